Context: an optimization exercise on an open-source flow, tuned for small area, a short achievable clock period and few clock cycles. The choices shown serve that exercise and are no tape-out recipe.
RTL that was checked went through simulation tests only; none was proved equivalent to the original.
Order is by start time. A run may have started before the one above it ended, and the first run may already hold edits.
Some runs may be left out. An edit can pass the tests and still lose a function that they never use.
For runs 7 to 15 and 23, only the layout was checked, not whether the RTL still works.

### design/flow/config.mk
export PLATFORM = sky130hd
export DESIGN_NAME = MM
export DESIGN_NICKNAME = MM
export VERILOG_FILES = /design/flow/design.v
export SDC_FILE = /design/flow/constraint.sdc
export NUM_CORES = 4
export LEC_CHECK = 0
export CAP_MARGIN = 20
export CORE_MARGIN = 2
export CORE_UTILIZATION = 40
export SLEW_MARGIN = 20
### design/flow/constraint.sdc
create_clock -name core_clock -period 9.0 [get_ports {clk}]
set_input_delay 1.8000 -clock core_clock [delete_from_list [all_inputs] [get_ports {clk}]]
set_output_delay 1.8000 -clock core_clock [all_outputs]
set_load 0.01 [all_outputs]
### design/flow/run.sh
#!/bin/bash
# synth_recipe.tcl (not shown) runs the flow's synth.tcl, then flattens the netlist and writes it again
# the make line also repeats each setting of config.mk as NAME=value (left out here)
make -C /OpenROAD-flow-scripts/flow DESIGN_CONFIG=/design/flow/config.mk WORK_HOME=/design/flow/orfs CLKGATE_MAP_FILE= SYNTH_SCRIPT=/design/flow/synth_recipe.tcl finish
### design/flow/design.v
module MM(clk,i,j,reset,read,write,index,read_data,write_data,finish);
	parameter n=20;
	input reset,clk;
	input signed [n-1:0]read_data;
	output [n-1:0]i,j;
	output read,write,index,finish;
	output signed[2*n-1:0]write_data;
	reg [1:0]state, next_state;
	reg signed [2*n-1:0]sum, next_sum;
	reg [n-1:0]row, next_row, col, next_col; 
	reg signed [n-1:0]rA, rB, next_rA, next_rB; 
	reg [n-1:0]ma, mb, mc, next_ma, next_mb, next_mc;
	reg [3:0]counter, next_counter; 
	reg idx_con, next_idx_con; 
	reg [n-1:0]B_col, next_B_col;
	wire signed [n-1:0]ra, rb;
	wire signed [n*2-1:0]p;
	assign ra = next_rA;
	assign rb = next_rB;
	assign p = ra*rb;
	always@(posedge clk)begin 
		if(reset == 1'd1)begin
			state <= 2'b00;
			sum <= 40'd0;
			row <= 20'd0;
			col <= 20'd0;
			idx_con <= 1'd0;
			counter <= 4'd0;
			B_col <= 20'd0;
			ma <= 20'd0;
			mb <= 20'd0;
			mc <= 20'd0;
			rA <= 20'd0;
			rB <= 20'd0;
		end
		else begin
			state <= next_state;
			sum <= next_sum;
			row <= next_row;
			col <= next_col;
			idx_con <= next_idx_con;
			counter <= next_counter;
			B_col <= next_B_col;
			ma <= next_ma;
			mb <= next_mb;
			mc <= next_mc;
			rA <= next_rA;
			rB <= next_rB;
		end
	end
	always@(*)begin 
		case(state)
			2'b00:begin 
				next_state = 2'b11;
			end
			2'b11:begin
				next_state = (row == 20'd2)? 2'b10 : 2'b11;
			end
			2'b10:begin
				next_state = (counter == 2*mb-1)? 2'b01 : 2'b10;
			end
			2'b01:begin
				next_state = 2'b10;
			end
			default:begin
				next_state = 2'b00;
			end
		endcase
	end
	always@(*)begin 
		case(state)
			2'b00:begin 
				next_sum = 40'd0;
				next_row = 20'd0;
				next_col = 20'd0;
				next_idx_con = 1'd0;
				next_counter = 4'd0;
				next_B_col = 20'd0;
			end
			2'b11:begin
				next_sum = sum; 
				next_row = (row == 20'd2)? 20'd0 : row + 20'd1;
				next_col = col; 
				next_idx_con = idx_con; 
				next_counter = 4'd0;
				next_B_col = 20'd0;
			end
			2'b10:begin
				next_sum = (idx_con == 1'd1)? sum + p : sum;
				next_row = row;
				next_col = (idx_con == 1'd1)? col + 20'd1 : col;
				next_idx_con = (idx_con == 1'd1)? 1'd0 : 1'd1;
				next_counter = (counter == 2*mb-1)? 4'd0 : counter + 4'd1;
				next_B_col = B_col;
			end
			2'b01:begin
				next_sum = 40'd0;
				next_row = (B_col == mc-1)? row + 20'b1 : row;
				next_col = 20'd0;
				next_idx_con = 1'd0;
				next_counter = 4'd0;
				next_B_col = (B_col == mc-1)? 20'd0 : B_col + 20'd1;
			end
			default:begin
				next_sum = 40'd0;
				next_row = 20'd0;
				next_col = 20'd0;
				next_idx_con = 1'd0;
				next_counter = 4'd0;
				next_B_col = 20'd0;
			end
		endcase
	end
	always@(*)begin
		case(state)
			2'b00:begin 
				next_ma = 20'd0;
				next_mb = 20'd0;
				next_mc = 20'd0;
				next_rA = 20'd0;
				next_rB = 20'd0;
			end
			2'b11:begin
				next_ma = (row == 20'd0)? read_data : ma; 
				next_mb = (row == 20'd1)? read_data : mb;
				next_mc = (row == 20'd2)? read_data : mc;
				next_rA = 20'd0;
				next_rB = 20'd0;
			end
			2'b10:begin
				next_ma = ma;
				next_mb = mb;
				next_mc = mc;
				next_rA = (idx_con == 1'd0)? read_data : rA;
				next_rB = (idx_con == 1'd1)? read_data : rB;
			end
			2'b01:begin
				next_ma = ma;
				next_mb = mb;
				next_mc = mc;
				next_rA = 20'd0;
				next_rB = 20'd0;
			end
			default:begin
				next_ma = 20'd0;
				next_mb = 20'd0;
				next_mc = 20'd0;
				next_rA = 20'd0;
				next_rB = 20'd0;
			end
		endcase
	end
	assign i = (idx_con == 1'b0)? row : col;
	assign j = (idx_con == 1'b0 && state != 2'b01)? col : B_col; 
	assign read = state[1];
	assign write = state[0];
	assign index = idx_con;
	assign finish = (state == 2'b10  && row == ma)? 1'd1 : 1'd0;
	assign write_data = sum;
endmodule
==> impl_results.md, run 1 <==
* Status: no timing/DRC/antenna violations
* Antenna diodes at 0
* Final ANT Viol Nets at 0
* Clock transition at path regs at 60 ps
* Setup repair after global routing missed its margin: no
* Row count at 94
* Area inside the core boundary at 65600 um2
* Dominant register cell in the synthesized netlist: dfxtp_1
* Number of clock sinks seen by CTS at 207
* Setup TNS at 0 ps
* Horizontal extent of the die at 261 um
* Cell count after placement at 4231
* Average footprint of a synthesized cell at 8.59 um2
* Final routed DRC violation total at 0
* Clock root cell: clkbuf_16
* Worst hold path class: flop to flop
* Count of synthesis-stage warnings from yosys at 1
* Overall via count from detail_route at 21000
* Post-Syn Instances at 3076
* Count of final hold-check violations at 0
* Highest achievable clock rate at 0.115 GHz
* Post-synthesis cell type with the largest combined area: fa_1
* Port Buffers at 105
* GRT Resource Usage Total at 22.9%
* Number of standard cells in the final layout excluding fillers at 4284
* Aggregate routed wire length at 75400 um
* Post-Route Skew at 23.8 ps
* Placement Cell Area at 30700 um2
* Maximum number of pins on one net before global-route repair at 70
* Slew at the pin closest to its max-slew limit at 1040 ps
* Number of vias per cell at 4.90
* Global routing met2 resource utilization at 38.7%
* Type of the setup path with the least slack: primary input to flop
* Minimum period implied by the final worst setup slack at 8710 ps
* Busiest layer in global routing: met2
* Syn-to-layout area delta at 20.5%
* Clk buf depth at 3
* Number of detailed-route iterations in the first pass at 6
* Final count of pins violating max slew at 0
* TritonCTS clock tree: done
* Yosys top cell area share at 35.4%
* Met3 routing resource usage after global routing at 2.19%
* Number of fill cells in the layout at 6426
* Required time of the worst setup path at 9450 ps
* Routed wire per std cell at 17.6 um
* Flip-flop and latch count after synthesis at 207
* Boundary Pins at 106
* Startpoint types: primary input
* Summed instance area of the synthesized netlist at 26400 um2
* Leading cell types by total area after synthesis: fa_1, dfxtp_1, inv_1
* Gp weighted congestion at 0.914
* Final setup violation count at 0
* GR met1 Demand/Resource at 31.0%
* Wire length of the first global-routing pass at 122000 um
* Fraction of registers with async set/reset at 0%
* Finished layout cell area at 31800 um2
* Clock buffers created by TritonCTS at 27
* Share of cells above drive strength 1 at 14.6%
* Distinct cell type count after synthesis at 66
* Crit path arrival time at 9170 ps
* Portion of the clock cycle consumed by the worst path in the final layout at 96.8%
* Count of routing violations after the opening detailed-route iteration at 1419
* Number of flops mapped to enable cells by yosys at 0
* Worst skew pair latency at 600 ps
* Starting Density at 40.3%
* Die Span Y at 261 um
* HPWL reported at the end of detailed placement at 63100 um
* Net count, final at 4031
* Global route total overflow at 0
* Number of antenna violations at the first check in global routing at 0
* Via count of the first global-routing pass at 21600
* Slew headroom at 30.4%
* CP Capture Type: flop
* Depth of the CTS H-tree at 1
* Number of nets produced by synthesis at 3708
* Number of maximum-capacitance violations at 0
* Die area at 68100 um2
* Register area share after synthesis at 15.7%
* Top fanout value on the critical path at 5
repair_timing:
| item | 4_1_cts | 5_1_grt |
|---|---|---|
| endpoints found under the hold margin | 0 | 0 |
| hold buffers | 0 | 0 |
| resized for setup | 3 | 49 |
| pin swaps | 1 | 4 |
| buffers inserted | 0 | 3 |
| setup endpoints to repair | 4 | 9 |
cell families (layout without fill, tap and decap cells):
group                    count (synthesis)  count (layout)  share of synthesized area (%)
AND/OR/NAND/NOR                        983             983                           16.3
XOR/XNOR                               152             152                           5.04
multiplexers                            80              80                           3.37
flip-flops                             207             207                           15.7
adder cells (fa/ha/maj)                610             610                           42.2
AO/OA/AOI/OAI                          251             251                           6.13
buffers and inverters                  793            1137                           11.3
cells in the final DEF (no fill, tap or decap), drive strengths merged, types with 88 or more instances in the layout:
cell type      count
buf              333
inv              650
fa               468
nand3            111
nor2             369
nand2            332
a21oi            106
clkdlybuf4s50     88
dfxtp            207
ha               142
per-layer routing:
metal	wire, um	vias to the layer above
li1	-	10000
met1	33200	10400
met2	36500	460
met3	3070	121
met4	2620	0
met5	0	-
critical path: stages:
cell and delay, ps:
clkdlybuf4s50_1 580, mux2_2 200, and2_2 300, buf_4 160, nand2_1 60, fa_1 490
inv_1 50, fa_1 580, fa_1 480, fa_1 410, fa_1 500, fa_1 490
inv_1 50, fa_1 470, inv_1 40, ha_1 310, buf_4 130, nand4_1 110
or2_2 340, or3_4 440, nor4_4 380, nor2_2 120, a21oi_2 200, a21o_1 210
and3_1 170, o22ai_1 90
synthesized netlist by cell type, drive strengths merged, types with 7 or more instances:
cell    number
clkbuf     126
o21bai       8
nor3        27
and2        28
nor4        22
and3        19
a21oi      106
ha         142
or2          7
nand2b       8
nor2       369
xnor2       76
dfxtp      207
mux2i        8
fa         468
a31oi        9
a22o        19
xor2        76
nand4       21
mux2        72
inv        649
a21o        25
o21ai       25
or3         12
nor2b        7
nand2      332
nand3      111
a22oi       14
buf         17
final timing paths:
path / start / end / slack, ps / cells after the start
worst max-delay path: read_data[8] / sum[37]$_SDFFE_PP0P_ / 290 / 26
worst min-delay path: mb[13]$_SDFFE_PP0P_ / mb[13]$_SDFFE_PP0P_ / 460 / 2
worst max register to register: state[0]$_SDFF_PP0_ / sum[37]$_SDFFE_PP0P_ / 640 / 28
worst min register to register: mb[13]$_SDFFE_PP0P_ / mb[13]$_SDFFE_PP0P_ / 460 / 2
state kept, by name (all words and copies together) (netlist names):
signal,count
B_col,20
col,20
counter,4
idx_con,1
ma,20
mb,20
mc,20
rA,20
rB,20
row,20
state,2
sum,40
final cells by class:
cell class                 count  area [um2]  share of cell area (%)
sequential                   207        4150                    13.0
multi-input combinational   2076       19400                    61.0
timing repair buffer         437        3830                    12.0
clock inverter                13         150                   0.472
clock buffer                  37         773                    2.43
tap                          864        1080                    3.40
inverter                     650        2440                    7.67
stage by stage:
stage	setup slack (ps)	utilization, %	hold slack [ps]
2_1_floorplan	42.0	-	426
3_3_place_gp	-1220	46.8	445
3_5_place_dp	-1100	46.8	447
4_1_cts	1.89	48.2	456
5_1_grt	3.22	48.5	475
6_report	286	48.5	459
Testbench counts, summed over its fixed seeds: cycles 19,422.
Power of run 1 is not shown: the default activity estimate is doubtful for this run.
==> inputs of run 2 (changes only) <==
==> design/flow/design.v (replaced) <==
module MM(clk,i,j,reset,read,write,index,read_data,write_data,finish);
	input clk, reset;
	input [19:0] read_data;
	output [19:0] i, j;
	output read, write, index, finish;
	output [39:0] write_data;
	localparam S_SZ = 3'd0, S_RA = 3'd1, S_RB = 3'd2, S_W = 3'd3,
	           S_X = 3'd4, S_DR = 3'd5, S_FIN = 3'd6;
	reg [2:0] st, st_n;
	reg [2:0] k, k_n;           
	reg pend, pend_n;           
	reg [1:0] dcnt, dcnt_n;
	reg lastw, lastw_n;
	reg [19:0] row, row_n, col, col_n;    
	reg [19:0] mcm1, mcm1_n;
	reg [2:0] mbm1, mbm1_n;
	reg [19:0] ir, ir_n, jr, jr_n;
	reg rd, rd_n, wr, wr_n, idx, idx_n, fin, fin_n;
	wire col0 = (col == 20'd0);
	wire row0 = (row == 20'd0);
	wire [19:0] rowm1 = row - 20'd1;
	wire [19:0] colm1 = col - 20'd1;
	wire [19:0] nrow = col0 ? rowm1 : row;
	wire [19:0] ncol = col0 ? mcm1 : colm1;
	wire elast = row0 & col0;
	wire nlast = col0 ? ((row == 20'd1) & (mcm1 == 20'd0)) : (row0 & (col == 20'd1));
	wire [19:0] rd_dec = read_data - 20'd1;
	always @(*) begin
		st_n = st; k_n = k; pend_n = pend; dcnt_n = dcnt; lastw_n = lastw;
		row_n = row; col_n = col; mcm1_n = mcm1; mbm1_n = mbm1;
		ir_n = ir; jr_n = jr;
		rd_n = 1'b0; wr_n = 1'b0; idx_n = 1'b0; fin_n = 1'b0;
		case (st)
		S_SZ: begin
			rd_n = 1'b1; wr_n = 1'b1;
			case (ir[1:0])
			2'd0: begin row_n = rd_dec; ir_n = 20'd1; end
			2'd1: begin mbm1_n = rd_dec[2:0]; ir_n = 20'd2; end
			default: begin
				mcm1_n = rd_dec; col_n = rd_dec;
				st_n = S_RA; k_n = 3'd0; pend_n = 1'b0; lastw_n = 1'b0;
				ir_n = row; jr_n = 20'd0; wr_n = 1'b0;
			end
			endcase
		end
		S_RA: begin
			if (k == 3'd1 && pend) begin
				st_n = S_W; ir_n = row; jr_n = col; wr_n = 1'b1;
			end else begin
				st_n = S_RB; ir_n = {17'd0, k}; jr_n = pend ? ncol : col;
				rd_n = 1'b1; idx_n = 1'b1;
			end
		end
		S_RB: begin
			if (k != mbm1) begin
				st_n = S_RA; k_n = k + 3'd1;
				ir_n = pend ? nrow : row; jr_n = {17'd0, k + 3'd1}; rd_n = 1'b1;
			end else if (pend) begin
				st_n = S_W; ir_n = row; jr_n = col; wr_n = 1'b1;
			end else if (elast) begin
				st_n = S_DR; dcnt_n = 2'd2;
			end else if (mbm1 == 3'd0) begin
				st_n = S_X; pend_n = 1'b1;
			end else begin
				st_n = S_RA; k_n = 3'd0; pend_n = 1'b1;
				ir_n = nrow; jr_n = 20'd0; rd_n = 1'b1;
			end
		end
		S_X: begin
			st_n = S_RA; k_n = 3'd0; ir_n = nrow; jr_n = 20'd0; rd_n = 1'b1;
		end
		S_W: begin
			if (lastw) begin
				st_n = S_FIN;
			end else begin
				row_n = nrow; col_n = ncol; pend_n = 1'b0;
				if (mbm1 != 3'd0) begin
					st_n = S_RB; ir_n = 20'd1; jr_n = ncol; rd_n = 1'b1; idx_n = 1'b1;
				end else if (nlast) begin
					st_n = S_DR; dcnt_n = 2'd1;
				end else begin
					st_n = S_X; pend_n = 1'b1;
				end
			end
		end
		S_DR: begin
			if (dcnt == 2'd0) begin
				st_n = S_W; lastw_n = 1'b1; ir_n = row; jr_n = col; wr_n = 1'b1; fin_n = 1'b1;
			end else dcnt_n = dcnt - 2'd1;
		end
		default: begin
			st_n = S_FIN;
		end
		endcase
	end
	always @(posedge clk) begin
		if (reset) begin
			st <= S_SZ; ir <= 20'd0; rd <= 1'b1; wr <= 1'b1; idx <= 1'b0; fin <= 1'b0;
		end else begin
			st <= st_n; ir <= ir_n; rd <= rd_n; wr <= wr_n; idx <= idx_n; fin <= fin_n;
		end
		k <= k_n; pend <= pend_n; dcnt <= dcnt_n; lastw <= lastw_n;
		row <= row_n; col <= col_n; mcm1 <= mcm1_n; mbm1 <= mbm1_n;
		jr <= jr_n;
	end
	assign i = ir;
	assign j = jr;
	assign read = rd;
	assign write = wr;
	assign index = idx;
	assign finish = fin;
	reg [19:0] areg, breg;
	always @(posedge clk) begin
		if (st == S_RA) areg <= read_data;
		if (st == S_RB) breg <= read_data;
	end
	wire [10:0] y = (st == S_RB) ? {areg[9:0], 1'b0} : areg[19:9];
	reg [4:0] e_one, e_two, e_neg;
	integer m;
	always @(posedge clk) begin
		for (m = 0; m < 5; m = m + 1) begin
			e_neg[m] <= y[2*m+2];
			e_one[m] <= y[2*m+1] ^ y[2*m];
			e_two[m] <= (y[2*m+2] & ~y[2*m+1] & ~y[2*m]) | (~y[2*m+2] & y[2*m+1] & y[2*m]);
		end
	end
	wire [20:0] bx = {breg[19], breg};
	wire [20:0] b2 = {breg, 1'b0};
	reg [29:0] r0, r1, r2, r3, r4, r5;
	reg [20:0] pp;
	integer q;
	always @(*) begin
		r0 = 30'd0; r1 = 30'd0; r2 = 30'd0; r3 = 30'd0; r4 = 30'd0; r5 = 30'd0;
		for (q = 0; q < 5; q = q + 1) begin
			pp = ((bx & {21{e_one[q]}}) | (b2 & {21{e_two[q]}})) ^ {21{e_neg[q]}};
			case (q)
			0: r0 = {9'd0, ~pp[20], pp[19:0]};
			1: r1 = {7'd0, ~pp[20], pp[19:0], 1'b0, e_neg[0]};
			2: r2 = {5'd0, ~pp[20], pp[19:0], 1'b0, e_neg[1], 2'd0};
			3: r3 = {3'd0, ~pp[20], pp[19:0], 1'b0, e_neg[2], 4'd0};
			default: r4 = {1'd0, ~pp[20], pp[19:0], 1'b0, e_neg[3], 6'd0};
			endcase
		end
		r5 = {21'd0, e_neg[4], 8'd0};
	end
	wire [29:0] a1s = r0 ^ r1 ^ r2;
	wire [29:0] a1c = {((r0 & r1) | (r0 & r2) | (r1 & r2)), 1'b0};
	wire [29:0] b1s = r3 ^ r4 ^ r5;
	wire [29:0] b1c = {((r3 & r4) | (r3 & r5) | (r4 & r5)), 1'b0};
	wire [29:0] a2s = a1s ^ a1c ^ b1s;
	wire [29:0] a2c = {((a1s & a1c) | (a1s & b1s) | (a1c & b1s)), 1'b0};
	wire [29:0] a3s = a2s ^ a2c ^ b1c;
	wire [29:0] a3c = {((a2s & a2c) | (a2s & b1c) | (a2c & b1c)), 1'b0};
	reg [29:0] ps, pc;
	reg v_lo1, f_lo1, v_hi1, v_lo2, f_lo2, v_hi2;
	always @(posedge clk) begin
		ps <= a3s; pc <= a3c;
		v_lo1 <= (st == S_RB); f_lo1 <= (st == S_RB) && (k == 3'd0);
		v_hi1 <= v_lo1; v_lo2 <= v_lo1; f_lo2 <= f_lo1; v_hi2 <= v_hi1;
	end
	reg [39:0] init;
	always @(*) begin
		case (mbm1)
		3'd0: init = 40'd0 - 40'd1 * 40'd341 * 40'd1025 * 40'd1048576;
		3'd1: init = 40'd0 - 40'd2 * 40'd341 * 40'd1025 * 40'd1048576;
		3'd2: init = 40'd0 - 40'd3 * 40'd341 * 40'd1025 * 40'd1048576;
		3'd3: init = 40'd0 - 40'd4 * 40'd341 * 40'd1025 * 40'd1048576;
		3'd4: init = 40'd0 - 40'd5 * 40'd341 * 40'd1025 * 40'd1048576;
		3'd5: init = 40'd0 - 40'd6 * 40'd341 * 40'd1025 * 40'd1048576;
		3'd6: init = 40'd0 - 40'd7 * 40'd341 * 40'd1025 * 40'd1048576;
		default: init = 40'd0 - 40'd8 * 40'd341 * 40'd1025 * 40'd1048576;
		endcase
	end
	reg [39:0] acc;
	wire [39:0] accm = f_lo2 ? init : acc;
	wire [39:0] sm = ({40{v_lo2}} & {10'd0, ps}) | ({40{v_hi2}} & {ps, 10'd0});
	wire [39:0] cm = ({40{v_lo2}} & {10'd0, pc}) | ({40{v_hi2}} & {pc, 10'd0});
	wire [39:0] t3 = accm ^ sm ^ cm;
	wire [39:0] w3 = {((accm & sm) | (accm & cm) | (sm & cm)), 1'b0};
	always @(posedge clk) acc <= t3 + w3;
	assign write_data = acc;
endmodule
==> run 2 against run 1 <==
  * Still clean on timing, DRC and antenna
  * First-iteration DRC count is 13% lower
  * Final area down 36%
  * Global-route usage fell by 1.4 points
  * Utilization is 2.4 points lower
  * Clock skew up 7.7 ps
  * Register-to-register slack improved by 3900 ps
  * Hold slack worse by 130 ps
  * Critical endpoint is now acc[39]$_DFF_P_
==> impl_results.md, run 2 <==
* Status: no timing/DRC/antenna violations
* Depth of the CTS H-tree at 1 (unchanged)
* Clock transition at path regs at 60 ps (about the same)
* Slew headroom at 30.7% (+0.24 points)
* Yosys top cell area share at 22.1% (-13 points)
* Number of vias per cell at 5.56 (+13%)
* Post-layout utilization of the core at 46.1% (-2.4 points)
* Startpoint types: flop
* Final setup violation count at 0 (unchanged)
* TritonCTS clock tree: done
* Clock root cell: clkbuf_16
* Reg2Reg Launch Point: f_lo2$_DFF_P_
* Fraction of registers with async set/reset at 0% (unchanged)
* Reg2Reg Setup Slack at 4590 ps (+3950 ps)
* Slew at the pin closest to its max-slew limit at 1040 ps (-6.54 ps)
* Leading cell types by total area after synthesis: edfxtp_1, dfxtp_1, fa_1
* Number of detailed-route iterations in the first pass at 5 (-1)
* Crit path to: acc[39]$_DFF_P_
* Summed instance area of the synthesized netlist at 17700 um2 (-33%)
* Final ANT Viol Nets at 0 (unchanged)
* Number of flip-flops under the largest register name at 40 (unchanged)
* CP Capture Type: flop
* Most common library cell in the layout ignoring fill and taps: xnor2_1
* Register area share after synthesis at 38.0% (+22 points)
* Average footprint of a synthesized cell at 9.78 um2 (+14%)
* # resized after CTS at 0 (-3)
* Largest registers in the final layout: acc (40), ps (29), pc (25)
* Worst skew pair latency at 590 ps (about the same)
* Wire length of the first global-routing pass at 78600 um (-35%)
* Final routed DRC violation total at 0 (unchanged)
* Required time of the worst setup path at 9480 ps (+30 ps)
* Count of synthesis-stage warnings from yosys at 1 (unchanged)
* Highest achievable clock rate at 0.227 GHz (+97%)
* Setup TNS at 0 ps (unchanged)
* Worst hold path class: flop to flop
* Post-CTS Setup Repair Bufs at 0 (unchanged)
* Distinct cell type count after synthesis at 73 (+11%)
* Number of fill cells in the layout at 4219 (-34%)
* Area inside the core boundary at 43900 um2 (-33%)
* Aggregate routed wire length at 49800 um (-34%)
* Critical Path Source: f_lo2$_DFF_P_
* Setup repair after global routing missed its margin: no
* Post-synthesis cell type with the largest combined area: edfxtp_1
* Clock buffers created by TritonCTS at 30 (+11%)
* Net count, final at 2043 (-49%)
* Post-Route Skew at 31.6 ps (+7.72 ps)
* Count of routing violations after the opening detailed-route iteration at 1232 (-13%)
* Dominant cell by count in the synthesized netlist: xnor2_1
* Die area at 45900 um2 (-33%)
* Global route total overflow at 0 (unchanged)
* Type of the setup path with the least slack: flop to flop
* Gp weighted congestion at 0.874 (-4.4%)
* Minimum period implied by the final worst setup slack at 4410 ps (-4300 ps)
* Number of maximum-capacitance violations at 0 (unchanged)
* HPWL reported at the end of detailed placement at 37800 um (-40%)
* Via count of the first global-routing pass at 13600 (-37%)
* Ranking of synthesized cells by instance count: xnor2_1, nor2_1, dfxtp_1
* Post-Syn Instances at 1808 (-41%)
* Starting Density at 40.2% (about the same)
* Overall via count from detail_route at 13700 (-35%)
* Number of flops mapped to enable cells by yosys at 130 (+130)
* Antenna diodes at 0 (unchanged)
* Horizontal extent of the die at 214 um (-18%)
* Syn-to-layout area delta at 14.6%
* Routed wire per std cell at 20.3 um (+15%)
* Share of cells above drive strength 1 at 5.03% (-9.6 points)
* Register bank with the most flops: acc
* Number of nets produced by synthesis at 2008 (-46%)
* GRT Resource Usage Total at 21.4% (-1.4 points)
* Die Span Y at 214 um (-18%)
* Logic depth of the worst register-to-register path at 14 (-50%)
* Boundary Pins at 106 (unchanged)
* Portion of the clock cycle consumed by the worst path in the final layout at 49.0% (-48 points)
* Row count at 77 (-18%)
* Crit path arrival time at 4890 ps (-4280 ps)
* Count of final hold-check violations at 0 (unchanged)
* Number of clock sinks seen by CTS at 271 (+31%)
* Top fanout value on the critical path at 41 (+36)
* Post-CTS Hold Fix Bufs at 0 (unchanged)
* Port Buffers at 105 (unchanged)
* Maximum number of pins on one net before global-route repair at 56 (-20%)
* Number of antenna violations at the first check in global routing at 0 (unchanged)
* Dominant register cell in the synthesized netlist: dfxtp_1
* Flip-flop and latch count after synthesis at 271 (+31%)
* Top library cells by usage in the layout, fill and taps aside: xnor2_1, nor2_1, dfxtp_1, edfxtp_1, nand2_1
* Capture point of the worst reg-to-reg path: acc[39]$_DFF_P_
* Clk buf depth at 3 (unchanged)
* Final count of pins violating max slew at 0 (unchanged)
==> run 2: logic make-up (layout without fill, tap and decap cells) <==
kind of cell | Yosys count | after routing | synth area share, %
AND/OR/NAND/NOR | 483 | 483 | 13.2
AO/OA/AOI/OAI | 466 | 466 | 17.3
flip-flops | 271 | 271 | 38.0
XOR/XNOR | 202 | 202 | 10.0
buffers and inverters | 194 | 253 | 4.25
adder cells (fa/ha/maj) | 178 | 178 | 16.4
multiplexers | 14 | 14 | 0.814
==> run 2: worst min path at each step <==
stage | start | end | slack (ps) | cells past startpoint
final | f_lo1$_DFF_P_ | f_lo2$_DFF_P_ | 320 | 0
after global routing | f_lo1$_DFF_P_ | f_lo2$_DFF_P_ | 330 | 0
after CTS | f_lo1$_DFF_P_ | f_lo2$_DFF_P_ | 330 | 0
after detailed placement | f_lo1$_DFF_P_ | f_lo2$_DFF_P_ | 320 | 0
after global placement | f_lo1$_DFF_P_ | f_lo2$_DFF_P_ | 310 | 0
after floorplan | f_lo1$_DFF_P_ | f_lo2$_DFF_P_ | 310 | 0
==> run 2: layout make-up <==
class / count / area, um2 / share of cell area (%)
clock buffer: 34 / 766 / 3.78
sequential: 271 / 6730 / 33.2
tap: 592 / 741 / 3.66
inverter: 72 / 270 / 1.33
timing repair buffer: 125 / 1230 / 6.06
clock inverter: 22 / 277 / 1.37
multi-input combinational: 1343 / 10200 / 50.6
==> run 2: per-layer routing <==
layer  GRT usage (%)  wire length [um]  vias up
met5               0                 0        -
met2            34.0             22400      459
met4            7.69              1720        0
met1            30.2             22600     6594
met3            2.62              3090       99
li1                -                 -     6510
==> run 2: critical path: stages (launching register included) <==
cell and delay, ps:
dfxtp_1 300, buf_4 360, inv_1 220, a211oi_1 760
nor2_1 140, fa_1 460, ha_1 440, and3_1 260
and3_1 200, nand4_1 100, a211o_1 280, a211o_1 310
o211ai_1 200, a21oi_1 110, xnor2_1 130
==> run 2: per-stage QoR <==
stage	setup slack, ps	instance area (um2)	hold slack (ps)	std cells
after floorplan	5180	17700	310	1808
after global placement	4680	19200	311	2400
after detailed placement	4600	19200	315	2402
after CTS	4570	20200	326	2458
after global routing	4260	20300	330	2459
final	4590	20300	324	2459
Testbench counts for the RTL of run 2, summed over its fixed seeds: cycles 19,549.
Power of run 2 is not shown: the default activity estimate is doubtful for this run.
==> inputs of run 3 (changes only) <==
--- a/design/flow/config.mk
+++ b/design/flow/config.mk
@@ -7,2 +7,3 @@
 export LEC_CHECK = 0
+export ABC_CLOCK_PERIOD_IN_PS = 3000
 export CAP_MARGIN = 20
@@ -10,2 +11,3 @@
 export CORE_UTILIZATION = 40
+export SETUP_SLACK_MARGIN = 5
 export SLEW_MARGIN = 20
==> run 3 against run 2 <==
  * Still clean on timing, DRC and antenna
  * Hold slack is essentially flat
  * Non-clock buffer count increased by 7
  * Die area unchanged
  * Cell count is 0.28% higher
  * Area after synthesis did not move
  * Utilization grew 0.32 points
  * Critical endpoint unchanged
==> impl_results.md, run 3 <==
* Routed wire per std cell at 20.3 um (+0.30%)
* Number of clock sinks seen by CTS at 271 (unchanged)
* Crit path arrival time at 4360 ps (-530 ps)
* Maximum number of pins on one net before global-route repair at 56 (unchanged)
* Count of synthesis-stage warnings from yosys at 1 (unchanged)
* Number of detailed-route iterations in the first pass at 5 (unchanged)
* Average footprint of a synthesized cell at 9.78 um2 (unchanged)
* Horizontal extent of the die at 214 um (unchanged)
* Net count, final at 2050 (+0.34%)
* Register area share after synthesis at 38.0% (unchanged)
* Top fanout value on the critical path at 7 (-83%)
* Antenna diodes at 0 (unchanged)
* Yosys top cell area share at 22.1% (unchanged)
* GRT Resource Usage Total at 21.4% (about the same)
* Area inside the core boundary at 43900 um2 (unchanged)
* Via count of the first global-routing pass at 13600 (+0.19%)
* Syn-to-layout area delta at 15.4%
* Count of final hold-check violations at 0 (unchanged)
* Overall via count from detail_route at 13700 (+0.60%)
* Flip-flop and latch count after synthesis at 271 (unchanged)
* Reg2Reg Launch Point: mbm1[0]$_DFFE_PP_
* Dominant register cell in the synthesized netlist: dfxtp_1
* Final ANT Viol Nets at 0 (unchanged)
* Largest registers in the final layout: acc (40), ps (29), pc (25)
* Starting Density at 40.2% (unchanged)
* Register area at 6730 um2 (about the same)
* Post-Route Skew at 31.1 ps (-0.484 ps)
* Critical Path Source: mbm1[0]$_DFFE_PP_
* Number of antenna violations at the first check in global routing at 0 (unchanged)
* Register bank with the most flops: acc
* Depth of the CTS H-tree at 1 (unchanged)
* Status: no timing/DRC/antenna violations
* Wire length of the first global-routing pass at 78600 um (about the same)
* Hold path startpoint: f_lo1$_DFF_P_
* Clock root cell: clkbuf_16
* Dominant cell by count in the synthesized netlist: xnor2_1
* Startpoint types: flop
* Final setup violation count at 0 (unchanged)
* Boundary Pins at 106 (unchanged)
* Top library cells by usage in the layout, fill and taps aside: xnor2_1, nor2_1, dfxtp_1, edfxtp_1, nand2_1
* Global route total overflow at 0 (unchanged)
* Final routed DRC violation total at 0 (unchanged)
* Clock transition at path regs at 60 ps (about the same)
* Port Buffers at 105 (unchanged)
* Ranking of synthesized cells by instance count: xnor2_1, nor2_1, dfxtp_1
* Die area at 45900 um2 (unchanged)
* Most common library cell in the layout ignoring fill and taps: xnor2_1
* Die Span Y at 214 um (unchanged)
* Worst hold path class: flop to flop
* Number of flip-flops under the largest register name at 40 (unchanged)
* Number of flops mapped to enable cells by yosys at 130 (unchanged)
* Number of nets produced by synthesis at 2008 (unchanged)
* Highest achievable clock rate at 0.258 GHz (+14%)
* Share of cells above drive strength 1 at 5.98% (+0.94 points)
* Row count at 77 (unchanged)
* Final count of pins violating max slew at 0 (unchanged)
* Multi-input logic area at 10300 um2 (+0.67%)
* Setup TNS at 0 ps (unchanged)
* Number of vias per cell at 5.57 (+0.31%)
* Post-synthesis cell type with the largest combined area: edfxtp_1
* Gp weighted congestion at 0.874 (unchanged)
* CP Capture Type: flop
* Portion of the clock cycle consumed by the worst path in the final layout at 43.1% (-5.9 points)
* Clk buf depth at 3 (unchanged)
* Leading cell types by total area after synthesis: edfxtp_1, dfxtp_1, fa_1
* Summed instance area of the synthesized netlist at 17700 um2 (unchanged)
* Count of routing violations after the opening detailed-route iteration at 1221 (-0.89%)
* Aggregate routed wire length at 50100 um (+0.58%)
* Type of the setup path with the least slack: flop to flop
* Number of maximum-capacitance violations at 0 (unchanged)
* Number of fill cells in the layout at 4216 (-0.071%)
* Required time of the worst setup path at 9480 ps (about the same)
* Setup repair after global routing missed its margin: yes
* Minimum period implied by the final worst setup slack at 3880 ps (-532 ps)
* Post-Syn Instances at 1808 (unchanged)
* HPWL reported at the end of detailed placement at 37800 um (unchanged)
* Fraction of registers with async set/reset at 0% (unchanged)
* TritonCTS clock tree: done
* Worst skew pair latency at 590 ps (about the same)
* Slew at the pin closest to its max-slew limit at 924 ps (-113 ps)
* Distinct cell type count after synthesis at 73 (unchanged)
* Slew headroom at 38.2% (+7.6 points)
* Clock buffers created by TritonCTS at 30 (unchanged)
[run 3: what timing repair did]
action,4_1_cts,5_1_grt
resized for setup,7,17
cloned,0,0
hold buffers,0,0
setup endpoints to repair,25,14
buffers inserted,3,4
pin swaps,1,2
[run 3: cell type report]
cell class | count | area share [%]
Multi-Input combinational cell | 1343 | 50.6
Sequential cell | 271 | 33.0
Timing Repair Buffer | 132 | 6.37
Clock buffer | 34 | 3.75
Tap cell | 592 | 3.63
Clock inverter | 22 | 1.36
Inverter | 72 | 1.33
[run 3: through the flow]
stage	hold WS [ps]	cells	area, um2	util, %	setup WS (ps)
2_1_floorplan	310	1808	17700	-	5180
3_3_place_gp	311	2400	19200	43.6	4680
3_5_place_dp	315	2402	19200	43.7	4600
4_1_cts	326	2461	20300	46.2	5030
5_1_grt	330	2466	20400	46.4	4940
6_report	324	2466	20400	46.4	5120
[run 3: worst max-delay path, stage by stage (launching register included)]
cell and delay [ps]:
edfxtp_1 520, buf_4 200, or3_1 410, a31oi_1 240, fa_1 500, ha_4 340
and3_1 230, and3_1 200, nand4_1 100, a211o_1 270, a211o_1 320, o211ai_1 210
a21oi_1 110, xnor2_1 130
[run 3: worst paths after layout]
| path | end | slack [ps] | depth (start not counted) |
|---|---|---|---|
| worst max register to register | acc[39]$_DFF_P_ | 5120 | 13 |
| worst min-delay path | f_lo2$_DFF_P_ | 320 | 0 |
| worst min register to register | f_lo2$_DFF_P_ | 320 | 0 |
| worst max-delay path | acc[39]$_DFF_P_ | 5120 | 13 |
[run 3: kinds of logic (layout without fill, tap and decap cells)]
logic type	after synthesis	after routing	synth area share, %
AND/OR/NAND/NOR	483	483	13.2
AO/OA/AOI/OAI	466	466	17.3
flip-flops	271	271	38.0
XOR/XNOR	202	202	10.0
buffers and inverters	194	260	4.25
adder cells (fa/ha/maj)	178	178	16.4
multiplexers	14	14	0.814
[run 3: metal layers]
metal	track usage, %	vias up	share of wire, %
li1	-	6522	-
met1	30.1	6658	46
met2	34.1	460	45
met3	2.68	104	5.7
met4	7.71	0	3.6
met5	0	-	0
Power of run 3 is not shown: the default activity estimate is doubtful for this run.
==> inputs of run 4 (changes only) <==
--- a/design/flow/config.mk
+++ b/design/flow/config.mk
@@ -7,3 +7,3 @@
 export LEC_CHECK = 0
-export ABC_CLOCK_PERIOD_IN_PS = 3000
+export ABC_CLOCK_PERIOD_IN_PS = 2000
 export CAP_MARGIN = 20
==> run 4 against run 3 <==
  * First-iteration DRC count is the same
  * Global-route usage is the same
  * Via count is the same
  * Routed wire length is the same
  * Die area is the same
  * Critical path type unchanged
  * Critical endpoint unchanged
  * Register-to-register slack is essentially flat
==> impl_results.md, run 4 <==
* Worst hold path class: flop to flop
* Gp weighted congestion at 0.874 (unchanged)
* Number of flip-flops under the largest register name at 40 (unchanged)
* Slew at the pin closest to its max-slew limit at 924 ps (unchanged)
* Flip-flop and latch count after synthesis at 271 (unchanged)
* Aggregate routed wire length at 50100 um (unchanged)
* Cell chain of the critical path: buf_4 -> or3_1 -> a31oi_1 -> fa_1 -> ha_4 -> and3_1 -> and3_1 -> nand4_1 -> a211o_1 -> a211o_1 -> o211ai_1 -> a21oi_1 -> xnor2_1
* Number of antenna violations at the first check in global routing at 0 (unchanged)
* Minimum period implied by the final worst setup slack at 3880 ps (unchanged)
* Syn-to-layout area delta at 15.4% (unchanged)
* Die area at 45900 um2 (unchanged)
* GRT Resource Usage Total at 21.4% (unchanged)
* Post-Route Skew at 31.1 ps (unchanged)
* Routed wire per std cell at 20.3 um (unchanged)
* Register bank with the most flops: acc
* Slew headroom at 38.2% (unchanged)
* Count of final hold-check violations at 0 (unchanged)
* Fraction of registers with async set/reset at 0% (unchanged)
* Post-synthesis cell type with the largest combined area: edfxtp_1
* Clock root cell: clkbuf_16
* Number of vias per cell at 5.57 (unchanged)
* Area inside the core boundary at 43900 um2 (unchanged)
* Number of clock sinks seen by CTS at 271 (unchanged)
* Top fanout value on the critical path at 7 (unchanged)
* Leading cell types by total area after synthesis: edfxtp_1, dfxtp_1, fa_1
* Portion of the clock cycle consumed by the worst path in the final layout at 43.1% (unchanged)
* Horizontal extent of the die at 214 um (unchanged)
* Clock buffers created by TritonCTS at 30 (unchanged)
* Number of standard cells in the final layout excluding fillers at 2466 (unchanged)
* Largest registers in the final layout: acc (40), ps (29), pc (25)
* Number of flops mapped to enable cells by yosys at 130 (unchanged)
* Worst skew pair latency at 590 ps (about the same)
* Startpoint types: flop
* Average footprint of a synthesized cell at 9.78 um2 (unchanged)
* Crit path arrival time at 4360 ps (about the same)
* Depth of the CTS H-tree at 1 (unchanged)
* Share of cells above drive strength 1 at 5.98% (unchanged)
* Highest achievable clock rate at 0.258 GHz (unchanged)
* Summed instance area of the synthesized netlist at 17700 um2 (unchanged)
* Final setup violation count at 0 (unchanged)
* Boundary Pins at 106 (unchanged)
* Required time of the worst setup path at 9480 ps (about the same)
* Number of maximum-capacitance violations at 0 (unchanged)
* Type of the setup path with the least slack: flop to flop
* Number of nets produced by synthesis at 2008 (unchanged)
* Net count, final at 2050 (unchanged)
* Top library cells by usage in the layout, fill and taps aside: xnor2_1, nor2_1, dfxtp_1, edfxtp_1, nand2_1
* Yosys top cell area share at 22.1% (unchanged)
* Slowest stage cell, crit path: edfxtp_1
* HPWL reported at the end of detailed placement at 37800 um (unchanged)
* Worst-case setup margin in the final layout at 5120 ps (unchanged)
* Count of synthesis-stage warnings from yosys at 1 (unchanged)
* Wire length of the first global-routing pass at 78600 um (unchanged)
* Antenna diodes at 0 (unchanged)
* Finished layout cell area at 20400 um2 (unchanged)
* TritonCTS clock tree: done
* Clock transition at path regs at 60 ps (about the same)
* Number of detailed-route iterations in the first pass at 5 (unchanged)
* Most common library cell in the layout ignoring fill and taps: xnor2_1
* Starting Density at 40.2% (unchanged)
* Overall via count from detail_route at 13700 (unchanged)
* Count of routing violations after the opening detailed-route iteration at 1221 (unchanged)
* Clk buf depth at 3 (unchanged)
* Setup repair after global routing missed its margin: yes
* Via count of the first global-routing pass at 13600 (unchanged)
* Final routed DRC violation total at 0 (unchanged)
* Stage delay of the slowest cell on the critical path at 520 ps (about the same)
* Ranking of synthesized cells by instance count: xnor2_1, nor2_1, dfxtp_1
* Dominant register cell in the synthesized netlist: dfxtp_1
* Maximum number of pins on one net before global-route repair at 56 (unchanged)
* Setup TNS at 0 ps (unchanged)
* Final ANT Viol Nets at 0 (unchanged)
* Port Buffers at 105 (unchanged)
* Register area share after synthesis at 38.0% (unchanged)
* Placement Cell Area at 19200 um2 (unchanged)
* Post-Syn Instances at 1808 (unchanged)
* Row count at 77 (unchanged)
* Die Span Y at 214 um (unchanged)
* Status: no timing/DRC/antenna violations
* Post-placement setup slack at 4600 ps (unchanged)
* Global route total overflow at 0 (unchanged)
* Distinct cell type count after synthesis at 73 (unchanged)
* Dominant cell by count in the synthesized netlist: xnor2_1
* CP Capture Type: flop
* Cell count after placement at 2402 (unchanged)
* Final count of pins violating max slew at 0 (unchanged)
## run 4: final cells by class
class                           instances  area [um2]
Clock buffer                           34         766
Timing Repair Buffer                  132        1300
Inverter                               72         270
Clock inverter                         22         277
Fill cell                            4216       23500
Multi-Input combinational cell       1343       10300
Tap cell                              592         741
Sequential cell                       271        6730
## run 4: worst paths after layout
check                          from               to  cells after the start  slack [ps]
setup / recovery  mbm1[0]$_DFFE_PP_  acc[39]$_DFF_P_                     13        5120
hold / removal        f_lo1$_DFF_P_    f_lo2$_DFF_P_                      0         320
setup reg to reg  mbm1[0]$_DFFE_PP_  acc[39]$_DFF_P_                     13        5120
hold reg to reg       f_lo1$_DFF_P_    f_lo2$_DFF_P_                      0         320
## run 4: metal layers
layer,GRT usage [%],part of all wire (%),vias to the layer above
li1,-,-,6522
met1,30.1,46,6658
met2,34.1,45,460
met3,2.68,5.7,104
met4,7.71,3.6,0
met5,0,0,-
## run 4: stage by stage
step                hold slack [ps]  util, %
floorplan                       310        -
global placement                311     43.6
detailed placement              315     43.7
CTS                             326     46.2
global route                    330     46.4
finish                          324     46.4
## run 4: logic make-up (layout without fill, tap and decap cells)
group | Yosys count | in the layout | synth area share [%]
AO/OA/AOI/OAI | 466 | 466 | 17.3
XOR/XNOR | 202 | 202 | 10.0
adder cells (fa/ha/maj) | 178 | 178 | 16.4
buffers and inverters | 194 | 260 | 4.25
flip-flops | 271 | 271 | 38.0
multiplexers | 14 | 14 | 0.814
AND/OR/NAND/NOR | 483 | 483 | 13.2
## run 4: worst max-delay path, delay by kind of cell (launching register included)
kind / cells / cell delay, ps
buffers and inverters: 1 / 200
xor gates and xnor gates: 1 / 130
and+or+nand+nor: 4 / 940
DFF: 1 / 520
adders and majority gates: 2 / 840
AOI/OAI and AO/OA: 5 / 1150
## run 4: repair_timing
| action | in CTS | in global routing |
|---|---|---|
| gates resized for setup | 7 | 17 |
| buffers inserted | 3 | 4 |
| hold buffers | 0 | 0 |
| pin swaps | 1 | 2 |
| endpoints found under the hold margin | 0 | 0 |
| setup endpoints to repair | 25 | 14 |
Power of run 4 is not shown: the default activity estimate is doubtful for this run.
==> inputs of run 5 (changes only) <==
==> design/flow/flow/run.sh (new file) <==
#!/bin/bash
# Standard ORFS layout, with repair_timing aiming further below the clock period.
set -euo pipefail
bash standard.sh SETUP_SLACK_MARGIN=6.0 finish > standard_flow.log 2>&1
==> design/flow/standard.sh (new file) <==
#!/bin/bash
# synth_recipe.tcl (not shown) runs the flow's synth.tcl, then flattens the netlist and writes it again
# the make line also repeats each setting of config.mk as NAME=value (left out here)
make -C /OpenROAD-flow-scripts/flow DESIGN_CONFIG=/design/flow/config.mk WORK_HOME=/design/flow/orfs CLKGATE_MAP_FILE= SYNTH_SCRIPT=/design/flow/synth_recipe.tcl "${@:-finish}"
--- a/design/flow/config.mk
+++ b/design/flow/config.mk
@@ -7,3 +7,2 @@
 export LEC_CHECK = 0
-export ABC_CLOCK_PERIOD_IN_PS = 2000
 export CAP_MARGIN = 20
removed: design/flow/run.sh
==> run 5 against run 4 <==
  * Still clean
  * Sequential share of layout area down 3.7 points
  * Global-route usage increased by 2.0 points
  * Flip-flop and latch count stayed put
  * Hold slack better by 3.5 ps
  * Area after synthesis unchanged
  * Synthesized cell count did not move
  * Critical endpoint unchanged
==> impl_results.md, run 5 <==
* Status: no timing/DRC/antenna violations
* Row count at 77 (unchanged)
* Gp weighted congestion at 0.887 (+1.4%)
* Die area at 45900 um2 (unchanged)
* Via count of the first global-routing pass at 14600 (+7.7%)
* Post-CTS Hold Fix Bufs at 0 (unchanged)
* Overall via count from detail_route at 14700 (+6.7%)
* Summed instance area of the synthesized netlist at 17700 um2 (unchanged)
* Final ANT Viol Nets at 0 (unchanged)
* Highest achievable clock rate at 0.277 GHz (+7.5%)
* Register area share after synthesis at 38.0% (unchanged)
* Worst-case setup margin in the final layout at 5390 ps (+269 ps)
* Type of the setup path with the least slack: flop to flop
* Leading cell types by total area after synthesis: edfxtp_1, dfxtp_1, fa_1
* Setup TNS at 0 ps (unchanged)
* Die Span Y at 214 um (unchanged)
* Logic depth of the worst register-to-register path at 14 (+1)
* Number of maximum-capacitance violations at 0 (unchanged)
* Clock transition at path regs at 60 ps (about the same)
* Number of detailed-route iterations in the first pass at 6 (+1)
* Startpoint types: flop
* Post-placement setup slack at 4930 ps (+327 ps)
* Register bank with the most flops: acc
* Number of standard cells in the final layout excluding fillers at 2593 (+5.2%)
* Yosys top cell area share at 22.1% (unchanged)
* Number of vias per cell at 5.65 (+1.5%)
* Horizontal extent of the die at 214 um (unchanged)
* Area inside the core boundary at 43900 um2 (unchanged)
* Instance count along the most critical hold path at 0 (unchanged)
* Clock root cell: clkbuf_16
* Number of flops mapped to enable cells by yosys at 130 (unchanged)
* Number of nets produced by synthesis at 2008 (unchanged)
* Fraction of registers with async set/reset at 0% (unchanged)
* Dominant register cell in the synthesized netlist: dfxtp_1
* Share of cells above drive strength 1 at 25.8% (+20 points)
* Reg2Reg Launch Point: mbm1[0]$_DFFE_PP_
* Number of flip-flops under the largest register name at 40 (unchanged)
* Portion of the clock cycle consumed by the worst path in the final layout at 40.1% (-3.0 points)
* Final count of pins violating max slew at 0 (unchanged)
* Top fanout value on the critical path at 5 (-2)
* Syn-to-layout area delta at 30.6%
* Average footprint of a synthesized cell at 9.78 um2 (unchanged)
* Cell count after placement at 2400 (-0.083%)
* Count of routing violations after the opening detailed-route iteration at 1301 (+6.6%)
* Crit path arrival time at 4050 ps (-310 ps)
* Slew at the pin closest to its max-slew limit at 1050 ps (+127 ps)
* Ranking of synthesized cells by instance count: xnor2_1, nor2_1, dfxtp_1
* Post-Syn Instances at 1808 (unchanged)
* Required time of the worst setup path at 9440 ps (-40 ps)
* Clock buffers created by TritonCTS at 34 (+13%)
* Worst hold path class: flop to flop
* Final setup violation count at 0 (unchanged)
* Post-Route Skew at 48.7 ps (+17.6 ps)
* Depth of the CTS H-tree at 2 (+1)
* Setup repair after global routing missed its margin: yes
* Critical Path Source: mbm1[0]$_DFFE_PP_
* Routed wire per std cell at 21.5 um (+6.0%)
* GRT Resource Usage Total at 23.4% (+2.0 points)
* Hold path startpoint: f_lo1$_DFF_P_
* Distinct cell type count after synthesis at 73 (unchanged)
* Number of clock sinks seen by CTS at 271 (unchanged)
* Worst skew pair latency at 570 ps (-20 ps)
* Count of final hold-check violations at 0 (unchanged)
* Minimum period implied by the final worst setup slack at 3610 ps (-269 ps)
* Post-synthesis cell type with the largest combined area: edfxtp_1
* Slew headroom at 29.8% (-8.4 points)
* Largest registers in the final layout: acc (40), ps (29), pc (25)
* Clk buf depth at 3 (unchanged)
* Post-layout utilization of the core at 52.6% (+6.2 points)
* Number of antenna violations at the first check in global routing at 0 (unchanged)
* Most common library cell in the layout ignoring fill and taps: xnor2_1
* Top library cells by usage in the layout, fill and taps aside: xnor2_1, edfxtp_1, nor2_1, nand2_1, dfxtp_1
* Aggregate routed wire length at 55800 um (+11%)
* Starting Density at 40.2% (unchanged)
* Port Buffers at 105 (unchanged)
* Antenna diodes at 0 (unchanged)
* HPWL reported at the end of detailed placement at 37800 um (+0.12%)
* Wire length of the first global-routing pass at 84800 um (+7.8%)
* CP Capture Type: flop
* Net count, final at 2177 (+6.2%)
* Boundary Pins at 106 (unchanged)
* Flip-flop and latch count after synthesis at 271 (unchanged)
* Dominant cell by count in the synthesized netlist: xnor2_1
* TritonCTS clock tree: done
* Maximum number of pins on one net before global-route repair at 55 (-1.8%)
* Final routed DRC violation total at 0 (unchanged)
* Global route total overflow at 0 (unchanged)
* Count of synthesis-stage warnings from yosys at 1 (unchanged)
[run 5: logic make-up (layout without fill, tap and decap cells)]
family | Yosys count | after routing | share of synthesized area [%]
simple gates | 483 | 487 | 13.2
compound gates | 466 | 469 | 17.3
flops | 271 | 271 | 38.0
xor+xnor | 202 | 202 | 10.0
buf+inv | 194 | 380 | 4.25
fa+ha+maj | 178 | 178 | 16.4
mux | 14 | 14 | 0.814
[run 5: what timing repair did]
action                                  4_1_cts  5_1_grt
gates cloned                                 13        3
hold endpoints to repair                      0        0
setup buffers                                79       38
endpoints found under the setup margin      231      154
pin swaps                                    97       89
resized for setup                           403      212
[run 5: worst max-delay path, stage by stage, from the launching register on]
cell and delay (ps):
edfxtp_1 520, inv_2 150, ha_4 210, mux2_4 260
fa_2 460, ha_4 300, buf_6 90, and3_4 180
and3_4 180, nand4_1 70, a211o_1 280, a211o_1 310
o211ai_1 210, a21oi_1 110, xnor2_1 130
[run 5: per-layer routing]
metal	share of wire [%]	routed length [um]	up-vias	track usage, %
met5	0	0	-	0
met4	4.4	2440	0	10.9
met3	5.5	3100	130	3.84
met2	47	26100	537	37.7
met1	43	24200	7194	30.9
li1	-	-	6801	-
[run 5: cell type report]
class,count,area (um2)
sequential,271,6770
clock inverter,15,245
clock buffer,45,956
inverter,72,277
multi-input combinational,1350,11800
timing repair buffer,248,2310
tap,592,741
fill,3938,20800
[run 5: final timing paths]
check | endpoint | slack (ps)
worst max-delay path | acc[39]$_DFF_P_ | 5390
worst min-delay path | f_lo2$_DFF_P_ | 330
worst max register to register | acc[39]$_DFF_P_ | 5390
worst min register to register | f_lo2$_DFF_P_ | 330
[run 5: metrics by stage]
stage	instance area, um2	hold slack, ps
6_report	23100	328
2_1_floorplan	18000	310
3_5_place_dp	19400	316
4_1_cts	22300	333
5_1_grt	23100	339
3_3_place_gp	19400	311
Power of run 5 is not shown: the default activity estimate is doubtful for this run.
==> inputs of run 6 (changes only) <==
==> design/flow/flow/run.sh (replaced) <==
#!/bin/bash
# Standard ORFS layout, with repair_timing aiming further below the clock period.
set -euo pipefail
bash standard.sh SETUP_SLACK_MARGIN=5.6 finish > standard_flow.log 2>&1
==> run 6 against run 5 <==
  * Highest routed layer unchanged
  * Via count is 5.1% lower
  * Non-clock buffer count fell by 92
  * Still clean on timing, DRC and antenna
  * Cell count down 3.9%
  * Fmax decreased by 1.3%
  * Worst setup slack lost 46 ps
  * Clock skew fell by 21 ps
  * First-iteration DRC count fell by 19%
  * Die area unchanged
  * Hold slack worse by 1.6 ps
  * Largest cell class unchanged
  * Sequential share of layout area increased by 2.7 points
  * Utilization shrank 4.7 points
==> impl_results.md, run 6 <==
* Minimum period implied by the final worst setup slack at 3660 ps (+46.2 ps)
* Antenna diodes at 0 (unchanged)
* Leading cell types by total area after synthesis: edfxtp_1, dfxtp_1, fa_1
* Post-synthesis cell type with the largest combined area: edfxtp_1
* CP Capture Type: flop
* Boundary Pins at 106 (unchanged)
* Area inside the core boundary at 43900 um2 (unchanged)
* Starting Density at 40.2% (unchanged)
* HPWL reported at the end of detailed placement at 37500 um (-0.89%)
* Count of buffering cells on the critical path with inverters included at 2 (unchanged)
* Final routed DRC violation total at 0 (unchanged)
* Summed instance area of the synthesized netlist at 17700 um2 (unchanged)
* Final count of pins violating max slew at 0 (unchanged)
* Cell chain of the critical path: buf_6 -> buf_6 -> or3_4 -> a31oi_4 -> fa_1 -> ha_4 -> and3_4 -> and3_4 -> nand4_1 -> a211o_1 -> a211o_1 -> o211ai_1 -> a21oi_1 -> xnor2_1
* Worst skew pair latency at 600 ps (+30 ps)
* Met3 Wirelength at 2790 um (-10%)
* Detailed-routed wire length on met2 at 22900 um (-12%)
* Status: no timing/DRC/antenna violations
* Net count, final at 2075 (-4.7%)
* Fraction of registers with async set/reset at 0% (unchanged)
* Overall via count from detail_route at 13900 (-5.1%)
* Flip-flop and latch count after synthesis at 271 (unchanged)
* Type of the setup path with the least slack: flop to flop
* Average footprint of a synthesized cell at 9.78 um2 (unchanged)
* Slowest stage cell, crit path: edfxtp_1
* Via count of the first global-routing pass at 13900 (-5.2%)
* Dominant register cell in the synthesized netlist: dfxtp_1
* Top library cells by usage in the layout, fill and taps aside: xnor2_1, nor2_1, dfxtp_1, edfxtp_1, nand2_1
* Routed met1 length at 23300 um (-3.5%)
* Clk buf depth at 3 (unchanged)
* TritonCTS clock tree: done
* Count of synthesis-stage warnings from yosys at 1 (unchanged)
* Largest registers in the final layout: acc (40), ps (29), pc (25)
* Setup repair after global routing missed its margin: yes
* Number of nets produced by synthesis at 2008 (unchanged)
* Aggregate routed wire length at 50900 um (-8.7%)
* Highest achievable clock rate at 0.273 GHz (-1.3%)
* Number of clock sinks seen by CTS at 271 (unchanged)
* Horizontal extent of the die at 214 um (unchanged)
* Depth of the CTS H-tree at 1 (-1)
* Syn-to-layout area delta at 19.0%
* Gate family responsible for the most delay along the worst path: compound AO/OA/AOI/OAI gates
* Setup TNS at 0 ps (unchanged)
* Highest signal layer in the routed design: met4
* Share of cells above drive strength 1 at 10.6% (-15 points)
* Number of flops mapped to enable cells by yosys at 130 (unchanged)
* Routed wire per std cell at 20.5 um (-5.0%)
* Clock root cell: clkbuf_16
* Number of maximum-capacitance violations at 0 (unchanged)
* Ranking of synthesized cells by instance count: xnor2_1, nor2_1, dfxtp_1
* Top fanout value on the critical path at 3 (-2)
* Count of routing violations after the opening detailed-route iteration at 1056 (-19%)
* Gp weighted congestion at 0.889 (+0.25%)
* Dominant cell by count in the synthesized netlist: xnor2_1
* GRT Resource Usage Total at 21.8% (-1.7 points)
* Startpoint types: flop
* Row count at 77 (unchanged)
* Stage delay of the slowest cell on the critical path at 500 ps (-20 ps)
* Global route total overflow at 0 (unchanged)
* Slew headroom at 30.9% (+1.0 points)
* Post-Syn Instances at 1808 (unchanged)
* Number of vias per cell at 5.59 (-1.2%)
* Wire length of the first global-routing pass at 79700 um (-6.0%)
* Yosys top cell area share at 22.1% (unchanged)
* Required time of the worst setup path at 9490 ps (+50 ps)
* Number of flip-flops under the largest register name at 40 (unchanged)
* Distinct cell type count after synthesis at 73 (unchanged)
* Die area at 45900 um2 (unchanged)
* Die Span Y at 214 um (unchanged)
* Number of antenna violations at the first check in global routing at 0 (unchanged)
* Slew at the pin closest to its max-slew limit at 1030 ps (-16.8 ps)
* Port Buffers at 105 (unchanged)
* Crit path arrival time at 4150 ps (+100 ps)
* Number of detailed-route iterations in the first pass at 7 (+1)
* Clock transition at path regs at 60 ps (about the same)
* Count of final hold-check violations at 0 (unchanged)
* Register area share after synthesis at 38.0% (unchanged)
* Clock buffers created by TritonCTS at 31 (-8.8%)
* Worst hold path class: flop to flop
* Portion of the clock cycle consumed by the worst path in the final layout at 40.6% (+0.51 points)
* Post-Route Skew at 27.9 ps (-20.7 ps)
* Register bank with the most flops: acc
* Final setup violation count at 0 (unchanged)
* Maximum number of pins on one net before global-route repair at 55 (unchanged)
* Final ANT Viol Nets at 0 (unchanged)
* Most common library cell in the layout ignoring fill and taps: xnor2_1
run 6: cell counts after synthesis:
Identical to the previous run, type by type.
run 6: path summary, 6_finish.rpt:
kind                startpoint         endpoint  slack (ps)  cells after the start
max          mbm1[0]$_DFFE_PP_  acc[39]$_DFF_P_        5340                     14
min reg2reg      v_lo1$_DFF_P_    v_lo2$_DFF_P_         330                      0
min              v_lo1$_DFF_P_    v_lo2$_DFF_P_         330                      0
max reg2reg  mbm1[0]$_DFFE_PP_  acc[39]$_DFF_P_        5340                     14
run 6: worst register-to-register path, delay by kind of cell, from the launching register on:
family | cells | cell delay, ps
DFF | 1 | 500
AOI/OAI and AO/OA | 5 | 1070
and+or+nand+nor | 4 | 800
adders and majority gates | 2 | 790
xor gates and xnor gates | 1 | 120
buffers and inverters | 2 | 280
run 6: repair_timing:
item,CTS,global route
endpoints found under the setup margin,85,57
gates cloned,2,0
resized for setup,68,58
pin swaps,17,24
hold buffers,0,0
setup buffers,16,15
run 6: cells by family after synthesis:
kind of cell    share of synthesized area, %
simple gates                            13.2
compound gates                          17.3
flops                                   38.0
xor+xnor                                10.0
buf+inv                                 4.25
fa+ha+maj                               16.4
mux                                    0.814
run 6: routing by layer:
| metal | vias to the layer above | GRT usage (%) |
|---|---|---|
| met5 | - | 0 |
| li1 | 6592 | - |
| met1 | 6771 | 30.2 |
| met3 | 99 | 2.92 |
| met2 | 452 | 34.6 |
| met4 | 0 | 8.61 |
run 6: final cells by class:
cell class / instances / area, um2
Inverter: 72 / 274
Fill cell: 4156 / 22900
Multi-Input combinational cell: 1343 / 10700
Sequential cell: 271 / 6740
Clock buffer: 37 / 840
Timing Repair Buffer: 156 / 1570
Tap cell: 592 / 741
Clock inverter: 20 / 178
run 6: metrics by stage:
| stage | util (%) | std cells | area (um2) | hold WS, ps | worst slack (ps) |
|---|---|---|---|---|---|
| detailed placement | 43.7 | 2400 | 19200 | 313 | 4840 |
| global route | 47.9 | 2491 | 21000 | 342 | 5260 |
| floorplan | - | 1808 | 17800 | 310 | 5550 |
| finish | 47.9 | 2491 | 21000 | 326 | 5340 |
| CTS | 47.1 | 2475 | 20700 | 326 | 5340 |
| global placement | 43.7 | 2400 | 19200 | 311 | 4890 |
Power of run 6 is not shown: the default activity estimate is doubtful for this run.
==> inputs of run 7 (changes only) <==
--- a/design/flow/design.v
+++ b/design/flow/design.v
@@ -179,3 +179,22 @@
 	wire [39:0] w3 = {((accm & sm) | (accm & cm) | (sm & cm)), 1'b0};
-	always @(posedge clk) acc <= t3 + w3;
+	wire [39:0] g0 = t3 & w3;
+	wire [39:0] p0 = t3 ^ w3;
+	reg [39:0] gg, pp2, gn, pn;
+	integer s, b;
+	always @(*) begin
+		gg = g0; pp2 = p0;
+		for (s = 1; s < 40; s = s * 2) begin
+			for (b = 0; b < 40; b = b + 1) begin
+				if (b >= s) begin
+					gn[b] = gg[b] | (pp2[b] & gg[b-s]);
+					pn[b] = pp2[b] & pp2[b-s];
+				end else begin
+					gn[b] = gg[b];
+					pn[b] = pp2[b];
+				end
+			end
+			gg = gn; pp2 = pn;
+		end
+	end
+	always @(posedge clk) acc <= p0 ^ {gg[38:0], 1'b0};
 	assign write_data = acc;
==> design/flow/flow/run.sh (replaced) <==
#!/bin/bash
# Standard ORFS layout, with repair_timing aiming further below the clock period.
set -euo pipefail
bash standard.sh SETUP_SLACK_MARGIN=6.0 finish > standard_flow.log 2>&1
==> run 7 against run 6 <==
  * Still clean on timing, DRC and antenna
  * Utilization grew 3.4 points
  * Area after synthesis shrank 1.5%
  * Die area shrank 1.5%
  * Flip-flop and latch count is the same
  * Critical path depth grew 1
  * Synthesized cell count shrank 3.7%
==> impl_results.md, run 7 <==
* Antenna diodes at 0 (unchanged)
* Syn-to-layout area delta at 26.7%
* Row count at 76 (-1.3%)
* Register area share after synthesis at 38.6% (+0.58 points)
* Adder-cell area share of the yosys netlist at 16.6% (+0.18 points)
* Average footprint of a synthesized cell at 10.0 um2 (+2.3%)
* Largest family of logic cells by synthesized area: compound AO/OA/AOI/OAI gates
* Slew at the pin closest to its max-slew limit at 976 ps (-57.8 ps)
* Number of detailed-route iterations in the first pass at 5 (-2)
* Setup TNS at 0 ps (unchanged)
* Post-synthesis cell type with the largest combined area: edfxtp_1
* Clock root cell: clkbuf_16
* Portion of the clock cycle consumed by the worst path in the final layout at 41.9% (+1.2 points)
* Boundary Pins at 106 (unchanged)
* Setup repair after global routing missed its margin: yes
* Overall via count from detail_route at 14000 (+0.52%)
* Final setup violation count at 0 (unchanged)
* Most repeated library cell on the critical path: and3_1
* Share of cells above drive strength 1 at 25.1% (+14 points)
* Gp weighted congestion at 0.887 (-0.22%)
* Die Span Y at 213 um (-0.74%)
* Reg2Reg Launch Point: mbm1[2]$_DFFE_PP_
* TritonCTS clock tree: done
* Logic depth of the worst register-to-register path at 15 (+1)
* Global route total overflow at 0 (unchanged)
* Highest achievable clock rate at 0.265 GHz (-3.0%)
* Most common library cell in the layout ignoring fill and taps: xnor2_1
* Reg2Reg Setup Slack at 5230 ps (-110 ps)
* Gate family responsible for the most delay along the worst path: compound AO/OA/AOI/OAI gates
* Number of antenna violations at the first check in global routing at 0 (unchanged)
* Slew headroom at 34.7% (+3.9 points)
* Wire length of the first global-routing pass at 79100 um (-0.73%)
* Hold path startpoint: f_lo1$_DFF_P_
* Crit path arrival time at 4270 ps (+120 ps)
* Number of clock sinks seen by CTS at 271 (unchanged)
* Largest registers in the final layout: acc (40), ps (29), pc (25)
* Dominant register cell in the synthesized netlist: dfxtp_1
* Hold path endpoint: f_lo2$_DFF_P_
* Routed wire per std cell at 21.0 um (+2.4%)
* Die area at 45200 um2 (-1.5%)
* Post-Route Skew at 22.5 ps (-5.47 ps)
* Flip-flop and latch count after synthesis at 271 (unchanged)
* Number of flops mapped to enable cells by yosys at 130 (unchanged)
* Clock buffers created by TritonCTS at 29 (-6.5%)
* Post-Syn Instances at 1741 (-3.7%)
* Multiplexer area fraction after synthesis at 0.769% (-0.045 points)
* Finished layout cell area at 22100 um2 (+4.8%)
* Final routed DRC violation total at 0 (unchanged)
* Xor and xnor area share after synthesis at 9.86% (-0.15 points)
* Depth of the CTS H-tree at 1 (unchanged)
* Cell chain of the critical path: buf_6 -> xnor2_4 -> o21ai_2 -> or2_4 -> o21a_1 -> fa_1 -> ha_1 -> and3_1 -> and3_1 -> a21oi_1 -> o31ai_4 -> a21o_1 -> a31o_2 -> a21oi_2 -> xnor2_1
* Required time of the worst setup path at 9500 ps (about the same)
* Net count, final at 2094 (+0.92%)
* Dominant cell by count in the synthesized netlist: dfxtp_1
* Count of buffering cells on the critical path with inverters included at 1 (-1)
* Number of flip-flops under the largest register name at 40 (unchanged)
* Cell count after placement at 2332 (-2.8%)
* Count of final hold-check violations at 0 (unchanged)
* CP Capture Type: flop
* Number of maximum-capacitance violations at 0 (unchanged)
* Capture point of the worst reg-to-reg path: acc[39]$_DFF_P_
* Placement Cell Area at 19200 um2 (+0.22%)
* Number of vias per cell at 5.59 (about the same)
* Port Buffers at 105 (unchanged)
* GRT Resource Usage Total at 22.5% (+0.68 points)
* Status: no timing/DRC/antenna violations
* Post-CTS Hold Fix Bufs at 0 (unchanged)
* Final count of pins violating max slew at 0 (unchanged)
* Register bank with the most flops: acc
* Worst-case setup margin in the final layout at 5230 ps (-112 ps)
* Count of synthesis-stage warnings from yosys at 1 (unchanged)
* Final ANT Viol Nets at 0 (unchanged)
* Top library cells by usage in the layout, fill and taps aside: xnor2_1, edfxtp_1, dfxtp_1, nor2_1, nand2_1
* Leading cell types by total area after synthesis: edfxtp_1, dfxtp_1, fa_1
* Area inside the core boundary at 43000 um2 (-2.2%)
* Aggregate routed wire length at 52400 um (+2.9%)
* Worst hold path class: flop to flop
* Top fanout value on the critical path at 6 (+3)
* Stage delay of the slowest cell on the critical path at 440 ps (-60 ps)
* Startpoint types: flop
* Compound-cell area share of the yosys netlist at 16.9% (-0.35 points)
* Worst skew pair latency at 590 ps (about the same)
* Maximum number of pins on one net before global-route repair at 60 (+9.1%)
* Ranking of synthesized cells by instance count: dfxtp_1, xnor2_1, edfxtp_1
* HPWL reported at the end of detailed placement at 35100 um (-6.3%)
* Clk buf depth at 3 (unchanged)
* Via count of the first global-routing pass at 13800 (-0.60%)
* Fraction of registers with async set/reset at 0% (unchanged)
* Number of nets produced by synthesis at 1940 (-3.4%)
* Summed instance area of the synthesized netlist at 17400 um2 (-1.5%)
* Slowest stage cell, crit path: fa_1
* Instance count along the most critical hold path at 0 (unchanged)
* Type of the setup path with the least slack: flop to flop
* Distinct cell type count after synthesis at 74 (+1.4%)
* Count of routing violations after the opening detailed-route iteration at 1067 (+1.0%)
* Simple-Gate Fraction of Synth Area at 13.2% (about the same)
* Starting Density at 40.5% (+0.27 points)
* Number of standard cells in the final layout excluding fillers at 2503 (+0.48%)
* Minimum period implied by the final worst setup slack at 3770 ps (+112 ps)
* Horizontal extent of the die at 213 um (-0.74%)
* Post-placement setup slack at 4450 ps (-389 ps)
* Yosys top cell area share at 22.4% (+0.34 points)
* Clock transition at path regs at 60 ps (about the same)
==> run 7: how the worst max path moves through the flow <==
stage                            startpoint                 to  slack [ps]  cells past startpoint
after global placement         read_data[5]  row[16]$_DFFE_PP_        4530                      9
after detailed placement       read_data[5]  row[16]$_DFFE_PP_        4450                      9
after floorplan                read_data[5]  col[19]$_DFFE_PP_        5210                      8
after CTS                 mbm1[0]$_DFFE_PP_    acc[39]$_DFF_P_        5200                     16
after global routing      mbm1[2]$_DFFE_PP_    acc[39]$_DFF_P_        5100                     16
final                     mbm1[2]$_DFFE_PP_    acc[39]$_DFF_P_        5230                     15
==> run 7: kinds of logic after synthesis <==
| family | Yosys count |
|---|---|
| AOI/OAI and AO/OA | 445 |
| xor gates and xnor gates | 196 |
| adders and majority gates | 177 |
| buffers and inverters | 183 |
| DFF | 271 |
| muxes | 13 |
| and+or+nand+nor | 456 |
==> run 7: worst register-to-register path, cell delays in order (launching register included) <==
cell and delay [ps]:
edfxtp_1 400, buf_6 160, xnor2_4 180, o21ai_2 80
or2_4 240, o21a_1 110, fa_1 440, ha_1 390
and3_1 250, and3_1 210, a21oi_1 420, o31ai_4 130
a21o_1 190, a31o_2 230, a21oi_2 140, xnor2_1 120
==> run 7: metal layers <==
layer  vias up  routed length [um]  part of all wire (%)  track usage [%]
li1       6545                   -                     -                -
met1      6883               23500                    45             31.2
met3        94                2950                   5.6             3.38
met2       464               24400                    46             36.2
met4         0                1610                   3.1             6.75
met5         -                   0                     0                0
==> run 7: layout make-up <==
cell class	count	area, um2
Timing Repair Buffer	232	2080
Multi-Input combinational cell	1290	11300
Fill cell	3899	20900
Clock inverter	13	124
Sequential cell	271	6780
Tap cell	585	732
Timing Repair inverter	1	5.00
Inverter	70	279
Clock buffer	41	812
==> run 7: timing repair <==
| item | in CTS | in global routing |
|---|---|---|
| setup endpoints to repair | 229 | 186 |
| setup buffers | 63 | 42 |
| hold endpoints to repair | 0 | 0 |
| gates resized for setup | 388 | 175 |
| cloned | 8 | 4 |
| pin swaps | 44 | 73 |
==> run 7: stage by stage <==
stage	utilization [%]	hold WS, ps
global placement	44.7	310
detailed placement	44.7	315
global route	51.3	332
finish	51.3	327
floorplan	-	310
CTS	49.6	329
Power of run 7 is not shown: the default activity estimate is doubtful for this run.
==> inputs of run 8 (changes only) <==
--- a/design/flow/design.v
+++ b/design/flow/design.v
@@ -12,2 +12,3 @@
 	reg [1:0] dcnt, dcnt_n;
+	reg xcnt, xcnt_n;
 	reg lastw, lastw_n;
@@ -27,4 +28,6 @@
 	wire [19:0] rd_dec = read_data - 20'd1;
+	wire b1 = (mbm1 == 3'd0);
+	wire b2 = (mbm1 == 3'd1);
 	always @(*) begin
-		st_n = st; k_n = k; pend_n = pend; dcnt_n = dcnt; lastw_n = lastw;
+		st_n = st; k_n = k; pend_n = pend; dcnt_n = dcnt; xcnt_n = xcnt; lastw_n = lastw;
 		row_n = row; col_n = col; mcm1_n = mcm1; mbm1_n = mbm1;
@@ -46,19 +49,15 @@
 		S_RA: begin
-			if (k == 3'd1 && pend) begin
-				st_n = S_W; ir_n = row; jr_n = col; wr_n = 1'b1;
-			end else begin
-				st_n = S_RB; ir_n = {17'd0, k}; jr_n = pend ? ncol : col;
-				rd_n = 1'b1; idx_n = 1'b1;
-			end
+			st_n = S_RB; ir_n = {17'd0, k}; jr_n = pend ? ncol : col;
+			rd_n = 1'b1; idx_n = 1'b1;
 		end
 		S_RB: begin
-			if (k != mbm1) begin
+			if (pend && (k == 3'd1 || b1)) begin
+				st_n = S_W; ir_n = row; jr_n = col; wr_n = 1'b1;
+			end else if (k != mbm1) begin
 				st_n = S_RA; k_n = k + 3'd1;
 				ir_n = pend ? nrow : row; jr_n = {17'd0, k + 3'd1}; rd_n = 1'b1;
-			end else if (pend) begin
-				st_n = S_W; ir_n = row; jr_n = col; wr_n = 1'b1;
 			end else if (elast) begin
-				st_n = S_DR; dcnt_n = 2'd2;
-			end else if (mbm1 == 3'd0) begin
-				st_n = S_X; pend_n = 1'b1;
+				st_n = S_DR; dcnt_n = 2'd3;
+			end else if (b1 | b2) begin
+				st_n = S_X; xcnt_n = b1; pend_n = 1'b1;
 			end else begin
@@ -69,3 +68,6 @@
 		S_X: begin
-			st_n = S_RA; k_n = 3'd0; ir_n = nrow; jr_n = 20'd0; rd_n = 1'b1;
+			if (xcnt) xcnt_n = 1'b0;
+			else begin
+				st_n = S_RA; k_n = 3'd0; ir_n = nrow; jr_n = 20'd0; rd_n = 1'b1;
+			end
 		end
@@ -76,8 +78,9 @@
 				row_n = nrow; col_n = ncol; pend_n = 1'b0;
-				if (mbm1 != 3'd0) begin
-					st_n = S_RB; ir_n = 20'd1; jr_n = ncol; rd_n = 1'b1; idx_n = 1'b1;
+				if (k != mbm1) begin
+					st_n = S_RA; k_n = k + 3'd1;
+					ir_n = nrow; jr_n = {17'd0, k + 3'd1}; rd_n = 1'b1;
 				end else if (nlast) begin
-					st_n = S_DR; dcnt_n = 2'd1;
+					st_n = S_DR; dcnt_n = 2'd2;
 				end else begin
-					st_n = S_X; pend_n = 1'b1;
+					st_n = S_X; xcnt_n = 1'b0; pend_n = 1'b1;
 				end
@@ -101,3 +104,3 @@
 		end
-		k <= k_n; pend <= pend_n; dcnt <= dcnt_n; lastw <= lastw_n;
+		k <= k_n; pend <= pend_n; dcnt <= dcnt_n; xcnt <= xcnt_n; lastw <= lastw_n;
 		row <= row_n; col <= col_n; mcm1 <= mcm1_n; mbm1 <= mbm1_n;
@@ -127,3 +130,3 @@
 	wire [20:0] bx = {breg[19], breg};
-	wire [20:0] b2 = {breg, 1'b0};
+	wire [20:0] b2x = {breg, 1'b0};
 	reg [29:0] r0, r1, r2, r3, r4, r5;
@@ -134,3 +137,3 @@
 		for (q = 0; q < 5; q = q + 1) begin
-			pp = ((bx & {21{e_one[q]}}) | (b2 & {21{e_two[q]}})) ^ {21{e_neg[q]}};
+			pp = ((bx & {21{e_one[q]}}) | (b2x & {21{e_two[q]}})) ^ {21{e_neg[q]}};
 			case (q)
@@ -153,8 +156,10 @@
 	wire [29:0] a3c = {((a2s & a2c) | (a2s & b1c) | (a2c & b1c)), 1'b0};
-	reg [29:0] ps, pc;
-	reg v_lo1, f_lo1, v_hi1, v_lo2, f_lo2, v_hi2;
+	reg [29:0] ps, pc, pr;
+	reg v_lo1, f_lo1, v_hi1, v_lo2, f_lo2, v_hi2, v_lo3, f_lo3, v_hi3;
 	always @(posedge clk) begin
 		ps <= a3s; pc <= a3c;
+		pr <= ps + pc;
 		v_lo1 <= (st == S_RB); f_lo1 <= (st == S_RB) && (k == 3'd0);
 		v_hi1 <= v_lo1; v_lo2 <= v_lo1; f_lo2 <= f_lo1; v_hi2 <= v_hi1;
+		v_lo3 <= v_lo2; f_lo3 <= f_lo2; v_hi3 <= v_hi2;
 	end
@@ -174,27 +179,5 @@
 	reg [39:0] acc;
-	wire [39:0] accm = f_lo2 ? init : acc;
-	wire [39:0] sm = ({40{v_lo2}} & {10'd0, ps}) | ({40{v_hi2}} & {ps, 10'd0});
-	wire [39:0] cm = ({40{v_lo2}} & {10'd0, pc}) | ({40{v_hi2}} & {pc, 10'd0});
-	wire [39:0] t3 = accm ^ sm ^ cm;
-	wire [39:0] w3 = {((accm & sm) | (accm & cm) | (sm & cm)), 1'b0};
-	wire [39:0] g0 = t3 & w3;
-	wire [39:0] p0 = t3 ^ w3;
-	reg [39:0] gg, pp2, gn, pn;
-	integer s, b;
-	always @(*) begin
-		gg = g0; pp2 = p0;
-		for (s = 1; s < 40; s = s * 2) begin
-			for (b = 0; b < 40; b = b + 1) begin
-				if (b >= s) begin
-					gn[b] = gg[b] | (pp2[b] & gg[b-s]);
-					pn[b] = pp2[b] & pp2[b-s];
-				end else begin
-					gn[b] = gg[b];
-					pn[b] = pp2[b];
-				end
-			end
-			gg = gn; pp2 = pn;
-		end
-	end
-	always @(posedge clk) acc <= p0 ^ {gg[38:0], 1'b0};
+	wire [39:0] accm = f_lo3 ? init : acc;
+	wire [39:0] pm = ({40{v_lo3}} & {10'd0, pr}) | ({40{v_hi3}} & {pr, 10'd0});
+	always @(posedge clk) acc <= accm + pm;
 	assign write_data = acc;
==> run 8 against run 7 <==
  * Still clean
  * Fmax rose by 12%
  * Via count rose by 8.5%
  * First-iteration DRC count rose by 18%
  * Cell count rose by 8.0%
  * Register-to-register slack improved by 410 ps
  * Critical path depth fell by 2
  * Area after synthesis rose by 7.0%
  * Worst setup slack improved by 410 ps
  * Clock-buffer cell count rose by 8
  * Clock skew rose by 6.3 ps
  * Critical endpoint unchanged
  * Highest routed layer unchanged
==> impl_results.md, run 8 <==
* Status: no timing/DRC/antenna violations
* Setup repair after global routing missed its margin: yes
* Area inside the core boundary at 46300 um2 (+7.6%)
* Clk buf depth at 3 (unchanged)
* Die Span Y at 220 um (+3.4%)
* Slowest stage cell, crit path: edfxtp_1
* Slew at the pin closest to its max-slew limit at 942 ps (-34.0 ps)
* Post-CTS Hold Fix Bufs at 0 (unchanged)
* Aggregate routed wire length at 52800 um (+0.77%)
* Largest registers in the final layout: acc (40), pr (30), ps (29)
* Clock root cell: clkbuf_16
* Ranking of synthesized cells by instance count: dfxtp_1, xnor2_1, nor2_1
* Instance count along the most critical hold path at 0 (unchanged)
* Cell chain of the critical path: inv_2 -> or3_4 -> o211a_4 -> nor2_4 -> ha_4 -> a21o_1 -> a22o_1 -> o41ai_4 -> o2111ai_2 -> a21oi_2 -> o31ai_4 -> or4_1 -> and3_1
* Post-Syn Instances at 1923 (+10%)
* TritonCTS clock tree: done
* Number of fill cells in the layout at 4220 (+8.2%)
* Post-Route Skew at 28.8 ps (+6.30 ps)
* Crit path arrival time at 3820 ps (-450 ps)
* Syn-to-layout area delta at 24.3%
* Hold path startpoint: f_lo2$_DFF_P_
* Final ANT Viol Nets at 0 (unchanged)
* Routed wire per std cell at 19.6 um (-6.7%)
* Leading cell types by total area after synthesis: edfxtp_1, dfxtp_1, xnor2_1
* Final routed DRC violation total at 0 (unchanged)
* Minimum period implied by the final worst setup slack at 3360 ps (-412 ps)
* Met3 routing resource usage after global routing at 3.85% (+0.47 points)
* Worst hold path class: flop to flop
* Fraction of registers with async set/reset at 0% (unchanged)
* Distinct cell type count after synthesis at 81 (+9.5%)
* Global route total overflow at 0 (unchanged)
* Setup TNS at 0 ps (unchanged)
* Count of final hold-check violations at 0 (unchanged)
* Overall via count from detail_route at 15200 (+8.5%)
* Horizontal extent of the die at 220 um (+3.4%)
* Boundary Pins at 106 (unchanged)
* GR met1 Demand/Resource at 28.3% (-2.9 points)
* Global routing met2 resource utilization at 33.7% (-2.5 points)
* Startpoint types: flop
* Dominant register cell in the synthesized netlist: dfxtp_1
* Busiest layer in global routing: met2
* Stage delay of the slowest cell on the critical path at 500 ps (+60 ps)
* Via count of the first global-routing pass at 14500 (+5.0%)
* Count of routing violations after the opening detailed-route iteration at 1263 (+18%)
* Logic depth of the worst register-to-register path at 13 (-2)
* Portion of the clock cycle consumed by the worst path in the final layout at 37.3% (-4.6 points)
* Die area at 48300 um2 (+6.9%)
* Required time of the worst setup path at 9460 ps (-40 ps)
* Capture point of the worst reg-to-reg path: acc[39]$_DFF_P_
* Final count of pins violating max slew at 0 (unchanged)
* Number of flip-flops under the largest register name at 40 (unchanged)
* Register area at 7440 um2 (+9.7%)
* Post-placement setup slack at 4610 ps (+161 ps)
* Most common library cell in the layout ignoring fill and taps: xnor2_1
* Register bank with the most flops: acc
* Average footprint of a synthesized cell at 9.69 um2 (-3.1%)
* Net count, final at 2256 (+7.7%)
* CP Capture Type: flop
* Row count at 79 (+3.9%)
* Reg2Reg Setup Slack at 5640 ps (+410 ps)
* HPWL reported at the end of detailed placement at 35600 um (+1.4%)
* Gate family responsible for the most delay along the worst path: compound AO/OA/AOI/OAI gates
* Number of flops mapped to enable cells by yosys at 131 (+0.77%)
* Number of clock sinks seen by CTS at 304 (+12%)
* Highest achievable clock rate at 0.298 GHz (+12%)
* Top fanout value on the critical path at 4 (-2)
* Worst-case setup margin in the final layout at 5640 ps (+412 ps)
* Worst skew pair latency at 570 ps (-20 ps)
* Dominant cell by count in the synthesized netlist: dfxtp_1
* Yosys top cell area share at 21.1% (-1.3 points)
* Summed instance area of the synthesized netlist at 18600 um2 (+7.0%)
* Number of detailed-route iterations in the first pass at 7 (+2)
* Register area share after synthesis at 39.7% (+1.1 points)
* Count of buffering cells on the critical path with inverters included at 1 (unchanged)
* Number of antenna violations at the first check in global routing at 0 (unchanged)
* Count of synthesis-stage warnings from yosys at 1 (unchanged)
* Depth of the CTS H-tree at 2 (+1)
* Wire length of the first global-routing pass at 79600 um (+0.65%)
* Port Buffers at 105 (unchanged)
* Starting Density at 40.3% (-0.22 points)
* Number of nets produced by synthesis at 2111 (+8.8%)
* Number of vias per cell at 5.61 (+0.43%)
* Gp weighted congestion at 0.871 (-1.8%)
* Multi-input logic area at 11500 um2 (+2.0%)
* Clock transition at path regs at 70 ps (about the same)
* Reg2Reg Launch Point: mbm1[2]$_DFFE_PP_
* Number of maximum-capacitance violations at 0 (unchanged)
* Slew headroom at 37.1% (+2.4 points)
* Hold path endpoint: f_lo3$_DFF_P_
* Post-synthesis cell type with the largest combined area: edfxtp_1
* Maximum number of pins on one net before global-route repair at 60 (unchanged)
* Flip-flop and latch count after synthesis at 304 (+12%)
* Share of cells above drive strength 1 at 19.7% (-5.4 points)
* Type of the setup path with the least slack: flop to flop
* Antenna diodes at 0 (unchanged)
* Top library cells by usage in the layout, fill and taps aside: xnor2_1, dfxtp_1, edfxtp_1, nor2_1, a21oi_1
* Final setup violation count at 0 (unchanged)
* Clock buffers created by TritonCTS at 36 (+24%)
* GRT Resource Usage Total at 20.9% (-1.5 points)
-- run 8: changes by cell type after synthesis, moves of 12 or more --
cell	before	now
o21a_1	7	19
o21ai_0	95	117
xnor2_1	139	168
ha_1	87	111
nor2_1	121	151
fa_1	90	55
and2_1	39	24
a211oi_1	10	27
a21oi_1	97	132
dfxtp_1	141	173
-- run 8: area by class of cell --
class,count,share of cell area (%)
clock buffer,49,4.59
multi-input combinational,1440,49.5
sequential,304,32.1
tap,607,3.28
clock inverter,17,0.918
inverter,68,1.12
timing repair buffer,218,8.48
-- run 8: per-layer routing --
| layer | share of wire, % | vias to the layer above |
|---|---|---|
| li1 | - | 7250 |
| met1 | 44 | 7326 |
| met3 | 6.1 | 101 |
| met2 | 46 | 492 |
| met4 | 3.0 | 0 |
| met5 | 0 | - |
-- run 8: stage by stage --
step                hold slack, ps  cell area, um2  utilization (%)  cells
detailed placement             314           20300             43.8   2536
floorplan                      310           18700                -   1923
global route                   334           23200             50.1   2703
finish                         320           23200             50.1   2703
global placement               313           20200             43.8   2536
CTS                            317           22300             48.2   2651
-- run 8: cells by family after synthesis --
| kind of cell | count (synthesis) | share of synthesized area (%) |
|---|---|---|
| compound gates | 523 | 18.1 |
| simple gates | 513 | 13.9 |
| flops | 304 | 39.7 |
| xor+xnor | 218 | 10.2 |
| buf+inv | 183 | 3.79 |
| mux | 16 | 0.879 |
| fa+ha+maj | 166 | 13.4 |
-- run 8: worst max path at each step --
stage / depth (start not counted) / slack (ps) / start / end
global route: 13 / 5540 / mbm1[2]$_DFFE_PP_ / acc[39]$_DFF_P_
global placement: 9 / 4660 / read_data[6] / col[19]$_DFFE_PP_
CTS: 12 / 5570 / mbm1[2]$_DFFE_PP_ / acc[39]$_DFF_P_
floorplan: 8 / 5440 / read_data[6] / col[19]$_DFFE_PP_
finish: 13 / 5640 / mbm1[2]$_DFFE_PP_ / acc[39]$_DFF_P_
detailed placement: 9 / 4610 / read_data[6] / col[19]$_DFFE_PP_
-- run 8: repair_timing --
action                                  in CTS  in global routing
endpoints found under the setup margin     242                160
gates resized for setup                    316                178
cloned                                       4                  7
buffers inserted                            45                 45
pin swaps                                   35                 58
Power of run 8 is not shown: the default activity estimate is doubtful for this run.
==> inputs of run 9 (changes only) <==
--- a/design/flow/design.v
+++ b/design/flow/design.v
@@ -160,3 +160,3 @@
 		ps <= a3s; pc <= a3c;
-		pr <= ps + pc;
+		pr <= ps + pc + {10'd683, 20'd0};    
 		v_lo1 <= (st == S_RB); f_lo1 <= (st == S_RB) && (k == 3'd0);
@@ -165,18 +165,5 @@
 	end
-	reg [39:0] init;
-	always @(*) begin
-		case (mbm1)
-		3'd0: init = 40'd0 - 40'd1 * 40'd341 * 40'd1025 * 40'd1048576;
-		3'd1: init = 40'd0 - 40'd2 * 40'd341 * 40'd1025 * 40'd1048576;
-		3'd2: init = 40'd0 - 40'd3 * 40'd341 * 40'd1025 * 40'd1048576;
-		3'd3: init = 40'd0 - 40'd4 * 40'd341 * 40'd1025 * 40'd1048576;
-		3'd4: init = 40'd0 - 40'd5 * 40'd341 * 40'd1025 * 40'd1048576;
-		3'd5: init = 40'd0 - 40'd6 * 40'd341 * 40'd1025 * 40'd1048576;
-		3'd6: init = 40'd0 - 40'd7 * 40'd341 * 40'd1025 * 40'd1048576;
-		default: init = 40'd0 - 40'd8 * 40'd341 * 40'd1025 * 40'd1048576;
-		endcase
-	end
 	reg [39:0] acc;
-	wire [39:0] accm = f_lo3 ? init : acc;
-	wire [39:0] pm = ({40{v_lo3}} & {10'd0, pr}) | ({40{v_hi3}} & {pr, 10'd0});
+	wire [39:0] accm = f_lo3 ? 40'd0 : acc;
+	wire [39:0] pm = ({40{v_lo3}} & {{10{pr[29]}}, pr}) | ({40{v_hi3}} & {pr, 10'd0});
 	always @(posedge clk) acc <= accm + pm;
==> run 9 against run 8 <==
  * Sequential share of layout area increased by 0.25 points
  * First-iteration DRC count decreased by 0.40%
  * Area after synthesis increased by 0.68%
  * Non-clock buffer count decreased by 29
  * Die area increased by 0.67%
  * Via count decreased by 1.9%
  * Cell count decreased by 0.70%
  * Clock-buffer cell count unchanged
  * Worst setup slack improved by 220 ps
==> impl_results.md, run 9 <==
* Worst hold path class: flop to flop
* Via count of the first global-routing pass at 14500 (+0.055%)
* Post-synthesis cell type with the largest combined area: edfxtp_1
* Cell count after placement at 2546 (+0.39%)
* Highest achievable clock rate at 0.319 GHz (+7.0%)
* Cell chain of the critical path: buf_12 -> nor2b_4 -> ha_4 -> fa_2 -> a21oi_4 -> o211ai_1 -> a2111o_1 -> o221ai_2 -> o21ai_2 -> a211oi_4 -> buf_6 -> a31oi_4 -> a31oi_1 -> o41ai_2
* Post-CTS Hold Fix Bufs at 0 (unchanged)
* Summed instance area of the synthesized netlist at 18800 um2 (+0.68%)
* Number of vias per cell at 5.55 (-1.2%)
* Status: no timing/DRC/antenna violations
* Placement Cell Area at 20300 um2 (+0.31%)
* Finished layout cell area at 23000 um2 (-0.93%)
* Maximum number of pins on one net before global-route repair at 55 (-8.3%)
* Top fanout value on the critical path at 3 (-1)
* Top library cells by usage in the layout, fill and taps aside: dfxtp_1, edfxtp_1, xnor2_1, a21oi_1, nand2_1
* Clock transition at path regs at 50 ps (-20 ps)
* Share of cells above drive strength 1 at 17.1% (-2.6 points)
* Number of clock sinks seen by CTS at 304 (unchanged)
* Number of flip-flops under the largest register name at 40 (unchanged)
* Count of routing violations after the opening detailed-route iteration at 1258 (-0.40%)
* Routed wire per std cell at 19.1 um (-2.4%)
* Final setup violation count at 0 (unchanged)
* Number of flops mapped to enable cells by yosys at 131 (unchanged)
* Minimum period implied by the final worst setup slack at 3140 ps (-219 ps)
* Final routed DRC violation total at 0 (unchanged)
* Depth of the CTS H-tree at 2 (unchanged)
* Syn-to-layout area delta at 22.3%
* Startpoint types: flop
* Setup repair after global routing missed its margin: yes
* Distinct cell type count after synthesis at 77 (-4.9%)
* Number of maximum-capacitance violations at 0 (unchanged)
* Dominant cell by count in the synthesized netlist: dfxtp_1
* Die area at 48700 um2 (+0.67%)
* Count of buffering cells on the critical path with inverters included at 2 (+1)
* Overall via count from detail_route at 14900 (-1.9%)
* Leading cell types by total area after synthesis: edfxtp_1, dfxtp_1, ha_1
* Boundary Pins at 106 (unchanged)
* Clk buf depth at 3 (unchanged)
* Post-Route Skew at 29.1 ps (+0.287 ps)
* Area inside the core boundary at 46500 um2 (+0.43%)
* Required time of the worst setup path at 9430 ps (-30 ps)
* Die Span Y at 221 um (+0.34%)
* CP Capture Type: flop
* Post-layout utilization of the core at 49.4% (-0.68 points)
* Final count of pins violating max slew at 0 (unchanged)
* Flip-flop and latch count after synthesis at 304 (unchanged)
* Most common library cell in the layout ignoring fill and taps: dfxtp_1
* Average footprint of a synthesized cell at 9.69 um2 (about the same)
* Portion of the clock cycle consumed by the worst path in the final layout at 34.9% (-2.4 points)
* Count of synthesis-stage warnings from yosys at 1 (unchanged)
* Row count at 79 (unchanged)
* Post-Syn Instances at 1936 (+0.68%)
* Slew headroom at 32.5% (-4.6 points)
* Slowest stage cell, crit path: fa_2
* Type of the setup path with the least slack: flop to flop
* Worst skew pair latency at 570 ps (about the same)
* Aggregate routed wire length at 51200 um (-3.1%)
* Dominant register cell in the synthesized netlist: dfxtp_1
* Number of fill cells in the layout at 4265 (+1.1%)
* Crit path arrival time at 3570 ps (-250 ps)
* Count of final hold-check violations at 0 (unchanged)
* Starting Density at 40.4% (+0.10 points)
* Setup TNS at 0 ps (unchanged)
* GRT Resource Usage Total at 20.7% (-0.25 points)
* Yosys top cell area share at 21.0% (-0.14 points)
* Wire length of the first global-routing pass at 79400 um (-0.30%)
* Slew at the pin closest to its max-slew limit at 1010 ps (+69.3 ps)
* Fraction of registers with async set/reset at 0% (unchanged)
* Stage delay of the slowest cell on the critical path at 420 ps (-80 ps)
* Number of antenna violations at the first check in global routing at 0 (unchanged)
* Clock root cell: clkbuf_16
* Final ANT Viol Nets at 0 (unchanged)
* Gate family responsible for the most delay along the worst path: compound AO/OA/AOI/OAI gates
* Global route total overflow at 0 (unchanged)
* HPWL reported at the end of detailed placement at 35200 um (-1.2%)
* Net count, final at 2263 (+0.31%)
* Register bank with the most flops: acc
* Antenna diodes at 0 (unchanged)
* Number of standard cells in the final layout excluding fillers at 2684 (-0.70%)
* Number of nets produced by synthesis at 2147 (+1.7%)
* Port Buffers at 105 (unchanged)
* Clock buffers created by TritonCTS at 37 (+2.8%)
* Ranking of synthesized cells by instance count: dfxtp_1, a21oi_1, ha_1
* Horizontal extent of the die at 221 um (+0.34%)
* Largest registers in the final layout: acc (40), pr (30), ps (29)
* Register area share after synthesis at 39.4% (-0.27 points)
* TritonCTS clock tree: done
* Gp weighted congestion at 0.915 (+5.1%)
* Number of detailed-route iterations in the first pass at 5 (-2)
## run 9: cell types whose count changed in the layout (fill, tap and decap cells not counted), moves of 10 or more
cell           change
xnor2_1           -36
ha_1              +16
o21a_1            -11
dlygate4sd2_1     +16
ha_4              +10
xor2_1            +38
buf_4             -20
nor2b_2           +11
and2_1            -10
nand2_1           +16
inv_1             +31
## run 9: metrics by stage
| step | hold WS [ps] | worst slack [ps] |
|---|---|---|
| finish | 323 | 5860 |
| detailed placement | 312 | 4860 |
| global route | 328 | 5770 |
| global placement | 315 | 4910 |
| CTS | 324 | 5770 |
| floorplan | 310 | 5700 |
## run 9: layout make-up
| cell class | instances | area, um2 | area share [%] |
|---|---|---|---|
| timing repair inverter | 1 | 5.00 | 0.0218 |
| clock inverter | 15 | 183 | 0.796 |
| clock buffer | 49 | 1040 | 4.54 |
| tap | 607 | 759 | 3.31 |
| sequential | 304 | 7430 | 32.3 |
| inverter | 95 | 360 | 1.57 |
| multi-input combinational | 1424 | 11500 | 49.9 |
| timing repair buffer | 189 | 1720 | 7.49 |
## run 9: cell families after synthesis
logic type,share of synthesized area (%)
and+or+nand+nor,13.4
AOI/OAI and AO/OA,17.1
DFF,39.4
xor gates and xnor gates,10.2
buffers and inverters,4.40
adders and majority gates,14.8
muxes,0.653
## run 9: worst paths after layout
kind	slack, ps	to	startpoint	cells after the start
worst max register to register	5860	acc[36]$_DFF_P_	f_lo3$_DFF_P_	14
worst min-delay path	320	f_lo3$_DFF_P_	f_lo2$_DFF_P_	0
worst max-delay path	5860	acc[36]$_DFF_P_	f_lo3$_DFF_P_	14
worst min register to register	320	f_lo3$_DFF_P_	f_lo2$_DFF_P_	0
## run 9: repair_timing
action	4_1_cts	5_1_grt
endpoints found under the setup margin	234	170
gates resized for setup	306	144
setup buffers	39	28
pin swaps	57	58
gates cloned	5	2
## run 9: layer usage
metal | vias to the layer above | track usage, % | wire length, um
met5 | - | 0 | 0
met4 | 0 | 7.27 | 1530
met3 | 95 | 3.38 | 3140
met2 | 491 | 34.1 | 24100
met1 | 7140 | 27.5 | 22400
li1 | 7157 | - | -
Power of run 9 is not shown: the default activity estimate is doubtful for this run.
==> inputs of run 10 (changes only) <==
--- a/design/flow/design.v
+++ b/design/flow/design.v
@@ -12,3 +12,2 @@
 	reg [1:0] dcnt, dcnt_n;
-	reg xcnt, xcnt_n;
 	reg lastw, lastw_n;
@@ -28,6 +27,4 @@
 	wire [19:0] rd_dec = read_data - 20'd1;
-	wire b1 = (mbm1 == 3'd0);
-	wire b2 = (mbm1 == 3'd1);
 	always @(*) begin
-		st_n = st; k_n = k; pend_n = pend; dcnt_n = dcnt; xcnt_n = xcnt; lastw_n = lastw;
+		st_n = st; k_n = k; pend_n = pend; dcnt_n = dcnt; lastw_n = lastw;
 		row_n = row; col_n = col; mcm1_n = mcm1; mbm1_n = mbm1;
@@ -49,15 +46,19 @@
 		S_RA: begin
-			st_n = S_RB; ir_n = {17'd0, k}; jr_n = pend ? ncol : col;
-			rd_n = 1'b1; idx_n = 1'b1;
+			if (k == 3'd1 && pend) begin
+				st_n = S_W; ir_n = row; jr_n = col; wr_n = 1'b1;
+			end else begin
+				st_n = S_RB; ir_n = {17'd0, k}; jr_n = pend ? ncol : col;
+				rd_n = 1'b1; idx_n = 1'b1;
+			end
 		end
 		S_RB: begin
-			if (pend && (k == 3'd1 || b1)) begin
-				st_n = S_W; ir_n = row; jr_n = col; wr_n = 1'b1;
-			end else if (k != mbm1) begin
+			if (k != mbm1) begin
 				st_n = S_RA; k_n = k + 3'd1;
 				ir_n = pend ? nrow : row; jr_n = {17'd0, k + 3'd1}; rd_n = 1'b1;
+			end else if (pend) begin
+				st_n = S_W; ir_n = row; jr_n = col; wr_n = 1'b1;
 			end else if (elast) begin
-				st_n = S_DR; dcnt_n = 2'd3;
-			end else if (b1 | b2) begin
-				st_n = S_X; xcnt_n = b1; pend_n = 1'b1;
+				st_n = S_DR; dcnt_n = 2'd2;
+			end else if (mbm1 == 3'd0) begin
+				st_n = S_X; pend_n = 1'b1;
 			end else begin
@@ -68,6 +69,3 @@
 		S_X: begin
-			if (xcnt) xcnt_n = 1'b0;
-			else begin
-				st_n = S_RA; k_n = 3'd0; ir_n = nrow; jr_n = 20'd0; rd_n = 1'b1;
-			end
+			st_n = S_RA; k_n = 3'd0; ir_n = nrow; jr_n = 20'd0; rd_n = 1'b1;
 		end
@@ -78,9 +76,8 @@
 				row_n = nrow; col_n = ncol; pend_n = 1'b0;
-				if (k != mbm1) begin
-					st_n = S_RA; k_n = k + 3'd1;
-					ir_n = nrow; jr_n = {17'd0, k + 3'd1}; rd_n = 1'b1;
+				if (mbm1 != 3'd0) begin
+					st_n = S_RB; ir_n = 20'd1; jr_n = ncol; rd_n = 1'b1; idx_n = 1'b1;
 				end else if (nlast) begin
-					st_n = S_DR; dcnt_n = 2'd2;
+					st_n = S_DR; dcnt_n = 2'd1;
 				end else begin
-					st_n = S_X; xcnt_n = 1'b0; pend_n = 1'b1;
+					st_n = S_X; pend_n = 1'b1;
 				end
@@ -104,3 +101,3 @@
 		end
-		k <= k_n; pend <= pend_n; dcnt <= dcnt_n; xcnt <= xcnt_n; lastw <= lastw_n;
+		k <= k_n; pend <= pend_n; dcnt <= dcnt_n; lastw <= lastw_n;
 		row <= row_n; col <= col_n; mcm1 <= mcm1_n; mbm1 <= mbm1_n;
@@ -130,3 +127,3 @@
 	wire [20:0] bx = {breg[19], breg};
-	wire [20:0] b2x = {breg, 1'b0};
+	wire [20:0] b2 = {breg, 1'b0};
 	reg [29:0] r0, r1, r2, r3, r4, r5;
@@ -137,3 +134,3 @@
 		for (q = 0; q < 5; q = q + 1) begin
-			pp = ((bx & {21{e_one[q]}}) | (b2x & {21{e_two[q]}})) ^ {21{e_neg[q]}};
+			pp = ((bx & {21{e_one[q]}}) | (b2 & {21{e_two[q]}})) ^ {21{e_neg[q]}};
 			case (q)
@@ -156,15 +153,31 @@
 	wire [29:0] a3c = {((a2s & a2c) | (a2s & b1c) | (a2c & b1c)), 1'b0};
-	reg [29:0] ps, pc, pr;
-	reg v_lo1, f_lo1, v_hi1, v_lo2, f_lo2, v_hi2, v_lo3, f_lo3, v_hi3;
+	reg [29:0] ps, pc;
+	reg v_lo1, f_lo1, v_hi1, v_lo2, f_lo2, v_hi2;
 	always @(posedge clk) begin
 		ps <= a3s; pc <= a3c;
-		pr <= ps + pc + {10'd683, 20'd0};    
 		v_lo1 <= (st == S_RB); f_lo1 <= (st == S_RB) && (k == 3'd0);
 		v_hi1 <= v_lo1; v_lo2 <= v_lo1; f_lo2 <= f_lo1; v_hi2 <= v_hi1;
-		v_lo3 <= v_lo2; f_lo3 <= f_lo2; v_hi3 <= v_hi2;
 	end
+	reg [39:0] init;
+	always @(*) begin
+		case (mbm1)
+		3'd0: init = 40'd0 - 40'd1 * 40'd341 * 40'd1025 * 40'd1048576;
+		3'd1: init = 40'd0 - 40'd2 * 40'd341 * 40'd1025 * 40'd1048576;
+		3'd2: init = 40'd0 - 40'd3 * 40'd341 * 40'd1025 * 40'd1048576;
+		3'd3: init = 40'd0 - 40'd4 * 40'd341 * 40'd1025 * 40'd1048576;
+		3'd4: init = 40'd0 - 40'd5 * 40'd341 * 40'd1025 * 40'd1048576;
+		3'd5: init = 40'd0 - 40'd6 * 40'd341 * 40'd1025 * 40'd1048576;
+		3'd6: init = 40'd0 - 40'd7 * 40'd341 * 40'd1025 * 40'd1048576;
+		default: init = 40'd0 - 40'd8 * 40'd341 * 40'd1025 * 40'd1048576;
+		endcase
+	end
+	reg [19:0] initr;    
+	always @(posedge clk) initr <= init[39:20];
 	reg [39:0] acc;
-	wire [39:0] accm = f_lo3 ? 40'd0 : acc;
-	wire [39:0] pm = ({40{v_lo3}} & {{10{pr[29]}}, pr}) | ({40{v_hi3}} & {pr, 10'd0});
-	always @(posedge clk) acc <= accm + pm;
+	wire [39:0] accm = f_lo2 ? {initr, 20'd0} : acc;
+	wire [39:0] sm = ({40{v_lo2}} & {10'd0, ps}) | ({40{v_hi2}} & {ps, 10'd0});
+	wire [39:0] cm = ({40{v_lo2}} & {10'd0, pc}) | ({40{v_hi2}} & {pc, 10'd0});
+	wire [39:0] t3 = accm ^ sm ^ cm;
+	wire [39:0] w3 = {((accm & sm) | (accm & cm) | (sm & cm)), 1'b0};
+	always @(posedge clk) acc <= t3 + w3;
 	assign write_data = acc;
==> run 10 against run 9 <==
  * Highest routed layer unchanged
  * Global-route usage increased by 1.4 points
  * Sequential share of layout area decreased by 1.8 points
  * Critical endpoint is now acc[26]$_DFF_P_
  * Final area decreased by 1.3%
  * Critical path type unchanged
  * Largest cell class unchanged
  * Still clean
  * Register-to-register slack got worse by 210 ps
  * Synthesized cell count decreased by 5.2%
==> impl_results.md, run 10 <==
* Status: no timing/DRC/antenna violations
* Largest registers in the final layout: acc (40), ps (29), pc (25)
* Top library cells by usage in the layout, fill and taps aside: xnor2_1, nand2_1, edfxtp_1, a21oi_1, a22oi_1
* Fraction of registers with async set/reset at 0% (unchanged)
* Final ANT Viol Nets at 0 (unchanged)
* Via count of the first global-routing pass at 14100 (-3.0%)
* Row count at 77 (-2.5%)
* Dominant register cell in the synthesized netlist: dfxtp_1
* Share of cells above drive strength 1 at 26.2% (+9.1 points)
* Distinct cell type count after synthesis at 76 (-1.3%)
* Count of synthesis-stage warnings from yosys at 1 (unchanged)
* Capture point of the worst reg-to-reg path: acc[26]$_DFF_P_
* Count of routing violations after the opening detailed-route iteration at 1213 (-3.6%)
* Worst skew pair latency at 610 ps (+40 ps)
* Reg2Reg Launch Point: v_lo2$_DFF_P_
* Die area at 46200 um2 (-5.1%)
* Number of antenna violations at the first check in global routing at 0 (unchanged)
* Antenna diodes at 0 (unchanged)
* Clock root cell: clkbuf_16
* Most repeated library cell on the critical path: a21oi_4
* Post-layout utilization of the core at 51.5% (+2.1 points)
* Register area at 6920 um2 (-6.8%)
* Count of buffering cells on the critical path with inverters included at 3 (+1)
* Slowest stage cell, crit path: fa_1
* Type of the setup path with the least slack: flop to flop
* Number of maximum-capacitance violations at 0 (unchanged)
* Number of flip-flops under the largest register name at 40 (unchanged)
* Logic depth of the worst register-to-register path at 14 (unchanged)
* Setup TNS at 0 ps (unchanged)
* Overall via count from detail_route at 14600 (-1.7%)
* Count of final hold-check violations at 0 (unchanged)
* CP Capture Type: flop
* TritonCTS clock tree: done
* Die Span Y at 215 um (-2.6%)
* Crit path arrival time at 3800 ps (+230 ps)
* Number of fill cells in the layout at 3906 (-8.4%)
* Register area share after synthesis at 38.5% (-0.93 points)
* Critical Path Stages at 14 (unchanged)
* Stage delay of the slowest cell on the critical path at 560 ps (+140 ps)
* Worst-case setup margin in the final layout at 5650 ps (-209 ps)
* Global route total overflow at 0 (unchanged)
* Port Buffers at 105 (unchanged)
* GRT Resource Usage Total at 22.1% (+1.4 points)
* Clock buffers created by TritonCTS at 30 (-19%)
* Top fanout value on the critical path at 7 (+4)
* Dominant cell by count in the synthesized netlist: xnor2_1
* Maximum number of pins on one net before global-route repair at 58 (+5.5%)
* Clock transition at path regs at 70 ps (+20 ps)
* Final setup violation count at 0 (unchanged)
* Wire length of the first global-routing pass at 81200 um (+2.2%)
* Horizontal extent of the die at 215 um (-2.6%)
* Yosys top cell area share at 21.9% (+0.98 points)
* Number of flops mapped to enable cells by yosys at 130 (-0.76%)
* Routed wire per std cell at 20.6 um (+7.8%)
* Average footprint of a synthesized cell at 9.70 um2 (about the same)
* Number of clock sinks seen by CTS at 277 (-8.9%)
* Final count of pins violating max slew at 0 (unchanged)
* Portion of the clock cycle consumed by the worst path in the final layout at 37.2% (+2.3 points)
* Cell chain of the critical path: buf_6 -> clkbuf_16 -> and2_4 -> fa_1 -> ha_4 -> a21oi_4 -> o221ai_2 -> o21bai_4 -> a21oi_4 -> o21a_4 -> o21ai_4 -> a311o_1 -> buf_4 -> xor2_1
* Syn-to-layout area delta at 27.4%
* Gate family responsible for the most delay along the worst path: compound AO/OA/AOI/OAI gates
* Number of nets produced by synthesis at 2036 (-5.2%)
* Flip-flop and latch count after synthesis at 277 (-8.9%)
* Multi-input logic area at 11400 um2 (-0.61%)
* Boundary Pins at 106 (unchanged)
* Register bank with the most flops: acc
* Required time of the worst setup path at 9460 ps (+30 ps)
* Worst hold path class: flop to flop
* Post-placement setup slack at 4530 ps (-328 ps)
* Post-synthesis cell type with the largest combined area: edfxtp_1
* Critical Path Source: v_lo2$_DFF_P_
* Highest achievable clock rate at 0.299 GHz (-6.2%)
* Setup repair after global routing missed its margin: yes
* Number of vias per cell at 5.61 (+1.2%)
* Final routed DRC violation total at 0 (unchanged)
* Minimum period implied by the final worst setup slack at 3350 ps (+209 ps)
* Area inside the core boundary at 44000 um2 (-5.2%)
* Post-Syn Instances at 1835 (-5.2%)
* Reg2Reg Setup Slack at 5650 ps (-210 ps)
* Slew headroom at 12.6% (-20 points)
* Number of detailed-route iterations in the first pass at 5 (unchanged)
* Starting Density at 40.4% (about the same)
* Aggregate routed wire length at 53600 um (+4.7%)
* Instance count along the most critical hold path at 0 (unchanged)
* Depth of the CTS H-tree at 1 (-1)
* Net count, final at 2194 (-3.0%)
* Slew at the pin closest to its max-slew limit at 1310 ps (+294 ps)
* Ranking of synthesized cells by instance count: xnor2_1, nand2_1, dfxtp_1
* HPWL reported at the end of detailed placement at 36200 um (+2.8%)
* Most common library cell in the layout ignoring fill and taps: xnor2_1
* Crit path to: acc[26]$_DFF_P_
* Summed instance area of the synthesized netlist at 17800 um2 (-5.2%)
* Clk buf depth at 3 (unchanged)
* Gp weighted congestion at 0.860 (-6.0%)
* Post-Route Skew at 42.9 ps (+13.8 ps)
* Startpoint types: flop
* Leading cell types by total area after synthesis: edfxtp_1, dfxtp_1, fa_1
## run 10: changes by cell type in the layout (fill, tap and decap cells not counted), moves of 32 or more
cell | previous run | this run
dfxtp_2 | 12 | 45
xor2_1 | 85 | 34
buf_4 | 65 | 97
fa_1 | 54 | 89
ha_1 | 114 | 65
clkdlybuf4s15_2 | 6 | 38
dfxtp_1 | 157 | 97
## run 10: final cells by class
cell class | instances | share of cell area [%]
tap | 592 | 3.27
timing repair buffer | 232 | 9.44
timing repair inverter | 3 | 0.0994
sequential | 277 | 30.5
inverter | 119 | 2.05
clock buffer | 32 | 3.39
clock inverter | 22 | 0.960
multi-input combinational | 1330 | 50.3
## run 10: stage by stage
step / instance area (um2) / hold slack (ps) / cells
after floorplan: 18200 / 310 / 1835
after global placement: 19500 / 310 / 2429
after detailed placement: 19500 / 313 / 2429
after CTS: 21500 / 326 / 2543
after global routing: 22700 / 341 / 2607
final: 22700 / 324 / 2607
## run 10: cell families after synthesis
family / count (synthesis) / share of synthesized area [%]
AO/OA/AOI/OAI: 471 / 16.9
XOR/XNOR: 197 / 9.70
adder cells (fa/ha/maj): 179 / 16.4
buffers and inverters: 235 / 5.23
flip-flops: 277 / 38.5
multiplexers: 16 / 0.914
AND/OR/NAND/NOR: 460 / 12.4
## run 10: per-layer routing
metal  global-route usage [%]  up-vias  routed length (um)
met5                        0        -                   0
met3                     2.42       98                3330
met2                     34.6      529               24100
met4                     6.37        0                1520
met1                     32.2     7217               24600
li1                         -     6788                   -
## run 10: worst min-delay path by stage
stage | startpoint | to | slack [ps]
after global placement | v_lo1$_DFF_P_ | v_lo2$_DFF_P_ | 310
after CTS | f_lo1$_DFF_P_ | f_lo2$_DFF_P_ | 330
after global routing | f_lo1$_DFF_P_ | f_lo2$_DFF_P_ | 340
after detailed placement | f_lo1$_DFF_P_ | f_lo2$_DFF_P_ | 310
final | f_lo1$_DFF_P_ | f_lo2$_DFF_P_ | 320
after floorplan | f_lo1$_DFF_P_ | f_lo2$_DFF_P_ | 310
## run 10: timing repair
action / in CTS / in global routing
hold buffers: 0 / 0
pin swaps: 35 / 88
resized for setup: 431 / 183
buffers inserted: 51 / 58
setup endpoints to repair: 236 / 135
gates cloned: 9 / 6
Power of run 10 is not shown: the default activity estimate is doubtful for this run.
==> inputs of run 11 (changes only) <==
==> design/flow/design.v: back to that of run 9 <==
==> design/flow/flow/run.sh (replaced) <==
#!/bin/bash
# Standard ORFS layout, with repair_timing aiming further below the clock period.
set -euo pipefail
bash standard.sh SETUP_SLACK_MARGIN=5.3 finish > standard_flow.log 2>&1
==> run 11 against run 10 <==
  * Still clean
  * Routed wire length down 12%
  * Sequential share of layout area grew 3.8 points
  * Die area grew 5.4%
  * Global-route usage decreased by 2.6 points
  * Final area fell by 4.8%
  * Worst setup slack worse by 200 ps
  * Clock skew about the same
  * Critical path depth down 5
  * Fmax decreased by 5.6%
  * Critical path type is now primary input to flop
  * Critical endpoint is now col[19]$_DFFE_PP_
==> impl_results.md, run 11 <==
* TritonCTS clock tree: done
* Clock transition at path regs at 70 ps (about the same)
* Portion of the clock cycle consumed by the worst path in the final layout at 39.4% (+2.2 points)
* Cell chain of the critical path: clkdlybuf4s50_1 -> nor4_4 -> nand2_1 -> nor3_4 -> nand3_2 -> nor3_1 -> xor2_1 -> nor2_1 -> a21oi_1
* Largest family of logic cells by synthesized area: compound AO/OA/AOI/OAI gates
* Highest achievable clock rate at 0.282 GHz (-5.6%)
* HPWL reported at the end of detailed placement at 34400 um (-4.9%)
* Count of synthesis-stage warnings from yosys at 1 (unchanged)
* Flip-flop and latch count after synthesis at 304 (+9.7%)
* Leading cell types by total area after synthesis: edfxtp_1, dfxtp_1, ha_1
* Worst hold path class: flop to flop
* Adder-cell area share of the yosys netlist at 14.8% (-1.6 points)
* Dominant register cell in the synthesized netlist: dfxtp_1
* Post-CTS Hold Fix Bufs at 0 (unchanged)
* Register bank with the most flops: acc
* Boundary Pins at 106 (unchanged)
* Horizontal extent of the die at 221 um (+2.7%)
* Post-layout utilization of the core at 46.4% (-5.1 points)
* Global route total overflow at 0 (unchanged)
* Type of the setup path with the least slack: primary input to flop
* Simple-Gate Fraction of Synth Area at 13.4% (+1.0 points)
* Net count, final at 2186 (-0.36%)
* Slew headroom at 37.6% (+25 points)
* CP Capture Type: flop
* Number of detailed-route iterations in the first pass at 6 (+1)
* Clk buf depth at 3 (unchanged)
* Number of vias per cell at 5.48 (-2.4%)
* Number of antenna violations at the first check in global routing at 1 (+1)
* Dominant cell by count in the synthesized netlist: dfxtp_1
* Die area at 48700 um2 (+5.4%)
* Post-synthesis cell type with the largest combined area: edfxtp_1
* GRT Resource Usage Total at 19.5% (-2.6 points)
* Number of flops mapped to enable cells by yosys at 131 (+0.77%)
* Slew at the pin closest to its max-slew limit at 935 ps (-371 ps)
* Required time of the worst setup path at 9310 ps (-150 ps)
* Worst skew pair latency at 580 ps (-30 ps)
* Area inside the core boundary at 46500 um2 (+5.5%)
* Register area share after synthesis at 39.4% (+0.93 points)
* Average footprint of a synthesized cell at 9.69 um2 (about the same)
* Number of clock sinks seen by CTS at 304 (+9.7%)
* Top fanout value on the critical path at 4 (-3)
* Xor and xnor area share after synthesis at 10.2% (+0.52 points)
* Depth of the CTS H-tree at 2 (+1)
* Most common library cell in the layout ignoring fill and taps: dfxtp_1
* Yosys top cell area share at 21.0% (-0.98 points)
* Crit path arrival time at 3860 ps (+60 ps)
* Clock root cell: clkbuf_16
* Count of routing violations after the opening detailed-route iteration at 1238 (+2.1%)
* Number of maximum-capacitance violations at 0 (unchanged)
* Stage delay of the slowest cell on the critical path at 520 ps (-40 ps)
* Overall via count from detail_route at 14300 (-2.3%)
* Distinct cell type count after synthesis at 77 (+1.3%)
* Fraction of registers with async set/reset at 0% (unchanged)
* Count of final hold-check violations at 0 (unchanged)
* Final ANT Viol Nets at 0 (unchanged)
* Setup TNS at 0 ps (unchanged)
* Port Buffers at 105 (unchanged)
* Number of fill cells in the layout at 4334 (+11%)
* Setup repair after global routing missed its margin: no
* Largest registers in the final layout: acc (40), pr (30), ps (29)
* Via count of the first global-routing pass at 14100 (+0.0071%)
* Post-Route Skew at 43.1 ps (+0.200 ps)
* Number of flip-flops under the largest register name at 40 (unchanged)
* Summed instance area of the synthesized netlist at 18800 um2 (+5.5%)
* Row count at 79 (+2.6%)
* Multiplexer area fraction after synthesis at 0.653% (-0.26 points)
* Starting Density at 40.4% (about the same)
* Routed wire per std cell at 18.0 um (-13%)
* Slowest stage cell, crit path: clkdlybuf4s50_1
* Status: no timing/DRC/antenna violations
* Top library cells by usage in the layout, fill and taps aside: dfxtp_1, a21oi_1, ha_1, xnor2_1, edfxtp_1
* Final routed DRC violation total at 0 (unchanged)
* Aggregate routed wire length at 46900 um (-12%)
* Minimum period implied by the final worst setup slack at 3550 ps (+200 ps)
* Wire length of the first global-routing pass at 75700 um (-6.7%)
* Compound-cell area share of the yosys netlist at 17.1% (+0.19 points)
* Die Span Y at 221 um (+2.7%)
* Gp weighted congestion at 0.926 (+7.6%)
* Ranking of synthesized cells by instance count: dfxtp_1, a21oi_1, ha_1
* Syn-to-layout area delta at 14.9%
* Startpoint types: primary input
* Final setup violation count at 0 (unchanged)
* Final count of pins violating max slew at 0 (unchanged)
* Post-Syn Instances at 1936 (+5.5%)
* Number of nets produced by synthesis at 2147 (+5.5%)
* Share of cells above drive strength 1 at 5.79% (-20 points)
* Maximum number of pins on one net before global-route repair at 58 (unchanged)
* Clock buffers created by TritonCTS at 35 (+17%)
-- run 11: critical path, delay by kind of cell --
| kind | cells | cell delay [ps] |
|---|---|---|
| AND/OR/NAND/NOR | 6 | 1360 |
| AO/OA/AOI/OAI | 1 | 50 |
| XOR/XNOR | 1 | 130 |
| buffers and inverters | 1 | 520 |
-- run 11: layout make-up --
| class | instances | area (um2) | share of cell area [%] |
|---|---|---|---|
| Timing Repair Buffer | 117 | 1150 | 5.34 |
| Antenna cell | 1 | 2.50 | 0.0116 |
| Clock inverter | 20 | 309 | 1.43 |
| Inverter | 95 | 360 | 1.67 |
| Clock buffer | 44 | 950 | 4.40 |
| Sequential cell | 304 | 7410 | 34.3 |
| Tap cell | 607 | 759 | 3.52 |
| Multi-Input combinational cell | 1422 | 10600 | 49.3 |
-- run 11: stage by stage --
stage	setup slack (ps)	instances	instance area, um2	hold slack [ps]
global placement	4500	2544	20200	317
finish	5450	2610	21600	325
CTS	5310	2609	21500	327
floorplan	5420	1936	18800	310
global route	5310	2609	21600	330
detailed placement	4420	2544	20200	312
-- run 11: layer usage --
| metal | up-vias | global-route usage, % | share of wire, % |
|---|---|---|---|
| li1 | 6973 | - | - |
| met1 | 6829 | 26.7 | 46 |
| met2 | 412 | 31.1 | 45 |
| met3 | 88 | 3.20 | 5.0 |
| met4 | 0 | 7.40 | 3.4 |
| met5 | - | 0 | 0 |
-- run 11: cell families after synthesis --
family	after synthesis
simple gates	505
compound gates	497
flops	304
xor+xnor	219
buf+inv	210
fa+ha+maj	189
mux	12
-- run 11: final timing paths --
check / from / to / slack, ps / depth (start not counted)
worst max-delay path: read_data[5] / col[19]$_DFFE_PP_ / 5450 / 9
worst min register to register: v_lo1$_DFF_P_ / v_lo2$_DFF_P_ / 320 / 0
worst min-delay path: v_lo1$_DFF_P_ / v_lo2$_DFF_P_ / 320 / 0
worst max register to register: row[9]$_DFFE_PP_ / jr[7]$_DFFE_PP_ / 5470 / 8
-- run 11: what timing repair did --
action,4_1_cts,5_1_grt
endpoints found under the setup margin,25,32
pin swaps,1,0
resized for setup,6,14
buffers inserted,1,0
Power of run 11 is not shown: the default activity estimate is doubtful for this run.
==> inputs of run 12 (changes only) <==
==> design/flow/flow/run.sh (replaced) <==
#!/bin/bash
# Standard ORFS layout, with repair_timing aiming further below the clock period.
set -euo pipefail
bash standard.sh SETUP_SLACK_MARGIN=5.7 finish > standard_flow.log 2>&1
==> run 12 against run 11 <==
  * Highest routed layer unchanged
  * Worst setup slack improved by 180 ps
  * Critical path depth increased by 5
  * Still clean on timing, DRC and antenna
  * Synthesized cell count unchanged
  * Die area unchanged
  * Largest cell class unchanged
  * Routed wire length increased by 3.6%
  * Cell count increased by 0.92%
  * Hold slack about the same
  * Via count increased by 2.6%
  * Clock skew decreased by 24 ps
  * Area after synthesis unchanged
==> impl_results.md, run 12 <==
* Status: no timing/DRC/antenna violations
* Hold path startpoint: v_lo2$_DFF_P_
* Yosys top cell area share at 21.0% (unchanged)
* Summed instance area of the synthesized netlist at 18800 um2 (unchanged)
* Reg2Reg Launch Point: v_hi2$_DFF_P_
* Gp weighted congestion at 0.913 (-1.4%)
* Syn-to-layout area delta at 17.4%
* Count of synthesis-stage warnings from yosys at 1 (unchanged)
* Critical Path Source: v_hi2$_DFF_P_
* Cell chain of the critical path: buf_6 -> and2_1 -> ha_2 -> fa_2 -> a21oi_4 -> o211ai_1 -> a2111o_1 -> o221ai_2 -> o21ai_2 -> a211oi_2 -> buf_4 -> a31oi_2 -> a31oi_1 -> o41ai_1
* Number of clock sinks seen by CTS at 304 (unchanged)
* Number of vias per cell at 5.57 (+1.7%)
* Instance count along the most critical hold path at 0 (unchanged)
* Area inside the core boundary at 46500 um2 (unchanged)
* Starting Density at 40.4% (unchanged)
* Wire length of the first global-routing pass at 76600 um (+1.1%)
* Number of standard cells in the final layout excluding fillers at 2634 (+0.92%)
* Final routed DRC violation total at 0 (unchanged)
* Type of the setup path with the least slack: flop to flop
* Number of detailed-route iterations in the first pass at 6 (unchanged)
* Slowest stage cell, crit path: a2111o_1
* Average footprint of a synthesized cell at 9.69 um2 (unchanged)
* Dominant register cell in the synthesized netlist: dfxtp_1
* Required time of the worst setup path at 9420 ps (+110 ps)
* Minimum period implied by the final worst setup slack at 3360 ps (-183 ps)
* Die Span Y at 221 um (unchanged)
* Routed wire per std cell at 18.5 um (+2.6%)
* Clock root cell: clkbuf_16
* Overall via count from detail_route at 14700 (+2.6%)
* Post-CTS Hold Fix Bufs at 0 (unchanged)
* Final ANT Viol Nets at 0 (unchanged)
* Fraction of registers with async set/reset at 0% (unchanged)
* Port Buffers at 105 (unchanged)
* Clock transition at path regs at 60 ps (about the same)
* Register area at 7420 um2 (+0.12%)
* Share of cells above drive strength 1 at 9.23% (+3.4 points)
* GRT Resource Usage Total at 19.7% (+0.16 points)
* Startpoint types: flop
* Flip-flop and latch count after synthesis at 304 (unchanged)
* Gate family responsible for the most delay along the worst path: compound AO/OA/AOI/OAI gates
* Antenna diodes at 0 (-1)
* Number of flops mapped to enable cells by yosys at 131 (unchanged)
* Global route total overflow at 0 (unchanged)
* Depth of the CTS H-tree at 2 (unchanged)
* Stage delay of the slowest cell on the critical path at 450 ps (-70 ps)
* Post-Route Skew at 19.4 ps (-23.6 ps)
* Post-synthesis cell type with the largest combined area: edfxtp_1
* Logic depth of the worst register-to-register path at 14 (+6)
* Ranking of synthesized cells by instance count: dfxtp_1, a21oi_1, ha_1
* Register area share after synthesis at 39.4% (unchanged)
* Worst hold path class: flop to flop
* Slew headroom at 38.2% (+0.54 points)
* Highest achievable clock rate at 0.297 GHz (+5.4%)
* Aggregate routed wire length at 48600 um (+3.6%)
* Maximum number of pins on one net before global-route repair at 58 (unchanged)
* Critical Path Stages at 14 (+5)
* Clk buf depth at 3 (unchanged)
* Count of buffering cells on the critical path with inverters included at 2 (+1)
* TritonCTS clock tree: done
* CP Capture Type: flop
* Post-Syn Instances at 1936 (unchanged)
* Boundary Pins at 106 (unchanged)
* Row count at 79 (unchanged)
* Clock buffers created by TritonCTS at 36 (+2.9%)
* Crit path arrival time at 3790 ps (-70 ps)
* Final count of pins violating max slew at 0 (unchanged)
* Number of flip-flops under the largest register name at 40 (unchanged)
* Count of routing violations after the opening detailed-route iteration at 1423 (+15%)
* Leading cell types by total area after synthesis: edfxtp_1, dfxtp_1, ha_1
* Portion of the clock cycle consumed by the worst path in the final layout at 37.4% (-2.0 points)
* HPWL reported at the end of detailed placement at 34700 um (+0.79%)
* Net count, final at 2211 (+1.1%)
* Cell count after placement at 2545 (+0.039%)
* Largest registers in the final layout: acc (40), pr (30), ps (29)
* Die area at 48700 um2 (unchanged)
* Worst skew pair latency at 550 ps (-30 ps)
* Count of final hold-check violations at 0 (unchanged)
* Post-Route Hold Slack at 325 ps (-0.0620 ps)
* Final setup violation count at 0 (unchanged)
* Setup repair after global routing missed its margin: yes
* Top fanout value on the critical path at 9 (+5)
* Register bank with the most flops: acc
* Finished layout cell area at 22000 um2 (+2.1%)
* Number of nets produced by synthesis at 2147 (unchanged)
* Dominant cell by count in the synthesized netlist: dfxtp_1
* Slew at the pin closest to its max-slew limit at 919 ps (-15.5 ps)
* Distinct cell type count after synthesis at 77 (unchanged)
* Via count of the first global-routing pass at 14200 (+0.66%)
* Number of maximum-capacitance violations at 0 (unchanged)
* Number of antenna violations at the first check in global routing at 0 (-1)
* Multi-input logic area at 10800 um2 (+2.0%)
* Horizontal extent of the die at 221 um (unchanged)
* Top library cells by usage in the layout, fill and taps aside: dfxtp_1, a21oi_1, xnor2_1, edfxtp_1, ha_1
* Number of fill cells in the layout at 4298 (-0.83%)
* Setup TNS at 0 ps (unchanged)
* Most common library cell in the layout ignoring fill and taps: dfxtp_1
* Placement Cell Area at 20300 um2 (+0.24%)
[run 12: path summary, 6_finish.rpt]
| check | endpoint | slack [ps] |
|---|---|---|
| worst min-delay path | v_hi2$_DFF_P_ | 320 |
| worst max register to register | acc[36]$_DFF_P_ | 5640 |
| worst max-delay path | acc[36]$_DFF_P_ | 5640 |
| worst min register to register | v_hi2$_DFF_P_ | 320 |
[run 12: final cells by class]
class | count | share of cell area [%]
well taps | 607 | 3.45
clock buffers | 45 | 4.48
multi-input cells | 1423 | 49.2
flip-flops and latches | 304 | 33.7
clock inverters | 20 | 1.26
repair buffers | 140 | 6.31
inverters | 95 | 1.64
[run 12: through the flow]
stage          util (%)  worst slack [ps]
2_1_floorplan         -              5700
3_3_place_gp       43.6              4890
3_5_place_dp       43.6              4820
4_1_cts            46.9              5690
5_1_grt            47.4              5540
6_report           47.4              5640
[run 12: timing repair]
item,in CTS,in global routing
setup buffers,6,13
cloned,3,1
endpoints found under the setup margin,112,89
gates resized for setup,53,50
pin swaps,12,24
[run 12: layer usage]
layer	global-route usage (%)	share of wire [%]	vias to the layer above
li1	-	-	7043
met1	26.6	44	7014
met2	32.2	47	525
met3	3.41	6.1	91
met4	6.00	2.7	0
met5	0	0	-
[run 12: cell families after synthesis]
group,after synthesis,synth area share [%]
simple gates,505,13.4
compound gates,497,17.1
flops,304,39.4
xor+xnor,219,10.2
buf+inv,210,4.40
fa+ha+maj,189,14.8
mux,12,0.653
Power of run 12 is not shown: the default activity estimate is doubtful for this run.
==> inputs of run 13 (changes only) <==
--- a/design/flow/design.v
+++ b/design/flow/design.v
@@ -33,3 +33,3 @@
 		row_n = row; col_n = col; mcm1_n = mcm1; mbm1_n = mbm1;
-		ir_n = ir; jr_n = jr;
+		ir_n = row; jr_n = col;    
 		rd_n = 1'b0; wr_n = 1'b0; idx_n = 1'b0; fin_n = 1'b0;
@@ -156,15 +156,27 @@
 	wire [29:0] a3c = {((a2s & a2c) | (a2s & b1c) | (a2c & b1c)), 1'b0};
-	reg [29:0] ps, pc, pr;
-	reg v_lo1, f_lo1, v_hi1, v_lo2, f_lo2, v_hi2, v_lo3, f_lo3, v_hi3;
+	reg [29:0] ps, pc;
+	reg v_lo1, f_lo1, v_hi1, v_lo2, f_lo2, v_hi2, f_lo3;
 	always @(posedge clk) begin
 		ps <= a3s; pc <= a3c;
-		pr <= ps + pc + {10'd683, 20'd0};    
 		v_lo1 <= (st == S_RB); f_lo1 <= (st == S_RB) && (k == 3'd0);
 		v_hi1 <= v_lo1; v_lo2 <= v_lo1; f_lo2 <= f_lo1; v_hi2 <= v_hi1;
-		v_lo3 <= v_lo2; f_lo3 <= f_lo2; v_hi3 <= v_hi2;
+		f_lo3 <= f_lo2;
 	end
-	reg [39:0] acc;
-	wire [39:0] accm = f_lo3 ? 40'd0 : acc;
-	wire [39:0] pm = ({40{v_lo3}} & {{10{pr[29]}}, pr}) | ({40{v_hi3}} & {pr, 10'd0});
-	always @(posedge clk) acc <= accm + pm;
+	wire [29:0] pr = ps + pc + {10'd683, 20'd0};
+	reg [29:0] qh;     
+	reg [9:0] ql;      
+	always @(posedge clk) begin
+		qh <= ({30{v_lo2}} & {{10{pr[29]}}, pr[29:10]}) | ({30{v_hi2}} & pr);
+		ql <= {10{v_lo2}} & pr[9:0];
+	end
+	reg [29:0] acch;
+	reg [9:0] accl;
+	reg cy;
+	wire [29:0] acchm = f_lo3 ? 30'd0 : acch;
+	wire [9:0] acclm = f_lo3 ? 10'd0 : accl;
+	always @(posedge clk) begin
+		acch <= acchm + qh + {29'd0, cy};
+		{cy, accl} <= {1'b0, acclm} + {1'b0, ql};
+	end
+	wire [39:0] acc = {acch, accl};
 	assign write_data = acc;
==> design/flow/flow/run.sh (replaced) <==
#!/bin/bash
# Standard ORFS layout, with repair_timing aiming further below the clock period.
set -euo pipefail
bash standard.sh SETUP_SLACK_MARGIN=6.4 finish > standard_flow.log 2>&1
==> run 13 against run 12 <==
  * Die area down 0.70%
  * Final area up 19%
  * Synthesized cell count down 2.3%
  * Worst setup slack better by 290 ps
  * Clock-buffer cell count up 6
  * Via count up 7.8%
  * Area after synthesis down 0.71%
  * Hold slack better by 1.9 ps
  * First-iteration DRC count down 0.70%
  * Critical path type is now primary input to flop
  * Largest cell class unchanged
==> impl_results.md, run 13 <==
* Adder-cell area share of the yosys netlist at 15.1% (+0.25 points)
* Xor and xnor area share after synthesis at 10.3% (+0.073 points)
* Boundary Pins at 106 (unchanged)
* Simple-Gate Fraction of Synth Area at 13.0% (-0.42 points)
* Slowest stage cell, crit path: nor4_4
* Crit path arrival time at 3340 ps (-450 ps)
* Antenna diodes at 0 (unchanged)
* Aggregate routed wire length at 56500 um (+16%)
* Gate family responsible for the most delay along the worst path: simple AND/OR/NAND/NOR gates
* Status: no timing/DRC/antenna violations
* Most repeated library cell on the critical path: nor4_4
* Final routed DRC violation total at 0 (unchanged)
* Worst hold path class: flop to flop
* Number of flops mapped to enable cells by yosys at 111 (-15%)
* Slew headroom at 35.5% (-2.6 points)
* Largest registers in the final layout: acch (30), qh (30), ps (29)
* Syn-to-layout area delta at 40.7%
* Number of vias per cell at 5.64 (+1.3%)
* Starting Density at 40.3% (-0.11 points)
* Clock transition at path regs at 60 ps (about the same)
* Post-Route Skew at 46.6 ps (+27.1 ps)
* Net count, final at 2381 (+7.7%)
* Required time of the worst setup path at 9260 ps (-160 ps)
* Via count of the first global-routing pass at 15500 (+9.4%)
* Clock root cell: clkbuf_16
* Die area at 48300 um2 (-0.70%)
* HPWL reported at the end of detailed placement at 35900 um (+3.5%)
* Row count at 79 (unchanged)
* Wire length of the first global-routing pass at 85600 um (+12%)
* Depth of the CTS H-tree at 2 (unchanged)
* Gp weighted congestion at 0.899 (-1.6%)
* Fraction of registers with async set/reset at 0% (unchanged)
* Post-synthesis cell type with the largest combined area: dfxtp_1
* Clk buf depth at 3 (unchanged)
* TritonCTS clock tree: done
* Most common library cell in the layout ignoring fill and taps: buf_4
* Dominant cell by count in the synthesized netlist: dfxtp_1
* Share of cells above drive strength 1 at 40.3% (+31 points)
* Horizontal extent of the die at 220 um (-0.35%)
* Type of the setup path with the least slack: primary input to flop
* CP Capture Type: flop
* Compound-cell area share of the yosys netlist at 17.4% (+0.28 points)
* Number of nets produced by synthesis at 2103 (-2.0%)
* Stage delay of the slowest cell on the critical path at 360 ps (-90 ps)
* Slew at the pin closest to its max-slew limit at 957 ps (+38.1 ps)
* Yosys top cell area share at 21.8% (+0.85 points)
* Number of antenna violations at the first check in global routing at 0 (unchanged)
* Count of buffering cells on the critical path with inverters included at 2 (unchanged)
* Number of detailed-route iterations in the first pass at 6 (unchanged)
* Leading cell types by total area after synthesis: dfxtp_1, edfxtp_1, ha_1
* Ranking of synthesized cells by instance count: dfxtp_1, xnor2_1, a21oi_1
* Worst-case setup margin in the final layout at 5920 ps (+286 ps)
* Placement Cell Area at 20300 um2 (+0.36%)
* Finished layout cell area at 26200 um2 (+19%)
* Worst skew pair latency at 570 ps (+20 ps)
* Overall via count from detail_route at 15800 (+7.8%)
* Number of maximum-capacitance violations at 0 (unchanged)
* Routed wire per std cell at 20.2 um (+9.3%)
* Global route total overflow at 0 (unchanged)
* Post-Syn Instances at 1891 (-2.3%)
* Post-layout utilization of the core at 56.7% (+9.3 points)
* Setup TNS at 0 ps (unchanged)
* Clock buffers created by TritonCTS at 38 (+5.6%)
* Count of final hold-check violations at 0 (unchanged)
* Final setup violation count at 0 (unchanged)
* Multiplexer area fraction after synthesis at 0.658% (+0.0047 points)
* Final count of pins violating max slew at 0 (unchanged)
* Dominant register cell in the synthesized netlist: dfxtp_1
* Register area share after synthesis at 39.7% (+0.28 points)
* Top library cells by usage in the layout, fill and taps aside: buf_4, xnor2_1, buf_6, edfxtp_1, a21oi_1
* Port Buffers at 105 (unchanged)
* Flip-flop and latch count after synthesis at 314 (+3.3%)
* Cell chain of the critical path: buf_12 -> nor4_4 -> nand2_2 -> nor4_4 -> buf_4 -> nand2_4 -> xnor2_2 -> nor2_2 -> a21oi_1
* Die Span Y at 220 um (-0.35%)
* Number of clock sinks seen by CTS at 314 (+3.3%)
* Startpoint types: primary input
* Top fanout value on the critical path at 4 (-5)
* Count of routing violations after the opening detailed-route iteration at 1413 (-0.70%)
* Portion of the clock cycle consumed by the worst path in the final layout at 34.2% (-3.2 points)
* Setup repair after global routing missed its margin: yes
* Distinct cell type count after synthesis at 77 (unchanged)
* GRT Resource Usage Total at 22.4% (+2.7 points)
* Area inside the core boundary at 46300 um2 (-0.43%)
* Average footprint of a synthesized cell at 9.85 um2 (+1.7%)
* Post-placement setup slack at 4840 ps (+23.2 ps)
* Maximum number of pins on one net before global-route repair at 62 (+6.9%)
* Largest family of logic cells by synthesized area: compound AO/OA/AOI/OAI gates
* Final ANT Viol Nets at 0 (unchanged)
* Summed instance area of the synthesized netlist at 18600 um2 (-0.71%)
* Highest achievable clock rate at 0.325 GHz (+9.3%)
* Count of synthesis-stage warnings from yosys at 1 (unchanged)
* Minimum period implied by the final worst setup slack at 3080 ps (-286 ps)
[run 13: changes by cell type after synthesis, sizes merged, moves of 12 or more]
cell and delta:
nor2 -41, a311oi +12, buf -13, nand2b +18, xnor2 +37, inv -13
edfxtp -20, a211oi -15, xor2 -37, dfxtp +30, nand3 -13
[run 13: cell families after synthesis]
kind of cell,count (synthesis)
flip-flops,314
buffers and inverters,191
AND/OR/NAND/NOR,466
multiplexers,12
AO/OA/AOI/OAI,499
adder cells (fa/ha/maj),190
XOR/XNOR,219
[run 13: stage by stage]
stage / std cells / hold WS [ps]
3_3_place_gp: 2510 / 315
2_1_floorplan: 1891 / 310
6_report: 2804 / 327
5_1_grt: 2804 / 342
3_5_place_dp: 2510 / 315
4_1_cts: 2732 / 329
[run 13: worst paths after layout]
check | start | end | slack, ps | cells after the start
worst max-delay path | read_data[3] | col[13]$_DFFE_PP_ | 5920 | 9
worst min-delay path | f_lo1$_DFF_P_ | f_lo2$_DFF_P_ | 330 | 0
worst max register to register | col[6]$_DFFE_PP_ | row[8]$_DFFE_PP_ | 6100 | 8
worst min register to register | f_lo1$_DFF_P_ | f_lo2$_DFF_P_ | 330 | 0
[run 13: final cells by class]
class | count | area (um2)
clock buffer | 51 | 1090
clock inverter | 17 | 196
fill | 3747 | 20000
inverter | 82 | 318
multi-input combinational | 1390 | 13000
sequential | 314 | 7560
tap | 607 | 759
timing repair buffer | 343 | 3290
[run 13: timing repair]
item / CTS / global route
hold buffers: 0 / 0
gates cloned: 7 / 0
setup endpoints to repair: 279 / 247
setup buffers: 147 / 72
gates resized for setup: 814 / 290
pin swaps: 162 / 167
[run 13: layer usage]
metal	global-route usage, %	vias up	routed length [um]
met5	0	-	0
met4	9.02	0	2350
met3	3.40	145	3270
met2	38.1	606	27300
met1	28.6	7731	23600
li1	-	7342	-
Power of run 13 is not shown: the default activity estimate is doubtful for this run.
==> inputs of run 14 (changes only) <==
==> design/flow/flow/run.sh (replaced) <==
#!/bin/bash
# Standard ORFS layout, with repair_timing aiming further below the clock period.
set -euo pipefail
bash standard.sh SETUP_SLACK_MARGIN=6.0 finish > standard_flow.log 2>&1
==> run 14 against run 13 <==
  * Cell count is 5.1% lower
  * Routed wire length shrank 9.3%
  * Hold slack worse by 3.1 ps
  * Fmax fell by 1.7%
  * Global-route usage down 1.7 points
  * Final area decreased by 13%
  * First-iteration DRC count decreased by 4.7%
  * Clock-buffer cell count decreased by 4
  * Critical path depth rose by 2
  * Utilization decreased by 7.4 points
  * Flip-flop and latch count unchanged
  * Clock skew shrank 11 ps
  * Largest cell class unchanged
==> impl_results.md, run 14 <==
* Status: no timing/DRC/antenna violations
* Worst hold path class: flop to flop
* Number of maximum-capacitance violations at 0 (unchanged)
* Number of standard cells in the final layout excluding fillers at 2661 (-5.1%)
* Post-placement setup slack at 4680 ps (-162 ps)
* Horizontal extent of the die at 220 um (unchanged)
* Post-layout utilization of the core at 49.3% (-7.4 points)
* Syn-to-layout area delta at 22.4%
* Post-Syn Instances at 1891 (unchanged)
* Flip-flop and latch count after synthesis at 314 (unchanged)
* Count of routing violations after the opening detailed-route iteration at 1346 (-4.7%)
* Routed wire per std cell at 19.3 um (-4.4%)
* Busiest layer in global routing: met2
* Cell count after placement at 2508 (-0.080%)
* Number of flops mapped to enable cells by yosys at 111 (unchanged)
* Number of fill cells in the layout at 4196 (+12%)
* Summed instance area of the synthesized netlist at 18600 um2 (unchanged)
* Dominant register cell in the synthesized netlist: dfxtp_1
* Distinct cell type count after synthesis at 77 (unchanged)
* Worst skew pair latency at 570 ps (about the same)
* Post-Route Skew at 36.0 ps (-10.6 ps)
* Type of the setup path with the least slack: primary input to flop
* Global routing met2 resource utilization at 34.1% (-4.0 points)
* Count of synthesis-stage warnings from yosys at 1 (unchanged)
* Count of final hold-check violations at 0 (unchanged)
* Stage delay of the slowest cell on the critical path at 310 ps (-50 ps)
* Worst-case setup margin in the final layout at 5870 ps (-51.8 ps)
* Post-synthesis cell type with the largest combined area: dfxtp_1
* Ranking of synthesized cells by instance count: dfxtp_1, xnor2_1, a21oi_1
* Crit path arrival time at 3540 ps (+200 ps)
* Die Span Y at 220 um (unchanged)
* Dominant cell by count in the synthesized netlist: dfxtp_1
* Final ANT Viol Nets at 0 (unchanged)
* Depth of the CTS H-tree at 2 (unchanged)
* Global route total overflow at 0 (unchanged)
* Overall via count from detail_route at 14800 (-6.2%)
* Slew headroom at 29.3% (-6.2 points)
* Port Buffers at 105 (unchanged)
* Via count of the first global-routing pass at 14200 (-8.4%)
* Setup TNS at 0 ps (unchanged)
* Number of antenna violations at the first check in global routing at 4 (+4)
* Boundary Pins at 106 (unchanged)
* Starting Density at 40.3% (unchanged)
* Die area at 48300 um2 (unchanged)
* Slowest stage cell, crit path: nor4_4
* Number of clock sinks seen by CTS at 314 (unchanged)
* Count of buffering cells on the critical path with inverters included at 3 (+1)
* CP Capture Type: flop
* Area inside the core boundary at 46300 um2 (unchanged)
* Leading cell types by total area after synthesis: dfxtp_1, edfxtp_1, ha_1
* Yosys top cell area share at 21.8% (unchanged)
* Gate family responsible for the most delay along the worst path: simple AND/OR/NAND/NOR gates
* Maximum number of pins on one net before global-route repair at 63 (+1.6%)
* Largest registers in the final layout: acch (30), qh (30), ps (29)
* GRT Resource Usage Total at 20.7% (-1.7 points)
* Net count, final at 2235 (-6.1%)
* Met3 routing resource usage after global routing at 3.57% (+0.18 points)
* Final count of pins violating max slew at 0 (unchanged)
* Aggregate routed wire length at 51300 um (-9.3%)
* Number of vias per cell at 5.58 (-1.2%)
* Clock transition at path regs at 60 ps (about the same)
* Gp weighted congestion at 0.914 (+1.7%)
* Top library cells by usage in the layout, fill and taps aside: dfxtp_1, xnor2_1, ha_1, a21oi_1, nand2_1
* Top fanout value on the critical path at 5 (+1)
* Startpoint types: primary input
* Highest achievable clock rate at 0.320 GHz (-1.7%)
* Share of cells above drive strength 1 at 15.1% (-25 points)
* Wire length of the first global-routing pass at 78800 um (-8.0%)
* Number of nets produced by synthesis at 2103 (unchanged)
* Row count at 79 (unchanged)
* HPWL reported at the end of detailed placement at 35500 um (-1.2%)
* Fraction of registers with async set/reset at 0% (unchanged)
* Slew at the pin closest to its max-slew limit at 1060 ps (+101 ps)
* GR met1 Demand/Resource at 27.4% (-1.2 points)
* Register area share after synthesis at 39.7% (unchanged)
* Most common library cell in the layout ignoring fill and taps: dfxtp_1
* Setup repair after global routing missed its margin: yes
* Clk buf depth at 3 (unchanged)
* Minimum period implied by the final worst setup slack at 3130 ps (+51.8 ps)
* Final setup violation count at 0 (unchanged)
* Average footprint of a synthesized cell at 9.85 um2 (unchanged)
* Number of detailed-route iterations in the first pass at 6 (unchanged)
* Final routed DRC violation total at 0 (unchanged)
* Portion of the clock cycle consumed by the worst path in the final layout at 34.8% (+0.58 points)
* Clock root cell: clkbuf_16
* Cell chain of the critical path: buf_12 -> nor4_4 -> buf_4 -> nand2_4 -> nor4_4 -> nand2_2 -> buf_4 -> nor2_2 -> xor2_1 -> nor2_1 -> a21oi_1
* Required time of the worst setup path at 9410 ps (+150 ps)
* TritonCTS clock tree: done
* Reg2Reg Setup Slack at 6050 ps (-50 ps)
* Clock buffers created by TritonCTS at 38 (unchanged)
## run 14: metal layers
metal	part of all wire (%)	vias to the layer above
met5	0.078	-
met4	3.2	6
met3	7.0	111
met2	47	563
met1	43	7102
li1	-	7054
## run 14: cell families (layout without fill, tap and decap cells)
group	count (synthesis)	after routing	share of synthesized area [%]
buffers and inverters	191	352	3.93
adders and majority gates	190	190	15.1
and+or+nand+nor	466	466	13.0
DFF	314	314	39.7
other	0	1	0
xor gates and xnor gates	219	219	10.3
muxes	12	12	0.658
AOI/OAI and AO/OA	499	500	17.4
## run 14: area by class of cell
type / instances / area, um2 / share of cell area (%)
inverter: 82 / 320 / 1.40
timing repair buffer: 200 / 1830 / 8.02
antenna: 1 / 2.50 / 0.0110
clock buffer: 47 / 1080 / 4.72
sequential: 314 / 7430 / 32.6
clock inverter: 23 / 233 / 1.02
multi-input combinational: 1387 / 11200 / 48.9
tap: 607 / 759 / 3.33
## run 14: worst paths after layout
path | startpoint | to | cells after the start
max | read_data[3] | col[16]$_DFFE_PP_ | 11
min | f_lo2$_DFF_P_ | f_lo3$_DFF_P_ | 0
max reg2reg | f_lo3$_DFF_P_ | acch[18]$_DFF_P_ | 14
min reg2reg | f_lo2$_DFF_P_ | f_lo3$_DFF_P_ | 0
## run 14: worst reg2reg max path: stages, from the launching register on
cell and delay, ps:
dfxtp_4 410, buf_12 140, nand2b_4 130, fa_2 210, inv_2 40, fa_2 410
a211oi_2 260, o21a_1 210, nor2_2 60, a211oi_2 180, buf_4 190, o21ai_4 70
a211o_1 320, a21oi_2 150, xnor2_1 80
## run 14: per-stage QoR
step	hold slack [ps]	instance area, um2
floorplan	310	18700
global placement	317	20200
detailed placement	314	20200
CTS	325	22200
global route	327	22800
finish	324	22800
## run 14: what timing repair did
action | CTS | global route
resized for setup | 258 | 69
pin swaps | 28 | 37
hold buffers | 0 | 0
cloned | 2 | 3
setup buffers | 39 | 38
setup endpoints to repair | 202 | 104
Power of run 14 is not shown: the default activity estimate is doubtful for this run.
==> inputs of run 15 (changes only) <==
--- a/design/flow/design.v
+++ b/design/flow/design.v
@@ -15,3 +15,3 @@
 	reg [19:0] row, row_n, col, col_n;    
-	reg [19:0] mcm1, mcm1_n;
+	reg [19:0] mcr, mcr_n;      
 	reg [2:0] mbm1, mbm1_n;
@@ -22,8 +22,6 @@
 	wire [19:0] rowm1 = row - 20'd1;
-	wire [19:0] colm1 = col - 20'd1;
 	wire [19:0] nrow = col0 ? rowm1 : row;
-	wire [19:0] ncol = col0 ? mcm1 : colm1;
+	wire [19:0] ncol = (col0 ? mcr : col) - 20'd1;
 	wire elast = row0 & col0;
-	wire nlast = col0 ? ((row == 20'd1) & (mcm1 == 20'd0)) : (row0 & (col == 20'd1));
-	wire [19:0] rd_dec = read_data - 20'd1;
+	wire nlast = col0 ? ((row == 20'd1) & (mcr == 20'd1)) : (row0 & (col == 20'd1));
 	wire b1 = (mbm1 == 3'd0);
@@ -32,3 +30,3 @@
 		st_n = st; k_n = k; pend_n = pend; dcnt_n = dcnt; xcnt_n = xcnt; lastw_n = lastw;
-		row_n = row; col_n = col; mcm1_n = mcm1; mbm1_n = mbm1;
+		row_n = row; col_n = col; mcr_n = mcr; mbm1_n = mbm1;
 		ir_n = row; jr_n = col;    
@@ -39,8 +37,8 @@
 			case (ir[1:0])
-			2'd0: begin row_n = rd_dec; ir_n = 20'd1; end
-			2'd1: begin mbm1_n = rd_dec[2:0]; ir_n = 20'd2; end
+			2'd2: begin mcr_n = read_data; col_n = read_data; ir_n = 20'd0; end
+			2'd0: begin col_n = ncol; row_n = read_data; ir_n = 20'd1; end
 			default: begin
-				mcm1_n = rd_dec; col_n = rd_dec;
+				row_n = rowm1; mbm1_n = read_data[2:0] - 3'd1;
 				st_n = S_RA; k_n = 3'd0; pend_n = 1'b0; lastw_n = 1'b0;
-				ir_n = row; jr_n = 20'd0; wr_n = 1'b0;
+				ir_n = rowm1; jr_n = 20'd0; wr_n = 1'b0;
 			end
@@ -100,3 +98,3 @@
 		if (reset) begin
-			st <= S_SZ; ir <= 20'd0; rd <= 1'b1; wr <= 1'b1; idx <= 1'b0; fin <= 1'b0;
+			st <= S_SZ; ir <= 20'd2; rd <= 1'b1; wr <= 1'b1; idx <= 1'b0; fin <= 1'b0;
 		end else begin
@@ -105,3 +103,3 @@
 		k <= k_n; pend <= pend_n; dcnt <= dcnt_n; xcnt <= xcnt_n; lastw <= lastw_n;
-		row <= row_n; col <= col_n; mcm1 <= mcm1_n; mbm1 <= mbm1_n;
+		row <= row_n; col <= col_n; mcr <= mcr_n; mbm1 <= mbm1_n;
 		jr <= jr_n;
==> run 15 against run 14 <==
  * First-iteration DRC count shrank 6.5%
  * Area after synthesis up 0.99%
  * Largest cell class unchanged
  * Clock-buffer cell count rose by 6
  * Flip-flop and latch count is the same
  * Clock skew increased by 3.6 ps
  * Non-clock buffer count grew 5
  * Cell count is 2.1% higher
  * Critical path depth increased by 2
  * Die area rose by 0.97%
==> impl_results.md, run 15 <==
* Status: no timing/DRC/antenna violations
* Startpoint types: flop
* Setup repair after global routing missed its margin: yes
* Number of standard cells in the final layout excluding fillers at 2717 (+2.1%)
* Number of maximum-capacitance violations at 0 (unchanged)
* Wire length of the first global-routing pass at 82700 um (+5.0%)
* TritonCTS clock tree: done
* Portion of the clock cycle consumed by the worst path in the final layout at 37.9% (+3.1 points)
* CP Capture Type: flop
* Fraction of registers with async set/reset at 0% (unchanged)
* Stage delay of the slowest cell on the critical path at 470 ps (+160 ps)
* Share of cells above drive strength 1 at 14.9% (-0.17 points)
* Aggregate routed wire length at 53300 um (+3.8%)
* Post-Route Hold Slack at 331 ps (+7.44 ps)
* Final count of pins violating max slew at 0 (unchanged)
* Number of clock sinks seen by CTS at 314 (unchanged)
* Ranking of synthesized cells by instance count: dfxtp_1, xnor2_1, nor2_1
* Count of synthesis-stage warnings from yosys at 1 (unchanged)
* Clk buf depth at 3 (unchanged)
* Cell count after placement at 2568 (+2.4%)
* Port Buffers at 105 (unchanged)
* Number of detailed-route iterations in the first pass at 6 (unchanged)
* Summed instance area of the synthesized netlist at 18800 um2 (+0.99%)
* Number of antenna violations at the first check in global routing at 0 (-4)
* Minimum period implied by the final worst setup slack at 3410 ps (+278 ps)
* Global route total overflow at 0 (unchanged)
* Worst-case setup margin in the final layout at 5590 ps (-278 ps)
* Routed wire per std cell at 19.6 um (+1.7%)
* Xor and xnor area share after synthesis at 8.84% (-1.5 points)
* Dominant register cell in the synthesized netlist: dfxtp_1
* Most repeated library cell on the critical path: fa_2
* Starting Density at 40.5% (+0.22 points)
* Cell chain of the critical path: nand2b_4 -> fa_2 -> inv_2 -> fa_2 -> a21o_1 -> a41o_1 -> o31a_1 -> a221oi_4 -> o22a_2 -> o32ai_4 -> o41ai_2 -> or4b_1 -> o211ai_1
* Busiest layer in global routing: met2
* Worst hold path class: flop to flop
* Count of routing violations after the opening detailed-route iteration at 1258 (-6.5%)
* Largest registers in the final layout: acch (30), qh (30), ps (29)
* Slew at the pin closest to its max-slew limit at 979 ps (-79.4 ps)
* Syn-to-layout area delta at 21.6%
* Post-Route Skew at 39.6 ps (+3.63 ps)
* Post-Syn Instances at 1947 (+3.0%)
* Crit path arrival time at 3880 ps (+340 ps)
* Dominant cell by count in the synthesized netlist: dfxtp_1
* Average footprint of a synthesized cell at 9.67 um2 (-1.9%)
* Post-synthesis cell type with the largest combined area: dfxtp_1
* Depth of the CTS H-tree at 2 (unchanged)
* Compound-cell area share of the yosys netlist at 19.3% (+1.9 points)
* Gp weighted congestion at 0.943 (+3.2%)
* Count of final hold-check violations at 0 (unchanged)
* Antenna diodes at 0 (-1)
* Post-placement setup slack at 4660 ps (-20.6 ps)
* Most common library cell in the layout ignoring fill and taps: dfxtp_1
* Yosys top cell area share at 21.6% (-0.21 points)
* Register area share after synthesis at 39.3% (-0.39 points)
* Final routed DRC violation total at 0 (unchanged)
* Adder-cell area share of the yosys netlist at 14.6% (-0.41 points)
* Type of the setup path with the least slack: flop to flop
* Flip-flop and latch count after synthesis at 314 (unchanged)
* Clock root cell: clkbuf_16
* Final setup violation count at 0 (unchanged)
* Slowest stage cell, crit path: or4b_1
* Gate family responsible for the most delay along the worst path: compound AO/OA/AOI/OAI gates
* Largest family of logic cells by synthesized area: compound AO/OA/AOI/OAI gates
* Net count, final at 2289 (+2.4%)
* Worst skew pair latency at 570 ps (about the same)
* Number of fill cells in the layout at 4256 (+1.4%)
* Row count at 79 (unchanged)
* Via count of the first global-routing pass at 14500 (+2.6%)
* GRT Resource Usage Total at 21.0% (+0.30 points)
* Final ANT Viol Nets at 0 (unchanged)
* Die Span Y at 221 um (+0.48%)
* Setup TNS at 0 ps (unchanged)
* Multiplexer area fraction after synthesis at 0.665% (+0.0069 points)
* Boundary Pins at 106 (unchanged)
* Slew headroom at 34.6% (+5.3 points)
* Clock buffers created by TritonCTS at 37 (-2.6%)
* Horizontal extent of the die at 221 um (+0.48%)
* Simple-Gate Fraction of Synth Area at 13.3% (+0.31 points)
* Overall via count from detail_route at 15300 (+2.9%)
* Count of buffering cells on the critical path with inverters included at 1 (-2)
* Maximum number of pins on one net before global-route repair at 40 (-37%)
* HPWL reported at the end of detailed placement at 36500 um (+2.8%)
* Met3 routing resource usage after global routing at 2.96% (-0.61 points)
* Top fanout value on the critical path at 2 (-3)
* Leading cell types by total area after synthesis: dfxtp_1, edfxtp_1, ha_1
* GR met1 Demand/Resource at 28.1% (+0.76 points)
* Highest achievable clock rate at 0.293 GHz (-8.1%)
* Die area at 48800 um2 (+0.97%)
* Distinct cell type count after synthesis at 82 (+6.5%)
* Global routing met2 resource utilization at 35.3% (+1.2 points)
* Number of flops mapped to enable cells by yosys at 111 (unchanged)
* Area inside the core boundary at 46500 um2 (+0.43%)
* Clock transition at path regs at 60 ps (about the same)
* Number of nets produced by synthesis at 2155 (+2.5%)
* Number of vias per cell at 5.62 (+0.74%)
* Required time of the worst setup path at 9480 ps (+70 ps)
* Top library cells by usage in the layout, fill and taps aside: dfxtp_1, xnor2_1, nor2_1, nand2_1, ha_1
## run 15: logic make-up after synthesis
group | Yosys count
compound gates | 544
simple gates | 503
flops | 314
buf+inv | 198
xor+xnor | 190
fa+ha+maj | 186
mux | 12
## run 15: stage by stage
stage	utilization (%)	area [um2]
final	49.3	22900
after floorplan	-	18900
after global routing	49.3	22900
after global placement	43.9	20400
after detailed placement	43.9	20400
after CTS	47.8	22200
## run 15: final timing paths
path,start,end,slack (ps),depth (start not counted)
worst min register to register,f_lo2$_DFF_P_,f_lo3$_DFF_P_,330,0
worst min-delay path,f_lo2$_DFF_P_,f_lo3$_DFF_P_,330,0
worst max-delay path,f_lo3$_DFF_P_,acch[28]$_DFF_P_,5590,13
worst max register to register,f_lo3$_DFF_P_,acch[28]$_DFF_P_,5590,13
## run 15: per-layer routing
layer | share of wire, % | routed length, um | up-vias
met5 | 0 | 0 | -
met4 | 2.8 | 1510 | 0
met3 | 5.7 | 3040 | 106
met2 | 47 | 25300 | 526
met1 | 44 | 23400 | 7362
li1 | - | - | 7267
## run 15: timing repair
action,4_1_cts,5_1_grt
setup buffers,41,39
pin swaps,19,49
gates resized for setup,175,99
hold buffers,0,0
gates cloned,1,0
endpoints found under the setup margin,197,97
## run 15: layout make-up
| type | count | area (um2) | share of cell area [%] |
|---|---|---|---|
| multi-input combinational | 1436 | 11300 | 49.6 |
| inverter | 87 | 333 | 1.45 |
| clock inverter | 15 | 131 | 0.574 |
| sequential | 314 | 7420 | 32.4 |
| clock buffer | 53 | 1140 | 4.99 |
| tap | 607 | 759 | 3.32 |
| timing repair buffer | 205 | 1750 | 7.64 |
Power of run 15 is not shown: the default activity estimate is doubtful for this run.
==> inputs of run 16 (changes only) <==
--- a/design/flow/design.v
+++ b/design/flow/design.v
@@ -174,4 +174,5 @@
 	wire [9:0] acclm = f_lo3 ? 10'd0 : accl;
+	wire [30:0] hsum = {acchm, 1'b1} + {qh, cy};    
 	always @(posedge clk) begin
-		acch <= acchm + qh + {29'd0, cy};
+		acch <= hsum[30:1];
 		{cy, accl} <= {1'b0, acclm} + {1'b0, ql};
==> design/flow/flow/run.sh (replaced) <==
#!/bin/bash
# Standard ORFS layout, with repair_timing aiming further below the clock period
# and small buffers on the ports.
set -euo pipefail
bash standard.sh SETUP_SLACK_MARGIN=6.0 "BUFFER_PORTS_ARGS=-buffer_cell sky130_fd_sc_hd__buf_2" finish > standard_flow.log 2>&1
--- a/design/flow/config.mk
+++ b/design/flow/config.mk
@@ -10,2 +10,5 @@
 export CORE_UTILIZATION = 40
+export CTS_BUF_LIST = sky130_fd_sc_hd__clkbuf_8
+export CTS_CLUSTER_DIAMETER = 50
+export CTS_CLUSTER_SIZE = 20
 export SETUP_SLACK_MARGIN = 5
==> run 16 against run 15 <==
  * Still clean on timing, DRC and antenna
  * Synthesized cell count rose by 1.8%
  * Via count is 2.6% higher
  * First-iteration DRC count fell by 0.64%
  * Sequential share of layout area up 0.59 points
  * Critical path type unchanged
==> impl_results.md, run 16 <==
* Count of routing violations after the opening detailed-route iteration at 1250 (-0.64%)
* Ranking of synthesized cells by instance count: dfxtp_1, xnor2_1, a21oi_1
* Number of vias per cell at 5.69 (+1.4%)
* Final count of pins violating max slew at 0 (unchanged)
* Number of maximum-capacitance violations at 0 (unchanged)
* Summed instance area of the synthesized netlist at 18900 um2 (+0.66%)
* Highest achievable clock rate at 0.320 GHz (+9.1%)
* Stage delay of the slowest cell on the critical path at 570 ps (+100 ps)
* Fraction of registers with async set/reset at 0% (unchanged)
* HPWL reported at the end of detailed placement at 36900 um (+1.2%)
* Die area at 49100 um2 (+0.65%)
* Top fanout value on the critical path at 8 (+6)
* Global route total overflow at 0 (unchanged)
* Minimum period implied by the final worst setup slack at 3120 ps (-285 ps)
* Cell count after placement at 2595 (+1.1%)
* Portion of the clock cycle consumed by the worst path in the final layout at 34.7% (-3.2 points)
* Average footprint of a synthesized cell at 9.55 um2 (-1.2%)
* Dominant cell by count in the synthesized netlist: dfxtp_1
* Status: no timing/DRC/antenna violations
* Worst skew pair latency at 660 ps (+90 ps)
* Setup TNS at 0 ps (unchanged)
* Final setup violation count at 0 (unchanged)
* Critical Path Source: col[13]$_DFFE_PP_
* Clock root cell: clkbuf_8
* Port Buffers at 105 (unchanged)
* Row count at 79 (unchanged)
* Leading cell types by total area after synthesis: dfxtp_1, edfxtp_1, ha_1
* Post-Route Skew at 85.8 ps (+46.2 ps)
* Number of nets produced by synthesis at 2191 (+1.7%)
* Post-CTS Hold Fix Bufs at 0 (unchanged)
* Largest registers in the final layout: acch (30), qh (30), ps (29)
* Routed wire per std cell at 19.8 um (+0.98%)
* Count of synthesis-stage warnings from yosys at 1 (unchanged)
* Post-synthesis cell type with the largest combined area: dfxtp_1
* Overall via count from detail_route at 15700 (+2.6%)
* Worst hold path class: flop to flop
* Post-Route Hold Slack at 335 ps (+3.91 ps)
* Slew headroom at 34.9% (+0.21 points)
* Hold path startpoint: f_lo1$_DFF_P_
* Number of antenna violations at the first check in global routing at 1 (+1)
* Slowest stage cell, crit path: or4_4
* Syn-to-layout area delta at 18.9%
* Post-Syn Instances at 1983 (+1.8%)
* Via count of the first global-routing pass at 15200 (+4.4%)
* Flip-flop and latch count after synthesis at 314 (unchanged)
* Share of cells above drive strength 1 at 20.6% (+5.7 points)
* Distinct cell type count after synthesis at 82 (unchanged)
* Post-layout utilization of the core at 48.3% (-0.99 points)
* Yosys top cell area share at 21.5% (-0.14 points)
* Count of final hold-check violations at 0 (unchanged)
* Most common library cell in the layout ignoring fill and taps: dfxtp_1
* Clock buffers created by TritonCTS at 38 (+2.7%)
* Number of flops mapped to enable cells by yosys at 111 (unchanged)
* Reg2Reg Launch Point: col[13]$_DFFE_PP_
* TritonCTS clock tree: done
* Register area share after synthesis at 39.0% (-0.26 points)
* Boundary Pins at 106 (unchanged)
* Gate family responsible for the most delay along the worst path: simple AND/OR/NAND/NOR gates
* GRT Resource Usage Total at 21.3% (+0.26 points)
* Starting Density at 40.6% (+0.097 points)
* Aggregate routed wire length at 54400 um (+2.2%)
* Horizontal extent of the die at 222 um (+0.33%)
* Crit path arrival time at 3660 ps (-220 ps)
* Number of fill cells in the layout at 4329 (+1.7%)
* Top library cells by usage in the layout, fill and taps aside: dfxtp_1, xnor2_1, nor2_1, nand2_1, a21oi_1
* Die Span Y at 222 um (+0.33%)
* CP Capture Type: flop
* Cell chain of the critical path: or4_4 -> or4_4 -> nor3_4 -> buf_12 -> buf_12 -> buf_6 -> a2111oi_4 -> o21ai_4 -> and2_4 -> o21ai_0 -> a22o_1
* Dominant register cell in the synthesized netlist: dfxtp_1
* Setup repair after global routing missed its margin: yes
* Final ANT Viol Nets at 0 (unchanged)
* Required time of the worst setup path at 9540 ps (+60 ps)
* Startpoint types: flop
* Slew at the pin closest to its max-slew limit at 977 ps (-1.89 ps)
* Gp weighted congestion at 0.930 (-1.3%)
* Depth of the CTS H-tree at 2 (unchanged)
* Clk buf depth at 3 (unchanged)
* Number of standard cells in the final layout excluding fillers at 2749 (+1.2%)
* Number of clock sinks seen by CTS at 314 (unchanged)
* Number of detailed-route iterations in the first pass at 16 (+10)
* Count of buffering cells on the critical path with inverters included at 3 (+2)
* Maximum number of pins on one net before global-route repair at 41 (+2.5%)
* Final routed DRC violation total at 0 (unchanged)
* Net count, final at 2321 (+1.4%)
* Reg2Reg Setup Slack at 5880 ps (+280 ps)
* Type of the setup path with the least slack: flop to flop
* Area inside the core boundary at 46700 um2 (+0.43%)
* Wire length of the first global-routing pass at 83900 um (+1.5%)
* Clock transition at path regs at 110 ps (+50 ps)
## run 16: logic make-up after synthesis
| kind of cell | Yosys count | share of synthesized area (%) |
|---|---|---|
| buffers and inverters | 204 | 4.17 |
| AOI/OAI and AO/OA | 558 | 19.2 |
| xor gates and xnor gates | 185 | 8.55 |
| adders and majority gates | 186 | 14.5 |
| and+or+nand+nor | 521 | 13.7 |
| muxes | 15 | 0.832 |
| DFF | 314 | 39.0 |
## run 16: final timing paths
kind              depth (start not counted)                to
setup / recovery                         11  ir[1]$_SDFF_PP1_
hold / removal                            0     f_lo2$_DFF_P_
setup reg to reg                         11  ir[1]$_SDFF_PP1_
hold reg to reg                           0     f_lo2$_DFF_P_
## run 16: final cells by class
cell class	instances	area [um2]	share of cell area (%)
clock inverter	29	362	1.61
clock buffer	39	537	2.38
inverter	91	362	1.61
antenna	1	2.50	0.0111
tap	607	759	3.37
multi-input combinational	1469	11700	51.8
sequential	314	7440	33.0
timing repair inverter	1	5.00	0.0222
timing repair buffer	198	1380	6.13
## run 16: repair_timing
action                                  CTS  global route
buffers inserted                         28            50
endpoints found under the setup margin  126           105
cloned                                    6             1
resized for setup                        92           129
pin swaps                                 8            73
## run 16: per-layer routing
layer  GRT usage, %  vias to the layer above  part of all wire (%)
li1               -                     7397                     -
met1           26.4                     7474                    40
met3           3.18                      141                   6.9
met5              0                        -                     0
met4           8.52                        0                   3.9
met2           37.1                      640                    49
## run 16: through the flow
step / worst slack (ps) / instance area (um2)
final: 5880 / 22500
after global routing: 5790 / 22500
after CTS: 5890 / 21500
after detailed placement: 4900 / 19900
after global placement: 5080 / 19900
after floorplan: 6040 / 18900
Testbench counts for the RTL of run 16, summed over its fixed seeds: cycles 19,884.
Power of run 16 is not shown: the default activity estimate is doubtful for this run.
==> inputs of run 17 (changes only) <==
--- a/design/flow/config.mk
+++ b/design/flow/config.mk
@@ -10,5 +10,5 @@
 export CORE_UTILIZATION = 40
-export CTS_BUF_LIST = sky130_fd_sc_hd__clkbuf_8
-export CTS_CLUSTER_DIAMETER = 50
-export CTS_CLUSTER_SIZE = 20
+export CTS_BUF_LIST = sky130_fd_sc_hd__clkbuf_16
+export CTS_CLUSTER_DIAMETER = 60
+export CTS_CLUSTER_SIZE = 40
 export SETUP_SLACK_MARGIN = 5
==> run 17 against run 16 <==
  * Critical path depth stayed put
  * Non-clock buffer count is 16 lower
  * First-iteration DRC count is 4.6% higher
  * Area after synthesis stayed put
  * Hold slack worse by 2.2 ps
  * Sequential share of layout area hardly changed
  * Register-to-register slack better by 20 ps
  * Critical path type unchanged
  * Critical endpoint is now jr[18]$_DFF_P_
==> impl_results.md, run 17 <==
* Status: no timing/DRC/antenna violations
* HPWL reported at the end of detailed placement at 36900 um (unchanged)
* Aggregate routed wire length at 54000 um (-0.79%)
* Routed wire per std cell at 19.9 um (+0.38%)
* Number of detailed-route iterations in the first pass at 16 (unchanged)
* Wire length of the first global-routing pass at 83200 um (-0.89%)
* Highest achievable clock rate at 0.322 GHz (+0.55%)
* Flip-flop and latch count after synthesis at 314 (unchanged)
* Count of final hold-check violations at 0 (unchanged)
* Number of clock sinks seen by CTS at 314 (unchanged)
* Finished layout cell area at 22500 um2 (-0.14%)
* Leading cell types by total area after synthesis: dfxtp_1, edfxtp_1, ha_1
* Worst hold path class: flop to flop
* Reg2Reg Launch Point: col[13]$_DFFE_PP_
* Setup TNS at 0 ps (unchanged)
* Logic depth of the worst register-to-register path at 11 (unchanged)
* Critical Path Source: col[13]$_DFFE_PP_
* Boundary Pins at 106 (unchanged)
* Placement Cell Area at 19900 um2 (unchanged)
* Share of cells above drive strength 1 at 18.2% (-2.4 points)
* Crit path to: jr[18]$_DFF_P_
* Worst skew pair latency at 620 ps (-40 ps)
* Register area share after synthesis at 39.0% (unchanged)
* Stage delay of the slowest cell on the critical path at 560 ps (about the same)
* Overall via count from detail_route at 15500 (-1.3%)
* Count of routing violations after the opening detailed-route iteration at 1307 (+4.6%)
* Number of nets produced by synthesis at 2191 (unchanged)
* Post-placement setup slack at 4900 ps (unchanged)
* Count of synthesis-stage warnings from yosys at 1 (unchanged)
* Ranking of synthesized cells by instance count: dfxtp_1, xnor2_1, a21oi_1
* Maximum number of pins on one net before global-route repair at 41 (unchanged)
* Clock root cell: clkbuf_16
* Die Span Y at 222 um (unchanged)
* Clock transition at path regs at 90 ps (-20 ps)
* Row count at 79 (unchanged)
* Top fanout value on the critical path at 7 (-1)
* Most common library cell in the layout ignoring fill and taps: dfxtp_1
* Area inside the core boundary at 46700 um2 (unchanged)
* Portion of the clock cycle consumed by the worst path in the final layout at 34.5% (-0.19 points)
* Post-Route Skew at 60.8 ps (-25.0 ps)
* Post-synthesis cell type with the largest combined area: dfxtp_1
* Die area at 49100 um2 (unchanged)
* Setup repair after global routing missed its margin: yes
* Clock buffers created by TritonCTS at 29 (-24%)
* Crit path arrival time at 3670 ps (about the same)
* Number of vias per cell at 5.69 (-0.12%)
* TritonCTS clock tree: done
* Largest registers in the final layout: acch (30), qh (30), ps (29)
* Slew headroom at 34.2% (-0.70 points)
* Slew at the pin closest to its max-slew limit at 986 ps (+9.16 ps)
* Syn-to-layout area delta at 18.7%
* Post-Syn Instances at 1983 (unchanged)
* Final count of pins violating max slew at 0 (unchanged)
* Type of the setup path with the least slack: flop to flop
* Antenna diodes at 0 (-1)
* Horizontal extent of the die at 222 um (unchanged)
* Final routed DRC violation total at 0 (unchanged)
* Minimum period implied by the final worst setup slack at 3110 ps (-17.2 ps)
* Starting Density at 40.6% (unchanged)
* Distinct cell type count after synthesis at 82 (unchanged)
* Startpoint types: flop
* Instance count along the most critical hold path at 0 (unchanged)
* Cell chain of the critical path: or4_4 -> or4_4 -> nor3_4 -> buf_12 -> buf_12 -> buf_8 -> a21oi_4 -> o31a_4 -> o211ai_4 -> a21o_1 -> a22o_1
* Worst-case setup margin in the final layout at 5890 ps (+17.2 ps)
* Summed instance area of the synthesized netlist at 18900 um2 (unchanged)
* Net count, final at 2296 (-1.1%)
* GRT Resource Usage Total at 20.9% (-0.39 points)
* Reg2Reg Setup Slack at 5890 ps (+20 ps)
* Global route total overflow at 0 (unchanged)
* Fraction of registers with async set/reset at 0% (unchanged)
* Slowest stage cell, crit path: or4_4
* Depth of the CTS H-tree at 1 (-1)
* Gp weighted congestion at 0.930 (unchanged)
* Top library cells by usage in the layout, fill and taps aside: dfxtp_1, xnor2_1, nor2_1, nand2_1, a21oi_1
* Dominant register cell in the synthesized netlist: dfxtp_1
* Port Buffers at 105 (unchanged)
* Cell count after placement at 2595 (unchanged)
* Dominant cell by count in the synthesized netlist: dfxtp_1
* Number of standard cells in the final layout excluding fillers at 2717 (-1.2%)
* Number of maximum-capacitance violations at 0 (unchanged)
* Required time of the worst setup path at 9560 ps (+20 ps)
* Number of antenna violations at the first check in global routing at 0 (-1)
* Final ANT Viol Nets at 0 (unchanged)
* Final setup violation count at 0 (unchanged)
* Average footprint of a synthesized cell at 9.55 um2 (unchanged)
* Via count of the first global-routing pass at 15100 (-0.84%)
* CP Capture Type: flop
* Yosys top cell area share at 21.5% (unchanged)
* Clk buf depth at 3 (unchanged)
* Capture point of the worst reg-to-reg path: jr[18]$_DFF_P_
* Number of flops mapped to enable cells by yosys at 111 (unchanged)
## run 17: cell counts after synthesis
No cell type changed its count.
## run 17: worst min-delay path by stage
| stage | start | end | slack [ps] |
|---|---|---|---|
| CTS | f_lo1$_DFF_P_ | f_lo2$_DFF_P_ | 340 |
| floorplan | f_lo1$_DFF_P_ | f_lo2$_DFF_P_ | 310 |
| global route | f_lo1$_DFF_P_ | f_lo2$_DFF_P_ | 340 |
| finish | f_lo1$_DFF_P_ | f_lo2$_DFF_P_ | 330 |
| detailed placement | f_lo1$_DFF_P_ | f_lo2$_DFF_P_ | 310 |
| global placement | f_lo1$_DFF_P_ | f_lo2$_DFF_P_ | 310 |
## run 17: routing by layer
metal	part of all wire, %	track usage [%]	vias up
li1	-	-	7348
met1	42	26.5	7436
met2	50	36.8	554
met3	5.6	2.57	113
met4	3.3	7.02	0
met5	0	0	-
## run 17: logic make-up after synthesis
family	Yosys count	synth area share, %
AO/OA/AOI/OAI	558	19.2
AND/OR/NAND/NOR	521	13.7
flip-flops	314	39.0
buffers and inverters	204	4.17
adder cells (fa/ha/maj)	186	14.5
XOR/XNOR	185	8.55
multiplexers	15	0.832
## run 17: layout make-up
| class | instances | area [um2] |
|---|---|---|
| Sequential cell | 314 | 7420 |
| Fill cell | 4296 | 24200 |
| Clock inverter | 24 | 404 |
| Timing Repair Buffer | 182 | 1210 |
| Tap cell | 607 | 759 |
| Clock buffer | 29 | 726 |
| Multi-Input combinational cell | 1469 | 11600 |
| Timing Repair inverter | 1 | 5.00 |
| Inverter | 91 | 362 |
## run 17: worst max-delay path: cells and delay by family, from the launching register on
family	cells	cell delay (ps)
flops	1	400
compound gates	5	980
simple gates	3	1270
buf+inv	3	370
## run 17: stage by stage
| step | hold slack [ps] | util [%] |
|---|---|---|
| 6_report | 333 | 48.2 |
| 4_1_cts | 335 | 46.4 |
| 3_3_place_gp | 314 | 42.6 |
| 2_1_floorplan | 310 | - |
| 3_5_place_dp | 315 | 42.6 |
| 5_1_grt | 344 | 48.2 |
## run 17: repair_timing
item,in CTS,in global routing
buffers inserted,26,36
resized for setup,81,102
pin swaps,7,52
hold buffers,0,0
setup endpoints to repair,120,106
gates cloned,5,2
Power of run 17 is not shown: the default activity estimate is doubtful for this run.
==> inputs of run 18 (changes only) <==
--- a/design/flow/config.mk
+++ b/design/flow/config.mk
@@ -9,3 +9,3 @@
 export CORE_MARGIN = 2
-export CORE_UTILIZATION = 40
+export CORE_UTILIZATION = 65
 export CTS_BUF_LIST = sky130_fd_sc_hd__clkbuf_16
@@ -13,2 +13,3 @@
 export CTS_CLUSTER_SIZE = 40
+export PLACE_DENSITY = 0.7
 export SETUP_SLACK_MARGIN = 5
==> run 18 against run 17 <==
  * Largest cell class unchanged
  * Hold slack gained 7.4 ps
  * Die area shrank 38%
  * Synthesized cell count is the same
  * Non-clock buffer count grew 2
  * Sequential share of layout area grew 0.68 points
  * Routed wire length shrank 0.77%
  * Utilization grew 29 points
  * Still clean
  * Worst setup slack gained 2.5 ps
  * Clock skew shrank 12 ps
==> impl_results.md, run 18 <==
* Number of maximum-capacitance violations at 0 (unchanged)
* Slew headroom at 33.1% (-1.1 points)
* Slew at the pin closest to its max-slew limit at 1000 ps (+16.4 ps)
* Number of clock sinks seen by CTS at 314 (unchanged)
* Count of final hold-check violations at 0 (unchanged)
* Count of routing violations after the opening detailed-route iteration at 1798 (+38%)
* Dominant register cell in the synthesized netlist: dfxtp_1
* Top fanout value on the critical path at 6 (-1)
* Number of nets produced by synthesis at 2191 (unchanged)
* Boundary Pins at 106 (unchanged)
* Final count of pins violating max slew at 0 (unchanged)
* Startpoint types: flop
* Share of cells above drive strength 1 at 17.5% (-0.73 points)
* Fraction of registers with async set/reset at 0% (unchanged)
* Overall via count from detail_route at 16200 (+5.0%)
* HPWL reported at the end of detailed placement at 35500 um (-3.9%)
* Leading cell types by total area after synthesis: dfxtp_1, edfxtp_1, ha_1
* Post-synthesis cell type with the largest combined area: dfxtp_1
* Number of flops mapped to enable cells by yosys at 111 (unchanged)
* Clk buf depth at 3 (unchanged)
* Minimum period implied by the final worst setup slack at 3100 ps (-2.49 ps)
* Clock buffers created by TritonCTS at 26 (-10%)
* Busiest layer in global routing: met2
* Starting Density at 66.0% (+25 points)
* Flip-flop and latch count after synthesis at 314 (unchanged)
* Placement Cell Area at 19600 um2 (-1.5%)
* Reg2Reg Launch Point: col[1]$_DFFE_PP_
* Type of the setup path with the least slack: flop to flop
* Clock transition at path regs at 100 ps (about the same)
* Critical Path Source: col[1]$_DFFE_PP_
* Maximum number of pins on one net before global-route repair at 41 (unchanged)
* Worst hold path class: flop to flop
* Aggregate routed wire length at 53600 um (-0.77%)
* Portion of the clock cycle consumed by the worst path in the final layout at 34.5% (about the same)
* Final setup violation count at 0 (unchanged)
* Most common library cell in the layout ignoring fill and taps: dfxtp_1
* Depth of the CTS H-tree at 1 (unchanged)
* Antenna diodes at 0 (unchanged)
* Crit path arrival time at 3570 ps (-100 ps)
* Worst skew pair latency at 590 ps (-30 ps)
* Status: no timing/DRC/antenna violations
* Finished layout cell area at 22000 um2 (-2.1%)
* Port Buffers at 105 (unchanged)
* Average footprint of a synthesized cell at 9.55 um2 (unchanged)
* Number of antenna violations at the first check in global routing at 0 (unchanged)
* Die area at 30500 um2 (-38%)
* Required time of the worst setup path at 9470 ps (-90 ps)
* Distinct cell type count after synthesis at 82 (unchanged)
* Area inside the core boundary at 28700 um2 (-38%)
* Row count at 62 (-22%)
* Post-Route Skew at 48.5 ps (-12.3 ps)
* TritonCTS clock tree: done
* Clock root cell: clkbuf_16
* Ranking of synthesized cells by instance count: dfxtp_1, xnor2_1, a21oi_1
* Net count, final at 2295 (-0.044%)
* Largest registers in the final layout: acch (30), qh (30), ps (29)
* Gp weighted congestion at 0.969 (+4.2%)
* GR met1 Demand/Resource at 40.1% (+14 points)
* Die Span Y at 175 um (-21%)
* Count of synthesis-stage warnings from yosys at 1 (unchanged)
* Syn-to-layout area delta at 16.2%
* Final routed DRC violation total at 0 (unchanged)
* Yosys top cell area share at 21.5% (unchanged)
* Top library cells by usage in the layout, fill and taps aside: dfxtp_1, xnor2_1, a21oi_1, nand2_1, nor2_1
* Number of detailed-route iterations in the first pass at 5 (-11)
* Number of vias per cell at 6.52 (+15%)
* Met3 routing resource usage after global routing at 4.59% (+2.0 points)
* Setup TNS at 0 ps (unchanged)
* Horizontal extent of the die at 175 um (-21%)
* Wire length of the first global-routing pass at 80500 um (-3.3%)
* Summed instance area of the synthesized netlist at 18900 um2 (unchanged)
* Final ANT Viol Nets at 0 (unchanged)
* Global routing met2 resource utilization at 57.3% (+21 points)
* Post-Syn Instances at 1983 (unchanged)
* Setup repair after global routing missed its margin: yes
* Hold path startpoint: v_lo1$_DFF_P_
* Register area share after synthesis at 39.0% (unchanged)
* CP Capture Type: flop
* Highest achievable clock rate at 0.322 GHz (about the same)
* Via count of the first global-routing pass at 15100 (+0.51%)
* Post-CTS Hold Fix Bufs at 0 (unchanged)
* Global route total overflow at 0 (unchanged)
* Dominant cell by count in the synthesized netlist: dfxtp_1
* GRT Resource Usage Total at 33.0% (+12 points)
* Routed wire per std cell at 21.5 um (+8.2%)
## run 18: cell types whose count changed in the layout (fill, tap and decap cells not counted), moves of 3 or more
cell / change
a21oi_1: +7
o21ai_1: -3
nor2_2: +5
a21oi_2: -5
buf_6: +3
o31ai_1: +3
nor2_1: -3
o21ai_0: +4
## run 18: final cells by class
class                   instances  area (um2)
clock inverters                21         385
repair inverters                1        5.00
fillers                      1972        6680
inverters                      91         362
repair buffers                184        1240
flip-flops and latches        314        7420
well taps                     384         480
clock buffers                  27         676
multi-input cells            1469       11400
## run 18: metrics by stage
step	hold slack [ps]	util, %	cells	setup WS (ps)
floorplan	310	-	1983	6040
global placement	312	68.3	2370	5170
detailed placement	318	68.3	2370	4980
CTS	342	74.7	2455	5920
global route	346	76.7	2491	5830
finish	340	76.7	2491	5900
## run 18: logic make-up after synthesis
family,count (synthesis),share of synthesized area [%]
compound gates,558,19.2
simple gates,521,13.7
flops,314,39.0
buf+inv,204,4.17
fa+ha+maj,186,14.5
xor+xnor,185,8.55
mux,15,0.832
## run 18: per-layer routing
| layer | wire length [um] | part of all wire (%) | vias to the layer above |
|---|---|---|---|
| li1 | - | - | 7352 |
| met1 | 19600 | 37 | 7683 |
| met2 | 25900 | 48 | 968 |
| met3 | 4730 | 8.8 | 226 |
| met4 | 3290 | 6.1 | 0 |
| met5 | 0 | 0 | - |
## run 18: worst max-delay path, cell delays in order, from the launching register on
cell and delay (ps):
edfxtp_1 470, buf_4 210, nor3_1 370, nand2_1 120, a311oi_1 630, o211a_4 290, buf_6 100, nand4_1 250
a31o_1 320, a22o_1 230
## run 18: worst paths after layout
kind                                        to  slack [ps]  cells after the start
worst max register to register  jr[18]$_DFF_P_        5900                      9
worst min register to register   v_lo2$_DFF_P_         340                      0
worst max-delay path            jr[18]$_DFF_P_        5900                      9
worst min-delay path             v_lo2$_DFF_P_         340                      0
## run 18: repair_timing
item | CTS | global route
gates resized for setup | 91 | 61
endpoints found under the setup margin | 121 | 107
setup buffers | 32 | 33
pin swaps | 16 | 19
cloned | 5 | 3
Power of run 18 is not shown: the default activity estimate is doubtful for this run.
==> inputs of run 19 (changes only) <==
--- a/design/flow/design.v
+++ b/design/flow/design.v
@@ -19,4 +19,6 @@
 	reg rd, rd_n, wr, wr_n, idx, idx_n, fin, fin_n;
-	wire col0 = (col == 20'd0);
+	reg col0, col0_n, mc1, mc1_n, elast, nlast;
+	wire col1 = (col == 20'd1);
 	wire row0 = (row == 20'd0);
+	wire row1 = (row == 20'd1);
 	wire [19:0] rowm1 = row - 20'd1;
@@ -24,4 +26,6 @@
 	wire [19:0] ncol = (col0 ? mcr : col) - 20'd1;
-	wire elast = row0 & col0;
-	wire nlast = col0 ? ((row == 20'd1) & (mcr == 20'd1)) : (row0 & (col == 20'd1));
+	always @(posedge clk) begin
+		elast <= row0 & col0;
+		nlast <= col0 ? (row1 & mc1) : (row0 & col1);
+	end
 	wire b1 = (mbm1 == 3'd0);
@@ -30,3 +34,3 @@
 		st_n = st; k_n = k; pend_n = pend; dcnt_n = dcnt; xcnt_n = xcnt; lastw_n = lastw;
-		row_n = row; col_n = col; mcr_n = mcr; mbm1_n = mbm1;
+		row_n = row; col_n = col; mcr_n = mcr; mbm1_n = mbm1; col0_n = col0; mc1_n = mc1;
 		ir_n = row; jr_n = col;    
@@ -37,4 +41,4 @@
 			case (ir[1:0])
-			2'd2: begin mcr_n = read_data; col_n = read_data; ir_n = 20'd0; end
-			2'd0: begin col_n = ncol; row_n = read_data; ir_n = 20'd1; end
+			2'd2: begin mcr_n = read_data; col_n = read_data; mc1_n = (read_data == 20'd1); ir_n = 20'd0; end
+			2'd0: begin col_n = ncol; col0_n = mc1; row_n = read_data; ir_n = 20'd1; end
 			default: begin
@@ -75,3 +79,3 @@
 			end else begin
-				row_n = nrow; col_n = ncol; pend_n = 1'b0;
+				row_n = nrow; col_n = ncol; col0_n = col0 ? mc1 : col1; pend_n = 1'b0;
 				if (k != mbm1) begin
@@ -104,2 +108,3 @@
 		row <= row_n; col <= col_n; mcr <= mcr_n; mbm1 <= mbm1_n;
+		col0 <= col0_n; mc1 <= mc1_n;
 		jr <= jr_n;
--- a/design/flow/config.mk
+++ b/design/flow/config.mk
@@ -9,3 +9,3 @@
 export CORE_MARGIN = 2
-export CORE_UTILIZATION = 65
+export CORE_UTILIZATION = 40
 export CTS_BUF_LIST = sky130_fd_sc_hd__clkbuf_16
@@ -13,3 +13,2 @@
 export CTS_CLUSTER_SIZE = 40
-export PLACE_DENSITY = 0.7
 export SETUP_SLACK_MARGIN = 5
==> run 19 against run 18 <==
  * Still clean on timing, DRC and antenna
  * Non-clock buffer count decreased by 33
  * Via count fell by 11%
  * Global-route usage down 14 points
  * Cell count up 5.0%
  * Sequential share of layout area is 0.93 points higher
  * Clock-buffer cell count rose by 2
==> impl_results.md, run 19 <==
* Status: no timing/DRC/antenna violations
* TritonCTS clock tree: done
* Largest family of logic cells by synthesized area: compound AO/OA/AOI/OAI gates
* Portion of the clock cycle consumed by the worst path in the final layout at 32.8% (-1.6 points)
* Port Buffers at 105 (unchanged)
* Gate family responsible for the most delay along the worst path: flip-flops
* Yosys top cell area share at 21.7% (+0.29 points)
* Ranking of synthesized cells by instance count: dfxtp_1, xnor2_1, ha_1
* Gp weighted congestion at 0.908 (-6.3%)
* Dominant cell by count in the synthesized netlist: dfxtp_1
* Via count of the first global-routing pass at 14100 (-6.8%)
* Number of antenna violations at the first check in global routing at 1 (+1)
* Distinct cell type count after synthesis at 84 (+2.4%)
* Horizontal extent of the die at 221 um (+27%)
* Post-Syn Instances at 1930 (-2.7%)
* Clock root cell: clkbuf_16
* Highest achievable clock rate at 0.338 GHz (+5.0%)
* Routed wire per std cell at 18.5 um (-14%)
* Count of buffering cells on the critical path with inverters included at 1 (-1)
* Depth of the CTS H-tree at 1 (unchanged)
* Top library cells by usage in the layout, fill and taps aside: dfxtp_1, xnor2_1, nand2_1, ha_1, edfxtp_1
* Syn-to-layout area delta at 15.0%
* Number of flops mapped to enable cells by yosys at 113 (+1.8%)
* Compound-cell area share of the yosys netlist at 17.5% (-1.7 points)
* Flip-flop and latch count after synthesis at 318 (+1.3%)
* Startpoint types: flop
* Most common library cell in the layout ignoring fill and taps: dfxtp_1
* Setup TNS at 0 ps (unchanged)
* Fraction of registers with async set/reset at 0% (unchanged)
* Reg2Reg Setup Slack at 6120 ps (+220 ps)
* Antenna diodes at 0 (unchanged)
* Summed instance area of the synthesized netlist at 18900 um2 (-0.35%)
* Stage delay of the slowest cell on the critical path at 410 ps (-220 ps)
* HPWL reported at the end of detailed placement at 33700 um (-5.1%)
* Leading cell types by total area after synthesis: dfxtp_1, edfxtp_1, ha_1
* Maximum number of pins on one net before global-route repair at 43 (+4.9%)
* Number of detailed-route iterations in the first pass at 6 (+1)
* Row count at 79 (+27%)
* Worst hold path class: flop to flop
* Required time of the worst setup path at 7200 ps (-2270 ps)
* Number of clock sinks seen by CTS at 318 (+1.3%)
* Global route total overflow at 0 (unchanged)
* Xor and xnor area share after synthesis at 9.09% (+0.54 points)
* Simple-Gate Fraction of Synth Area at 13.1% (-0.61 points)
* Final setup violation count at 0 (unchanged)
* Register area share after synthesis at 39.7% (+0.67 points)
* Count of final hold-check violations at 0 (unchanged)
* Final count of pins violating max slew at 0 (unchanged)
* Worst skew pair latency at 610 ps (+20 ps)
* Clock transition at path regs at 80 ps (-20 ps)
* Overall via count from detail_route at 14500 (-11%)
* Minimum period implied by the final worst setup slack at 2960 ps (-148 ps)
* Die area at 48900 um2 (+60%)
* Placement Cell Area at 19800 um2 (+1.0%)
* Aggregate routed wire length at 48400 um (-9.7%)
* Type of the setup path with the least slack: flop to output port
* Boundary Pins at 106 (unchanged)
* Number of nets produced by synthesis at 2141 (-2.3%)
* Number of vias per cell at 5.54 (-15%)
* Setup repair after global routing missed its margin: no
* Adder-cell area share of the yosys netlist at 14.8% (+0.30 points)
* Clock buffers created by TritonCTS at 28 (+7.7%)
* Net count, final at 2198 (-4.2%)
* Multiplexer area fraction after synthesis at 1.74% (+0.91 points)
* Slowest stage cell, crit path: dfxtp_4
* Area inside the core boundary at 46600 um2 (+62%)
* Count of synthesis-stage warnings from yosys at 1 (unchanged)
* Post-Route Skew at 49.4 ps (+0.919 ps)
* Number of fill cells in the layout at 4291 (+120%)
* Final ANT Viol Nets at 0 (unchanged)
* Post-synthesis cell type with the largest combined area: dfxtp_1
* Crit path arrival time at 1160 ps (-2410 ps)
* Average footprint of a synthesized cell at 9.78 um2 (+2.4%)
* Count of routing violations after the opening detailed-route iteration at 1351 (-25%)
* GRT Resource Usage Total at 18.9% (-14 points)
* Final routed DRC violation total at 0 (unchanged)
* Share of cells above drive strength 1 at 15.4% (-2.1 points)
* Number of maximum-capacitance violations at 0 (unchanged)
* Starting Density at 40.5% (-25 points)
* Slew headroom at 32.3% (-0.81 points)
* Dominant register cell in the synthesized netlist: dfxtp_1
* Clk buf depth at 3 (unchanged)
* Post-CTS Hold Fix Bufs at 0 (unchanged)
* Top fanout value on the critical path at 9 (+3)
* Largest registers in the final layout: acch (30), qh (30), ps (29)
* Wire length of the first global-routing pass at 75900 um (-5.6%)
* Cell chain of the critical path: buf_2
* CP Capture Type: output port
* Slew at the pin closest to its max-slew limit at 1010 ps (+12.1 ps)
* Die Span Y at 221 um (+27%)
* Finished layout cell area at 21700 um2 (-1.4%)
## run 19: changes by cell type after synthesis, sizes merged, moves of 6 or more
cell,previous run,this run
or4,12,3
mux2i,9,28
clkbuf,91,100
or3,25,13
nor3,40,54
a21oi,140,104
nor2,135,112
xnor2,147,153
inv,91,74
a31oi,21,15
a21o,37,45
o22ai,16,8
## run 19: cells by family (layout without fill, tap and decap cells)
| family | after synthesis | after routing |
|---|---|---|
| compound gates | 500 | 500 |
| simple gates | 495 | 495 |
| flops | 318 | 318 |
| buf+inv | 199 | 277 |
| xor+xnor | 196 | 196 |
| fa+ha+maj | 190 | 190 |
| mux | 32 | 33 |
## run 19: routing by layer
| layer | GRT usage, % | routed length [um] | vias up |
|---|---|---|---|
| met2 | 30.1 | 22100 | 449 |
| met3 | 2.91 | 2650 | 88 |
| li1 | - | - | 6992 |
| met5 | 0 | 0 | - |
| met4 | 6.39 | 1340 | 0 |
| met1 | 26.2 | 22300 | 6959 |
## run 19: layout make-up
type,count,area (um2),area share (%)
tap,607,759,3.50
sequential,318,7520,34.6
timing repair buffer,151,960,4.42
multi-input combinational,1414,11100,51.3
clock buffer,29,726,3.34
clock inverter,23,319,1.47
inverter,74,284,1.31
## run 19: worst paths after layout
check / start / endpoint / cells past startpoint
worst max-delay path: ir[0]$_SDFF_PP0_ / i[0] / 1
worst min-delay path: f_lo2$_DFF_P_ / f_lo3$_DFF_P_ / 0
worst max register to register: ps[7]$_DFF_P_ / qh[25]$_DFF_P_ / 11
worst min register to register: f_lo2$_DFF_P_ / f_lo3$_DFF_P_ / 0
## run 19: stage by stage
step / setup WS (ps) / instances / hold WS (ps) / util (%)
after detailed placement: 5580 / 2531 / 322 / 42.5
final: 6040 / 2616 / 332 / 46.6
after CTS: 5990 / 2600 / 340 / 45.7
after global placement: 5680 / 2531 / 322 / 42.5
after global routing: 5920 / 2616 / 345 / 46.6
after floorplan: 5830 / 1930 / 310 / -
## run 19: repair_timing
| item | in CTS | in global routing |
|---|---|---|
| gates cloned | 2 | 2 |
| setup endpoints to repair | 133 | 94 |
| gates resized for setup | 54 | 57 |
| pin swaps | 7 | 17 |
| setup buffers | 15 | 14 |
Testbench counts for the RTL of run 19, summed over its fixed seeds: cycles 19,884.
Power of run 19 is not shown: the default activity estimate is doubtful for this run.
==> inputs of run 20 (changes only) <==
==> design/flow/flow/run.sh (replaced) <==
#!/bin/bash
# Standard ORFS layout, with repair_timing aiming further below the clock period
# and small buffers on the ports.
set -euo pipefail
bash standard.sh SETUP_SLACK_MARGIN=6.2 "BUFFER_PORTS_ARGS=-buffer_cell sky130_fd_sc_hd__buf_2" finish > standard_flow.log 2>&1
==> run 20 against run 19 <==
  * Still clean
  * Critical path depth is the same
  * First-iteration DRC count shrank 3.5%
  * Hold slack lost 9.3 ps
  * Global-route usage grew 0.93 points
  * Critical path type unchanged
  * Largest cell class unchanged
  * Highest routed layer unchanged
==> impl_results.md, run 20 <==
* Top fanout value on the critical path at 4 (-5)
* Highest achievable clock rate at 0.343 GHz (+1.3%)
* Crit path arrival time at 1120 ps (-40 ps)
* Post-Syn Instances at 1930 (unchanged)
* Clock root cell: clkbuf_16
* Share of cells above drive strength 1 at 25.9% (+10 points)
* Minimum period implied by the final worst setup slack at 2920 ps (-37.4 ps)
* Dominant register cell in the synthesized netlist: dfxtp_1
* Global routing met2 resource utilization at 32.5% (+2.4 points)
* Reg2Reg Setup Slack at 6140 ps (+20 ps)
* Slowest stage cell, crit path: dfxtp_4
* Leading cell types by total area after synthesis: dfxtp_1, edfxtp_1, ha_1
* Clk buf depth at 3 (unchanged)
* TritonCTS clock tree: done
* Number of maximum-capacitance violations at 0 (unchanged)
* Count of final hold-check violations at 0 (unchanged)
* Yosys top cell area share at 21.7% (unchanged)
* Number of clock sinks seen by CTS at 318 (unchanged)
* Post-Route Hold Slack at 323 ps (-9.27 ps)
* Die area at 48900 um2 (unchanged)
* GR met1 Demand/Resource at 26.9% (+0.71 points)
* Hold path startpoint: f_lo2$_DFF_P_
* Busiest layer in global routing: met2
* Via count of the first global-routing pass at 14700 (+4.0%)
* Stage delay of the slowest cell on the critical path at 380 ps (-30 ps)
* Gp weighted congestion at 0.880 (-3.0%)
* Maximum number of pins on one net before global-route repair at 44 (+2.3%)
* Syn-to-layout area delta at 24.5%
* Horizontal extent of the die at 221 um (unchanged)
* Cell chain of the critical path: buf_6
* Number of vias per cell at 5.58 (+0.72%)
* Setup repair after global routing missed its margin: yes
* HPWL reported at the end of detailed placement at 34100 um (+1.3%)
* Largest registers in the final layout: acch (30), qh (30), ps (29)
* GRT Resource Usage Total at 19.8% (+0.93 points)
* Final count of pins violating max slew at 0 (unchanged)
* Dominant cell by count in the synthesized netlist: dfxtp_1
* Port Buffers at 105 (unchanged)
* Reg2Reg Launch Point: pc[6]$_DFF_P_
* Area inside the core boundary at 46600 um2 (unchanged)
* Slew headroom at 36.5% (+4.3 points)
* Most common library cell in the layout ignoring fill and taps: xnor2_1
* Count of synthesis-stage warnings from yosys at 1 (unchanged)
* Boundary Pins at 106 (unchanged)
* Final setup violation count at 0 (unchanged)
* Fraction of registers with async set/reset at 0% (unchanged)
* Worst skew pair latency at 620 ps (about the same)
* Die Span Y at 221 um (unchanged)
* Slew at the pin closest to its max-slew limit at 950 ps (-64.4 ps)
* Portion of the clock cycle consumed by the worst path in the final layout at 32.4% (-0.42 points)
* Met3 routing resource usage after global routing at 2.26% (-0.65 points)
* Summed instance area of the synthesized netlist at 18900 um2 (unchanged)
* Final ANT Viol Nets at 0 (unchanged)
* Depth of the CTS H-tree at 1 (unchanged)
* Logic depth of the worst register-to-register path at 12 (+1)
* Post-synthesis cell type with the largest combined area: dfxtp_1
* Number of detailed-route iterations in the first pass at 5 (-1)
* Antenna diodes at 0 (unchanged)
* Aggregate routed wire length at 51400 um (+6.2%)
* Top library cells by usage in the layout, fill and taps aside: xnor2_1, nand2_1, dfxtp_1, edfxtp_1, buf_4
* Overall via count from detail_route at 15100 (+4.2%)
* Number of antenna violations at the first check in global routing at 0 (-1)
* Number of nets produced by synthesis at 2141 (unchanged)
* Setup TNS at 0 ps (unchanged)
* Status: no timing/DRC/antenna violations
* Clock buffers created by TritonCTS at 30 (+7.1%)
* Count of routing violations after the opening detailed-route iteration at 1304 (-3.5%)
* Hold path endpoint: f_lo3$_DFF_P_
* Instance count along the most critical hold path at 0 (unchanged)
* Routed wire per std cell at 19.0 um (+2.6%)
* Worst hold path class: flop to flop
* Capture point of the worst reg-to-reg path: qh[25]$_DFF_P_
* Global route total overflow at 0 (unchanged)
* Required time of the worst setup path at 7200 ps (about the same)
* Starting Density at 40.5% (unchanged)
* Clock transition at path regs at 90 ps (about the same)
* Gate family responsible for the most delay along the worst path: flip-flops
* Flip-flop and latch count after synthesis at 318 (unchanged)
* Wire length of the first global-routing pass at 79400 um (+4.5%)
* Final routed DRC violation total at 0 (unchanged)
* Distinct cell type count after synthesis at 84 (unchanged)
* Type of the setup path with the least slack: flop to output port
* Count of buffering cells on the critical path with inverters included at 1 (unchanged)
* Post-Route Skew at 55.6 ps (+6.21 ps)
* Net count, final at 2287 (+4.0%)
* Register area share after synthesis at 39.7% (unchanged)
* CP Capture Type: output port
* Average footprint of a synthesized cell at 9.78 um2 (unchanged)
* Ranking of synthesized cells by instance count: dfxtp_1, xnor2_1, ha_1
* Number of flops mapped to enable cells by yosys at 113 (unchanged)
* Row count at 79 (unchanged)
* Startpoint types: flop
-- run 20: cell counts after synthesis --
No cell type changed its count.
-- run 20: metrics by stage --
stage               std cells  instance area [um2]  setup slack [ps]  utilization (%)
floorplan                1930                19000              6000                -
global placement         2531                19900              5350             42.7
detailed placement       2531                19900              5280             42.7
CTS                      2641                22400              6040             48.0
global route             2707                23500              6040             50.5
finish                   2707                23500              6080             50.5
-- run 20: per-layer routing --
metal	part of all wire, %	up-vias
met2	47	509
met5	0	-
met1	45	7311
li1	-	7176
met3	4.9	104
met4	3.3	0
-- run 20: kinds of logic (layout without fill, tap and decap cells) --
logic type | count (synthesis) | in the layout | share of synthesized area, %
buf+inv | 199 | 367 | 4.11
xor+xnor | 196 | 196 | 9.09
flops | 318 | 318 | 39.7
compound gates | 500 | 500 | 17.5
fa+ha+maj | 190 | 190 | 14.8
simple gates | 495 | 496 | 13.1
mux | 32 | 33 | 1.74
-- run 20: cell type report --
| cell class | instances | area, um2 |
|---|---|---|
| clock buffers | 31 | 776 |
| multi-input cells | 1415 | 11600 |
| inverters | 74 | 287 |
| repair buffers | 237 | 2140 |
| well taps | 607 | 759 |
| fillers | 4145 | 23000 |
| clock inverters | 25 | 302 |
| flip-flops and latches | 318 | 7630 |
-- run 20: worst max path at each step --
stage                                start  slack (ps)                end  depth (start not counted)
final                     ir[1]$_SDFF_PP1_        6080               i[1]                          1
after global routing         pc[6]$_DFF_P_        6040     qh[25]$_DFF_P_                         12
after CTS                    pc[6]$_DFF_P_        6040     qh[25]$_DFF_P_                         12
after detailed placement    col0$_DFFE_PP_        5280  col[19]$_DFFE_PP_                         10
after global placement      col0$_DFFE_PP_        5350  col[19]$_DFFE_PP_                         10
after floorplan             col0$_DFFE_PP_        6000  col[16]$_DFFE_PP_                         15
-- run 20: timing repair --
action | in CTS | in global routing
cloned | 5 | 2
resized for setup | 210 | 150
pin swaps | 49 | 75
buffers inserted | 49 | 64
setup endpoints to repair | 261 | 198
hold buffers | 0 | 0
Power of run 20 is not shown: the default activity estimate is doubtful for this run.
==> inputs of run 21 (changes only) <==
==> design/flow/flow/run.sh (replaced) <==
#!/bin/bash
# Standard ORFS layout, with repair_timing aiming further below the clock period
# and small buffers on the ports.
set -euo pipefail
bash standard.sh SETUP_SLACK_MARGIN=5.9 "BUFFER_PORTS_ARGS=-buffer_cell sky130_fd_sc_hd__buf_2" finish > standard_flow.log 2>&1
==> run 21 against run 20 <==
  * Routed wire length decreased by 6.3%
  * Area after synthesis unchanged
  * Critical path depth increased by 8
  * Clock-buffer cell count decreased by 3
  * Die area unchanged
  * Synthesized cell count unchanged
  * Worst setup slack got worse by 110 ps
  * Global-route usage decreased by 1.0 points
  * Register-to-register slack got worse by 170 ps
  * Hold slack improved by 7.4 ps
  * Largest cell class unchanged
==> impl_results.md, run 21 <==
* Row count at 79 (unchanged)
* Type of the setup path with the least slack: flop to flop
* Average footprint of a synthesized cell at 9.78 um2 (unchanged)
* Distinct cell type count after synthesis at 84 (unchanged)
* Final routed DRC violation total at 0 (unchanged)
* Multi-input logic area at 10900 um2 (-6.0%)
* Post-CTS Hold Fix Bufs at 0 (unchanged)
* Wire length of the first global-routing pass at 75700 um (-4.6%)
* Flip-flop and latch count after synthesis at 318 (unchanged)
* Depth of the CTS H-tree at 1 (unchanged)
* Highest achievable clock rate at 0.330 GHz (-3.8%)
* Count of synthesis-stage warnings from yosys at 1 (unchanged)
* Gate family responsible for the most delay along the worst path: simple AND/OR/NAND/NOR gates
* Crit path arrival time at 3480 ps (+2360 ps)
* Slew at the pin closest to its max-slew limit at 981 ps (+30.6 ps)
* Number of nets produced by synthesis at 2141 (unchanged)
* Slowest stage cell, crit path: or4_4
* GRT Resource Usage Total at 18.8% (-1.0 points)
* Final setup violation count at 0 (unchanged)
* Ranking of synthesized cells by instance count: dfxtp_1, xnor2_1, ha_1
* Clk buf depth at 3 (unchanged)
* Required time of the worst setup path at 9450 ps (+2250 ps)
* Worst hold path class: flop to flop
* Die area at 48900 um2 (unchanged)
* Clock transition at path regs at 90 ps (about the same)
* Post-Route Skew at 20.8 ps (-34.8 ps)
* Number of flops mapped to enable cells by yosys at 113 (unchanged)
* Summed instance area of the synthesized netlist at 18900 um2 (unchanged)
* Setup repair after global routing missed its margin: yes
* Number of maximum-capacitance violations at 0 (unchanged)
* Reg2Reg Setup Slack at 5970 ps (-170 ps)
* Antenna diodes at 0 (unchanged)
* Dominant cell by count in the synthesized netlist: dfxtp_1
* Aggregate routed wire length at 48100 um (-6.3%)
* Fraction of registers with async set/reset at 0% (unchanged)
* Leading cell types by total area after synthesis: dfxtp_1, edfxtp_1, ha_1
* Yosys top cell area share at 21.7% (unchanged)
* Cell chain of the critical path: buf_6 -> or4_4 -> or2_4 -> nor4_4 -> nand2_2 -> or2_4 -> or3_4 -> a21oi_2 -> o21a_1
* Startpoint types: flop
* Share of cells above drive strength 1 at 13.6% (-12 points)
* Boundary Pins at 106 (unchanged)
* Slew headroom at 34.5% (-2.0 points)
* Register area at 7510 um2 (-1.5%)
* Most repeated library cell on the critical path: or2_4
* CP Capture Type: flop
* Via count of the first global-routing pass at 13900 (-5.0%)
* HPWL reported at the end of detailed placement at 33800 um (-0.75%)
* Number of fill cells in the layout at 4322 (+4.3%)
* Count of final hold-check violations at 0 (unchanged)
* Post-Syn Instances at 1930 (unchanged)
* Stage delay of the slowest cell on the critical path at 570 ps (+190 ps)
* Top library cells by usage in the layout, fill and taps aside: dfxtp_1, xnor2_1, nand2_1, ha_1, edfxtp_1
* Horizontal extent of the die at 221 um (unchanged)
* Final ANT Viol Nets at 0 (unchanged)
* Number of clock sinks seen by CTS at 318 (unchanged)
* Count of routing violations after the opening detailed-route iteration at 1391 (+6.7%)
* Maximum number of pins on one net before global-route repair at 74 (+68%)
* Gp weighted congestion at 0.906 (+2.9%)
* Dominant register cell in the synthesized netlist: dfxtp_1
* Global route total overflow at 0 (unchanged)
* Top fanout value on the critical path at 5 (+1)
* Portion of the clock cycle consumed by the worst path in the final layout at 33.7% (+1.3 points)
* Starting Density at 40.5% (unchanged)
* TritonCTS clock tree: done
* Routed wire per std cell at 18.5 um (-2.6%)
* Register area share after synthesis at 39.7% (unchanged)
* Overall via count from detail_route at 14400 (-4.4%)
* Most common library cell in the layout ignoring fill and taps: dfxtp_1
* Number of detailed-route iterations in the first pass at 5 (unchanged)
* Largest registers in the final layout: acch (30), qh (30), ps (29)
* Clock root cell: clkbuf_16
* Area inside the core boundary at 46600 um2 (unchanged)
* Post-synthesis cell type with the largest combined area: dfxtp_1
* Worst skew pair latency at 580 ps (-40 ps)
* Syn-to-layout area delta at 13.1%
* Count of buffering cells on the critical path with inverters included at 1 (unchanged)
* Net count, final at 2187 (-4.4%)
* Status: no timing/DRC/antenna violations
* Number of antenna violations at the first check in global routing at 1 (+1)
* Port Buffers at 105 (unchanged)
* Die Span Y at 221 um (unchanged)
* Minimum period implied by the final worst setup slack at 3030 ps (+115 ps)
* Final count of pins violating max slew at 0 (unchanged)
* Number of vias per cell at 5.54 (-0.67%)
* Setup TNS at 0 ps (unchanged)
* Clock buffers created by TritonCTS at 28 (-6.7%)
run 21: cell counts after synthesis:
Identical to the previous run, type by type.
run 21: what timing repair did:
| action | CTS | global route |
|---|---|---|
| gates cloned | 1 | 1 |
| resized for setup | 28 | 43 |
| buffers inserted | 3 | 16 |
| setup endpoints to repair | 70 | 90 |
| pin swaps | 5 | 13 |
run 21: logic make-up (layout without fill, tap and decap cells):
logic type      Yosys count  after routing  synth area share, %
buf+inv                 199            266                 4.11
mux                      32             33                 1.74
simple gates            495            495                 13.1
fa+ha+maj               190            190                 14.8
xor+xnor                196            196                 9.09
compound gates          500            500                 17.5
flops                   318            318                 39.7
run 21: stage by stage:
stage	area [um2]	hold WS (ps)	std cells	util, %	setup slack (ps)
after floorplan	18900	310	1930	-	5740
after global placement	19800	323	2532	42.5	5570
after detailed placement	19800	316	2532	42.5	5470
after CTS	21000	333	2588	45.1	5900
after global routing	21300	349	2605	45.8	5880
final	21300	331	2605	45.8	5970
run 21: final cells by class:
class,instances,area share (%)
multi-input combinational,1414,51.2
sequential,318,35.2
timing repair buffer,140,3.89
tap,607,3.56
clock buffer,28,3.28
clock inverter,24,1.57
inverter,74,1.32
run 21: layer usage:
layer  GRT usage, %  up-vias  part of all wire [%]
li1               -     6975                     -
met1           26.2     6943                    46
met2           31.1      450                    47
met3           2.14       66                   5.4
met4           4.96        0                   2.1
met5              0        -                     0
run 21: worst paths after layout:
check | start | endpoint | cells past startpoint
min | f_lo2$_DFF_P_ | f_lo3$_DFF_P_ | 0
max reg2reg | row[1]$_DFFE_PP_ | row[15]$_DFFE_PP_ | 9
min reg2reg | f_lo2$_DFF_P_ | f_lo3$_DFF_P_ | 0
max | row[1]$_DFFE_PP_ | row[15]$_DFFE_PP_ | 9
run 21: worst register-to-register path: stages, from the launching register on:
cell      delay, ps
edfxtp_1        420
buf_6           150
or4_4           570
or2_4           310
nor4_4          400
nand2_2         150
or2_4           310
or3_4           350
a21oi_2         140
o21a_1          110
Power of run 21 is not shown: the default activity estimate is doubtful for this run.
==> inputs of run 22 (changes only) <==
==> design/flow/flow/run.sh (replaced) <==
#!/bin/bash
# Standard ORFS layout, with repair_timing aiming further below the clock period
# and small buffers on the ports.
set -euo pipefail
bash standard.sh SETUP_SLACK_MARGIN=6.0 "BUFFER_PORTS_ARGS=-buffer_cell sky130_fd_sc_hd__buf_2" finish > standard_flow.log 2>&1
--- a/design/flow/config.mk
+++ b/design/flow/config.mk
@@ -11,4 +11,4 @@
 export CTS_BUF_LIST = sky130_fd_sc_hd__clkbuf_16
-export CTS_CLUSTER_DIAMETER = 60
-export CTS_CLUSTER_SIZE = 40
+export CTS_CLUSTER_DIAMETER = 50
+export CTS_CLUSTER_SIZE = 50
 export SETUP_SLACK_MARGIN = 5
==> run 22 against run 21 <==
  * Still clean
  * Final area up 2.6%
  * Critical path depth decreased by 8
  * Via count is 0.78% higher
  * Routed wire length rose by 1.1%
==> impl_results.md, run 22 <==
* Count of synthesis-stage warnings from yosys at 1 (unchanged)
* Flip-flop and latch count after synthesis at 318 (unchanged)
* Overall via count from detail_route at 14500 (+0.78%)
* Distinct cell type count after synthesis at 84 (unchanged)
* Top library cells by usage in the layout, fill and taps aside: dfxtp_1, xnor2_1, nand2_1, ha_1, edfxtp_1
* Row count at 79 (unchanged)
* Hold path endpoint: f_lo3$_DFF_P_
* Post-CTS Hold Fix Bufs at 0 (unchanged)
* Post-Syn Instances at 1930 (unchanged)
* Gp weighted congestion at 0.908 (+0.19%)
* Aggregate routed wire length at 48700 um (+1.1%)
* Minimum period implied by the final worst setup slack at 2970 ps (-62.7 ps)
* Horizontal extent of the die at 221 um (unchanged)
* Number of nets produced by synthesis at 2141 (unchanged)
* Syn-to-layout area delta at 16.0%
* Leading cell types by total area after synthesis: dfxtp_1, edfxtp_1, ha_1
* Count of routing violations after the opening detailed-route iteration at 1339 (-3.7%)
* Largest registers in the final layout: acch (30), qh (30), ps (29)
* Maximum number of pins on one net before global-route repair at 43 (-42%)
* Clock root cell: clkbuf_16
* GRT Resource Usage Total at 19.1% (+0.31 points)
* Worst hold path class: flop to flop
* Area inside the core boundary at 46600 um2 (unchanged)
* Depth of the CTS H-tree at 2 (+1)
* Capture point of the worst reg-to-reg path: qh[25]$_DFF_P_
* Reg2Reg Setup Slack at 6110 ps (+140 ps)
* Port Buffers at 105 (unchanged)
* Hold path startpoint: f_lo2$_DFF_P_
* Ranking of synthesized cells by instance count: dfxtp_1, xnor2_1, ha_1
* Crit path arrival time at 1170 ps (-2310 ps)
* Cell chain of the critical path: buf_2
* Number of antenna violations at the first check in global routing at 1 (unchanged)
* Slew at the pin closest to its max-slew limit at 1010 ps (+28.1 ps)
* Clk buf depth at 3 (unchanged)
* Final count of pins violating max slew at 0 (unchanged)
* Status: no timing/DRC/antenna violations
* Top fanout value on the critical path at 4 (-1)
* Post-synthesis cell type with the largest combined area: dfxtp_1
* Global route total overflow at 0 (unchanged)
* Routed wire per std cell at 18.5 um (+0.21%)
* Antenna diodes at 0 (unchanged)
* Fraction of registers with async set/reset at 0% (unchanged)
* Number of maximum-capacitance violations at 0 (unchanged)
* Yosys top cell area share at 21.7% (unchanged)
* Dominant register cell in the synthesized netlist: dfxtp_1
* Setup repair after global routing missed its margin: yes
* Boundary Pins at 106 (unchanged)
* Number of detailed-route iterations in the first pass at 5 (unchanged)
* Count of buffering cells on the critical path with inverters included at 1 (unchanged)
* Number of flops mapped to enable cells by yosys at 113 (unchanged)
* Clock transition at path regs at 80 ps (about the same)
* Final ANT Viol Nets at 0 (unchanged)
* Highest achievable clock rate at 0.337 GHz (+2.1%)
* Wire length of the first global-routing pass at 76500 um (+1.0%)
* Starting Density at 40.5% (unchanged)
* Summed instance area of the synthesized netlist at 18900 um2 (unchanged)
* Count of final hold-check violations at 0 (unchanged)
* HPWL reported at the end of detailed placement at 33700 um (-0.57%)
* Net count, final at 2204 (+0.78%)
* Via count of the first global-routing pass at 14200 (+1.7%)
* Die Span Y at 221 um (unchanged)
* Setup TNS at 0 ps (unchanged)
* Most common library cell in the layout ignoring fill and taps: dfxtp_1
* Share of cells above drive strength 1 at 15.7% (+2.1 points)
* Final setup violation count at 0 (unchanged)
* Worst skew pair latency at 580 ps (about the same)
* Number of clock sinks seen by CTS at 318 (unchanged)
* Average footprint of a synthesized cell at 9.78 um2 (unchanged)
* Startpoint types: flop
* Logic depth of the worst register-to-register path at 11 (+2)
* Slew headroom at 32.6% (-1.9 points)
* Register area share after synthesis at 39.7% (unchanged)
* Post-Route Skew at 39.2 ps (+18.4 ps)
* Slowest stage cell, crit path: dfxtp_1
* Dominant cell by count in the synthesized netlist: dfxtp_1
* Required time of the worst setup path at 7200 ps (-2250 ps)
* Reg2Reg Launch Point: ps[7]$_DFF_P_
* Final routed DRC violation total at 0 (unchanged)
* Clock buffers created by TritonCTS at 36 (+29%)
* Portion of the clock cycle consumed by the worst path in the final layout at 33.0% (-0.70 points)
* Stage delay of the slowest cell on the critical path at 430 ps (-140 ps)
* CP Capture Type: output port
* Gate family responsible for the most delay along the worst path: flip-flops
* Type of the setup path with the least slack: flop to output port
* Number of vias per cell at 5.54 (about the same)
* Instance count along the most critical hold path at 0 (unchanged)
* TritonCTS clock tree: done
* Die area at 48900 um2 (unchanged)
-- run 22: cell families after synthesis --
family                   count (synthesis)  synth area share [%]
adder cells (fa/ha/maj)                190                  14.8
AND/OR/NAND/NOR                        495                  13.1
AO/OA/AOI/OAI                          500                  17.5
buffers and inverters                  199                  4.11
XOR/XNOR                               196                  9.09
flip-flops                             318                  39.7
multiplexers                            32                  1.74
-- run 22: area by class of cell --
class / count / area, um2
Timing Repair Buffer: 149 / 927
Clock buffer: 39 / 976
Fill cell: 4286 / 24700
Inverter: 74 / 284
Clock inverter: 27 / 295
Sequential cell: 318 / 7510
Multi-Input combinational cell: 1414 / 11100
Tap cell: 607 / 759
-- run 22: layer usage --
layer,global-route usage (%),wire length [um],part of all wire [%],vias up
li1,-,-,-,7017
met3,3.55,2880,5.9,89
met2,30.5,22000,45,500
met4,6.39,1300,2.7,0
met5,0,0,0,-
met1,26.2,22500,46,6941
-- run 22: worst max path at each step --
| stage | startpoint | end | slack, ps | cells past startpoint |
|---|---|---|---|---|
| floorplan | col0$_DFFE_PP_ | col[16]$_DFFE_PP_ | 5830 | 15 |
| global placement | row[0]$_DFFE_PP_ | ir[18]$_SDFF_PP0_ | 5680 | 11 |
| detailed placement | ps[6]$_DFF_P_ | qh[25]$_DFF_P_ | 5580 | 11 |
| CTS | ps[6]$_DFF_P_ | qh[20]$_DFF_P_ | 6000 | 11 |
| global route | ps[9]$_DFF_P_ | qh[18]$_DFF_P_ | 5920 | 11 |
| finish | ir[1]$_SDFF_PP1_ | i[1] | 6030 | 1 |
-- run 22: metrics by stage --
| stage | hold WS (ps) | utilization (%) | instances | instance area, um2 | setup slack (ps) |
|---|---|---|---|---|---|
| 5_1_grt | 341 | 47.0 | 2628 | 21900 | 5920 |
| 2_1_floorplan | 310 | - | 1930 | 18900 | 5830 |
| 6_report | 330 | 47.0 | 2628 | 21900 | 6030 |
| 3_5_place_dp | 322 | 42.5 | 2531 | 19800 | 5580 |
| 4_1_cts | 336 | 46.1 | 2614 | 21500 | 6000 |
| 3_3_place_gp | 322 | 42.5 | 2531 | 19800 | 5680 |
-- run 22: what timing repair did --
item	CTS	global route
setup endpoints to repair	127	98
resized for setup	50	54
setup buffers	15	13
pin swaps	7	14
hold endpoints to repair	0	0
cloned	2	1
Power of run 22 is not shown: the default activity estimate is doubtful for this run.
==> inputs of run 23 (changes only) <==
--- a/design/flow/design.v
+++ b/design/flow/design.v
@@ -13,3 +13,2 @@
 	reg xcnt, xcnt_n;
-	reg lastw, lastw_n;
 	reg [19:0] row, row_n, col, col_n;    
@@ -33,3 +32,3 @@
 	always @(*) begin
-		st_n = st; k_n = k; pend_n = pend; dcnt_n = dcnt; xcnt_n = xcnt; lastw_n = lastw;
+		st_n = st; k_n = k; pend_n = pend; dcnt_n = dcnt; xcnt_n = xcnt;
 		row_n = row; col_n = col; mcr_n = mcr; mbm1_n = mbm1; col0_n = col0; mc1_n = mc1;
@@ -45,3 +44,3 @@
 				row_n = rowm1; mbm1_n = read_data[2:0] - 3'd1;
-				st_n = S_RA; k_n = 3'd0; pend_n = 1'b0; lastw_n = 1'b0;
+				st_n = S_RA; k_n = 3'd0; pend_n = 1'b0;
 				ir_n = rowm1; jr_n = 20'd0; wr_n = 1'b0;
@@ -76,3 +75,3 @@
 		S_W: begin
-			if (lastw) begin
+			if (fin) begin    
 				st_n = S_FIN;
@@ -92,3 +91,3 @@
 			if (dcnt == 2'd0) begin
-				st_n = S_W; lastw_n = 1'b1; ir_n = row; jr_n = col; wr_n = 1'b1; fin_n = 1'b1;
+				st_n = S_W; ir_n = row; jr_n = col; wr_n = 1'b1; fin_n = 1'b1;
 			end else dcnt_n = dcnt - 2'd1;
@@ -106,3 +105,3 @@
 		end
-		k <= k_n; pend <= pend_n; dcnt <= dcnt_n; xcnt <= xcnt_n; lastw <= lastw_n;
+		k <= k_n; pend <= pend_n; dcnt <= dcnt_n; xcnt <= xcnt_n;
 		row <= row_n; col <= col_n; mcr <= mcr_n; mbm1 <= mbm1_n;
--- a/design/flow/config.mk
+++ b/design/flow/config.mk
@@ -11,4 +11,4 @@
 export CTS_BUF_LIST = sky130_fd_sc_hd__clkbuf_16
-export CTS_CLUSTER_DIAMETER = 50
-export CTS_CLUSTER_SIZE = 50
+export CTS_CLUSTER_DIAMETER = 60
+export CTS_CLUSTER_SIZE = 40
 export SETUP_SLACK_MARGIN = 5
==> run 23 against run 22 <==
  * Clock skew fell by 6.9 ps
  * Via count down 1.6%
  * Register-to-register slack worse by 110 ps
  * Flip-flop and latch count is 1 lower
  * Synthesized cell count decreased by 1.4%
  * Global-route usage rose by 0.42 points
  * Critical path depth is 9 higher
  * Die area shrank 0.52%
  * Non-clock buffer count shrank 14
  * Routed wire length about the same
==> impl_results.md, run 23 <==
* Status: no timing/DRC/antenna violations
* Number of clock sinks seen by CTS at 317 (-0.31%)
* Top fanout value on the critical path at 4 (unchanged)
* GRT Resource Usage Total at 19.6% (+0.42 points)
* Via count of the first global-routing pass at 13800 (-2.4%)
* Clock root cell: clkbuf_16
* Startpoint types: flop
* Port Buffers at 105 (unchanged)
* Number of fill cells in the layout at 4415 (+3.0%)
* Setup repair after global routing missed its margin: yes
* Number of detailed-route iterations in the first pass at 5 (unchanged)
* Top library cells by usage in the layout, fill and taps aside: dfxtp_1, xnor2_1, ha_1, nand2_1, a21oi_1
* Detailed-routed wire length on met2 at 22300 um (+1.3%)
* Maximum number of pins on one net before global-route repair at 48 (+12%)
* Met3 Wirelength at 2760 um (-4.2%)
* Xor and xnor area share after synthesis at 8.91% (-0.18 points)
* Number of vias per cell at 5.54 (about the same)
* HPWL reported at the end of detailed placement at 34200 um (+1.8%)
* Distinct cell type count after synthesis at 83 (-1.2%)
* Largest family of logic cells by synthesized area: compound AO/OA/AOI/OAI gates
* Count of final hold-check violations at 0 (unchanged)
* Required time of the worst setup path at 9510 ps (+2310 ps)
* Type of the setup path with the least slack: flop to flop
* Final setup violation count at 0 (unchanged)
* Compound-cell area share of the yosys netlist at 17.4% (-0.11 points)
* Post-CTS Hold Fix Bufs at 0 (unchanged)
* Gp weighted congestion at 0.871 (-4.0%)
* Post-Route Skew at 32.3 ps (-6.91 ps)
* Boundary Pins at 106 (unchanged)
* Worst skew pair latency at 600 ps (+20 ps)
* Clock buffers created by TritonCTS at 29 (-19%)
* Depth of the CTS H-tree at 1 (-1)
* Post-Route Hold Slack at 335 ps (+4.72 ps)
* Dominant cell by count in the synthesized netlist: dfxtp_1
* Aggregate routed wire length at 48700 um (about the same)
* Post-Syn Instances at 1903 (-1.4%)
* Die area at 48700 um2 (-0.52%)
* Slew headroom at 34.6% (+2.0 points)
* Worst hold path class: flop to flop
* Flip-flop and latch count after synthesis at 317 (-0.31%)
* Multiplexer area fraction after synthesis at 1.85% (+0.10 points)
* Final ANT Viol Nets at 0 (unchanged)
* Highest achievable clock rate at 0.334 GHz (-0.83%)
* Dominant register cell in the synthesized netlist: dfxtp_1
* Crit path arrival time at 3500 ps (+2330 ps)
* Syn-to-layout area delta at 12.9%
* Average footprint of a synthesized cell at 9.87 um2 (+0.87%)
* Clk buf depth at 3 (unchanged)
* Highest signal layer in the routed design: met5
* Setup TNS at 0 ps (unchanged)
* Most common library cell in the layout ignoring fill and taps: dfxtp_1
* Adder-cell area share of the yosys netlist at 14.8% (+0.027 points)
* Final count of pins violating max slew at 0 (unchanged)
* CP Capture Type: flop
* Yosys top cell area share at 21.9% (+0.12 points)
* Global route total overflow at 0 (unchanged)
* Antenna diodes at 0 (unchanged)
* Largest registers in the final layout: acch (30), qh (30), ps (29)
* Number of antenna violations at the first check in global routing at 1 (unchanged)
* Die Span Y at 221 um (-0.26%)
* Slew at the pin closest to its max-slew limit at 980 ps (-29.5 ps)
* Routed wire per std cell at 18.8 um (+1.7%)
* Number of flops mapped to enable cells by yosys at 112 (-0.88%)
* Summed instance area of the synthesized netlist at 18800 um2 (-0.54%)
* Post-synthesis cell type with the largest combined area: dfxtp_1
* Minimum period implied by the final worst setup slack at 3000 ps (+24.8 ps)
* Leading cell types by total area after synthesis: dfxtp_1, edfxtp_1, ha_1
* Number of maximum-capacitance violations at 0 (unchanged)
* Wire length of the first global-routing pass at 75900 um (-0.77%)
* Register area share after synthesis at 39.8% (+0.054 points)
* Net count, final at 2168 (-1.6%)
* Area inside the core boundary at 46500 um2 (-0.21%)
* Count of routing violations after the opening detailed-route iteration at 1245 (-7.0%)
* Clock transition at path regs at 80 ps (about the same)
* TritonCTS clock tree: done
* Share of cells above drive strength 1 at 14.0% (-1.6 points)
* Overall via count from detail_route at 14300 (-1.6%)
* Simple-Gate Fraction of Synth Area at 12.9% (-0.12 points)
* Row count at 79 (unchanged)
* Final routed DRC violation total at 0 (unchanged)
* Routed met1 length at 22300 um (-0.67%)
* Portion of the clock cycle consumed by the worst path in the final layout at 33.3% (+0.28 points)
* Ranking of synthesized cells by instance count: dfxtp_1, xnor2_1, ha_1
* Horizontal extent of the die at 221 um (-0.26%)
* Starting Density at 40.4% (-0.13 points)
* Number of nets produced by synthesis at 2114 (-1.3%)
* Count of synthesis-stage warnings from yosys at 1 (unchanged)
* Fraction of registers with async set/reset at 0% (unchanged)
run 23: final timing paths:
kind	from	to	slack, ps	depth (start not counted)
setup / recovery	ps[7]$_DFF_P_	qh[29]$_DFF_P_	6000	10
hold / removal	f_lo2$_DFF_P_	f_lo3$_DFF_P_	330	0
setup reg to reg	ps[7]$_DFF_P_	qh[29]$_DFF_P_	6000	10
hold reg to reg	f_lo2$_DFF_P_	f_lo3$_DFF_P_	330	0
run 23: critical path: stages, from the launching register on:
cell	delay, ps
dfxtp_1	300
ha_1	290
ha_1	340
o21ai_2	190
a22oi_1	180
a311oi_2	360
o22ai_1	240
o41ai_4	410
a21oi_1	150
or3_1	330
a21oi_1	140
run 23: what timing repair did:
item | in CTS | in global routing
setup endpoints to repair | 154 | 95
pin swaps | 4 | 5
gates resized for setup | 28 | 31
hold endpoints to repair | 0 | 0
buffers inserted | 10 | 4
cloned | 0 | 1
run 23: cells by family after synthesis:
| logic type | count (synthesis) |
|---|---|
| compound gates | 485 |
| buf+inv | 201 |
| simple gates | 486 |
| mux | 34 |
| fa+ha+maj | 189 |
| xor+xnor | 191 |
| flops | 317 |
run 23: cell type report:
type                            count  area (um2)  area share (%)
Timing Repair Buffer              135         810            3.82
Clock inverter                     24         328            1.55
Tap cell                          607         759            3.58
Multi-Input combinational cell   1385       10800            50.7
Inverter                           89         335            1.58
Sequential cell                   317        7480            35.3
Clock buffer                       29         726            3.42
run 23: layer usage:
metal  vias up  global-route usage, %
met5         -                      0
met4         2                   5.96
met3        80                   2.61
met2       445                   31.5
met1      6860                   27.3
li1       6932                      -
run 23: stage by stage:
step | utilization, % | std cells | setup slack [ps] | cell area [um2]
after floorplan | - | 1903 | 5890 | 18800
after global placement | 42.5 | 2518 | 5200 | 19700
final | 45.6 | 2586 | 6000 | 21200
after global routing | 45.6 | 2586 | 5890 | 21200
after CTS | 45.2 | 2581 | 6000 | 21000
after detailed placement | 42.5 | 2518 | 5030 | 19700
Power of run 23 is not shown: the default activity estimate is doubtful for this run.
==> inputs of run 24 (changes only) <==
--- a/design/flow/design.v
+++ b/design/flow/design.v
@@ -13,2 +13,3 @@
 	reg xcnt, xcnt_n;
+	reg lastw, lastw_n;
 	reg [19:0] row, row_n, col, col_n;    
@@ -32,3 +33,3 @@
 	always @(*) begin
-		st_n = st; k_n = k; pend_n = pend; dcnt_n = dcnt; xcnt_n = xcnt;
+		st_n = st; k_n = k; pend_n = pend; dcnt_n = dcnt; xcnt_n = xcnt; lastw_n = lastw;
 		row_n = row; col_n = col; mcr_n = mcr; mbm1_n = mbm1; col0_n = col0; mc1_n = mc1;
@@ -44,3 +45,3 @@
 				row_n = rowm1; mbm1_n = read_data[2:0] - 3'd1;
-				st_n = S_RA; k_n = 3'd0; pend_n = 1'b0;
+				st_n = S_RA; k_n = 3'd0; pend_n = 1'b0; lastw_n = 1'b0;
 				ir_n = rowm1; jr_n = 20'd0; wr_n = 1'b0;
@@ -75,3 +76,3 @@
 		S_W: begin
-			if (fin) begin    
+			if (lastw) begin
 				st_n = S_FIN;
@@ -91,3 +92,3 @@
 			if (dcnt == 2'd0) begin
-				st_n = S_W; ir_n = row; jr_n = col; wr_n = 1'b1; fin_n = 1'b1;
+				st_n = S_W; lastw_n = 1'b1; ir_n = row; jr_n = col; wr_n = 1'b1; fin_n = 1'b1;
 			end else dcnt_n = dcnt - 2'd1;
@@ -105,3 +106,3 @@
 		end
-		k <= k_n; pend <= pend_n; dcnt <= dcnt_n; xcnt <= xcnt_n;
+		k <= k_n; pend <= pend_n; dcnt <= dcnt_n; xcnt <= xcnt_n; lastw <= lastw_n;
 		row <= row_n; col <= col_n; mcr <= mcr_n; mbm1 <= mbm1_n;
--- a/design/flow/config.mk
+++ b/design/flow/config.mk
@@ -9,3 +9,3 @@
 export CORE_MARGIN = 2
-export CORE_UTILIZATION = 40
+export CORE_UTILIZATION = 55
 export CTS_BUF_LIST = sky130_fd_sc_hd__clkbuf_16
==> run 24 against run 23 <==
  * Still clean on timing, DRC and antenna
  * Flip-flop and latch count up 1
  * Global-route usage up 7.5 points
  * Synthesized cell count up 1.4%
  * Via count up 2.1%
  * Critical endpoint is now i[0]
  * Highest routed layer is now met4
==> impl_results.md, run 24 <==
* Average footprint of a synthesized cell at 9.78 um2 (-0.87%)
* Yosys top cell area share at 21.7% (-0.12 points)
* HPWL reported at the end of detailed placement at 34900 um (+2.0%)
* Count of synthesis-stage warnings from yosys at 1 (unchanged)
* Final routed DRC violation total at 0 (unchanged)
* Final count of pins violating max slew at 0 (unchanged)
* Crit path to: i[0]
* Ranking of synthesized cells by instance count: dfxtp_1, xnor2_1, ha_1
* Boundary Pins at 106 (unchanged)
* Slowest stage cell, crit path: dfxtp_4
* Placement Cell Area at 19600 um2 (-0.64%)
* TritonCTS clock tree: done
* Dominant cell by count in the synthesized netlist: dfxtp_1
* Logic depth of the worst register-to-register path at 13 (+3)
* Summed instance area of the synthesized netlist at 18900 um2 (+0.54%)
* Count of final hold-check violations at 0 (unchanged)
* Cell chain of the critical path: buf_2
* Final ANT Viol Nets at 0 (unchanged)
* Setup TNS at 0 ps (unchanged)
* Number of detailed-route iterations in the first pass at 6 (+1)
* Critical Path Source: ir[0]$_SDFF_PP0_
* Setup repair after global routing missed its margin: yes
* Post-placement setup slack at 5270 ps (+237 ps)
* Critical Path Stages at 1 (-9)
* Final setup violation count at 0 (unchanged)
* Worst skew pair latency at 580 ps (-20 ps)
* Distinct cell type count after synthesis at 84 (+1.2%)
* Port Buffers at 105 (unchanged)
* Overall via count from detail_route at 14600 (+2.1%)
* Leading cell types by total area after synthesis: dfxtp_1, edfxtp_1, ha_1
* Die Span Y at 189 um (-14%)
* Clock buffers created by TritonCTS at 29 (unchanged)
* Syn-to-layout area delta at 13.1%
* Clk buf depth at 3 (unchanged)
* Number of fill cells in the layout at 2853 (-35%)
* Finished layout cell area at 21400 um2 (+0.76%)
* Cell count after placement at 2373 (-5.8%)
* Portion of the clock cycle consumed by the worst path in the final layout at 32.8% (-0.46 points)
* Routed met1 length at 20500 um (-8.1%)
* Aggregate routed wire length at 49400 um (+1.4%)
* Count of buffering cells on the critical path with inverters included at 1 (+1)
* Dominant register cell in the synthesized netlist: dfxtp_1
* Number of antenna violations at the first check in global routing at 0 (-1)
* Required time of the worst setup path at 7200 ps (-2310 ps)
* Top library cells by usage in the layout, fill and taps aside: dfxtp_1, xnor2_1, nand2_1, ha_1, edfxtp_1
* Worst-case setup margin in the final layout at 6050 ps (+41.5 ps)
* Capture point of the worst reg-to-reg path: qh[20]$_DFF_P_
* Net count, final at 2193 (+1.2%)
* Share of cells above drive strength 1 at 14.7% (+0.62 points)
* Maximum number of pins on one net before global-route repair at 43 (-10%)
* Detailed-routed wire length on met2 at 23900 um (+7.1%)
* Clock root cell: clkbuf_16
* Hold path startpoint: f_lo2$_DFF_P_
* Highest signal layer in the routed design: met4
* Top fanout value on the critical path at 9 (+5)
* Number of clock sinks seen by CTS at 318 (+0.32%)
* Area inside the core boundary at 33700 um2 (-27%)
* Routed wire per std cell at 20.1 um (+6.9%)
* Number of vias per cell at 5.96 (+7.7%)
* Highest achievable clock rate at 0.339 GHz (+1.4%)
* Die area at 35800 um2 (-26%)
* Number of nets produced by synthesis at 2141 (+1.3%)
* Flip-flop and latch count after synthesis at 318 (+0.32%)
* Depth of the CTS H-tree at 1 (unchanged)
* CP Capture Type: output port
* Number of standard cells in the final layout excluding fillers at 2452 (-5.2%)
* Slew headroom at 32.2% (-2.4 points)
* Starting Density at 56.0% (+16 points)
* Number of flops mapped to enable cells by yosys at 113 (+0.89%)
* Stage delay of the slowest cell on the critical path at 420 ps (about the same)
* Post-Route Skew at 15.7 ps (-16.6 ps)
* Row count at 67 (-15%)
* Gp weighted congestion at 0.967 (+11%)
* Met3 Wirelength at 3060 um (+11%)
* Horizontal extent of the die at 189 um (-14%)
* Minimum period implied by the final worst setup slack at 2950 ps (-41.5 ps)
* Most common library cell in the layout ignoring fill and taps: dfxtp_1
* Post-Syn Instances at 1930 (+1.4%)
* Gate family responsible for the most delay along the worst path: flip-flops
* Register area share after synthesis at 39.7% (-0.054 points)
* Global route total overflow at 0 (unchanged)
* Slew at the pin closest to its max-slew limit at 1020 ps (+35.8 ps)
* Number of maximum-capacitance violations at 0 (unchanged)
* Antenna diodes at 0 (unchanged)
* Post-synthesis cell type with the largest combined area: dfxtp_1
* Reg2Reg Launch Point: ps[6]$_DFF_P_
* Via count of the first global-routing pass at 14300 (+3.2%)
* Type of the setup path with the least slack: flop to output port
* Fraction of registers with async set/reset at 0% (unchanged)
* Crit path arrival time at 1150 ps (-2350 ps)
* Clock transition at path regs at 80 ps (about the same)
* Wire length of the first global-routing pass at 77500 um (+2.2%)
* Worst hold path class: flop to flop
* Largest registers in the final layout: acch (30), qh (30), ps (29)
* GRT Resource Usage Total at 27.0% (+7.5 points)
* Startpoint types: flop
* Reg2Reg Setup Slack at 6070 ps (+70 ps)
* Count of routing violations after the opening detailed-route iteration at 1136 (-8.8%)
* Status: no timing/DRC/antenna violations
## run 24: cell types whose count changed after synthesis, sizes merged, moves of 13 or more
cell,previous run,this run
o21ai,105,118
inv,87,74
a21oi,123,104
clkbuf,80,100
a21o,25,45
## run 24: how the worst min path moves through the flow
stage | depth (start not counted) | endpoint | slack, ps
floorplan | 0 | f_lo2$_DFF_P_ | 310
global placement | 0 | v_lo2$_DFF_P_ | 310
detailed placement | 0 | f_lo3$_DFF_P_ | 310
CTS | 0 | v_lo2$_DFF_P_ | 330
global route | 0 | v_lo2$_DFF_P_ | 330
finish | 0 | f_lo3$_DFF_P_ | 330
## run 24: kinds of logic after synthesis
kind of cell             synth area share (%)
AO/OA/AOI/OAI                            17.5
XOR/XNOR                                 9.09
adder cells (fa/ha/maj)                  14.8
buffers and inverters                    4.11
flip-flops                               39.7
multiplexers                             1.74
AND/OR/NAND/NOR                          13.1
## run 24: area by class of cell
cell class / count / area [um2] / share of cell area (%)
flip-flops and latches: 318 / 7520 / 35.2
inverters: 74 / 284 / 1.33
clock buffers: 29 / 726 / 3.40
well taps: 448 / 561 / 2.63
repair buffers: 146 / 935 / 4.38
clock inverters: 24 / 342 / 1.60
multi-input cells: 1413 / 11000 / 51.5
## run 24: repair_timing
action | in CTS | in global routing
cloned | 1 | 2
setup buffers | 10 | 13
hold buffers | 0 | 0
resized for setup | 44 | 44
endpoints found under the setup margin | 114 | 85
pin swaps | 9 | 10
## run 24: through the flow
stage                     util, %  hold slack [ps]
after floorplan                 -              310
after global placement       58.2              311
after global routing         63.4              333
after CTS                    62.3              329
after detailed placement     58.2              312
final                        63.4              327
## run 24: routing by layer
layer  global-route usage, %  up-vias
met5                       0        -
met4                    9.42        0
met3                    3.56      114
met2                    47.1      487
met1                    34.5     7023
li1                        -     6998
Testbench counts for the RTL of run 24, summed over its fixed seeds: cycles 19,884.
Power of run 24 is not shown: the default activity estimate is doubtful for this run.

## what the ideal ports hide
Ports are ideal in the flow. The routed layouts listed here were re-timed in OpenROAD.
Step 1, drivers: a clkbuf_16 drives clk and a buf_2 each remaining input, both assumed.
Step 2 adds t to the input delays and takes it off the output delays; t is the mean of the earliest and latest rising clock arrival at the registers after step 1. Input paths then give back, and output paths get back, about the clock's delay inside the block.
Three values: ideal ports, drivers, drivers and shift; two values: the first two.
| run | shift t [ns] | setup WS [ns] | latest minus earliest clock arrival (ns) | slew at the worst register clock pin (ns) | pins driven straight from the clock port |
|---|---|---|---|---|---|
| run 1 | 0.650 | 0.286 / 0.313 / -0.337 | 0.024 / 0.024 | 0.06 / 0.06 | 1 |
| run 2 | 0.635 | 4.588 / 4.588 / 4.588 | 0.036 / 0.035 | 0.07 / 0.07 | 1 |
| run 3 | 0.635 | 5.120 / 5.120 / 4.629 | 0.034 / 0.035 | 0.07 / 0.07 | 1 |
| run 4 | 0.635 | 5.120 / 5.120 / 4.629 | 0.034 / 0.035 | 0.07 / 0.07 | 1 |
| run 5 | 0.605 | 5.389 / 5.389 / 5.389 | 0.049 / 0.049 | 0.07 / 0.07 | 1 |
| run 6 | 0.651 | 5.343 / 5.343 / 5.122 | 0.029 / 0.030 | 0.06 / 0.06 | 1 |
| run 7 | 0.635 | 5.231 / 5.231 / 4.827 | 0.024 / 0.023 | 0.07 / 0.07 | 1 |
| run 8 | 0.613 | 5.643 / 5.643 / 5.101 | 0.030 / 0.030 | 0.07 / 0.07 | 1 |
| run 9 | 0.614 | 5.862 / 5.862 / 5.400 | 0.030 / 0.030 | 0.06 / 0.06 | 1 |
| run 10 | 0.650 | 5.653 / 5.653 / 5.141 | 0.043 / 0.042 | 0.07 / 0.07 | 1 |
| run 11 | 0.621 | 5.453 / 5.467 / 4.868 | 0.044 / 0.045 | 0.07 / 0.07 | 1 |
| run 12 | 0.599 | 5.636 / 5.636 / 5.159 | 0.026 / 0.026 | 0.07 / 0.07 | 1 |
| run 13 | 0.605 | 5.922 / 5.934 / 5.329 | 0.047 / 0.047 | 0.06 / 0.06 | 1 |
| run 14 | 0.605 | 5.870 / 5.876 / 5.271 | 0.037 / 0.036 | 0.07 / 0.07 | 1 |
| run 15 | 0.599 | 5.593 / 5.593 / 5.593 | 0.040 / 0.039 | 0.06 / 0.06 | 1 |
| run 16 | 0.673 | 5.877 / 5.877 / 5.877 | 0.086 / 0.086 | 0.12 / 0.12 | 1 |
| run 17 | 0.645 | 5.894 / 5.894 / 5.894 | 0.061 / 0.061 | 0.10 / 0.10 | 1 |
| run 18 | 0.615 | 5.897 / 5.897 / 5.897 | 0.049 / 0.049 | 0.11 / 0.11 | 1 |
| run 19 | 0.645 | 6.045 / 5.988 / 6.047 | 0.051 / 0.051 | 0.09 / 0.09 | 1 |
| run 20 | 0.643 | 6.082 / 6.029 / 5.991 | 0.059 / 0.059 | 0.09 / 0.09 | 1 |
| run 21 | 0.623 | 5.967 / 5.963 / 5.864 | 0.021 / 0.021 | 0.09 / 0.09 | 1 |
| run 22 | 0.605 | 6.030 / 5.979 / 6.081 | 0.043 / 0.043 | 0.08 / 0.08 | 1 |
| run 23 | 0.635 | 6.005 / 5.985 / 5.985 | 0.035 / 0.035 | 0.09 / 0.09 | 1 |
| run 24 | 0.623 | 6.046 / 5.993 / 5.889 | 0.018 / 0.019 | 0.08 / 0.08 | 1 |
With both steps, setup timing fails in run 1, where it was met with ideal ports. The setup slack of run 1, which loses most, moves by +0.027 ns with the drivers and by -0.623 ns with both steps.
